From an optimization exercise on the open Yosys and OpenROAD flow, aimed at small area; shortcuts taken in it are not production practice. RTL that was checked went through simulation tests only; none was proved equivalent to the original. The runs stand in the order in which they began. Some may have run side by side, so a run need not build on the results above it, and the first need not be the original design. The series may have gaps, and a smaller design here may also do less where the tests do not look. For runs 1 to 3, 6 to 8 and 11 to 16, only the layout was checked, not whether the RTL still works. Power and IR drop assume default switching activity.

--- design/flow/config.mk ---
export PLATFORM = sky130hd
export DESIGN_NAME = accel
export DESIGN_NICKNAME = accel
export VERILOG_FILES = /design/flow/design.v
export SDC_FILE = /design/flow/constraint.sdc
export NUM_CORES = 4
export LEC_CHECK = 0
export CAP_MARGIN = 20
export CORE_MARGIN = 2
export CORE_UTILIZATION = 40
export SLEW_MARGIN = 20
--- design/flow/constraint.sdc ---
create_clock -name core_clock -period 5.0 [get_ports {clock}]
set_input_delay 1.0000 -clock core_clock [delete_from_list [all_inputs] [get_ports {clock}]]
set_output_delay 1.0000 -clock core_clock [all_outputs]
set_load 0.01 [all_outputs]
--- design/flow/design.v ---
module adder #
(
  parameter ADDER_BITS = 8
)
(
  input                         clock,
  input                         reset,
  input                         rd_fire,
  input                         rd_first,
  input        [ADDER_BITS-1:0] rd_data,
  output       [ADDER_BITS-1:0] c_data
);
  logic [ADDER_BITS-1:0] acc;
  always_ff @(posedge clock)
    if (reset)
      acc <= 'd0;
    else if (rd_fire)
      acc <= (rd_first ? '0 : acc) + rd_data;
  assign c_data = acc;
endmodule
module csr #
 (parameter HOST_ADDR_BITS = 8,
  parameter HOST_DATA_BITS = 32
)
(
  input                         clock,
  input                         reset,
  input                         host_req_valid,
  input                         host_req_opcode,
  input    [HOST_ADDR_BITS-1:0] host_req_addr,
  input    [HOST_DATA_BITS-1:0] host_req_value,
  output                        host_req_deq,
  output                        host_resp_valid,
  output logic [HOST_DATA_BITS-1:0] host_resp_bits,
  output                        launch,
  input                         finish,
  input    [HOST_DATA_BITS-1:0] cycles,
  output   [HOST_DATA_BITS-1:0] length,
  output   [HOST_DATA_BITS-1:0] a_addr,
  output   [HOST_DATA_BITS-1:0] b_addr,
  output   [HOST_DATA_BITS-1:0] c_addr
);
  localparam NUM_REG = 6;
  logic rsp;
  always_ff @(posedge clock)
    if (reset)
      rsp <= 1'b0;
    else
      rsp <= host_req_valid & ~host_req_opcode & ~rsp;
  assign host_req_deq = host_req_valid & ~rsp;
  logic [HOST_DATA_BITS-1:0] rf [NUM_REG-1:0];
  logic        [NUM_REG-1:0] sel;
  logic [HOST_DATA_BITS-1:0] wdata;
  assign wdata = reset ? '0 : host_req_value;
  genvar i;
  for (i = 0; i < NUM_REG; i++) begin : g_reg
    wire hit = host_req_valid & ~rsp & (host_req_addr == i*4);
    wire wen = hit & host_req_opcode;
    always_ff @(posedge clock)
      if (reset)
        sel[i] <= 1'b0;
      else
        sel[i] <= hit & ~host_req_opcode;
    if (i == 0) begin
      always_ff @(posedge clock)
        if (finish & ~reset)
          rf[i] <= 'd2;
        else if (reset | wen)
          rf[i] <= wdata;
    end else if (i == 1) begin
      always_ff @(posedge clock)
        if (finish & ~reset)
          rf[i] <= cycles;
        else if (reset | wen)
          rf[i] <= wdata;
    end else begin
      always_ff @(posedge clock)
        if (reset | wen)
          rf[i] <= wdata;
    end
  end
  always_comb begin
    host_resp_bits = '0;
    for (int k = 0; k < NUM_REG; k++)
      host_resp_bits = host_resp_bits | (rf[k] & {HOST_DATA_BITS{sel[k]}});
  end
  assign host_resp_valid = rsp;
  assign launch = rf[0][0];
  assign length = rf[2];
  assign a_addr = rf[3];
  assign b_addr = rf[4];
  assign c_addr = rf[5];
endmodule
module mmu #
(
  parameter MEM_LEN_BITS = 8,
  parameter MEM_ADDR_BITS = 32,
  parameter HOST_DATA_BITS = 32
)
(
  input                         clock,
  input                         reset,
  output                        mem_req_valid,
  output                        mem_req_opcode,
  output     [MEM_LEN_BITS-1:0] mem_req_len,
  output    [MEM_ADDR_BITS-1:0] mem_req_addr,
  output                        mem_wr_valid,
  input                         mem_rd_valid,
  output                        mem_rd_ready,
  input                         launch,
  output                        finish,
  output   [HOST_DATA_BITS-1:0] cycles,
  input    [HOST_DATA_BITS-1:0] length,
  input    [HOST_DATA_BITS-1:0] a_addr,
  input    [HOST_DATA_BITS-1:0] b_addr,
  input    [HOST_DATA_BITS-1:0] c_addr,
  output                        rd_fire,
  output                        rd_first
);
  typedef enum logic [2:0] {IDLE   = 3'b000,
                            REQ_A  = 3'b001,
                            DATA_A = 3'b010,
                            REQ_B  = 3'b011,
                            DATA_B = 3'b110,
                            REQ_C  = 3'b101,
                            DATA_C = 3'b111,
                            FIN    = 3'b100} state_t;
  state_t nstate, cstate;
  logic [HOST_DATA_BITS-1:0] cnt;
  logic [HOST_DATA_BITS-1:0] cnt_inc;
  logic [HOST_DATA_BITS-1:0] cyc;
  logic                      last;
  assign cnt_inc = cnt + 1'b1;
  assign last = cnt_inc == length;
  always_ff @(posedge clock)
    if (reset)
      cstate <= IDLE;
    else
      cstate <= nstate;
  always_comb begin
    nstate = cstate;
    case (cstate)
      IDLE:   if (launch) nstate = REQ_A;
      REQ_A:  nstate = DATA_A;
      DATA_A: if (mem_rd_valid) nstate = REQ_B;
      REQ_B:  nstate = DATA_B;
      DATA_B: if (mem_rd_valid) nstate = REQ_C;
      REQ_C:  nstate = DATA_C;
      DATA_C: if (last) nstate = FIN; else nstate = REQ_A;
      FIN:    nstate = IDLE;
      default: ;
    endcase
  end
  always_ff @(posedge clock)
    if (reset | cstate == IDLE | cstate == FIN)
      cnt <= '0;
    else if (cstate == DATA_C)
      cnt <= cnt_inc;
  always_ff @(posedge clock)
    if (reset | cstate == IDLE)
      cyc <= '1;
    else
      cyc <= cyc + 1'b1;
  assign cycles = cyc;
  assign finish = cstate == FIN;
  localparam H = HOST_DATA_BITS / 2;
  logic                      nxt_b, nxt_c, nxt_inc;
  logic [HOST_DATA_BITS-1:0] base;
  logic                      lo_carry;
  logic              [H-1:0] lo_sum;
  logic [HOST_DATA_BITS-1:H] hi_sum;
  logic                      carry_q;
  logic [HOST_DATA_BITS-1:0] raddr;
  assign nxt_b = (cstate == REQ_A) | (cstate == DATA_A);
  assign nxt_c = (cstate == REQ_B) | (cstate == DATA_B);
  assign nxt_inc = (cstate == REQ_C) | (cstate == DATA_C);
  assign base = nxt_b ? b_addr : nxt_c ? c_addr : a_addr;
  logic [HOST_DATA_BITS:0] cy;
  logic [HOST_DATA_BITS-1:0] sum;
  always_comb begin
    cy[0] = nxt_inc;
    for (int i = 0; i < HOST_DATA_BITS; i++) begin
      sum[i] = base[i] ^ cnt[i] ^ ((i == H) ? carry_q : cy[i]);
      cy[i+1] = (base[i] & cnt[i]) | (((i == H) ? carry_q : cy[i]) & (base[i] ^ cnt[i]));
    end
  end
  assign lo_carry = cy[H];
  assign lo_sum = sum[H-1:0];
  assign hi_sum = sum[HOST_DATA_BITS-1:H];
  always_ff @(posedge clock) begin
    carry_q <= lo_carry;
    raddr <= {hi_sum, lo_sum};
  end
  assign mem_req_valid = (cstate == REQ_A) | (cstate == REQ_B) | (cstate == REQ_C);
  assign mem_req_opcode = cstate == REQ_C;
  assign mem_req_len = 'd0;
  assign mem_req_addr = raddr;
  assign mem_rd_ready = (cstate == DATA_A) | (cstate == DATA_B);
  assign mem_wr_valid = cstate == DATA_C;
  assign rd_fire = mem_rd_ready & mem_rd_valid;
  assign rd_first = cstate == DATA_A;
endmodule
module accel #
( parameter HOST_ADDR_BITS = 8,
  parameter HOST_DATA_BITS = 32,
  parameter MEM_LEN_BITS = 8,
  parameter MEM_ADDR_BITS = 32,
  parameter MEM_DATA_BITS = 64
)
(
  input                         clock,
  input                         reset,
  input                         host_req_valid,
  input                         host_req_opcode,
  input    [HOST_ADDR_BITS-1:0] host_req_addr,
  input    [HOST_DATA_BITS-1:0] host_req_value,
  output                        host_req_deq,
  output                        host_resp_valid,
  output   [HOST_DATA_BITS-1:0] host_resp_bits,
  output                        mem_req_valid,
  output                        mem_req_opcode,
  output     [MEM_LEN_BITS-1:0] mem_req_len,
  output    [MEM_ADDR_BITS-1:0] mem_req_addr,
  output                        mem_wr_valid,
  output    [MEM_DATA_BITS-1:0] mem_wr_bits,
  input                         mem_rd_valid,
  input     [MEM_DATA_BITS-1:0] mem_rd_bits,
  output                        mem_rd_ready
);
  localparam ADDER_BITS = 8;
  logic                      launch;
  logic                      finish;
  logic [HOST_DATA_BITS-1:0] cycles;
  logic [HOST_DATA_BITS-1:0] length;
  logic [HOST_DATA_BITS-1:0] a_addr;
  logic [HOST_DATA_BITS-1:0] b_addr;
  logic [HOST_DATA_BITS-1:0] c_addr;
  logic                      rd_fire;
  logic                      rd_first;
  logic     [ADDER_BITS-1:0] c_data;
  csr #
  (
    .HOST_ADDR_BITS(HOST_ADDR_BITS),
    .HOST_DATA_BITS(HOST_DATA_BITS)
  )
  c
  (
    .clock           (clock),
    .reset           (reset),
    .host_req_valid  (host_req_valid),
    .host_req_opcode (host_req_opcode),
    .host_req_addr   (host_req_addr),
    .host_req_value  (host_req_value),
    .host_req_deq    (host_req_deq),
    .host_resp_valid (host_resp_valid),
    .host_resp_bits  (host_resp_bits),
    .launch          (launch),
    .finish          (finish),
    .cycles          (cycles),
    .length          (length),
    .a_addr          (a_addr),
    .b_addr          (b_addr),
    .c_addr          (c_addr)
  );
  adder #
  (
    .ADDER_BITS(ADDER_BITS)
  )
  a
  (
    .clock    (clock),
    .reset    (reset),
    .rd_fire  (rd_fire),
    .rd_first (rd_first),
    .rd_data  (mem_rd_bits[ADDER_BITS-1:0]),
    .c_data   (c_data)
  );
  mmu #
  (
    .MEM_LEN_BITS(MEM_LEN_BITS),
    .MEM_ADDR_BITS(MEM_ADDR_BITS),
    .HOST_DATA_BITS(HOST_DATA_BITS)
  )
  m
  (
    .clock          (clock),
    .reset          (reset),
    .mem_req_valid  (mem_req_valid),
    .mem_req_opcode (mem_req_opcode),
    .mem_req_len    (mem_req_len),
    .mem_req_addr   (mem_req_addr),
    .mem_wr_valid   (mem_wr_valid),
    .mem_rd_valid   (mem_rd_valid),
    .mem_rd_ready   (mem_rd_ready),
    .launch         (launch),
    .finish         (finish),
    .cycles         (cycles),
    .length         (length),
    .a_addr         (a_addr),
    .b_addr         (b_addr),
    .c_addr         (c_addr),
    .rd_fire        (rd_fire),
    .rd_first       (rd_first)
  );
  assign mem_wr_bits = {{(MEM_DATA_BITS-ADDER_BITS){1'b0}}, c_data};
endmodule
--- design/flow/run.sh ---
#!/bin/bash
# synth_recipe.tcl (not shown) runs the flow's synth.tcl, then flattens the netlist and writes it again
# the make line also repeats each setting of config.mk as NAME=value (left out here)
make -C /OpenROAD-flow-scripts/flow DESIGN_CONFIG=/design/flow/config.mk WORK_HOME=/design/flow/orfs CLKGATE_MAP_FILE= SYNTH_SCRIPT=/design/flow/synth_recipe.tcl finish
==> results of run 1 <==
==> worst max-delay path, stage by stage (launching register included) <==
cell and delay (ns):
sky130_fd_sc_hd__dfxtp_2 0.35, sky130_fd_sc_hd__xor2_1 0.17, sky130_fd_sc_hd__nand2_2 0.10, sky130_fd_sc_hd__mux2i_1 0.13
sky130_fd_sc_hd__nor2_1 0.12, sky130_fd_sc_hd__a21oi_2 0.05, sky130_fd_sc_hd__fa_2 0.35, sky130_fd_sc_hd__fa_2 0.37
sky130_fd_sc_hd__fa_2 0.36, sky130_fd_sc_hd__fa_2 0.36, sky130_fd_sc_hd__fa_2 0.37, sky130_fd_sc_hd__fa_2 0.35
sky130_fd_sc_hd__fa_2 0.35, sky130_fd_sc_hd__fa_2 0.35, sky130_fd_sc_hd__fa_2 0.35, sky130_fd_sc_hd__fa_2 0.35
sky130_fd_sc_hd__fa_2 0.34, sky130_fd_sc_hd__fa_2 0.36, sky130_fd_sc_hd__fa_2 0.35, sky130_fd_sc_hd__inv_2 0.06
sky130_fd_sc_hd__fa_2 0.18, sky130_fd_sc_hd__inv_2 0.04, sky130_fd_sc_hd__fa_2 0.33, sky130_fd_sc_hd__inv_2 0.06
sky130_fd_sc_hd__fa_1 0.39
==> power by group through the flow <==
stage	Combinational (mW)	Clock (mW)	Sequential, mW
2_1_floorplan	0.218	0	2.90
3_3_place_gp	0.382	0	2.92
3_5_place_dp	0.386	0	2.92
4_1_cts	0.387	2.89	2.87
5_1_grt	0.424	3.00	2.88
6_report	0.388	2.85	2.87
==> worst min-delay path by stage <==
stage / startpoint / end / slack, ns / depth (start not counted)
floorplan: m.cyc[0]$_SDFF_PP1_ / m.cyc[0]$_SDFF_PP1_ / 0.40 / 1
global placement: m.cyc[0]$_SDFF_PP1_ / m.cyc[0]$_SDFF_PP1_ / 0.43 / 1
detailed placement: m.cyc[0]$_SDFF_PP1_ / m.cyc[0]$_SDFF_PP1_ / 0.44 / 1
CTS: c.rf[0][21]$_SDFFE_PP0P_ / c.rf[0][21]$_SDFFE_PP0P_ / 0.46 / 2
global route: c.rf[0][17]$_SDFFE_PP0P_ / c.rf[0][17]$_SDFFE_PP0P_ / 0.47 / 2
finish: m.cyc[0]$_SDFF_PP1_ / m.cyc[0]$_SDFF_PP1_ / 0.45 / 1
==> cell usage after synthesis, types with 3 or more instances <==
master,number,area share [%]
sky130_fd_sc_hd__clkbuf_8,3,0.27
sky130_fd_sc_hd__and4_1,5,0.29
sky130_fd_sc_hd__nor3_1,22,0.72
sky130_fd_sc_hd__o211ai_1,4,0.20
sky130_fd_sc_hd__ha_1,9,0.74
sky130_fd_sc_hd__clkbuf_1,64,1.6
sky130_fd_sc_hd__and2_1,5,0.21
sky130_fd_sc_hd__nor4_2,5,0.41
sky130_fd_sc_hd__nand3_1,64,2.1
sky130_fd_sc_hd__nor4_1,11,0.45
sky130_fd_sc_hd__nand2b_1,3,0.12
sky130_fd_sc_hd__nor2_1,93,2.3
sky130_fd_sc_hd__edfxtp_1,160,32
sky130_fd_sc_hd__a22oi_1,96,4.7
sky130_fd_sc_hd__a31oi_1,4,0.16
sky130_fd_sc_hd__o21ai_0,33,1.1
sky130_fd_sc_hd__nand4_1,24,0.99
sky130_fd_sc_hd__buf_1,6,0.15
sky130_fd_sc_hd__buf_6,4,0.30
sky130_fd_sc_hd__xnor2_1,58,3.3
sky130_fd_sc_hd__fa_1,32,4.2
sky130_fd_sc_hd__nor2b_1,44,1.8
sky130_fd_sc_hd__mux2i_1,33,2.2
sky130_fd_sc_hd__a21oi_1,119,3.9
sky130_fd_sc_hd__buf_4,68,3.4
sky130_fd_sc_hd__dfxtp_1,147,19
sky130_fd_sc_hd__xor2_1,33,1.9
sky130_fd_sc_hd__and3_1,15,0.62
sky130_fd_sc_hd__a211oi_1,6,0.30
sky130_fd_sc_hd__inv_1,73,1.8
sky130_fd_sc_hd__or3_1,14,0.58
sky130_fd_sc_hd__nand2_1,210,5.2
==> layout make-up <==
| class | instances | area [sq um] | share of cell area [%] |
|---|---|---|---|
| timing repair buffer | 192 | 1770 | 9.61 |
| sequential | 307 | 7760 | 42.0 |
| tap | 511 | 639 | 3.46 |
| inverter | 74 | 278 | 1.50 |
| multi-input combinational | 1053 | 6720 | 36.4 |
| clock inverter | 14 | 238 | 1.29 |
| clock buffer | 51 | 1060 | 5.74 |
==> cell families after synthesis <==
kind of cell	synth area share (%)
simple gates	17.2
flops	50.9
compound gates	11.9
buf+inv	7.54
xor+xnor	5.24
fa+ha+maj	4.95
mux	2.17
other cells	0.0246
==> stage by stage <==
stage / setup TNS, ns / util (%) / hold WS (ns) / area (sq um) / power [mW]
after floorplan: -13.17 / - / 0.400 / 15600 / 3.12
after global placement: -12.86 / 45.6 / 0.434 / 17200 / 3.30
after detailed placement: -13.28 / 45.6 / 0.444 / 17200 / 3.31
after CTS: -12.86 / 49.1 / 0.456 / 18500 / 6.15
after global routing: -16.24 / 49.1 / 0.468 / 18500 / 6.30
final: -13.67 / 49.1 / 0.452 / 18500 / 6.11
==> layer usage <==
layer	wire (um)	track usage, %
met1	20300	32.7
met2	19200	33.5
met3	3310	4.17
met4	773	4.92
met5	0	0
==> registers in the layout (all words and copies together), names as in the netlist <==
signal and count:
c.rf 192, m.cnt 32, m.cyc 32, m.raddr 32, a.acc 8, c.sel 6, m.cstate 3, c.rsp 1
m.carry_q 1
==> timing repair <==
item,4_1_cts,5_1_grt
pin swaps,2,3
resized for setup,1,6
endpoints found under the setup margin,13,13
endpoints found under the hold margin,0,0
buffers inserted,1,0
==> impl_metrics.json, run 1 <==
{
  "worst-r2r-cell-count": 24,
  "globalRoute.totalOverflow": 0,
  "violations": "setup timing",
  "syn-instance-count": 1518,
  "timing.setup.critical_path_class": "reg2reg",
  "cts_num_sinks": 307,
  "worst_setup_path_start": "m.cstate[0]$_SDFFE_PP0P_",
  "cts.root.buffer_cell": "sky130_fd_sc_hd__clkbuf_16",
  "share_seq_of_total_power_pct": 47.0,
  "drv_cap": 0,
  "grt_first_pass_wirelength_um": 66500,
  "cts_hold_buffers": 0,
  "placeableCoreArea_sq_um": 37600,
  "synth.distinct_cells": 70,
  "period_needed_ns": 6.72,
  "final_hold_viol_count": 0,
  "endpoint": "m.raddr[15]$_DFF_P_",
  "finish.net_count": 1814,
  "power.internal_mw": 4.75,
  "detail_route.vias_per_cell": 5.25,
  "std_cell_rows": 71,
  "setup-violations-final": 13,
  "flow.area_growth_from_synthesis_pct": 21.4,
  "async_flop_share_pct": 0,
  "num_vias": 11600,
  "ir_worst_vdd_v": 0.000187,
  "power_switching_share_pct": 22.2,
  "final_common_cell": "sky130_fd_sc_hd__nand2_1",
  "final_critical_path_setup_slack_ns": -1.72,
  "power.clock.fraction_pct": 46.7,
  "status": "failed layout checks",
  "worst_ep_arrival_time_ns": 7.11,
  "wire_per_inst_um": 19.8,
  "layout.cells.most_common_list": "sky130_fd_sc_hd__nand2_1 (209), sky130_fd_sc_hd__edfxtp_1 (160), sky130_fd_sc_hd__dfxtp_1 (139), sky130_fd_sc_hd__clkdlybuf4s50_1 (129), sky130_fd_sc_hd__a21oi_1 (117)",
  "layout.cells.non_filler": 2202,
  "worst_r2r_startpoint": "m.cstate[0]$_SDFFE_PP0P_",
  "die_w_um": 199,
  "worst_pin_slew_ns": 0.983,
  "endpoint_of_the_most_critical_register_to_register_path": "m.raddr[15]$_DFF_P_",
  "synth_seq_area_share_pct": 50.9,
  "hold_class": "reg2reg",
  "vias_in_the_first_global_route": 11200,
  "cp-end-kind": "flop",
  "fin_crit_sh_pct": 134,
  "post_place_cells": 2136,
  "num_io_pins": 251,
  "clock_insertion_delay_at_the_later_pin_of_the_skew_report_ns": 0.52,
  "combinationalPowerShare_pct": 6.3,
  "route.antenna.remaining_nets": 0,
  "relSlewSlack_pct": 34.3,
  "power-per-cell-area_nw_per_um2": 331,
  "place.detailed.hpwl_um": 30300,
  "synth-edff-count": 160,
  "worst_setup_hold_path_clk_slew_ns": 0.06,
  "worst-endpoint-required_ns": 5.39,
  "setup_repair_after_global_routing_missed_its_margin": "true",
  "antennaDiodeCount": 0,
  "detail_route.wirelength_um": 43600,
  "gp_routability_congestion": 0.841,
  "number_of_levels_in_the_clock_h_tree": 2,
  "grt_max_degree": 82,
  "timing_max_transition_violations_final": 0,
  "drt-pass1-iter-count": 5,
  "setup.worst_path.start_class": "flop",
  "tritoncts": "yes",
  "io_buffer_count": 130,
  "clock-skew-final_ns": 0.0195,
  "power.static_leakage_nw": 6.83,
  "synth-seq-cells": 307,
  "final_layout_size_suffix_gt1_share_pct": 11.8,
  "drt_first_iter_violations": 974,
  "dpl_ws_ns": -1.71,
  "syn-cell-area_sq_um": 15200,
  "synth_area_per_cell_sq_um": 10.0,
  "cts-buffers-inserted": 36,
  "start_util_pct": 40.5,
  "ctsLongestPathBuffers": 3,
  "critical_path_peak_fanout": 4,
  "gr-usage-all-layers_pct": 22.1,
  "die_height_um": 199,
  "remaining_drc_errors": 0,
  "switching_component_of_the_power_mw": 1.36,
  "die_area_sq_um": 39600,
  "antenna_violations_before_repair": 0,
  "ys_dominant_reg_cell": "sky130_fd_sc_hd__edfxtp_1",
  "yosys_warnings": 4,
  "regToRegSetupSlack_ns": -1.72,
  "filler_cell_count": 3416,
  "maximum_frequency_from_static_timing_analysis_ghz": 0.149
}
==> run 2: changes to the inputs <==
--- a/design/flow/design.v
+++ b/design/flow/design.v
@@ -154,3 +154,3 @@
   always_ff @(posedge clock)
-    if (reset | cstate == IDLE | cstate == FIN)
+    if (reset | cstate == IDLE)
       cnt <= '0;
@@ -165,30 +165,6 @@
   assign finish = cstate == FIN;
-  localparam H = HOST_DATA_BITS / 2;
-  logic                      nxt_b, nxt_c, nxt_inc;
   logic [HOST_DATA_BITS-1:0] base;
-  logic                      lo_carry;
-  logic              [H-1:0] lo_sum;
-  logic [HOST_DATA_BITS-1:H] hi_sum;
-  logic                      carry_q;
-  logic [HOST_DATA_BITS-1:0] raddr;
-  assign nxt_b = (cstate == REQ_A) | (cstate == DATA_A);
-  assign nxt_c = (cstate == REQ_B) | (cstate == DATA_B);
-  assign nxt_inc = (cstate == REQ_C) | (cstate == DATA_C);
-  assign base = nxt_b ? b_addr : nxt_c ? c_addr : a_addr;
-  logic [HOST_DATA_BITS:0] cy;
-  logic [HOST_DATA_BITS-1:0] sum;
-  always_comb begin
-    cy[0] = nxt_inc;
-    for (int i = 0; i < HOST_DATA_BITS; i++) begin
-      sum[i] = base[i] ^ cnt[i] ^ ((i == H) ? carry_q : cy[i]);
-      cy[i+1] = (base[i] & cnt[i]) | (((i == H) ? carry_q : cy[i]) & (base[i] ^ cnt[i]));
-    end
-  end
-  assign lo_carry = cy[H];
-  assign lo_sum = sum[H-1:0];
-  assign hi_sum = sum[HOST_DATA_BITS-1:H];
-  always_ff @(posedge clock) begin
-    carry_q <= lo_carry;
-    raddr <= {hi_sum, lo_sum};
-  end
+  assign base = (cstate == REQ_A) ? a_addr
+              : (cstate == REQ_B) ? b_addr
+              : c_addr;
   assign mem_req_valid = (cstate == REQ_A) | (cstate == REQ_B) | (cstate == REQ_C);
@@ -196,3 +172,22 @@
   assign mem_req_len = 'd0;
-  assign mem_req_addr = raddr;
+  logic [HOST_DATA_BITS-1:0] ap, ag, gg, pp;
+  always_comb begin
+    ap = base ^ cnt;
+    ag = base & cnt;
+    gg = ag;
+    pp = ap;
+    for (int l = 0; l < $clog2(HOST_DATA_BITS); l++)
+      for (int i = 0; i < HOST_DATA_BITS; i++)
+        if ((i % (2 << l)) == (2 << l) - 1) begin
+          gg[i] = gg[i] | (pp[i] & gg[i - (1 << l)]);
+          pp[i] = pp[i] & pp[i - (1 << l)];
+        end
+    for (int l = $clog2(HOST_DATA_BITS) - 2; l >= 0; l--)
+      for (int i = 0; i < HOST_DATA_BITS; i++)
+        if (i >= (2 << l) && (i % (2 << l)) == (1 << l) - 1) begin
+          gg[i] = gg[i] | (pp[i] & gg[i - (1 << l)]);
+          pp[i] = pp[i] & pp[i - (1 << l)];
+        end
+  end
+  assign mem_req_addr = ap ^ {gg[HOST_DATA_BITS-2:0], 1'b0};
   assign mem_rd_ready = (cstate == DATA_A) | (cstate == DATA_B);
==> run 2 against run 1 <==
  * The layout still fails its checks (setup timing)
  * Non-clock buffer count increased by 38
  * Combinational power rose by 7.5%
  * Maximum frequency is 20% higher
  * Total power is 14% lower
  * Setup slack improved by 1.1 ns
  * Sequential share of layout area shrank 2.8 points
  * Global-route usage grew 0.11 points
  * Clock power shrank about 20%
  * Sequential cell count fell by 33
  * Utilization rose by 0.49 points
  * Die area decreased by 2.6%
  * Largest cell class is now multi-input gates
  * Largest power group unchanged
  * Highest routed layer unchanged
==> impl_metrics.json, run 2 <==
{
  "final_common_cell": "sky130_fd_sc_hd__nand2_1",
  "worst_hold_slack_ns": 0.455,
  "final_layout_size_suffix_gt1_share_pct": 11.9,
  "critical_path_peak_fanout": 6,
  "syn-cell-area_sq_um": 14800,
  "worst_setup_hold_path_clk_slew_ns": 0.06,
  "route.antenna.remaining_nets": 0,
  "drv_cap": 0,
  "num_vias": 12000,
  "place.detailed.hpwl_um": 30500,
  "status": "failed layout checks",
  "cts_hold_buffers": 0,
  "syn-instance-count": 1543,
  "min_path_cells": 1,
  "ir_worst_vdd_v": 0.000283,
  "drt_first_iter_violations": 1094,
  "cp-end-kind": "primary output",
  "regToRegSetupSlack_ns": 1.16,
  "relSlewSlack_pct": 36.1,
  "power.clock.fraction_pct": 43.3,
  "final_hold_viol_count": 0,
  "timing.setup.critical_path_class": "reg2out",
  "io_buffer_count": 130,
  "worst-r2r-cell-count": 9,
  "cts-buffers-inserted": 29,
  "share_seq_of_total_power_pct": 48.8,
  "dpl_ws_ns": -0.655,
  "post_synth_main_area_contributors": "sky130_fd_sc_hd__edfxtp_1 (32%), sky130_fd_sc_hd__dfxtp_1 (15%), sky130_fd_sc_hd__nand2_1 (6.2%)",
  "antenna_violations_before_repair": 0,
  "combinationalPowerShare_pct": 7.9,
  "start_util_pct": 40.5,
  "detail_route.wirelength_um": 43600,
  "power_switching_share_pct": 22.9,
  "worst_pin_slew_ns": 0.958,
  "synth.top_cells.by_count": "sky130_fd_sc_hd__nand2_1 (243), sky130_fd_sc_hd__edfxtp_1 (160), sky130_fd_sc_hd__dfxtp_1 (114)",
  "wire_per_inst_um": 19.7,
  "num_io_pins": 251,
  "power.internal_mw": 4.06,
  "synth-seq-cells": 274,
  "switching_component_of_the_power_mw": 1.20,
  "setup-violations-final": 18,
  "placeableCoreArea_sq_um": 36500,
  "maximum_frequency_from_static_timing_analysis_ghz": 0.179,
  "number_of_levels_in_the_clock_h_tree": 1,
  "globalRoute.totalOverflow": 0,
  "reg_top3": "c.rf: 192 flops, m.cnt: 32 flops, m.cyc: 32 flops",
  "cts_num_sinks": 274,
  "flow.area_growth_from_synthesis_pct": 22.4,
  "die_w_um": 196,
  "synthMostInstantiatedCell": "sky130_fd_sc_hd__nand2_1",
  "grt_first_pass_wirelength_um": 66300,
  "critical-path-max-stage-delay_ns": 0.41,
  "ctsLongestPathBuffers": 3,
  "placed_area_sq_um": 17000,
  "synth.distinct_cells": 60,
  "worstPathCellList": "nand2b_4 -> nor2_4 -> nand2_1 -> o21ai_2 -> ha_2 -> inv_2 -> fa_2 -> nand2b_4 -> a21oi_4 -> o2111ai_4 -> o41ai_4 -> a2111oi_2 -> or3_4 -> o21a_1 -> o21a_1 -> fa_2 -> xor2_2 -> xnor2_1 -> buf_2",
  "detail_route.vias_per_cell": 5.44,
  "async_flop_share_pct": 0,
  "power-per-cell-area_nw_per_um2": 290,
  "tritoncts": "yes",
  "grt_max_degree": 37,
  "std_cell_rows": 70,
  "worst_path_max_delay_cell": "sky130_fd_sc_hd__o41ai_4",
  "yosys_warnings": 4,
  "largest_reg_flops": 192,
  "finish.net_count": 1884,
  "synth_area_per_cell_sq_um": 9.60,
  "synth_area_leader_cell": "sky130_fd_sc_hd__edfxtp_1",
  "setup.worst_path.start_class": "flop",
  "vias_in_the_first_global_route": 11600,
  "hold_class": "reg2reg",
  "drt-pass1-iter-count": 6,
  "clock_insertion_delay_at_the_later_pin_of_the_skew_report_ns": 0.54,
  "worst_ep_arrival_time_ns": 4.60,
  "gp_routability_congestion": 0.892,
  "fin_crit_sh_pct": 112,
  "layout.cells.most_common_list": "sky130_fd_sc_hd__nand2_1 (242), sky130_fd_sc_hd__edfxtp_1 (160), sky130_fd_sc_hd__clkdlybuf4s50_1 (115), sky130_fd_sc_hd__dfxtp_1 (105), sky130_fd_sc_hd__a21oi_1 (103)",
  "synth_seq_area_share_pct": 47.9,
  "layout.cell_area.non_filler_sq_um": 18100,
  "ys_dominant_reg_cell": "sky130_fd_sc_hd__edfxtp_1",
  "setup_repair_after_global_routing_missed_its_margin": "true",
  "die_area_sq_um": 38600,
  "period_needed_ns": 5.60,
  "synthDominantCellAreaShare_pct": 32.5,
  "antennaDiodeCount": 0,
  "violations": "setup timing",
  "power.static_leakage_nw": 7.13,
  "clock-skew-final_ns": 0.00945,
  "finalCoreUtilization_pct": 49.6,
  "timing_max_transition_violations_final": 0,
  "cts.root.buffer_cell": "sky130_fd_sc_hd__clkbuf_16",
  "final_critical_path_setup_slack_ns": -0.602,
  "register_with_the_most_flip_flops": "c.rf",
  "gr-usage-all-layers_pct": 22.2,
  "worst-endpoint-required_ns": 4.00,
  "synth-edff-count": 160,
  "remaining_drc_errors": 0,
  "die_height_um": 196
}
run 2: changes by cell type after synthesis, sizes merged, moves of 11 or more:
cell,previous run,this run
inv,74,37
fa,32,17
nand2,210,243
a21o,3,15
nand2b,3,16
ha,9,38
dfxtp,147,114
o21ai,35,54
a21oi,119,108
xor2,33,56
run 2: what timing repair did:
action / CTS / global route
endpoints found under the setup margin: 23 / 24
pin swaps: 7 / 12
cloned: 0 / 0
setup buffers: 3 / 1
resized for setup: 42 / 35
run 2: stage by stage:
step / TNS, ns / std cells / power, mW
CTS: -7.67 / 2209 / 5.29
finish: -5.85 / 2210 / 5.26
detailed placement: -2.93 / 2153 / 3.03
floorplan: -0.0161 / 1606 / 2.84
global route: -9.35 / 2210 / 5.42
global placement: -2.48 / 2153 / 3.02
run 2: layout make-up:
| class | count | area [sq um] |
|---|---|---|
| clock buffer | 35 | 788 |
| clock inverter | 18 | 223 |
| fill | 3375 | 18400 |
| inverter | 37 | 144 |
| multi-input combinational | 1148 | 7240 |
| sequential | 274 | 7100 |
| tap | 468 | 586 |
| timing repair buffer | 230 | 2050 |
run 2: logic make-up (layout without fill, tap and decap cells):
kind of cell	count (synthesis)	in the layout	synth area share, %
fa+ha+maj	55	55	5.51
simple gates	569	569	18.1
flops	274	274	47.9
other cells	1	64	0.0253
buf+inv	184	320	6.31
xor+xnor	104	104	6.15
compound gates	322	322	13.7
mux	34	34	2.30
run 2: routing by layer:
metal	routed length, um	global-route usage (%)	share of wire [%]	vias to the layer above
met2	20200	36.7	46	422
met5	0	0	0	-
met3	2690	2.91	6.2	63
met1	19500	30.6	45	5817
met4	1150	6.48	2.6	0
li1	-	-	-	5719
run 2: power by group through the flow:
stage / Clock, mW / Sequential (mW) / Combinational, mW
floorplan: 0 / 2.59 / 0.248
global placement: 0 / 2.61 / 0.409
detailed placement: 0 / 2.62 / 0.415
CTS: 2.31 / 2.57 / 0.415
global route: 2.39 / 2.58 / 0.456
finish: 2.28 / 2.57 / 0.417
run 2: worst max-delay path, delay by kind of cell (launching register included):
kind | cells | cell delay [ns]
DFF | 1 | 0.36
buffers and inverters | 2 | 0.20
and+or+nand+nor | 5 | 0.98
AOI/OAI and AO/OA | 7 | 1.32
adders and majority gates | 3 | 0.87
xor gates and xnor gates | 2 | 0.31
run 2: path summary, 6_finish.rpt:
kind	end	start
max	mem_req_addr[31]	m.cstate[1]$_SDFFE_PP0P_
max reg2reg	m.cstate[0]$_SDFFE_PP0P_	m.cnt[4]$_SDFFE_PP0P_
min	m.cyc[0]$_SDFF_PP1_	m.cyc[0]$_SDFF_PP1_
min reg2reg	m.cyc[0]$_SDFF_PP1_	m.cyc[0]$_SDFF_PP1_
==> run 3: changes to the inputs <==
==> design/flow/flow/run.sh (new file) <==
#!/bin/bash
set -euo pipefail
bash standard.sh BUFFER_PORTS_ARGS="-buffer_cell sky130_fd_sc_hd__buf_1" finish > standard.log 2>&1
==> design/flow/standard.sh (new file) <==
#!/bin/bash
# synth_recipe.tcl (not shown) runs the flow's synth.tcl, then flattens the netlist and writes it again
# the make line also repeats each setting of config.mk as NAME=value (left out here)
make -C /OpenROAD-flow-scripts/flow DESIGN_CONFIG=/design/flow/config.mk WORK_HOME=/design/flow/orfs CLKGATE_MAP_FILE= SYNTH_SCRIPT=/design/flow/synth_recipe.tcl "${@:-finish}"
removed: design/flow/run.sh
==> run 3 against run 2 <==
  * Still fails the layout checks on setup timing
  * Largest power group unchanged
  * Cell count barely moved
  * Maximum frequency fell by 1.1%
  * Clock power rose by 6%
  * Wire length rose by 2.3%
  * Combinational power fell by 7.4%
  * Synthesized cell count did not move
  * Synthesized area did not move
  * Global-route usage rose by 0.085 points
  * Register-to-register slack got worse by 0.04 ns
  * Clock-buffer cell count rose by 8
==> impl_metrics.json, run 3 <==
{
  "post_synth_main_area_contributors": "sky130_fd_sc_hd__edfxtp_1 (32%), sky130_fd_sc_hd__dfxtp_1 (15%), sky130_fd_sc_hd__nand2_1 (6.2%)",
  "register_with_the_most_flip_flops": "c.rf",
  "setup-violations-final": 16,
  "worstPathCellList": "nand2b_4 -> nor2_4 -> nand2_2 -> o21ai_2 -> ha_2 -> inv_2 -> fa_2 -> nand2b_4 -> a21oi_4 -> o2111ai_4 -> o41ai_4 -> a2111oi_2 -> or3_4 -> o21a_1 -> o21a_1 -> fa_2 -> xor2_2 -> xnor2_1 -> buf_2",
  "finish.net_count": 1883,
  "timing.critical_path.buf_inv": 2,
  "die_w_um": 196,
  "min-delay-start": "c.rf[0][5]$_SDFFE_PP0P_",
  "synthDominantCellAreaShare_pct": 32.5,
  "route.antenna.remaining_nets": 0,
  "power.internal_mw": 4.11,
  "regToRegSetupSlack_ns": 1.12,
  "drt-pass1-iter-count": 7,
  "synth-edff-count": 160,
  "remaining_drc_errors": 0,
  "power.static_leakage_nw": 6.93,
  "share_seq_of_total_power_pct": 47.8,
  "die_area_sq_um": 38600,
  "ctsLongestPathBuffers": 3,
  "endpoint_of_the_most_critical_register_to_register_path": "m.cstate[0]$_SDFFE_PP0P_",
  "ys_dominant_reg_cell": "sky130_fd_sc_hd__edfxtp_1",
  "number_of_levels_in_the_clock_h_tree": 1,
  "start_util_pct": 40.5,
  "final_hold_viol_count": 0,
  "num_vias": 12100,
  "die_height_um": 196,
  "worst-r2r-cell-count": 8,
  "timing.hold.worst_endpoint": "c.rf[0][5]$_SDFFE_PP0P_",
  "place.detailed.hpwl_um": 30100,
  "power.clock.fraction_pct": 45.0,
  "worst_ep_arrival_time_ns": 4.67,
  "synth-seq-cells": 274,
  "ir_worst_vdd_v": 0.000235,
  "detail_route.wirelength_um": 44600,
  "syn-cell-area_sq_um": 14800,
  "drt_first_iter_violations": 901,
  "detail_route.vias_per_cell": 5.46,
  "clock-skew-final_ns": 0.0331,
  "power_switching_share_pct": 23.5,
  "num_io_pins": 251,
  "synth_seq_area_share_pct": 47.9,
  "worst_setup_hold_path_clk_slew_ns": 0.06,
  "layout.cell_area.non_filler_sq_um": 17800,
  "io_buffer_count": 130,
  "tritoncts": "yes",
  "placeableCoreArea_sq_um": 36500,
  "dpl_ws_ns": -0.304,
  "worst-endpoint-required_ns": 4.00,
  "hold_class": "reg2reg",
  "synthMostInstantiatedCell": "sky130_fd_sc_hd__nand2_1",
  "largest_reg_flops": 192,
  "cts_num_sinks": 274,
  "final_layout_size_suffix_gt1_share_pct": 15.0,
  "std_cell_rows": 70,
  "filler_cell_count": 3392,
  "synth_area_leader_cell": "sky130_fd_sc_hd__edfxtp_1",
  "path_delay_family": "compound AO/OA/AOI/OAI gates",
  "synth.top_cells.by_count": "sky130_fd_sc_hd__nand2_1 (243), sky130_fd_sc_hd__edfxtp_1 (160), sky130_fd_sc_hd__dfxtp_1 (114)",
  "synth_area_per_cell_sq_um": 9.60,
  "worst_path_max_delay_cell": "sky130_fd_sc_hd__o41ai_4",
  "layout.cells.most_common_list": "sky130_fd_sc_hd__nand2_1 (231), sky130_fd_sc_hd__edfxtp_1 (160), sky130_fd_sc_hd__buf_1 (108), sky130_fd_sc_hd__dfxtp_1 (105), sky130_fd_sc_hd__a21oi_1 (98)",
  "cp-end-kind": "primary output",
  "gr-usage-all-layers_pct": 22.3,
  "worst_hold_slack_ns": 0.456,
  "placed_area_sq_um": 16000,
  "total_power_mw": 5.37,
  "status": "failed layout checks",
  "drv_cap": 0,
  "yosys_warnings": 4,
  "switching_component_of_the_power_mw": 1.27,
  "power-per-cell-area_nw_per_um2": 301,
  "flow.area_growth_from_synthesis_pct": 20.5,
  "critical-path-max-stage-delay_ns": 0.46,
  "violations": "setup timing",
  "syn-instance-count": 1543,
  "wire_per_inst_um": 20.2,
  "globalRoute.totalOverflow": 0,
  "cts.root.buffer_cell": "sky130_fd_sc_hd__clkbuf_16",
  "cts-buffers-inserted": 30,
  "timing_max_transition_violations_final": 0,
  "multi_input_area_sq_um": 7480,
  "min_path_cells": 2,
  "reg_top3": "c.rf: 192 flops, m.cnt: 32 flops, m.cyc: 32 flops",
  "grt_first_pass_wirelength_um": 66200,
  "async_flop_share_pct": 0,
  "flip_flop_and_latch_area_sq_um": 7100,
  "timing.setup.critical_path_class": "reg2out",
  "setup_repair_after_global_routing_missed_its_margin": "true",
  "final_common_cell": "sky130_fd_sc_hd__nand2_1",
  "grt_max_degree": 53,
  "worst_r2r_startpoint": "m.cnt[3]$_SDFFE_PP0P_",
  "relSlewSlack_pct": 30.0,
  "vias_in_the_first_global_route": 11500,
  "setup.worst_path.start_class": "flop",
  "antenna_violations_before_repair": 2,
  "clock_insertion_delay_at_the_later_pin_of_the_skew_report_ns": 0.59,
  "final_critical_path_setup_slack_ns": -0.665,
  "period_needed_ns": 5.67,
  "gp_routability_congestion": 0.901,
  "critical_path_peak_fanout": 6,
  "maximum_frequency_from_static_timing_analysis_ghz": 0.177,
  "synth.distinct_cells": 60,
  "fin_crit_sh_pct": 113,
  "combinationalPowerShare_pct": 7.2,
  "worst_pin_slew_ns": 1.05
}
run 3: cell types whose count changed in the layout (fill, tap and decap cells not counted), sizes merged, moves of 2 or more:
cell and delta:
inv +2, clkinvlp -2, buf +114, clkdlybuf4s50 -115, dlymetal6s2s -4, clkbuf +13, clkinv -4
run 3: layout make-up:
type                            count  area share [%]
Antenna cell                        1          0.0140
Multi-Input combinational cell   1148            41.9
Inverter                           37           0.807
Tap cell                          468            3.28
Clock buffer                       43            5.06
Sequential cell                   274            39.8
Timing Repair Buffer              228            8.05
Clock inverter                     13            1.06
run 3: per-stage QoR:
step,setup TNS [ns],utilization [%],cells
global placement,-0.411,43.8,2127
detailed placement,-0.552,43.8,2127
CTS,-4.61,47.0,2186
floorplan,-0.0161,-,1606
global route,-9.15,48.8,2211
finish,-6.04,48.8,2212
run 3: logic make-up after synthesis:
group           after synthesis  share of synthesized area [%]
flops                       274                           47.9
buf+inv                     184                           6.31
compound gates              322                           13.7
fa+ha+maj                    55                           5.51
mux                          34                           2.30
other cells                   1                         0.0253
simple gates                569                           18.1
xor+xnor                    104                           6.15
run 3: how the worst max path moves through the flow:
stage / endpoint / from / cells past startpoint / slack (ns)
global placement: mem_req_addr[31] / m.cstate[2]$_SDFFE_PP0P_ / 19 / -0.26
floorplan: mem_req_addr[31] / m.cstate[0]$_SDFFE_PP0P_ / 19 / -0.02
detailed placement: mem_req_addr[31] / m.cstate[2]$_SDFFE_PP0P_ / 19 / -0.30
global route: mem_req_addr[31] / m.cstate[1]$_SDFFE_PP0P_ / 19 / -0.88
finish: mem_req_addr[31] / m.cstate[1]$_SDFFE_PP0P_ / 19 / -0.67
CTS: mem_req_addr[31] / m.cstate[1]$_SDFFE_PP0P_ / 19 / -0.67
run 3: layer usage:
metal	up-vias	wire length (um)	track usage, %
met2	436	21300	37.4
met5	-	8	0
met3	72	3220	3.73
met1	5828	19000	29.7
li1	5732	-	-
met4	2	1120	6.57
run 3: repair_timing:
item,in CTS,in global routing
hold buffers,0,0
gates cloned,0,2
setup buffers,4,23
setup endpoints to repair,18,20
gates resized for setup,24,125
pin swaps,14,37
run 3: power by group through the flow:
stage / clock, mW / combinational (mW) / sequential [mW]
floorplan: 0 / 0.248 / 2.59
CTS: 2.44 / 0.359 / 2.57
detailed placement: 0 / 0.354 / 2.62
global route: 2.53 / 0.423 / 2.58
global placement: 0 / 0.348 / 2.61
finish: 2.42 / 0.386 / 2.57
run 3: worst reg2reg max path, stage by stage (launching register included):
cell	delay, ns
sky130_fd_sc_hd__dfxtp_1	0.51
sky130_fd_sc_hd__nand4_1	0.51
sky130_fd_sc_hd__or3_1	0.65
sky130_fd_sc_hd__or4_1	0.50
sky130_fd_sc_hd__a21oi_1	0.16
sky130_fd_sc_hd__a311oi_1	0.07
sky130_fd_sc_hd__or4b_1	0.46
sky130_fd_sc_hd__or4_1	0.59
sky130_fd_sc_hd__a211o_1	0.33
==> run 4: changes to the inputs <==
--- a/design/flow/design.v
+++ b/design/flow/design.v
@@ -172,22 +172,3 @@
   assign mem_req_len = 'd0;
-  logic [HOST_DATA_BITS-1:0] ap, ag, gg, pp;
-  always_comb begin
-    ap = base ^ cnt;
-    ag = base & cnt;
-    gg = ag;
-    pp = ap;
-    for (int l = 0; l < $clog2(HOST_DATA_BITS); l++)
-      for (int i = 0; i < HOST_DATA_BITS; i++)
-        if ((i % (2 << l)) == (2 << l) - 1) begin
-          gg[i] = gg[i] | (pp[i] & gg[i - (1 << l)]);
-          pp[i] = pp[i] & pp[i - (1 << l)];
-        end
-    for (int l = $clog2(HOST_DATA_BITS) - 2; l >= 0; l--)
-      for (int i = 0; i < HOST_DATA_BITS; i++)
-        if (i >= (2 << l) && (i % (2 << l)) == (1 << l) - 1) begin
-          gg[i] = gg[i] | (pp[i] & gg[i - (1 << l)]);
-          pp[i] = pp[i] & pp[i - (1 << l)];
-        end
-  end
-  assign mem_req_addr = ap ^ {gg[HOST_DATA_BITS-2:0], 1'b0};
+  assign mem_req_addr = base + cnt;
   assign mem_rd_ready = (cstate == DATA_A) | (cstate == DATA_B);
==> run 4 against run 3 <==
  * Maximum frequency is 18% higher
  * Cell count is 3.4% higher
  * First-iteration DRC count is 4.6% higher
  * The run now finishes clean
  * Register-to-register slack better by 0.19 ns
==> impl_metrics.json, run 4 <==
{
  "use_met3_pct": 2.48,
  "power-per-cell-area_nw_per_um2": 302,
  "setup-violations-final": 0,
  "wire_per_inst_um": 18.7,
  "timing.setup.critical_path_class": "reg2out",
  "share_seq_of_total_power_pct": 48.5,
  "cp-end-kind": "primary output",
  "synthDominantCellAreaShare_pct": 31.5,
  "syn-cell-area_sq_um": 15200,
  "synth.distinct_cells": 72,
  "num_vias": 12200,
  "period_needed_ns": 4.81,
  "start_util_pct": 40.6,
  "worst-endpoint-required_ns": 4.00,
  "maximum_frequency_from_static_timing_analysis_ghz": 0.208,
  "largest_reg_flops": 192,
  "ir_worst_vdd_v": 0.000221,
  "finish.net_count": 1906,
  "synth-edff-count": 160,
  "die_area_sq_um": 39700,
  "setup_repair_after_global_routing_missed_its_margin": "true",
  "die_height_um": 199,
  "clock_insertion_delay_at_the_later_pin_of_the_skew_report_ns": 0.55,
  "globalRoute.totalOverflow": 0,
  "async_flop_share_pct": 0,
  "reg_top3": "c.rf: 192 flops, m.cnt: 32 flops, m.cyc: 32 flops",
  "cts-buffers-inserted": 28,
  "drv_cap": 0,
  "synthMostInstantiatedCell": "sky130_fd_sc_hd__nand2_1",
  "power.static_leakage_nw": 6.32,
  "tritoncts": "yes",
  "std_cell_rows": 71,
  "critical_path_peak_fanout": 8,
  "cts.root.buffer_cell": "sky130_fd_sc_hd__clkbuf_16",
  "worst_pin_slew_ns": 0.897,
  "groute.layer.met1.usage_pct": 29.5,
  "final_hold_viol_count": 0,
  "post_synth_main_area_contributors": "sky130_fd_sc_hd__edfxtp_1 (32%), sky130_fd_sc_hd__dfxtp_1 (15%), sky130_fd_sc_hd__nand2_1 (6.1%)",
  "route.antenna.remaining_nets": 0,
  "ys_dominant_reg_cell": "sky130_fd_sc_hd__edfxtp_1",
  "io_buffer_count": 130,
  "hold_class": "reg2reg",
  "syn-instance-count": 1636,
  "fin_crit_sh_pct": 96.1,
  "detail_route.wirelength_um": 42900,
  "fin_tns_setup_ns": 0,
  "antenna_violations_before_repair": 0,
  "worst_ep_arrival_time_ns": 3.81,
  "num_io_pins": 251,
  "final_common_cell": "sky130_fd_sc_hd__nand2_1",
  "timing_max_transition_violations_final": 0,
  "cts_hold_buffers": 0,
  "antennaDiodeCount": 0,
  "flow.area_growth_from_synthesis_pct": 14.9,
  "clock-skew-final_ns": 0.0166,
  "number_of_levels_in_the_clock_h_tree": 1,
  "combinationalPowerShare_pct": 7.4,
  "status": "timing/DRC/antenna clean",
  "power.clock.fraction_pct": 44.1,
  "switching_component_of_the_power_mw": 1.24,
  "gr-usage-all-layers_pct": 21.0,
  "power.internal_mw": 4.05,
  "grt_max_degree": 49,
  "grt_first_pass_wirelength_um": 64200,
  "detail_route.vias_per_cell": 5.33,
  "filler_cell_count": 3579,
  "layout.cells.non_filler": 2288,
  "layout.cells.most_common_list": "sky130_fd_sc_hd__nand2_1 (246), sky130_fd_sc_hd__edfxtp_1 (160), sky130_fd_sc_hd__buf_1 (127), sky130_fd_sc_hd__a21oi_1 (122), sky130_fd_sc_hd__dfxtp_1 (110)",
  "die_w_um": 199,
  "met2_track_utilization_from_global_routing_pct": 34.5,
  "place.detailed.hpwl_um": 31300,
  "setup.worst_path.start_class": "flop",
  "synth_area_per_cell_sq_um": 9.32,
  "gp_routability_congestion": 0.893,
  "drt-pass1-iter-count": 5,
  "synth_seq_area_share_pct": 46.5,
  "yosys_warnings": 4,
  "worst_hold_slack_ns": 0.430,
  "register_with_the_most_flip_flops": "c.rf",
  "synth-seq-cells": 274,
  "synth_area_leader_cell": "sky130_fd_sc_hd__edfxtp_1",
  "final_layout_size_suffix_gt1_share_pct": 9.00,
  "cts_num_sinks": 274,
  "synth.top_cells.by_count": "sky130_fd_sc_hd__nand2_1 (247), sky130_fd_sc_hd__edfxtp_1 (160), sky130_fd_sc_hd__a21oi_1 (122)",
  "relSlewSlack_pct": 40.0,
  "placeableCoreArea_sq_um": 37600,
  "worst_setup_hold_path_clk_slew_ns": 0.06,
  "ctsLongestPathBuffers": 3,
  "post_place_cells": 2220,
  "remaining_drc_errors": 0,
  "power_switching_share_pct": 23.4,
  "busiest_layer": "met2",
  "vias_in_the_first_global_route": 11400,
  "drt_first_iter_violations": 942
}
run 4: cell count changes in the layout (fill, tap and decap cells not counted), sizes merged, moves of 8 or more:
cell and change:
fa -15, a21oi +14, xor2 -12, inv -16
nor2 +8, clkbuf -11, xnor2 +20, o21ai +16
nand3 +18, buf -47
run 4: critical path, cell delays in order (launching register included):
cell and delay [ns]:
sky130_fd_sc_hd__dfxtp_4 0.41, sky130_fd_sc_hd__buf_12 0.15, sky130_fd_sc_hd__buf_6 0.10, sky130_fd_sc_hd__mux2i_2 0.23, sky130_fd_sc_hd__o21ai_2 0.11, sky130_fd_sc_hd__ha_1 0.35
sky130_fd_sc_hd__buf_4 0.15, sky130_fd_sc_hd__nor2b_4 0.13, sky130_fd_sc_hd__o2111ai_4 0.20, sky130_fd_sc_hd__a2111o_1 0.26, sky130_fd_sc_hd__nand3_2 0.10, sky130_fd_sc_hd__a221o_1 0.38
sky130_fd_sc_hd__a211oi_2 0.28, sky130_fd_sc_hd__o21bai_1 0.12, sky130_fd_sc_hd__xor2_1 0.14, sky130_fd_sc_hd__buf_2 0.14
run 4: cell families after synthesis:
family / count (synthesis) / share of synthesized area [%]
AOI/OAI and AO/OA: 371 / 15.3
xor gates and xnor gates: 112 / 6.44
adders and majority gates: 42 / 3.55
buffers and inverters: 175 / 6.15
DFF: 274 / 46.5
muxes: 35 / 2.31
other: 1 / 0.0246
and+or+nand+nor: 626 / 19.7
run 4: cell type report:
class / instances / area [sq um] / share of cell area (%)
clock buffers: 37 / 858 / 4.90
multi-input cells: 1250 / 7700 / 43.9
flip-flops and latches: 274 / 7090 / 40.5
inverters: 24 / 90.1 / 0.514
repair buffers: 177 / 941 / 5.37
well taps: 511 / 639 / 3.65
clock inverters: 15 / 198 / 1.13
run 4: per-stage QoR:
stage | cell area (sq um) | setup WS, ns | power, mW | util (%)
after global routing | 17500 | -0.0434 | 5.47 | 46.6
after CTS | 17300 | 0.00392 | 5.31 | 46.0
after detailed placement | 16100 | 0.159 | 2.98 | 42.8
after floorplan | 15500 | 0.466 | 2.87 | -
after global placement | 16100 | 0.171 | 2.98 | 42.8
final | 17500 | 0.193 | 5.29 | 46.6
run 4: worst paths after layout:
check	startpoint	cells after the start	slack, ns	end
worst min register to register	m.cyc[0]$_SDFF_PP1_	1	0.43	m.cyc[0]$_SDFF_PP1_
worst max-delay path	m.cstate[1]$_SDFFE_PP0P_	15	0.19	mem_req_addr[30]
worst min-delay path	m.cyc[0]$_SDFF_PP1_	1	0.43	m.cyc[0]$_SDFF_PP1_
worst max register to register	m.cnt[0]$_SDFFE_PP0P_	9	1.31	m.cstate[2]$_SDFFE_PP0P_
run 4: what timing repair did:
item                       in CTS  in global routing
setup buffers                   3                 11
cloned                          1                  1
resized for setup              23                 41
setup endpoints to repair      12                  9
pin swaps                       7                 20
run 4: power by group through the flow:
stage / logic [mW] / registers, mW / clock network (mW)
floorplan: 0.276 / 2.59 / 0
global placement: 0.369 / 2.61 / 0
detailed placement: 0.373 / 2.61 / 0
CTS: 0.381 / 2.56 / 2.36
global route: 0.435 / 2.57 / 2.46
finish: 0.393 / 2.56 / 2.33
run 4: layer usage:
layer	part of all wire [%]	wire (um)
met2	46	19900
met3	5.6	2400
met4	2.2	958
met1	46	19600
met5	0	0
==> run 5: changes to the inputs <==
--- a/design/flow/config.mk
+++ b/design/flow/config.mk
@@ -9,3 +9,4 @@
 export CORE_MARGIN = 2
-export CORE_UTILIZATION = 40
+export CORE_UTILIZATION = 60
+export CTS_BUF_LIST = sky130_fd_sc_hd__clkbuf_4 sky130_fd_sc_hd__clkbuf_8
 export SLEW_MARGIN = 20
==> run 5 against run 4 <==
  * Design area decreased by 2.6%
  * Still clean on timing, DRC and antenna
  * Total power fell by 4.4%
  * Sequential power about the same
  * Critical path type unchanged
==> impl_metrics.json, run 5 <==
{
  "status": "timing/DRC/antenna clean",
  "clock_insertion_delay_at_the_later_pin_of_the_skew_report_ns": 0.56,
  "remaining_drc_errors": 0,
  "relSlewSlack_pct": 28.7,
  "synth-seq-cells": 274,
  "clock-skew-final_ns": 0.0122,
  "total_power_mw": 5.06,
  "synth_mux_area_share_pct": 2.31,
  "post_synth_main_area_contributors": "sky130_fd_sc_hd__edfxtp_1 (32%), sky130_fd_sc_hd__dfxtp_1 (15%), sky130_fd_sc_hd__nand2_1 (6.1%)",
  "ys_dominant_reg_cell": "sky130_fd_sc_hd__edfxtp_1",
  "synth.distinct_cells": 72,
  "syn-instance-count": 1636,
  "placed_area_sq_um": 15800,
  "yosys.area_share.xor_xnor_pct": 6.44,
  "final_layout_size_suffix_gt1_share_pct": 9.77,
  "synthDominantCellAreaShare_pct": 31.5,
  "cts-buffers-inserted": 45,
  "layout.cell_area.non_filler_sq_um": 17100,
  "period_needed_ns": 4.93,
  "start_util_pct": 60.9,
  "worst_ep_arrival_time_ns": 3.93,
  "gp_routability_congestion": 0.876,
  "post_place_cells": 2036,
  "grt_first_pass_wirelength_um": 62600,
  "synth-edff-count": 160,
  "synth_area_leader_cell": "sky130_fd_sc_hd__edfxtp_1",
  "die_area_sq_um": 26700,
  "synth_area_per_cell_sq_um": 9.32,
  "power.static_leakage_nw": 6.27,
  "dpl_ws_ns": 0.204,
  "die_w_um": 163,
  "yosys.area_share.adder_pct": 3.55,
  "synth_seq_area_share_pct": 46.5,
  "gr-usage-all-layers_pct": 30.4,
  "finish.net_count": 1917,
  "power.internal_mw": 3.84,
  "final_critical_path_setup_slack_ns": 0.0720,
  "num_vias": 12500,
  "setup_repair_after_global_routing_missed_its_margin": "true",
  "antennaDiodeCount": 0,
  "largest_reg_flops": 192,
  "min_path_cells": 1,
  "synth-compound-area-share_pct": 15.3,
  "flow.area_growth_from_synthesis_pct": 12.0,
  "switching_component_of_the_power_mw": 1.22,
  "tritoncts": "yes",
  "setup-violations-final": 0,
  "route.antenna.remaining_nets": 0,
  "synthMostInstantiatedCell": "sky130_fd_sc_hd__nand2_1",
  "worst_setup_hold_path_clk_slew_ns": 0.07,
  "number_of_levels_in_the_clock_h_tree": 2,
  "drt-pass1-iter-count": 5,
  "yosys_warnings": 4,
  "vias_in_the_first_global_route": 11400,
  "power_switching_share_pct": 24.0,
  "drt_first_iter_violations": 924,
  "timing.setup.critical_path_class": "reg2out",
  "layout.cells.non_filler": 2132,
  "syn-cell-area_sq_um": 15200,
  "worst-r2r-cell-count": 9,
  "detail_route.wirelength_um": 41400,
  "fin_crit_sh_pct": 98.6,
  "power.clock.fraction_pct": 41.7,
  "antenna_violations_before_repair": 0,
  "setup.worst_path.start_class": "flop",
  "register_with_the_most_flip_flops": "c.rf",
  "share_seq_of_total_power_pct": 50.7,
  "drv_cap": 0,
  "timing_max_transition_violations_final": 0,
  "die_height_um": 163,
  "power-per-cell-area_nw_per_um2": 296,
  "reg_top3": "c.rf: 192 flops, m.cnt: 32 flops, m.cyc: 32 flops",
  "placeableCoreArea_sq_um": 25000,
  "num_io_pins": 251,
  "grt_max_degree": 85,
  "globalRoute.totalOverflow": 0,
  "place.detailed.hpwl_um": 29200,
  "combinationalPowerShare_pct": 7.6,
  "async_flop_share_pct": 0,
  "ctsLongestPathBuffers": 3,
  "worst_pin_slew_ns": 1.07,
  "io_buffer_count": 130,
  "synth.top_cells.by_count": "sky130_fd_sc_hd__nand2_1 (247), sky130_fd_sc_hd__edfxtp_1 (160), sky130_fd_sc_hd__a21oi_1 (122)",
  "cts.root.buffer_cell": "sky130_fd_sc_hd__clkbuf_8",
  "combinational_family_with_the_most_area_after_synthesis": "simple AND/OR/NAND/NOR gates",
  "cts_num_sinks": 274,
  "std_cell_rows": 58,
  "critical_path_peak_fanout": 11,
  "filler_cell_count": 2086,
  "cp-end-kind": "primary output",
  "fin_tns_setup_ns": 0,
  "final_common_cell": "sky130_fd_sc_hd__nand2_1",
  "wire_per_inst_um": 19.4,
  "synth-simple-area-share_pct": 19.7,
  "detail_route.vias_per_cell": 5.88,
  "maximum_frequency_from_static_timing_analysis_ghz": 0.203,
  "worst-endpoint-required_ns": 4.00,
  "final_hold_viol_count": 0,
  "layout.cells.most_common_list": "sky130_fd_sc_hd__nand2_1 (247), sky130_fd_sc_hd__edfxtp_1 (160), sky130_fd_sc_hd__buf_1 (126), sky130_fd_sc_hd__a21oi_1 (122), sky130_fd_sc_hd__dfxtp_1 (107)",
  "ir_worst_vdd_v": 0.000218,
  "hold_class": "reg2reg"
}
run 5: timing repair:
item,CTS,global route
setup buffers,3,9
cloned,0,1
endpoints found under the setup margin,11,9
hold buffers,0,0
pin swaps,2,17
endpoints found under the hold margin,0,0
gates resized for setup,15,39
run 5: kinds of logic (layout without fill, tap and decap cells):
| kind of cell | Yosys count | in the layout |
|---|---|---|
| other | 1 | 64 |
| DFF | 274 | 274 |
| adders and majority gates | 42 | 42 |
| and+or+nand+nor | 626 | 627 |
| AOI/OAI and AO/OA | 371 | 371 |
| xor gates and xnor gates | 112 | 112 |
| buffers and inverters | 175 | 277 |
| muxes | 35 | 35 |
run 5: layer usage:
metal  vias up  global-route usage (%)  wire length (um)
li1       6048                       -                 -
met4         0                    10.3              1010
met2       467                    47.1             19000
met1      5952                    44.3             18500
met3        66                    4.06              2840
met5         -                       0                 0
run 5: worst max-delay path, cell delays in order (launching register included):
cell                       delay, ns
sky130_fd_sc_hd__dfxtp_4        0.43
sky130_fd_sc_hd__buf_6          0.20
sky130_fd_sc_hd__mux2i_1        0.10
sky130_fd_sc_hd__o21ai_1        0.32
sky130_fd_sc_hd__ha_2           0.39
sky130_fd_sc_hd__and2_1         0.18
sky130_fd_sc_hd__a221o_1        0.32
sky130_fd_sc_hd__a211oi_2       0.22
sky130_fd_sc_hd__nand3_1        0.14
sky130_fd_sc_hd__a221o_1        0.41
sky130_fd_sc_hd__a21o_1         0.20
sky130_fd_sc_hd__a21oi_1        0.17
sky130_fd_sc_hd__xnor2_1        0.13
sky130_fd_sc_hd__clkbuf_2       0.15
run 5: per-stage QoR:
stage | hold WS (ns) | util [%]
finish | 0.425 | 68.2
global route | 0.469 | 68.2
CTS | 0.423 | 67.4
detailed placement | 0.409 | 63.2
global placement | 0.403 | 63.2
floorplan | 0.388 | -
run 5: power by group through the flow:
stage                     logic (mW)  registers (mW)  clock network (mW)
after floorplan                0.276            2.59                   0
after global routing           0.422            2.58                2.23
after global placement         0.357            2.61                   0
after CTS                      0.367            2.56                2.13
after detailed placement       0.362            2.61                   0
final                          0.385            2.57                2.11
run 5: cell type report:
type / instances / area (sq um) / area share [%]
multi-input cells: 1251 / 7640 / 44.8
flip-flops and latches: 274 / 7100 / 41.6
repair buffers: 170 / 846 / 4.96
inverters: 24 / 90.1 / 0.528
well taps: 330 / 413 / 2.42
clock buffers: 71 / 865 / 5.07
clock inverters: 12 / 116 / 0.682
run 5: path summary, 6_finish.rpt:
check                           startpoint                  endpoint  slack (ns)
hold reg to reg        m.cyc[0]$_SDFF_PP1_       m.cyc[0]$_SDFF_PP1_        0.42
setup reg to reg     m.cnt[0]$_SDFFE_PP0P_  m.cstate[2]$_SDFFE_PP0P_        1.25
setup / recovery  m.cstate[1]$_SDFFE_PP0P_          mem_req_addr[28]        0.07
hold / removal         m.cyc[0]$_SDFF_PP1_       m.cyc[0]$_SDFF_PP1_        0.42
==> run 6: changes to the inputs <==
--- a/design/flow/design.v
+++ b/design/flow/design.v
@@ -53,3 +53,4 @@
   logic [HOST_DATA_BITS-1:0] wdata;
-  assign wdata = reset ? '0 : host_req_value;
+  logic                      done;
+  assign wdata = reset ? '0 : finish ? cycles : host_req_value;
   genvar i;
@@ -63,15 +64,18 @@
         sel[i] <= hit & ~host_req_opcode;
-    if (i == 0) begin
-      always_ff @(posedge clock)
-        if (finish & ~reset)
-          rf[i] <= 'd2;
-        else if (reset | wen)
+    if (i == 0) begin : g_ctrl
+      always_ff @(posedge clock)
+        if (reset)
+          done <= 1'b0;
+        else if (finish)
+          done <= 1'b1;
+        else if (wen)
+          done <= 1'b0;
+      always_ff @(posedge clock)
+        if (reset | wen)
           rf[i] <= wdata;
-    end else if (i == 1) begin
-      always_ff @(posedge clock)
-        if (finish & ~reset)
-          rf[i] <= cycles;
-        else if (reset | wen)
+    end else if (i == 1) begin : g_cycles
+      always_ff @(posedge clock)
+        if (reset | finish | wen)
           rf[i] <= wdata;
-    end else begin
+    end else begin : g_plain
       always_ff @(posedge clock)
@@ -81,5 +85,9 @@
   end
+  logic sel0_val, sel0_done;
+  assign sel0_val = sel[0] & ~done;
+  assign sel0_done = sel[0] & done;
   always_comb begin
-    host_resp_bits = '0;
-    for (int k = 0; k < NUM_REG; k++)
+    host_resp_bits = (rf[0] & {HOST_DATA_BITS{sel0_val}})
+                   | {{(HOST_DATA_BITS-2){1'b0}}, sel0_done, 1'b0};
+    for (int k = 1; k < NUM_REG; k++)
       host_resp_bits = host_resp_bits | (rf[k] & {HOST_DATA_BITS{sel[k]}});
@@ -87,3 +95,3 @@
   assign host_resp_valid = rsp;
-  assign launch = rf[0][0];
+  assign launch = rf[0][0] & ~done;
   assign length = rf[2];
--- a/design/flow/config.mk
+++ b/design/flow/config.mk
@@ -10,3 +10,2 @@
 export CORE_UTILIZATION = 60
-export CTS_BUF_LIST = sky130_fd_sc_hd__clkbuf_4 sky130_fd_sc_hd__clkbuf_8
 export SLEW_MARGIN = 20
==> run 6 against run 5 <==
  * Synthesized cell count decreased by 18%
  * Utilization increased by 0.39 points
  * Setup slack improved by 0.12 ns
  * Cell count shrank 15%
  * Critical path type unchanged
  * Critical endpoint is now mem_req_addr[25]
  * Largest cell class is now sequential cells
==> impl_metrics.json, run 6 <==
{
  "post_synth_main_area_contributors": "sky130_fd_sc_hd__edfxtp_1 (40%), sky130_fd_sc_hd__dfxtp_1 (12%), sky130_fd_sc_hd__a222oi_1 (4.4%)",
  "layout.cells.most_common_list": "sky130_fd_sc_hd__edfxtp_1 (192), sky130_fd_sc_hd__nand2_1 (159), sky130_fd_sc_hd__buf_1 (130), sky130_fd_sc_hd__nor2_1 (87), sky130_fd_sc_hd__dfxtp_1 (76)",
  "switching_component_of_the_power_mw": 1.44,
  "gp_routability_congestion": 0.924,
  "detail_route.vias_per_cell": 6.03,
  "drt_first_iter_violations": 1364,
  "final_hold_viol_count": 0,
  "clock_insertion_delay_at_the_later_pin_of_the_skew_report_ns": 0.54,
  "worst_path_max_delay_cell": "sky130_fd_sc_hd__dfxtp_2",
  "worst-r2r-cell-count": 9,
  "setup-violations-final": 0,
  "worst_setup_hold_path_clk_slew_ns": 0.06,
  "highest_metal_layer_with_signal_wires": "met4",
  "worst_r2r_startpoint": "m.cnt[0]$_SDFFE_PP0P_",
  "route.layer.met1.wl_um": 16000,
  "die_height_um": 159,
  "synthDominantCellAreaShare_pct": 40.2,
  "place.detailed.hpwl_um": 24800,
  "finish.net_count": 1621,
  "wl_met3_um": 3470,
  "combinationalPowerShare_pct": 13.7,
  "hold_class": "reg2reg",
  "regToRegSetupSlack_ns": 1.35,
  "worst_setup_path_start": "m.cstate[1]$_SDFFE_PP0P_",
  "critPathMostFrequentCell": "sky130_fd_sc_hd__a21oi_1",
  "setup.worst_path.start_class": "flop",
  "detail_route.wirelength_um": 37100,
  "tritoncts": "yes",
  "start_util_pct": 61.1,
  "critical_path_peak_fanout": 18,
  "post_place_cells": 1755,
  "gr-usage-all-layers_pct": 28.8,
  "ctsLongestPathBuffers": 3,
  "min-delay-start": "m.cyc[0]$_SDFF_PP1_",
  "cp-end-kind": "primary output",
  "placeableCoreArea_sq_um": 23500,
  "fin_crit_sh_pct": 96.2,
  "relSlewSlack_pct": 32.1,
  "final_layout_size_suffix_gt1_share_pct": 7.31,
  "clock-skew-final_ns": 0.0141,
  "share_seq_of_total_power_pct": 48.1,
  "number_of_levels_in_the_clock_h_tree": 1,
  "async_flop_share_pct": 0,
  "worst-endpoint-required_ns": 4.00,
  "timing_max_transition_violations_final": 0,
  "grt_first_pass_wirelength_um": 54500,
  "power.internal_mw": 4.14,
  "ir_worst_vdd_v": 0.000286,
  "globalRoute.totalOverflow": 0,
  "die_area_sq_um": 25200,
  "synth.top_cells.by_count": "sky130_fd_sc_hd__edfxtp_1 (192), sky130_fd_sc_hd__nand2_1 (159), sky130_fd_sc_hd__nor2_1 (88)",
  "power.clock.fraction_pct": 38.3,
  "num_vias": 10900,
  "grt_max_degree": 53,
  "io_buffer_count": 130,
  "remaining_drc_errors": 0,
  "num_io_pins": 251,
  "std_cell_rows": 56,
  "antennaDiodeCount": 0,
  "wire_per_inst_um": 20.5,
  "maximum_frequency_from_static_timing_analysis_ghz": 0.208,
  "synth_seq_area_share_pct": 51.8,
  "endpoint_of_the_most_critical_register_to_register_path": "m.cstate[2]$_SDFFE_PP0P_",
  "synth-edff-count": 192,
  "status": "timing/DRC/antenna clean",
  "synth-seq-cells": 275,
  "power.static_leakage_nw": 6.01,
  "synthMostInstantiatedCell": "sky130_fd_sc_hd__edfxtp_1",
  "cts-buffers-inserted": 28,
  "worstPathCellList": "buf_12 -> mux2i_1 -> o21ai_2 -> ha_2 -> a2111oi_1 -> o21ai_1 -> nand4_1 -> buf_4 -> a21oi_1 -> nor4_1 -> o21bai_1 -> a21oi_1 -> xnor2_1 -> buf_1",
  "drt-pass1-iter-count": 6,
  "endpoint": "mem_req_addr[25]",
  "critical-path-max-stage-delay_ns": 0.42,
  "flow.area_growth_from_synthesis_pct": 12.2,
  "ys_dominant_reg_cell": "sky130_fd_sc_hd__edfxtp_1",
  "cts_num_sinks": 275,
  "synth.distinct_cells": 66,
  "largest_reg_flops": 192,
  "drv_cap": 0,
  "layout.cells.non_filler": 1811,
  "cts.root.buffer_cell": "sky130_fd_sc_hd__clkbuf_16",
  "syn-instance-count": 1346,
  "worst_pin_slew_ns": 1.02,
  "met2_wirelength_um": 16800,
  "final_common_cell": "sky130_fd_sc_hd__edfxtp_1",
  "antenna_violations_before_repair": 0,
  "power-per-cell-area_nw_per_um2": 346,
  "worst_ep_arrival_time_ns": 3.81,
  "synth_area_leader_cell": "sky130_fd_sc_hd__edfxtp_1",
  "synth_area_per_cell_sq_um": 10.7,
  "vias_in_the_first_global_route": 9981,
  "yosys_warnings": 4,
  "die_w_um": 159,
  "period_needed_ns": 4.81,
  "power_switching_share_pct": 25.8,
  "cts_hold_buffers": 0,
  "reg_top3": "c.rf: 192 flops, m.cnt: 32 flops, m.cyc: 32 flops",
  "finalCoreUtilization_pct": 68.6,
  "timing.setup.critical_path_class": "reg2out",
  "syn-cell-area_sq_um": 14300,
  "register_with_the_most_flip_flops": "c.rf",
  "route.antenna.remaining_nets": 0
}
-- run 6: changes by cell type after synthesis, moves of 31 or more --
cell,before,now
sky130_fd_sc_hd__edfxtp_1,160,192
sky130_fd_sc_hd__nand3_1,86,34
sky130_fd_sc_hd__nor2b_1,52,15
sky130_fd_sc_hd__nand2_1,247,159
sky130_fd_sc_hd__a22o_1,0,32
sky130_fd_sc_hd__dfxtp_1,114,83
sky130_fd_sc_hd__a22oi_1,96,4
sky130_fd_sc_hd__a21oi_1,122,58
sky130_fd_sc_hd__a222oi_1,0,63
-- run 6: area by class of cell --
| type | count | area (sq um) |
|---|---|---|
| fillers | 1904 | 7380 |
| clock inverters | 18 | 190 |
| clock buffers | 34 | 744 |
| flip-flops and latches | 275 | 7440 |
| inverters | 27 | 101 |
| well taps | 319 | 399 |
| repair buffers | 156 | 756 |
| multi-input cells | 982 | 6460 |
-- run 6: power groups by stage --
stage | Clock [mW] | Sequential (mW) | Combinational [mW]
2_1_floorplan | 0 | 2.70 | 0.578
3_3_place_gp | 0 | 2.72 | 0.728
6_report | 2.13 | 2.68 | 0.762
4_1_cts | 2.14 | 2.67 | 0.745
5_1_grt | 2.22 | 2.69 | 0.850
3_5_place_dp | 0 | 2.72 | 0.736
-- run 6: logic make-up (layout without fill, tap and decap cells) --
kind of cell               count (synthesis)  after routing  share of synthesized area, %
AOI/OAI and AO/OA                        289            289                          14.5
adders and majority gates                 42             42                          3.77
buffers and inverters                    152            235                          5.70
muxes                                     38             38                          2.65
DFF                                      275            275                          51.8
xor gates and xnor gates                 123            123                          7.51
and+or+nand+nor                          426            426                          14.1
other                                      1             64                        0.0261
-- run 6: stage by stage --
stage               TNS (ns)  power (mW)  hold WS [ns]  instance area [sq um]  setup slack, ns
floorplan                  0        3.28         0.400                  14600            0.148
CTS                        0        5.56         0.436                  16000           0.0170
global route        -0.00232        5.76         0.452                  16100         -0.00232
detailed placement         0        3.46         0.422                  15000            0.325
global placement           0        3.44         0.416                  15000            0.377
finish                     0        5.57         0.436                  16100            0.192
-- run 6: how the worst min path moves through the flow --
stage / end / depth (start not counted)
after floorplan: m.cyc[0]$_SDFF_PP1_ / 1
after global placement: m.cyc[0]$_SDFF_PP1_ / 1
after detailed placement: m.cyc[0]$_SDFF_PP1_ / 1
after CTS: m.cyc[0]$_SDFF_PP1_ / 1
after global routing: m.cyc[0]$_SDFF_PP1_ / 1
final: m.cyc[0]$_SDFF_PP1_ / 1
-- run 6: metal layers --
layer	track usage (%)	vias to the layer above
met3	5.20	61
li1	-	5159
met4	7.98	0
met5	0	-
met1	41.5	5201
met2	45.0	499
-- run 6: what timing repair did --
| item | CTS | global route |
|---|---|---|
| endpoints found under the hold margin | 0 | 0 |
| pin swaps | 1 | 5 |
| setup endpoints to repair | 7 | 6 |
| setup buffers | 0 | 2 |
| cloned | 0 | 2 |
| gates resized for setup | 10 | 16 |
-- run 6: worst max-delay path, delay by kind of cell (launching register included) --
kind            cells  cell delay, ns
simple gates        2            0.55
compound gates      6            1.04
flops               1            0.42
fa+ha+maj           1            0.32
mux                 1            0.24
buf+inv             3            0.55
xor+xnor            1            0.14
==> run 7: changes to the inputs <==
--- a/design/flow/design.v
+++ b/design/flow/design.v
@@ -180,3 +180,15 @@
   assign mem_req_len = 'd0;
-  assign mem_req_addr = base + cnt;
+  logic [HOST_DATA_BITS-1:0] ap, gg, pp;
+  always_comb begin
+    ap = base ^ cnt;
+    gg = base & cnt;
+    pp = ap;
+    for (int l = 0; l < $clog2(HOST_DATA_BITS); l++)
+      for (int i = 0; i < HOST_DATA_BITS; i++)
+        if (((i >> l) & 1) == 1) begin
+          gg[i] = gg[i] | (pp[i] & gg[((i >> l) << l) - 1]);
+          pp[i] = pp[i] & pp[((i >> l) << l) - 1];
+        end
+  end
+  assign mem_req_addr = ap ^ {gg[HOST_DATA_BITS-2:0], 1'b0};
   assign mem_rd_ready = (cstate == DATA_A) | (cstate == DATA_B);
==> run 7 against run 6 <==
  * The layout now fails its checks (setup timing)
  * Clock power increased by 7%
  * Synthesized cell count decreased by 4.8%
  * Synthesized area down 1.3%
  * Critical path type unchanged
  * Critical endpoint is now mem_req_addr[22]
  * Highest routed layer unchanged
==> impl_metrics.json, run 7 <==
{
  "status": "failed layout checks",
  "violations": "setup timing",
  "power.internal_mw": 4.24,
  "switching_component_of_the_power_mw": 1.44,
  "setup-violations-final": 5,
  "num_io_pins": 251,
  "worst-endpoint-required_ns": 4.00,
  "power-per-cell-area_nw_per_um2": 350,
  "setup.worst_path.start_class": "flop",
  "synth_area_per_cell_sq_um": 11.0,
  "total_power_mw": 5.69,
  "worst_pin_slew_ns": 1.00,
  "std_cell_rows": 56,
  "die_height_um": 158,
  "synth.distinct_cells": 68,
  "route.antenna.remaining_nets": 0,
  "power.clock.fraction_pct": 40.0,
  "combinationalPowerShare_pct": 12.9,
  "synth-edff-count": 192,
  "synth_area_leader_cell": "sky130_fd_sc_hd__edfxtp_1",
  "syn-instance-count": 1282,
  "hold_class": "reg2reg",
  "yosys_warnings": 4,
  "ir_worst_vdd_v": 0.000261,
  "power.static_leakage_nw": 6.38,
  "final_critical_path_setup_slack_ns": -0.0840,
  "gr-usage-all-layers_pct": 29.3,
  "filler_cell_count": 1791,
  "final_hold_viol_count": 0,
  "maximum_frequency_from_static_timing_analysis_ghz": 0.197,
  "antennaDiodeCount": 0,
  "worst_hold_slack_ns": 0.426,
  "flow.area_growth_from_synthesis_pct": 15.0,
  "grt_first_pass_wirelength_um": 54900,
  "synthDominantCellAreaShare_pct": 40.7,
  "die_w_um": 158,
  "detail_route.wirelength_um": 36800,
  "timing.setup.critical_path_class": "reg2out",
  "layout.cells.most_common_list": "sky130_fd_sc_hd__edfxtp_1 (192), sky130_fd_sc_hd__nand2_1 (124), sky130_fd_sc_hd__buf_1 (117), sky130_fd_sc_hd__nor2_1 (88), sky130_fd_sc_hd__dfxtp_1 (75)",
  "cts_num_sinks": 275,
  "cp-end-kind": "primary output",
  "placeableCoreArea_sq_um": 23300,
  "place.detailed.hpwl_um": 24600,
  "drv_cap": 0,
  "multi_input_area_sq_um": 6390,
  "reg_top3": "c.rf: 192 flops, m.cnt: 32 flops, m.cyc: 32 flops",
  "clock-skew-final_ns": 0.00922,
  "largest_reg_flops": 192,
  "fin_crit_sh_pct": 102,
  "ctsLongestPathBuffers": 3,
  "post_synth_main_area_contributors": "sky130_fd_sc_hd__edfxtp_1 (41%), sky130_fd_sc_hd__dfxtp_1 (12%), sky130_fd_sc_hd__a222oi_1 (4.5%)",
  "share_seq_of_total_power_pct": 47.1,
  "start_util_pct": 60.7,
  "drt-pass1-iter-count": 7,
  "synthMostInstantiatedCell": "sky130_fd_sc_hd__edfxtp_1",
  "cts-buffers-inserted": 29,
  "detail_route.vias_per_cell": 5.96,
  "worst_setup_hold_path_clk_slew_ns": 0.06,
  "grt_max_degree": 47,
  "syn-cell-area_sq_um": 14200,
  "die_area_sq_um": 24800,
  "ys_dominant_reg_cell": "sky130_fd_sc_hd__edfxtp_1",
  "setup_repair_after_global_routing_missed_its_margin": "true",
  "dpl_ws_ns": 0.0855,
  "flip_flop_and_latch_area_sq_um": 7440,
  "synth-seq-cells": 275,
  "layout.cells.non_filler": 1772,
  "drt_first_iter_violations": 1251,
  "globalRoute.totalOverflow": 0,
  "relSlewSlack_pct": 32.9,
  "synth_seq_area_share_pct": 52.5,
  "async_flop_share_pct": 0,
  "worst_ep_arrival_time_ns": 4.08,
  "cts.root.buffer_cell": "sky130_fd_sc_hd__clkbuf_16",
  "final_common_cell": "sky130_fd_sc_hd__edfxtp_1",
  "number_of_levels_in_the_clock_h_tree": 1,
  "antenna_violations_before_repair": 0,
  "io_buffer_count": 130,
  "cts_hold_buffers": 0,
  "period_needed_ns": 5.08,
  "vias_in_the_first_global_route": 9785,
  "final_layout_size_suffix_gt1_share_pct": 12.0,
  "critical_path_peak_fanout": 9,
  "finish.net_count": 1586,
  "wire_per_inst_um": 20.7,
  "synth.top_cells.by_count": "sky130_fd_sc_hd__edfxtp_1 (192), sky130_fd_sc_hd__nand2_1 (125), sky130_fd_sc_hd__nor2_1 (90)",
  "register_with_the_most_flip_flops": "c.rf",
  "clock_insertion_delay_at_the_later_pin_of_the_skew_report_ns": 0.56,
  "tritoncts": "yes",
  "timing_max_transition_violations_final": 0,
  "gp_routability_congestion": 0.850,
  "power_switching_share_pct": 25.4,
  "num_vias": 10600,
  "post_place_cells": 1706,
  "remaining_drc_errors": 0
}
==> run 7: worst paths after layout <==
| kind | slack, ns | start | cells after the start | end |
|---|---|---|---|---|
| min | 0.43 | m.cyc[0]$_SDFF_PP1_ | 1 | m.cyc[0]$_SDFF_PP1_ |
| max | -0.08 | m.cstate[2]$_SDFFE_PP0P_ | 15 | mem_req_addr[22] |
| min reg2reg | 0.43 | m.cyc[0]$_SDFF_PP1_ | 1 | m.cyc[0]$_SDFF_PP1_ |
| max reg2reg | 1.51 | m.cnt[3]$_SDFFE_PP0P_ | 9 | m.cstate[0]$_SDFFE_PP0P_ |
==> run 7: critical path, stage by stage, from the launching register on <==
cell,delay (ns)
sky130_fd_sc_hd__dfxtp_4,0.36
sky130_fd_sc_hd__nand3b_1,0.24
sky130_fd_sc_hd__buf_6,0.19
sky130_fd_sc_hd__buf_8,0.15
sky130_fd_sc_hd__mux2i_1,0.11
sky130_fd_sc_hd__o21ai_0,0.39
sky130_fd_sc_hd__ha_1,0.34
sky130_fd_sc_hd__a21boi_0,0.16
sky130_fd_sc_hd__nor2_1,0.21
sky130_fd_sc_hd__o21ai_4,0.10
sky130_fd_sc_hd__a211o_1,0.32
sky130_fd_sc_hd__a2111oi_4,0.34
sky130_fd_sc_hd__o31ai_2,0.13
sky130_fd_sc_hd__a21oi_1,0.20
sky130_fd_sc_hd__xnor2_1,0.13
sky130_fd_sc_hd__buf_2,0.14
==> run 7: power groups by stage <==
stage                     clock network, mW  registers, mW  logic [mW]
after floorplan                           0           2.70       0.532
after global placement                    0           2.72       0.688
after detailed placement                  0           2.72       0.697
after CTS                              2.29           2.68       0.716
after global routing                   2.39           2.69       0.818
final                                  2.28           2.68       0.733
==> run 7: kinds of logic (layout without fill, tap and decap cells) <==
kind of cell | Yosys count | in the layout | share of synthesized area, %
compound gates | 269 | 269 | 13.8
xor+xnor | 112 | 112 | 6.93
fa+ha+maj | 45 | 45 | 4.30
buf+inv | 149 | 257 | 6.18
flops | 275 | 275 | 52.5
mux | 33 | 33 | 2.33
other cells | 1 | 64 | 0.0265
simple gates | 398 | 398 | 14.0
==> run 7: area by class of cell <==
class	instances	area share [%]
Sequential cell	275	45.7
Multi-Input combinational cell	921	39.3
Timing Repair Buffer	181	5.80
Clock buffer	34	4.57
Tap cell	319	2.45
Clock inverter	18	1.61
Inverter	24	0.554
==> run 7: stage by stage <==
step,setup TNS (ns),cell area [sq um],utilization [%]
final,-0.136,16300,69.7
after global routing,-1.27,16300,69.7
after CTS,-0.468,16100,69.0
after detailed placement,0,14900,63.7
after global placement,0,14900,63.7
after floorplan,0,14400,-
==> run 7: what timing repair did <==
item	in CTS	in global routing
buffers inserted	8	5
resized for setup	40	40
endpoints found under the setup margin	15	16
gates cloned	0	1
pin swaps	12	17
==> run 7: routing by layer <==
metal / global-route usage [%] / share of wire [%] / up-vias
met4: 7.19 / 1.8 / 0
met5: 0 / 0 / -
li1: - / - / 4983
met2: 45.7 / 46 / 501
met3: 4.46 / 9.0 / 50
met1: 43.4 / 44 / 5027
==> run 8: changes to the inputs <==
--- a/design/flow/design.v
+++ b/design/flow/design.v
@@ -180,15 +180,3 @@
   assign mem_req_len = 'd0;
-  logic [HOST_DATA_BITS-1:0] ap, gg, pp;
-  always_comb begin
-    ap = base ^ cnt;
-    gg = base & cnt;
-    pp = ap;
-    for (int l = 0; l < $clog2(HOST_DATA_BITS); l++)
-      for (int i = 0; i < HOST_DATA_BITS; i++)
-        if (((i >> l) & 1) == 1) begin
-          gg[i] = gg[i] | (pp[i] & gg[((i >> l) << l) - 1]);
-          pp[i] = pp[i] & pp[((i >> l) << l) - 1];
-        end
-  end
-  assign mem_req_addr = ap ^ {gg[HOST_DATA_BITS-2:0], 1'b0};
+  assign mem_req_addr = base + cnt;
   assign mem_rd_ready = (cstate == DATA_A) | (cstate == DATA_B);
--- a/design/flow/config.mk
+++ b/design/flow/config.mk
@@ -10,2 +10,4 @@
 export CORE_UTILIZATION = 60
+export CTS_CLUSTER_DIAMETER = 100
+export CTS_CLUSTER_SIZE = 25
 export SLEW_MARGIN = 20
==> run 8 against run 7 <==
  * Now clean on timing, DRC and antenna
  * Clock-buffer cell count is 10 lower
  * Setup slack better by 0.25 ns
  * Via count is 1.5% higher
  * Sequential share of layout area is 2.1 points higher
  * Cell count is 0.56% higher
  * Register-to-register slack worse by 0.13 ns
  * Utilization is 3.5 points lower
  * Sequential power hardly changed
  * Non-clock buffer count is 26 lower
  * Design area is 4.5% lower
  * Synthesized area is 1.3% higher
  * Critical endpoint is now mem_req_addr[25]
  * Largest cell class unchanged
  * Largest power group unchanged
==> impl_metrics.json, run 8 <==
{
  "syn-cell-area_sq_um": 14300,
  "finish.net_count": 1606,
  "cts_hold_buffers": 0,
  "timing_max_transition_violations_final": 0,
  "drt-pass1-iter-count": 7,
  "clock_insertion_delay_at_the_later_pin_of_the_skew_report_ns": 0.49,
  "synthMostInstantiatedCell": "sky130_fd_sc_hd__edfxtp_1",
  "die_area_sq_um": 25200,
  "cts_num_sinks": 275,
  "ir_worst_vdd_v": 0.000233,
  "clock-skew-final_ns": 0.0133,
  "placeableCoreArea_sq_um": 23500,
  "synthDominantCellAreaShare_pct": 40.2,
  "worst_pin_slew_ns": 1.01,
  "fin_tns_setup_ns": 0,
  "worst_r2r_startpoint": "m.cnt[0]$_SDFFE_PP0P_",
  "critical-path-max-stage-delay_ns": 0.43,
  "fin_crit_sh_pct": 96.7,
  "async_flop_share_pct": 0,
  "die_w_um": 159,
  "cp-end-kind": "primary output",
  "power.static_leakage_nw": 5.74,
  "status": "timing/DRC/antenna clean",
  "place.detailed.hpwl_um": 24800,
  "synth-seq-cells": 275,
  "synth_area_leader_cell": "sky130_fd_sc_hd__edfxtp_1",
  "antenna_violations_before_repair": 0,
  "layout.cell_area.non_filler_sq_um": 15500,
  "remaining_drc_errors": 0,
  "worst_setup_path_start": "m.cstate[1]$_SDFFE_PP0P_",
  "worst_setup_hold_path_clk_slew_ns": 0.10,
  "ys_dominant_reg_cell": "sky130_fd_sc_hd__edfxtp_1",
  "syn-instance-count": 1346,
  "power-per-cell-area_nw_per_um2": 301,
  "layout.cells.most_common_list": "sky130_fd_sc_hd__edfxtp_1 (192), sky130_fd_sc_hd__nand2_1 (159), sky130_fd_sc_hd__buf_1 (130), sky130_fd_sc_hd__nor2_1 (87), sky130_fd_sc_hd__dfxtp_1 (77)",
  "gp_routability_congestion": 0.924,
  "drt_first_iter_violations": 1218,
  "grt_max_degree": 53,
  "worstPathCellList": "buf_12 -> mux2i_1 -> o21ai_1 -> ha_1 -> a2111oi_1 -> o21ai_1 -> nand4_1 -> buf_4 -> a21oi_1 -> nor4_1 -> o21bai_1 -> a21oi_1 -> xnor2_1 -> buf_1",
  "vias_in_the_first_global_route": 9699,
  "synth_area_per_cell_sq_um": 10.7,
  "io_buffer_count": 130,
  "placed_area_sq_um": 15000,
  "gr-usage-all-layers_pct": 28.1,
  "setup-violations-final": 0,
  "min-delay-start": "m.cyc[0]$_SDFF_PP1_",
  "synth.top_cells.by_count": "sky130_fd_sc_hd__edfxtp_1 (192), sky130_fd_sc_hd__nand2_1 (159), sky130_fd_sc_hd__nor2_1 (88)",
  "std_cell_rows": 56,
  "maximum_frequency_from_static_timing_analysis_ghz": 0.207,
  "synth.distinct_cells": 66,
  "regToRegSetupSlack_ns": 1.38,
  "tritoncts": "yes",
  "start_util_pct": 61.1,
  "num_io_pins": 251,
  "hold_class": "reg2reg",
  "number_of_levels_in_the_clock_h_tree": 1,
  "globalRoute.totalOverflow": 0,
  "antennaDiodeCount": 0,
  "cts-buffers-inserted": 14,
  "worst_ep_arrival_time_ns": 3.84,
  "detail_route.wirelength_um": 36200,
  "worst-endpoint-required_ns": 4.00,
  "wire_per_inst_um": 20.3,
  "period_needed_ns": 4.84,
  "post_synth_main_area_contributors": "sky130_fd_sc_hd__edfxtp_1 (40%), sky130_fd_sc_hd__dfxtp_1 (12%), sky130_fd_sc_hd__a222oi_1 (4.4%)",
  "critical_path_peak_fanout": 18,
  "synth-edff-count": 192,
  "timing.setup.critical_path_class": "reg2out",
  "num_vias": 10700,
  "relSlewSlack_pct": 32.8,
  "reg_top3": "c.rf: 192 flops, m.cnt: 32 flops, m.cyc: 32 flops",
  "total_power_mw": 4.68,
  "flow.area_growth_from_synthesis_pct": 8.33,
  "die_height_um": 159,
  "route.antenna.remaining_nets": 0,
  "drv_cap": 0,
  "final_layout_size_suffix_gt1_share_pct": 5.13,
  "yosys_warnings": 4,
  "worst_path_max_delay_cell": "sky130_fd_sc_hd__dfxtp_2",
  "setup.worst_path.start_class": "flop",
  "final_hold_viol_count": 0,
  "synth_seq_area_share_pct": 51.8,
  "ctsLongestPathBuffers": 3,
  "detail_route.vias_per_cell": 6.02,
  "cts.root.buffer_cell": "sky130_fd_sc_hd__clkbuf_16",
  "register_with_the_most_flip_flops": "c.rf",
  "final_common_cell": "sky130_fd_sc_hd__edfxtp_1",
  "largest_reg_flops": 192,
  "grt_first_pass_wirelength_um": 53300
}
[run 8: changes by cell type in the layout (fill, tap and decap cells not counted), moves of 10 or more]
cell                        delta
sky130_fd_sc_hd__buf_2        -11
sky130_fd_sc_hd__buf_1        +13
sky130_fd_sc_hd__clkbuf_16    -13
sky130_fd_sc_hd__nand2_1      +35
sky130_fd_sc_hd__xnor2_1      +20
sky130_fd_sc_hd__buf_4        -24
sky130_fd_sc_hd__ha_1         +10
[run 8: per-layer routing]
| metal | share of wire (%) | GRT usage [%] |
|---|---|---|
| met1 | 44 | 41.7 |
| met5 | 0 | 0 |
| met2 | 45 | 43.6 |
| met3 | 9.3 | 4.06 |
| met4 | 2.1 | 7.25 |
[run 8: layout make-up]
| type | count | area, sq um |
|---|---|---|
| Timing Repair Buffer | 155 | 748 |
| Sequential cell | 275 | 7430 |
| Inverter | 27 | 101 |
| Multi-Input combinational cell | 982 | 6450 |
| Tap cell | 319 | 399 |
| Fill cell | 1968 | 7930 |
| Clock buffer | 24 | 409 |
[run 8: through the flow]
step	setup WS [ns]	utilization [%]	std cells	hold WS (ns)
floorplan	0.148	-	1409	0.400
global placement	0.377	64.0	1755	0.416
detailed placement	0.325	64.0	1755	0.422
CTS	0.000137	65.8	1779	0.445
global route	-0.0560	66.2	1782	0.463
finish	0.163	66.2	1782	0.441
[run 8: cell families after synthesis]
kind of cell	after synthesis	share of synthesized area, %
and+or+nand+nor	426	14.1
AOI/OAI and AO/OA	289	14.5
DFF	275	51.8
buffers and inverters	152	5.70
xor gates and xnor gates	123	7.51
adders and majority gates	42	3.77
muxes	38	2.65
other	1	0.0261
[run 8: power breakdown]
group	internal (mW)	switching (mW)
clock	0.567	0.682
sequential	2.58	0.0913
combinational	0.286	0.472
total	3.43	1.24
[run 8: repair_timing]
| item | in CTS | in global routing |
|---|---|---|
| pin swaps | 1 | 4 |
| setup buffers | 0 | 1 |
| cloned | 0 | 2 |
| setup endpoints to repair | 5 | 8 |
| resized for setup | 5 | 17 |
[run 8: path summary, 6_finish.rpt]
check,endpoint,cells after the start
worst min-delay path,m.cyc[0]$_SDFF_PP1_,1
worst max-delay path,mem_req_addr[25],14
worst max register to register,m.cstate[2]$_SDFFE_PP0P_,9
worst min register to register,m.cyc[0]$_SDFF_PP1_,1
[run 8: critical path, delay by kind of cell, from the launching register on]
kind / cells / cell delay (ns)
xor+xnor: 1 / 0.14
simple gates: 2 / 0.55
flops: 1 / 0.43
mux: 1 / 0.21
fa+ha+maj: 1 / 0.39
compound gates: 6 / 1.07
buf+inv: 3 / 0.56
==> run 9: changes to the inputs <==
--- a/design/flow/design.v
+++ b/design/flow/design.v
@@ -140,4 +140,24 @@
   logic                      last;
-  assign cnt_inc = cnt + 1'b1;
-  assign last = cnt_inc == length;
+  localparam H = HOST_DATA_BITS / 2;
+  logic cnt_wrap;
+  logic cyc_wrap;
+  logic last_q;
+  logic [HOST_DATA_BITS-1:0] cnt_cy, cyc_cy, cyc_inc;
+  assign cnt_cy[0] = 1'b1;
+  assign cyc_cy[0] = 1'b1;
+  assign cnt_cy[H] = cnt_wrap;
+  assign cyc_cy[H] = cyc_wrap;
+  for (genvar i = 1; i < HOST_DATA_BITS; i++) begin : g_cy
+    if (i != H) begin : g_rc
+      assign cnt_cy[i] = cnt_cy[i-1] & cnt[i-1];
+      assign cyc_cy[i] = cyc_cy[i-1] & cyc[i-1];
+    end
+  end
+  assign cnt_inc = cnt ^ cnt_cy;
+  assign cyc_inc = cyc ^ cyc_cy;
+  always_ff @(posedge clock) begin
+    cnt_wrap <= &cnt[H-1:0];
+    last_q <= cnt_inc == length;
+  end
+  assign last = last_q;
   always_ff @(posedge clock)
@@ -167,6 +187,9 @@
   always_ff @(posedge clock)
-    if (reset | cstate == IDLE)
+    if (reset | cstate == IDLE) begin
       cyc <= '1;
-    else
-      cyc <= cyc + 1'b1;
+      cyc_wrap <= 1'b1;
+    end else begin
+      cyc <= cyc_inc;
+      cyc_wrap <= (&cyc[H-1:1]) & ~cyc[0];
+    end
   assign cycles = cyc;
--- a/design/flow/config.mk
+++ b/design/flow/config.mk
@@ -10,4 +10,4 @@
 export CORE_UTILIZATION = 60
-export CTS_CLUSTER_DIAMETER = 100
-export CTS_CLUSTER_SIZE = 25
+export CTS_CLUSTER_DIAMETER = 120
+export CTS_CLUSTER_SIZE = 32
 export SLEW_MARGIN = 20
==> run 9 against run 8 <==
  * Clock skew is 0.0050 ns higher
  * First-iteration DRC count up 2.3%
  * Synthesized area down 1.6%
  * Critical path type unchanged
==> impl_metrics.json, run 9 <==
{
  "ctsLongestPathBuffers": 3,
  "cts_setup_buffers": 0,
  "syn-cell-area_sq_um": 14100,
  "final_common_cell": "sky130_fd_sc_hd__edfxtp_1",
  "die_area_sq_um": 24800,
  "placed_area_sq_um": 14800,
  "antennaDiodeCount": 0,
  "yosys.area_share.xor_xnor_pct": 4.22,
  "timing_max_transition_violations_final": 0,
  "syn-instance-count": 1227,
  "fin_tns_setup_ns": 0,
  "worst-r2r-cell-count": 19,
  "start_util_pct": 60.6,
  "ys_dominant_reg_cell": "sky130_fd_sc_hd__edfxtp_1",
  "combinational_family_with_the_most_area_after_synthesis": "compound AO/OA/AOI/OAI gates",
  "power.internal_mw": 3.34,
  "synthMostInstantiatedCell": "sky130_fd_sc_hd__edfxtp_1",
  "synth-edff-count": 192,
  "synth-seq-cells": 278,
  "die_height_um": 157,
  "register_with_the_most_flip_flops": "c.rf",
  "detail_route.wirelength_um": 33700,
  "combinationalPowerShare_pct": 13.8,
  "cts_num_sinks": 278,
  "finish.net_count": 1533,
  "grt_max_degree": 45,
  "wire_per_inst_um": 20.4,
  "synth.top_cells.by_count": "sky130_fd_sc_hd__edfxtp_1 (192), sky130_fd_sc_hd__nand2_1 (168), sky130_fd_sc_hd__ha_1 (96)",
  "die_w_um": 157,
  "cp-end-kind": "primary output",
  "setup-violations-final": 0,
  "power.static_leakage_nw": 5.80,
  "worst_path_max_delay_cell": "sky130_fd_sc_hd__a2111oi_2",
  "route.antenna.remaining_nets": 0,
  "min-delay-start": "m.cyc[0]$_SDFF_PP1_",
  "period_needed_ns": 4.72,
  "use_met3_pct": 3.30,
  "critical-path-max-stage-delay_ns": 0.40,
  "min_path_cells": 1,
  "worst_ep_arrival_time_ns": 3.72,
  "fin_crit_sh_pct": 94.3,
  "cts.root.buffer_cell": "sky130_fd_sc_hd__clkbuf_16",
  "antenna_violations_before_repair": 0,
  "critPathMostFrequentCell": "sky130_fd_sc_hd__o21ai_2",
  "remaining_drc_errors": 0,
  "endpoint_of_the_most_critical_register_to_register_path": "m.last_q$_DFF_P_",
  "vias_in_the_first_global_route": 9140,
  "hold_class": "reg2reg",
  "yosys.area_share.adder_pct": 8.80,
  "synth_mux_area_share_pct": 2.35,
  "num_vias": 9847,
  "ir_worst_vdd_v": 0.000237,
  "gp_routability_congestion": 0.846,
  "regToRegSetupSlack_ns": 0.67,
  "setup.worst_path.start_class": "flop",
  "post_place_cells": 1631,
  "synthDominantCellAreaShare_pct": 40.9,
  "async_flop_share_pct": 0,
  "synth.distinct_cells": 77,
  "final_hold_viol_count": 0,
  "busiest_layer": "met2",
  "setup_repair_after_global_routing_missed_its_margin": "false",
  "met2_track_utilization_from_global_routing_pct": 44.0,
  "worst_pin_slew_ns": 0.984,
  "synth_area_leader_cell": "sky130_fd_sc_hd__edfxtp_1",
  "io_buffer_count": 130,
  "worst_r2r_startpoint": "m.cnt[0]$_SDFFE_PP0P_",
  "gr-usage-all-layers_pct": 27.0,
  "std_cell_rows": 56,
  "critical_path_peak_fanout": 14,
  "power.clock.fraction_pct": 26.3,
  "yosys_warnings": 4,
  "timing.hold.worst_endpoint": "m.cyc[0]$_SDFF_PP1_",
  "final_layout_size_suffix_gt1_share_pct": 6.16,
  "switching_component_of_the_power_mw": 1.15,
  "clock_insertion_delay_at_the_later_pin_of_the_skew_report_ns": 0.49,
  "worst-endpoint-required_ns": 4.00,
  "cts-buffers-inserted": 12,
  "post_synth_main_area_contributors": "sky130_fd_sc_hd__edfxtp_1 (41%), sky130_fd_sc_hd__dfxtp_1 (12%), sky130_fd_sc_hd__ha_1 (8.5%)",
  "globalRoute.totalOverflow": 0,
  "reg_top3": "c.rf: 192 flops, m.cnt: 32 flops, m.cyc: 32 flops",
  "drv_cap": 0,
  "share_seq_of_total_power_pct": 59.9,
  "number_of_levels_in_the_clock_h_tree": 1,
  "place.detailed.hpwl_um": 23800,
  "num_io_pins": 251,
  "flow.area_growth_from_synthesis_pct": 7.16,
  "filler_cell_count": 1902,
  "layout.cell_area.non_filler_sq_um": 15100,
  "groute.layer.met1.usage_pct": 39.4,
  "synth_seq_area_share_pct": 53.1,
  "power_switching_share_pct": 25.7,
  "multi_input_area_sq_um": 6180,
  "detail_route.vias_per_cell": 5.96,
  "synth-simple-area-share_pct": 11.0,
  "timing.setup.critical_path_class": "reg2out",
  "power-per-cell-area_nw_per_um2": 297,
  "maximum_frequency_from_static_timing_analysis_ghz": 0.212,
  "synth-compound-area-share_pct": 15.1,
  "grt_first_pass_wirelength_um": 50900,
  "status": "timing/DRC/antenna clean",
  "drt-pass1-iter-count": 6,
  "clock-skew-final_ns": 0.0183,
  "drt_first_iter_violations": 1246,
  "worstPathCellList": "nand2b_2 -> buf_4 -> nand2_1 -> o21ai_0 -> ha_1 -> a2111oi_2 -> o21ai_2 -> a31oi_4 -> o21ai_2 -> o221ai_2 -> a31oi_1 -> xnor2_1 -> buf_1",
  "synth_area_per_cell_sq_um": 11.5,
  "layout.cells.non_filler": 1651,
  "total_power_mw": 4.49,
  "flip_flop_and_latch_area_sq_um": 7500,
  "largest_reg_flops": 192,
  "relSlewSlack_pct": 34.0,
  "tritoncts": "yes",
  "layout.cells.most_common_list": "sky130_fd_sc_hd__edfxtp_1 (192), sky130_fd_sc_hd__nand2_1 (168), sky130_fd_sc_hd__buf_1 (129), sky130_fd_sc_hd__ha_1 (96), sky130_fd_sc_hd__dfxtp_1 (80)",
  "worst_setup_hold_path_clk_slew_ns": 0.12,
  "placeableCoreArea_sq_um": 23300
}
[run 9: per-stage QoR]
step / utilization [%] / setup slack [ns] / hold slack [ns]
5_1_grt: 65.0 / 0.0128 / 0.491
3_5_place_dp: 63.4 / 0.689 / 0.442
2_1_floorplan: - / 0.440 / 0.383
4_1_cts: 65.0 / 0.157 / 0.468
3_3_place_gp: 63.4 / 0.723 / 0.436
6_report: 65.0 / 0.284 / 0.462
[run 9: metal layers]
metal	share of wire [%]	vias up	routed length (um)
met5	0	-	0
met4	1.5	0	505
met2	46	416	15600
met1	44	4697	15000
met3	7.8	27	2630
li1	-	4707	-
[run 9: how the worst max path moves through the flow]
stage / cells after the start / endpoint / startpoint
3_5_place_dp: 12 / mem_req_addr[30] / m.cstate[1]$_SDFFE_PP0P_
2_1_floorplan: 4 / c.rf[1][0]$_DFFE_PP_ / host_req_addr[1]
6_report: 13 / mem_req_addr[31] / m.cstate[2]$_SDFFE_PP0P_
4_1_cts: 12 / mem_req_addr[30] / m.cstate[1]$_SDFFE_PP0P_
3_3_place_gp: 19 / m.last_q$_DFF_P_ / m.cnt[0]$_SDFFE_PP0P_
5_1_grt: 12 / mem_req_addr[30] / m.cstate[2]$_SDFFE_PP0P_
[run 9: area by class of cell]
class	instances	area share [%]
Sequential cell	278	49.6
Multi-Input combinational cell	873	40.9
Timing Repair Buffer	147	4.19
Tap cell	319	2.64
Clock buffer	19	2.30
Inverter	14	0.348
Clock inverter	1	0.0745
[run 9: timing repair]
action / CTS / global route
gates resized for setup: 0 / 4
endpoints found under the setup margin: 0 / 6
hold buffers: 0 / 0
endpoints found under the hold margin: 0 / 0
[run 9: critical path: cells and delay by family (launching register included)]
family | cells | cell delay (ns)
xor+xnor | 1 | 0.19
flops | 1 | 0.32
simple gates | 2 | 0.37
buf+inv | 2 | 0.41
compound gates | 7 | 1.55
fa+ha+maj | 1 | 0.35
[run 9: kinds of logic after synthesis]
family,Yosys count
AOI/OAI and AO/OA,282
xor gates and xnor gates,68
adders and majority gates,98
buffers and inverters,139
DFF,278
muxes,33
other,1
and+or+nand+nor,328
[run 9: power groups by stage]
stage          Clock (mW)  Combinational [mW]  Sequential, mW
2_1_floorplan           0               0.465            2.72
3_3_place_gp            0               0.607            2.74
3_5_place_dp            0               0.620            2.74
4_1_cts              1.20               0.624            2.69
5_1_grt              1.27               0.707            2.71
6_report             1.18               0.619            2.69
==> run 10: changes to the inputs <==
--- a/design/flow/config.mk
+++ b/design/flow/config.mk
@@ -10,4 +10,4 @@
 export CORE_UTILIZATION = 60
-export CTS_CLUSTER_DIAMETER = 120
-export CTS_CLUSTER_SIZE = 32
+export CTS_CLUSTER_DIAMETER = 100
+export CTS_CLUSTER_SIZE = 25
 export SLEW_MARGIN = 20
==> run 10 against run 9 <==
  * Sequential share of layout area is 0.26 points lower
  * Via count is essentially flat
  * Synthesized area stayed put
  * Clock skew rose by 0.0029 ns
  * Clock-buffer cell count increased by 4
  * Total power is 2.9% higher
  * Clock power increased by 11%
  * Sequential cell count stayed put
  * Global-route usage rose by 0.13 points
  * Still clean on timing, DRC and antenna
  * Wire length rose by 0.42%
==> impl_metrics.json, run 10 <==
{
  "syn-instance-count": 1227,
  "fin_tns_setup_ns": 0,
  "cp-end-kind": "primary output",
  "worst_hold_slack_ns": 0.458,
  "synthDominantCellAreaShare_pct": 40.9,
  "start_util_pct": 60.6,
  "power-per-cell-area_nw_per_um2": 304,
  "flow.area_growth_from_synthesis_pct": 7.73,
  "layout.cells.most_common_list": "sky130_fd_sc_hd__edfxtp_1 (192), sky130_fd_sc_hd__nand2_1 (168), sky130_fd_sc_hd__buf_1 (129), sky130_fd_sc_hd__ha_1 (96), sky130_fd_sc_hd__dfxtp_1 (80)",
  "async_flop_share_pct": 0,
  "final_layout_size_suffix_gt1_share_pct": 6.43,
  "cts_hold_buffers": 0,
  "combinationalPowerShare_pct": 13.4,
  "share_seq_of_total_power_pct": 58.2,
  "synth_area_leader_cell": "sky130_fd_sc_hd__edfxtp_1",
  "power.internal_mw": 3.43,
  "critical_path_peak_fanout": 14,
  "number_of_levels_in_the_clock_h_tree": 1,
  "place.detailed.hpwl_um": 23800,
  "syn-cell-area_sq_um": 14100,
  "cts.root.buffer_cell": "sky130_fd_sc_hd__clkbuf_16",
  "reg_top3": "c.rf: 192 flops, m.cnt: 32 flops, m.cyc: 32 flops",
  "wire_per_inst_um": 20.4,
  "worst_ep_arrival_time_ns": 3.71,
  "drv_cap": 0,
  "layout.cells.non_filler": 1657,
  "switching_component_of_the_power_mw": 1.20,
  "die_w_um": 157,
  "synthMostInstantiatedCell": "sky130_fd_sc_hd__edfxtp_1",
  "synth_seq_area_share_pct": 53.1,
  "fin_crit_sh_pct": 94.2,
  "num_io_pins": 251,
  "setup.worst_path.start_class": "flop",
  "num_vias": 9854,
  "grt_max_degree": 45,
  "setup-violations-final": 0,
  "detail_route.vias_per_cell": 5.95,
  "ctsLongestPathBuffers": 3,
  "remaining_drc_errors": 0,
  "cts_num_sinks": 278,
  "ir_worst_vdd_v": 0.000273,
  "synth.distinct_cells": 77,
  "tritoncts": "yes",
  "register_with_the_most_flip_flops": "c.rf",
  "worst-endpoint-required_ns": 4.00,
  "placed_area_sq_um": 14800,
  "clock-skew-final_ns": 0.0212,
  "cts-buffers-inserted": 15,
  "maximum_frequency_from_static_timing_analysis_ghz": 0.212,
  "detail_route.wirelength_um": 33900,
  "route.layer.met1.wl_um": 14800,
  "placeableCoreArea_sq_um": 23300,
  "synth.top_cells.by_count": "sky130_fd_sc_hd__edfxtp_1 (192), sky130_fd_sc_hd__nand2_1 (168), sky130_fd_sc_hd__ha_1 (96)",
  "final_hold_viol_count": 0,
  "status": "timing/DRC/antenna clean",
  "relSlewSlack_pct": 33.6,
  "power_switching_share_pct": 25.9,
  "clock_insertion_delay_at_the_later_pin_of_the_skew_report_ns": 0.50,
  "largest_reg_flops": 192,
  "hold_class": "reg2reg",
  "layout.cell_area.non_filler_sq_um": 15200,
  "highest_metal_layer_with_signal_wires": "met4",
  "cts_setup_buffers": 0,
  "worst_pin_slew_ns": 0.994,
  "synth-seq-cells": 278,
  "synth-edff-count": 192,
  "met2_wirelength_um": 15800,
  "route.antenna.remaining_nets": 0,
  "grt_first_pass_wirelength_um": 51200,
  "power.clock.fraction_pct": 28.4,
  "drt_first_iter_violations": 1172,
  "drt-pass1-iter-count": 9,
  "std_cell_rows": 56,
  "wl_met3_um": 2780,
  "die_height_um": 157,
  "post_place_cells": 1631,
  "synth_area_per_cell_sq_um": 11.5,
  "gr-usage-all-layers_pct": 27.2,
  "worst_setup_hold_path_clk_slew_ns": 0.10,
  "timing.setup.critical_path_class": "reg2out",
  "die_area_sq_um": 24800,
  "post_synth_main_area_contributors": "sky130_fd_sc_hd__edfxtp_1 (41%), sky130_fd_sc_hd__dfxtp_1 (12%), sky130_fd_sc_hd__ha_1 (8.5%)",
  "timing_max_transition_violations_final": 0,
  "final_common_cell": "sky130_fd_sc_hd__edfxtp_1",
  "gp_routability_congestion": 0.846,
  "antenna_violations_before_repair": 0,
  "globalRoute.totalOverflow": 0,
  "setup_repair_after_global_routing_missed_its_margin": "false",
  "period_needed_ns": 4.71,
  "finish.net_count": 1536,
  "filler_cell_count": 1893,
  "vias_in_the_first_global_route": 9247,
  "ys_dominant_reg_cell": "sky130_fd_sc_hd__edfxtp_1",
  "io_buffer_count": 130,
  "antennaDiodeCount": 0,
  "power.static_leakage_nw": 5.84,
  "yosys_warnings": 4
}
run 10: metrics by stage:
stage | util, % | worst slack [ns] | power (mW)
global placement | 63.4 | 0.723 | 3.35
finish | 65.3 | 0.289 | 4.62
CTS | 65.3 | 0.159 | 4.65
floorplan | - | 0.440 | 3.18
detailed placement | 63.4 | 0.689 | 3.36
global route | 65.3 | 0.0150 | 4.83
run 10: worst max-delay path, stage by stage, from the launching register on:
cell	delay, ns
sky130_fd_sc_hd__dfxtp_1	0.32
sky130_fd_sc_hd__nand2b_2	0.30
sky130_fd_sc_hd__buf_4	0.23
sky130_fd_sc_hd__nand2_1	0.06
sky130_fd_sc_hd__o21ai_0	0.23
sky130_fd_sc_hd__ha_1	0.35
sky130_fd_sc_hd__a2111oi_2	0.40
sky130_fd_sc_hd__o21ai_2	0.15
sky130_fd_sc_hd__a31oi_4	0.26
sky130_fd_sc_hd__o21ai_2	0.13
sky130_fd_sc_hd__o221ai_2	0.26
sky130_fd_sc_hd__a31oi_1	0.15
sky130_fd_sc_hd__xnor2_1	0.19
sky130_fd_sc_hd__buf_1	0.17
run 10: cell families (layout without fill, tap and decap cells):
kind of cell / Yosys count / after routing / share of synthesized area [%]
buffers and inverters: 139 / 187 / 5.45
muxes: 33 / 33 / 2.35
and+or+nand+nor: 328 / 328 / 11.0
AOI/OAI and AO/OA: 282 / 282 / 15.1
adders and majority gates: 98 / 98 / 8.80
xor gates and xnor gates: 68 / 68 / 4.22
other: 1 / 64 / 0.0266
DFF: 278 / 278 / 53.1
run 10: final timing paths:
| check | from | endpoint | slack (ns) | cells after the start |
|---|---|---|---|---|
| max | m.cstate[2]$_SDFFE_PP0P_ | mem_req_addr[31] | 0.29 | 13 |
| min reg2reg | m.cyc[0]$_SDFF_PP1_ | m.cyc[0]$_SDFF_PP1_ | 0.46 | 1 |
| max reg2reg | m.cnt[0]$_SDFFE_PP0P_ | m.last_q$_DFF_P_ | 0.65 | 19 |
| min | m.cyc[0]$_SDFF_PP1_ | m.cyc[0]$_SDFF_PP1_ | 0.46 | 1 |
run 10: what timing repair did:
action,in CTS,in global routing
hold endpoints to repair,0,0
endpoints found under the setup margin,0,6
gates resized for setup,0,4
run 10: final cells by class:
| type | instances | area [sq um] | share of cell area, % |
|---|---|---|---|
| clock buffers | 23 | 405 | 2.67 |
| multi-input cells | 873 | 6180 | 40.6 |
| repair buffers | 147 | 633 | 4.17 |
| flip-flops and latches | 278 | 7500 | 49.3 |
| well taps | 319 | 399 | 2.63 |
| clock inverters | 3 | 33.8 | 0.222 |
| inverters | 14 | 52.6 | 0.346 |
run 10: layer usage:
layer / up-vias / global-route usage (%)
li1: 4714 / -
met2: 425 / 44.5
met5: - / 0
met1: 4686 / 39.1
met4: 0 / 5.67
met3: 29 / 3.58
run 10: power by group through the flow:
stage / Sequential (mW) / Clock (mW) / Combinational (mW)
4_1_cts: 2.69 / 1.33 / 0.624
3_3_place_gp: 2.74 / 0 / 0.607
6_report: 2.69 / 1.31 / 0.619
2_1_floorplan: 2.72 / 0 / 0.465
3_5_place_dp: 2.74 / 0 / 0.620
5_1_grt: 2.71 / 1.41 / 0.707
==> run 11: changes to the inputs <==
--- a/design/flow/design.v
+++ b/design/flow/design.v
@@ -137,13 +137,24 @@
   logic [HOST_DATA_BITS-1:0] cnt;
-  logic [HOST_DATA_BITS-1:0] cnt_inc;
   logic [HOST_DATA_BITS-1:0] cyc;
-  logic                      last;
+  logic                      last_q;
+  logic                      op_a, op_b, op_c, op_l, op_ci;
+  logic [HOST_DATA_BITS-1:0] opnd;
+  logic [HOST_DATA_BITS-1:0] sum;
+  assign op_a = cstate == REQ_A;
+  assign op_b = cstate == REQ_B;
+  assign op_c = cstate == REQ_C;
+  assign op_l = (cstate == DATA_A) | (cstate == DATA_B);
+  assign op_ci = op_l | (cstate == DATA_C);
+  assign opnd = (a_addr & {HOST_DATA_BITS{op_a}})
+              | (b_addr & {HOST_DATA_BITS{op_b}})
+              | (c_addr & {HOST_DATA_BITS{op_c}})
+              | (~length & {HOST_DATA_BITS{op_l}});
+  assign sum = opnd + cnt + op_ci;
+  always_ff @(posedge clock)
+    if (op_l)
+      last_q <= &sum;
   localparam H = HOST_DATA_BITS / 2;
-  logic cnt_wrap;
-  logic cyc_wrap;
-  logic last_q;
-  logic [HOST_DATA_BITS-1:0] cnt_cy, cyc_cy, cyc_inc;
-  assign cnt_cy[0] = 1'b1;
+  logic                      cyc_wrap;
+  logic [HOST_DATA_BITS-1:0] cyc_cy, cyc_inc;
   assign cyc_cy[0] = 1'b1;
-  assign cnt_cy[H] = cnt_wrap;
   assign cyc_cy[H] = cyc_wrap;
@@ -151,3 +162,2 @@
     if (i != H) begin : g_rc
-      assign cnt_cy[i] = cnt_cy[i-1] & cnt[i-1];
       assign cyc_cy[i] = cyc_cy[i-1] & cyc[i-1];
@@ -155,9 +165,3 @@
   end
-  assign cnt_inc = cnt ^ cnt_cy;
   assign cyc_inc = cyc ^ cyc_cy;
-  always_ff @(posedge clock) begin
-    cnt_wrap <= &cnt[H-1:0];
-    last_q <= cnt_inc == length;
-  end
-  assign last = last_q;
   always_ff @(posedge clock)
@@ -176,3 +180,3 @@
       REQ_C:  nstate = DATA_C;
-      DATA_C: if (last) nstate = FIN; else nstate = REQ_A;
+      DATA_C: if (last_q) nstate = FIN; else nstate = REQ_A;
       FIN:    nstate = IDLE;
@@ -185,3 +189,3 @@
     else if (cstate == DATA_C)
-      cnt <= cnt_inc;
+      cnt <= sum;
   always_ff @(posedge clock)
@@ -196,11 +200,7 @@
   assign finish = cstate == FIN;
-  logic [HOST_DATA_BITS-1:0] base;
-  assign base = (cstate == REQ_A) ? a_addr
-              : (cstate == REQ_B) ? b_addr
-              : c_addr;
-  assign mem_req_valid = (cstate == REQ_A) | (cstate == REQ_B) | (cstate == REQ_C);
-  assign mem_req_opcode = cstate == REQ_C;
+  assign mem_req_valid = op_a | op_b | op_c;
+  assign mem_req_opcode = op_c;
   assign mem_req_len = 'd0;
-  assign mem_req_addr = base + cnt;
-  assign mem_rd_ready = (cstate == DATA_A) | (cstate == DATA_B);
+  assign mem_req_addr = sum;
+  assign mem_rd_ready = op_l;
   assign mem_wr_valid = cstate == DATA_C;
==> run 11 against run 10 <==
  * Still clean
  * Wire length up 2.1%
  * Register-to-register slack worse by 0.10 ns
  * First-iteration DRC count up 0.60%
  * Synthesized area down 5.2%
  * Sequential share of layout area up 0.34 points
  * Critical path depth up 5
  * Via count up 0.59%
  * Highest routed layer unchanged
==> impl_metrics.json, run 11 <==
{
  "status": "timing/DRC/antenna clean",
  "synth-edff-count": 193,
  "reg_top3": "c.rf: 192 flops, m.cnt: 32 flops, m.cyc: 32 flops",
  "period_needed_ns": 4.92,
  "num_io_pins": 251,
  "die_height_um": 153,
  "gr-usage-all-layers_pct": 28.1,
  "setup_repair_after_global_routing_missed_its_margin": "true",
  "final_hold_viol_count": 0,
  "relSlewSlack_pct": 27.7,
  "total_power_mw": 4.60,
  "drt-pass1-iter-count": 10,
  "cp-end-kind": "primary output",
  "power.clock.fraction_pct": 28.7,
  "ir_worst_vdd_v": 0.000226,
  "filler_cell_count": 1651,
  "number_of_levels_in_the_clock_h_tree": 1,
  "timing.setup.critical_path_class": "reg2out",
  "worst_setup_hold_path_clk_slew_ns": 0.10,
  "critical_path_peak_fanout": 3,
  "antenna_violations_before_repair": 0,
  "power_switching_share_pct": 25.7,
  "globalRoute.totalOverflow": 0,
  "syn-instance-count": 1165,
  "switching_component_of_the_power_mw": 1.18,
  "power.internal_mw": 3.42,
  "detail_route.wirelength_um": 34600,
  "critical-path-max-stage-delay_ns": 0.36,
  "flow.area_growth_from_synthesis_pct": 12.8,
  "std_cell_rows": 54,
  "post_synth_main_area_contributors": "sky130_fd_sc_hd__edfxtp_1 (43%), sky130_fd_sc_hd__dfxtp_1 (13%), sky130_fd_sc_hd__ha_1 (6.2%)",
  "placeableCoreArea_sq_um": 21800,
  "timing_max_transition_violations_final": 0,
  "synth_area_per_cell_sq_um": 11.5,
  "register_with_the_most_flip_flops": "c.rf",
  "die_w_um": 153,
  "gp_routability_congestion": 0.849,
  "worst_hold_slack_ns": 0.443,
  "post_place_cells": 1545,
  "worst_pin_slew_ns": 1.08,
  "power-per-cell-area_nw_per_um2": 305,
  "grt_first_pass_wirelength_um": 51600,
  "synthDominantCellAreaShare_pct": 43.3,
  "synth_area_leader_cell": "sky130_fd_sc_hd__edfxtp_1",
  "die_area_sq_um": 23500,
  "drt_first_iter_violations": 1179,
  "clock_insertion_delay_at_the_later_pin_of_the_skew_report_ns": 0.51,
  "timing.critical_path.buf_inv": 3,
  "io_buffer_count": 130,
  "combinationalPowerShare_pct": 13.4,
  "drv_cap": 0,
  "syn-cell-area_sq_um": 13400,
  "worst_ep_arrival_time_ns": 3.92,
  "cts_num_sinks": 277,
  "power.static_leakage_nw": 5.73,
  "place.detailed.hpwl_um": 21800,
  "setup-violations-final": 0,
  "maximum_frequency_from_static_timing_analysis_ghz": 0.203,
  "vias_in_the_first_global_route": 9366,
  "yosys_warnings": 4,
  "cts-buffers-inserted": 15,
  "finish.net_count": 1484,
  "grt_max_degree": 35,
  "final_layout_size_suffix_gt1_share_pct": 11.9,
  "synth-seq-cells": 277,
  "hold_class": "reg2reg",
  "synth_seq_area_share_pct": 55.9,
  "clock-skew-final_ns": 0.0258,
  "ys_dominant_reg_cell": "sky130_fd_sc_hd__edfxtp_1",
  "placed_area_sq_um": 14100,
  "tritoncts": "yes",
  "remaining_drc_errors": 0,
  "ctsLongestPathBuffers": 3,
  "path_delay_family": "compound AO/OA/AOI/OAI gates",
  "setup.worst_path.start_class": "flop",
  "fin_crit_sh_pct": 98.5,
  "layout.cells.non_filler": 1595,
  "detail_route.vias_per_cell": 6.21,
  "final_common_cell": "sky130_fd_sc_hd__edfxtp_1",
  "wire_per_inst_um": 21.7,
  "share_seq_of_total_power_pct": 57.9,
  "start_util_pct": 61.3,
  "worst_path_max_delay_cell": "sky130_fd_sc_hd__dfxtp_2",
  "cts_hold_buffers": 0,
  "worstPathCellList": "nand2b_4 -> nor2_4 -> nand2_1 -> o21ai_1 -> a221oi_2 -> buf_4 -> fa_2 -> fa_2 -> nor2b_4 -> o2111ai_2 -> nand3_2 -> a31o_1 -> a31o_4 -> buf_6 -> a31o_4 -> a221oi_2 -> xnor2_1 -> buf_2",
  "synthMostInstantiatedCell": "sky130_fd_sc_hd__edfxtp_1",
  "layout.cell_area.non_filler_sq_um": 15100,
  "largest_reg_flops": 192,
  "fin_tns_setup_ns": 0,
  "antennaDiodeCount": 0,
  "synth.distinct_cells": 61,
  "route.antenna.remaining_nets": 0,
  "synth.top_cells.by_count": "sky130_fd_sc_hd__edfxtp_1 (193), sky130_fd_sc_hd__nand2_1 (152), sky130_fd_sc_hd__dfxtp_1 (84)",
  "worst-endpoint-required_ns": 4.00,
  "async_flop_share_pct": 0,
  "num_vias": 9912,
  "layout.cells.most_common_list": "sky130_fd_sc_hd__edfxtp_1 (193), sky130_fd_sc_hd__nand2_1 (151), sky130_fd_sc_hd__buf_1 (125), sky130_fd_sc_hd__dfxtp_1 (76), sky130_fd_sc_hd__a21oi_1 (66)",
  "cts.root.buffer_cell": "sky130_fd_sc_hd__clkbuf_16"
}
==> run 11: cell types whose count changed after synthesis, sizes merged, moves of 14 or more <==
cell / delta
xor2: -14
mux2i: -32
xnor2: -18
ha: -30
a221o: +30
nand2: -16
==> run 11: layer usage <==
layer	vias up	track usage, %	share of wire [%]
met5	-	0	0
met4	0	5.91	1.5
met3	44	3.80	8.7
met2	490	45.6	47
met1	4781	41.0	43
li1	4597	-	-
==> run 11: logic make-up (layout without fill, tap and decap cells) <==
| group | Yosys count | after routing | synth area share [%] |
|---|---|---|---|
| compound gates | 313 | 313 | 17.7 |
| xor+xnor | 36 | 36 | 2.58 |
| fa+ha+maj | 69 | 69 | 6.62 |
| buf+inv | 154 | 241 | 6.12 |
| flops | 277 | 277 | 55.9 |
| other cells | 1 | 64 | 0.0280 |
| simple gates | 315 | 315 | 11.0 |
==> run 11: final timing paths <==
check                                         startpoint                  end  slack, ns  depth (start not counted)
worst min register to register       m.cyc[0]$_SDFF_PP1_  m.cyc[0]$_SDFF_PP1_       0.44                          1
worst min-delay path                 m.cyc[0]$_SDFF_PP1_  m.cyc[0]$_SDFF_PP1_       0.44                          1
worst max register to register  m.cstate[2]$_SDFFE_PP0P_   m.last_q$_DFFE_PN_       0.55                         23
worst max-delay path            m.cstate[2]$_SDFFE_PP0P_     mem_req_addr[28]       0.08                         18
==> run 11: power by group through the flow <==
stage                     registers (mW)  clock network (mW)  logic, mW
after floorplan                     2.70                   0      0.419
after global routing                2.68                1.41      0.691
after global placement              2.71                   0      0.573
final                               2.66                1.32      0.615
after CTS                           2.66                1.34      0.596
after detailed placement            2.71                   0      0.582
==> run 11: repair_timing <==
item	CTS	global route
setup buffers	11	10
gates cloned	2	1
pin swaps	16	19
setup endpoints to repair	10	10
resized for setup	23	33
==> run 11: area by class of cell <==
class                           instances  area, sq um  area share (%)
Inverter                               25         93.8           0.622
Timing Repair Buffer                  190         1080            7.13
Sequential cell                       277         7490            49.7
Clock inverter                          3         41.3           0.274
Multi-Input combinational cell        797         5620            37.3
Tap cell                              280          350            2.32
Clock buffer                           23          405            2.69
==> run 11: stage by stage <==
step / utilization [%] / worst slack (ns)
floorplan: - / 0.389
global placement: 64.8 / 0.322
detailed placement: 64.8 / 0.241
CTS: 67.9 / -0.0113
global route: 69.1 / -0.0611
finish: 69.1 / 0.0752
==> run 12: changes to the inputs <==
--- a/design/flow/design.v
+++ b/design/flow/design.v
@@ -139,10 +139,10 @@
   logic                      last_q;
-  logic                      op_a, op_b, op_c, op_l, op_ci;
+  logic                      op_a, op_b, op_c, op_l, op_1;
   logic [HOST_DATA_BITS-1:0] opnd;
   logic [HOST_DATA_BITS-1:0] sum;
-  assign op_a = cstate == REQ_A;
-  assign op_b = cstate == REQ_B;
-  assign op_c = cstate == REQ_C;
-  assign op_l = (cstate == DATA_A) | (cstate == DATA_B);
-  assign op_ci = op_l | (cstate == DATA_C);
+  assign op_a = ~cstate[2] & ~cstate[1];              
+  assign op_b = ~cstate[2] & cstate[1] & cstate[0];   
+  assign op_c = cstate[2] & ~cstate[1];               
+  assign op_l = cstate[1] & ~cstate[0];               
+  assign op_1 = cstate[2] & cstate[1] & cstate[0];    
   assign opnd = (a_addr & {HOST_DATA_BITS{op_a}})
@@ -150,7 +150,8 @@
               | (c_addr & {HOST_DATA_BITS{op_c}})
-              | (~length & {HOST_DATA_BITS{op_l}});
-  assign sum = opnd + cnt + op_ci;
+              | (~length & {HOST_DATA_BITS{op_l}})
+              | {{(HOST_DATA_BITS-1){1'b0}}, op_1};
+  assign sum = opnd + cnt;
   always_ff @(posedge clock)
     if (op_l)
-      last_q <= &sum;
+      last_q <= sum == {{(HOST_DATA_BITS-1){1'b1}}, 1'b0};
   localparam H = HOST_DATA_BITS / 2;
@@ -200,4 +201,4 @@
   assign finish = cstate == FIN;
-  assign mem_req_valid = op_a | op_b | op_c;
-  assign mem_req_opcode = op_c;
+  assign mem_req_valid = (cstate == REQ_A) | (cstate == REQ_B) | (cstate == REQ_C);
+  assign mem_req_opcode = cstate[2];
   assign mem_req_len = 'd0;
==> run 12 against run 11 <==
  * Setup slack got worse by 0.31 ns
  * Register-to-register slack got worse by 0.22 ns
  * Synthesized cell count increased by 6.5%
  * Clock-buffer cell count decreased by 2
  * Non-clock buffer count increased by 21
  * Critical endpoint is now mem_req_addr[30]
  * Global-route usage increased by 0.36 points
  * Critical path type unchanged
  * First-iteration DRC count increased by 5.4%
  * Sequential power about the same
  * Design area increased by 2.7%
  * Via count increased by 5.0%
  * Now fails the layout checks on setup timing
  * Synthesized area increased by 3.0%
  * Clock power about the same
==> impl_metrics.json, run 12 <==
{
  "status": "failed layout checks",
  "violations": "setup timing",
  "post_place_cells": 1648,
  "filler_cell_count": 1748,
  "worst-r2r-cell-count": 18,
  "worst_ep_arrival_time_ns": 4.23,
  "hold_class": "reg2reg",
  "power-per-cell-area_nw_per_um2": 302,
  "num_vias": 10400,
  "globalRoute.totalOverflow": 0,
  "die_height_um": 156,
  "syn-cell-area_sq_um": 13800,
  "critical_path_peak_fanout": 2,
  "wire_per_inst_um": 20.9,
  "finalCoreUtilization_pct": 68.7,
  "synth-edff-count": 193,
  "vias_in_the_first_global_route": 9802,
  "ctsLongestPathBuffers": 3,
  "layout.cell_area.non_filler_sq_um": 15500,
  "layout.cells.most_common_list": "sky130_fd_sc_hd__edfxtp_1 (193), sky130_fd_sc_hd__nand2_1 (178), sky130_fd_sc_hd__buf_1 (124), sky130_fd_sc_hd__dfxtp_1 (76), sky130_fd_sc_hd__ha_1 (70)",
  "synthMostInstantiatedCell": "sky130_fd_sc_hd__edfxtp_1",
  "ys_dominant_reg_cell": "sky130_fd_sc_hd__edfxtp_1",
  "fin_crit_sh_pct": 105,
  "timing.critical_path.buf_inv": 2,
  "final_hold_viol_count": 0,
  "antenna_violations_before_repair": 0,
  "endpoint_of_the_most_critical_register_to_register_path": "m.last_q$_DFFE_PN_",
  "clock-skew-final_ns": 0.0265,
  "min-delay-start": "m.cyc[0]$_SDFF_PP1_",
  "layout.cells.non_filler": 1690,
  "critical-path-max-stage-delay_ns": 0.40,
  "worstPathCellList": "mux2_2 -> a22oi_2 -> nand2_2 -> ha_4 -> fa_2 -> a21o_1 -> a221oi_4 -> nand4b_1 -> a31oi_4 -> o41ai_2 -> nor4b_4 -> o31ai_1 -> a21oi_1 -> xor2_1 -> inv_1 -> buf_2",
  "num_io_pins": 251,
  "start_util_pct": 61.1,
  "final_layout_size_suffix_gt1_share_pct": 11.5,
  "worst_setup_hold_path_clk_slew_ns": 0.10,
  "synth_area_leader_cell": "sky130_fd_sc_hd__edfxtp_1",
  "tritoncts": "yes",
  "gr-usage-all-layers_pct": 28.5,
  "setup.worst_path.start_class": "flop",
  "grt_max_degree": 40,
  "synth.distinct_cells": 75,
  "async_flop_share_pct": 0,
  "cp-end-kind": "primary output",
  "detail_route.wirelength_um": 35400,
  "drt_first_iter_violations": 1243,
  "remaining_drc_errors": 0,
  "flow.area_growth_from_synthesis_pct": 12.4,
  "placeableCoreArea_sq_um": 22600,
  "path_delay_family": "compound AO/OA/AOI/OAI gates",
  "worst_setup_path_start": "c.rf[5][0]$_DFFE_PP_",
  "cts-buffers-inserted": 15,
  "post_synth_main_area_contributors": "sky130_fd_sc_hd__edfxtp_1 (42%), sky130_fd_sc_hd__dfxtp_1 (12%), sky130_fd_sc_hd__ha_1 (6.5%)",
  "detail_route.vias_per_cell": 6.16,
  "worst_r2r_startpoint": "c.rf[5][0]$_DFFE_PP_",
  "cts.root.buffer_cell": "sky130_fd_sc_hd__clkbuf_16",
  "yosys_warnings": 4,
  "place.detailed.hpwl_um": 23600,
  "ir_worst_vdd_v": 0.000232,
  "synth.top_cells.by_count": "sky130_fd_sc_hd__edfxtp_1 (193), sky130_fd_sc_hd__nand2_1 (179), sky130_fd_sc_hd__dfxtp_1 (84)",
  "syn-instance-count": 1241,
  "placed_area_sq_um": 14700,
  "timing_max_transition_violations_final": 0,
  "std_cell_rows": 55,
  "number_of_levels_in_the_clock_h_tree": 1,
  "worst_path_max_delay_cell": "sky130_fd_sc_hd__edfxtp_1",
  "synth-seq-cells": 277,
  "io_buffer_count": 130,
  "worst_pin_slew_ns": 0.990,
  "setup-violations-final": 3,
  "register_with_the_most_flip_flops": "c.rf",
  "period_needed_ns": 5.23,
  "timing.setup.critical_path_class": "reg2out",
  "min_path_cells": 1,
  "maximum_frequency_from_static_timing_analysis_ghz": 0.191,
  "worst_hold_slack_ns": 0.464,
  "die_area_sq_um": 24200,
  "final_common_cell": "sky130_fd_sc_hd__edfxtp_1",
  "relSlewSlack_pct": 33.7,
  "final_critical_path_setup_slack_ns": -0.230,
  "antennaDiodeCount": 0,
  "grt_first_pass_wirelength_um": 53300,
  "gp_routability_congestion": 0.840,
  "synthDominantCellAreaShare_pct": 42.1,
  "largest_reg_flops": 192,
  "drt-pass1-iter-count": 6,
  "synth_area_per_cell_sq_um": 11.1,
  "cts_num_sinks": 277,
  "route.antenna.remaining_nets": 0,
  "reg_top3": "c.rf: 192 flops, m.cnt: 32 flops, m.cyc: 32 flops",
  "die_w_um": 156,
  "regToRegSetupSlack_ns": 0.33,
  "synth_seq_area_share_pct": 54.3,
  "power.static_leakage_nw": 5.90,
  "drv_cap": 0,
  "clock_insertion_delay_at_the_later_pin_of_the_skew_report_ns": 0.50,
  "finish.net_count": 1580,
  "worst-endpoint-required_ns": 4.00,
  "timing.hold.worst_endpoint": "m.cyc[0]$_SDFF_PP1_",
  "setup_repair_after_global_routing_missed_its_margin": "true"
}
[run 12: worst max-delay path by stage]
stage	slack (ns)	cells past startpoint	to
after detailed placement	-0.04	16	mem_req_addr[30]
final	-0.23	16	mem_req_addr[30]
after global routing	-0.39	16	mem_req_addr[30]
after global placement	-0.02	16	mem_req_addr[30]
after CTS	-0.36	16	mem_req_addr[30]
after floorplan	0.05	18	mem_req_addr[30]
[run 12: layout make-up]
cell class	instances	area, sq um	share of cell area, %
Timing Repair Buffer	211	1200	7.74
Clock buffer	21	398	2.57
Clock inverter	4	33.8	0.218
Inverter	25	93.8	0.606
Sequential cell	277	7490	48.3
Multi-Input combinational cell	867	5920	38.2
Tap cell	285	357	2.30
[run 12: power by group]
| part | internal, mW | switching (mW) |
|---|---|---|
| logic | 0.272 | 0.440 |
| registers | 2.60 | 0.0653 |
| clock network | 0.573 | 0.734 |
| total | 3.44 | 1.24 |
[run 12: per-layer routing]
layer	GRT usage, %	vias up	routed length (um)
li1	-	4858	-
met1	40.0	5028	14900
met2	48.8	472	17000
met3	3.28	49	2930
met4	4.89	0	537
met5	0	-	0
[run 12: logic make-up (layout without fill, tap and decap cells)]
kind of cell	count (synthesis)	count (layout)	synth area share (%)
AOI/OAI and AO/OA	308	308	16.1
xor gates and xnor gates	32	32	2.09
adders and majority gates	74	74	6.83
buffers and inverters	160	261	6.18
DFF	277	277	54.3
muxes	35	35	2.55
other	1	64	0.0272
and+or+nand+nor	354	354	12.0
[run 12: metrics by stage]
step / power (mW) / TNS, ns / setup slack (ns)
floorplan: 3.17 / 0 / 0.0541
global placement: 3.37 / -0.0168 / -0.0168
global route: 4.90 / -1.19 / -0.394
detailed placement: 3.39 / -0.0359 / -0.0359
CTS: 4.69 / -0.657 / -0.360
finish: 4.68 / -0.385 / -0.230
[run 12: what timing repair did]
| item | 4_1_cts | 5_1_grt |
|---|---|---|
| resized for setup | 40 | 14 |
| setup buffers | 9 | 7 |
| hold buffers | 0 | 0 |
| cloned | 1 | 0 |
| endpoints found under the setup margin | 6 | 7 |
| pin swaps | 24 | 12 |
==> run 13: changes to the inputs <==
--- a/design/flow/design.v
+++ b/design/flow/design.v
@@ -150,8 +150,7 @@
               | (c_addr & {HOST_DATA_BITS{op_c}})
-              | (~length & {HOST_DATA_BITS{op_l}})
-              | {{(HOST_DATA_BITS-1){1'b0}}, op_1};
-  assign sum = opnd + cnt;
+              | (~length & {HOST_DATA_BITS{op_l}});
+  assign sum = opnd + cnt + (op_l | op_1);
   always_ff @(posedge clock)
     if (op_l)
-      last_q <= sum == {{(HOST_DATA_BITS-1){1'b1}}, 1'b0};
+      last_q <= &sum;
   localparam H = HOST_DATA_BITS / 2;
==> run 13 against run 12 <==
  * Wire length is 2.2% higher
  * Cell count increased by 1.6%
  * Now clean on timing, DRC and antenna
  * Via count up 2.2%
  * Critical path type unchanged
  * Critical path depth is the same
  * Largest cell class unchanged
  * Largest power group unchanged
  * Worst hold slack worse by 0.020 ns
  * Design area up 0.36%
  * Global-route usage increased by 0.21 points
  * Setup slack better by 0.36 ns
==> impl_metrics.json, run 13 <==
{
  "antennaDiodeCount": 0,
  "dpl_ws_ns": 0.225,
  "synthDominantCellAreaShare_pct": 41.3,
  "worst_hold_slack_ns": 0.444,
  "timing.critical_path.buf_inv": 3,
  "setup-violations-final": 0,
  "critical-path-max-stage-delay_ns": 0.40,
  "critical_path_peak_fanout": 8,
  "worst_pin_slew_ns": 0.960,
  "worst_setup_hold_path_clk_slew_ns": 0.10,
  "cp-end-kind": "primary output",
  "post_synth_main_area_contributors": "sky130_fd_sc_hd__edfxtp_1 (41%), sky130_fd_sc_hd__dfxtp_1 (12%), sky130_fd_sc_hd__ha_1 (5.9%)",
  "drt-pass1-iter-count": 6,
  "power.clock.fraction_pct": 27.9,
  "globalRoute.totalOverflow": 0,
  "std_cell_rows": 55,
  "layout.cell_area.non_filler_sq_um": 15600,
  "timing_max_transition_violations_final": 0,
  "finish.net_count": 1574,
  "multi_input_area_sq_um": 6150,
  "num_vias": 10600,
  "detail_route.vias_per_cell": 6.19,
  "layout.cells.non_filler": 1717,
  "status": "timing/DRC/antenna clean",
  "fin_tns_setup_ns": 0,
  "synth-compound-area-share_pct": 16.9,
  "final_critical_path_setup_slack_ns": 0.128,
  "switching_component_of_the_power_mw": 1.25,
  "drt_first_iter_violations": 1218,
  "ir_worst_vdd_v": 0.000332,
  "number_of_levels_in_the_clock_h_tree": 1,
  "combinational_family_with_the_most_area_after_synthesis": "compound AO/OA/AOI/OAI gates",
  "cts-buffers-inserted": 15,
  "gp_routability_congestion": 0.816,
  "synth.top_cells.by_count": "sky130_fd_sc_hd__edfxtp_1 (193), sky130_fd_sc_hd__nand2_1 (189), sky130_fd_sc_hd__dfxtp_1 (84)",
  "setup_repair_after_global_routing_missed_its_margin": "true",
  "antenna_violations_before_repair": 1,
  "power-per-cell-area_nw_per_um2": 302,
  "flow.area_growth_from_synthesis_pct": 10.8,
  "yosys.area_share.xor_xnor_pct": 1.86,
  "synth-seq-cells": 277,
  "reg_top3": "c.rf: 192 flops, m.cnt: 32 flops, m.cyc: 32 flops",
  "cts_num_sinks": 277,
  "final_common_cell": "sky130_fd_sc_hd__edfxtp_1",
  "clock-skew-final_ns": 0.0215,
  "synth_seq_area_share_pct": 53.3,
  "num_io_pins": 251,
  "synthMostInstantiatedCell": "sky130_fd_sc_hd__edfxtp_1",
  "grt_max_degree": 45,
  "clock_insertion_delay_at_the_later_pin_of_the_skew_report_ns": 0.50,
  "hold_class": "reg2reg",
  "fin_crit_sh_pct": 97.4,
  "yosys_warnings": 4,
  "die_height_um": 157,
  "die_w_um": 157,
  "vias_in_the_first_global_route": 9603,
  "die_area_sq_um": 24600,
  "start_util_pct": 61.6,
  "tritoncts": "yes",
  "largest_reg_flops": 192,
  "place.detailed.hpwl_um": 23700,
  "post_place_cells": 1666,
  "syn-cell-area_sq_um": 14000,
  "synth.distinct_cells": 78,
  "io_buffer_count": 130,
  "power_switching_share_pct": 26.7,
  "worst-endpoint-required_ns": 4.00,
  "wire_per_inst_um": 21.1,
  "power.static_leakage_nw": 5.76,
  "synth_area_leader_cell": "sky130_fd_sc_hd__edfxtp_1",
  "filler_cell_count": 1772,
  "register_with_the_most_flip_flops": "c.rf",
  "layout.cells.most_common_list": "sky130_fd_sc_hd__edfxtp_1 (193), sky130_fd_sc_hd__nand2_1 (189), sky130_fd_sc_hd__buf_1 (126), sky130_fd_sc_hd__dfxtp_1 (76), sky130_fd_sc_hd__a21oi_1 (72)",
  "placed_area_sq_um": 14600,
  "flip_flop_and_latch_area_sq_um": 7490,
  "period_needed_ns": 4.87,
  "maximum_frequency_from_static_timing_analysis_ghz": 0.205,
  "timing.setup.critical_path_class": "reg2out",
  "yosys.area_share.adder_pct": 6.31,
  "synth_area_per_cell_sq_um": 11.0,
  "final_hold_viol_count": 0,
  "combinationalPowerShare_pct": 15.3,
  "syn-instance-count": 1270,
  "power.internal_mw": 3.44,
  "placeableCoreArea_sq_um": 22800,
  "path_delay_family": "compound AO/OA/AOI/OAI gates",
  "ctsLongestPathBuffers": 3,
  "worstPathCellList": "nor2b_4 -> buf_8 -> nand2_1 -> o21ai_0 -> nand2_1 -> o21ai_1 -> ha_2 -> a31o_1 -> o2111ai_4 -> a21oi_4 -> o41ai_4 -> and2_4 -> mux2i_1 -> nand2_1 -> inv_1 -> clkbuf_2",
  "drv_cap": 0,
  "detail_route.wirelength_um": 36100,
  "ys_dominant_reg_cell": "sky130_fd_sc_hd__edfxtp_1",
  "final_layout_size_suffix_gt1_share_pct": 10.7,
  "route.antenna.remaining_nets": 0,
  "total_power_mw": 4.69,
  "critPathMostFrequentCell": "sky130_fd_sc_hd__nand2_1",
  "synth-simple-area-share_pct": 12.7,
  "synth_mux_area_share_pct": 2.43,
  "finalCoreUtilization_pct": 68.3,
  "setup.worst_path.start_class": "flop",
  "share_seq_of_total_power_pct": 56.8,
  "gr-usage-all-layers_pct": 28.7,
  "synth-edff-count": 193,
  "relSlewSlack_pct": 35.7,
  "remaining_drc_errors": 0,
  "worst_ep_arrival_time_ns": 3.87,
  "async_flop_share_pct": 0,
  "cts.root.buffer_cell": "sky130_fd_sc_hd__clkbuf_16",
  "worst_path_max_delay_cell": "sky130_fd_sc_hd__o41ai_4",
  "grt_first_pass_wirelength_um": 53600
}
[run 13: final timing paths]
check / from / to / slack [ns] / cells past startpoint
worst max register to register: m.cstate[0]$_SDFFE_PP0P_ / m.last_q$_DFFE_PN_ / 0.59 / 18
worst min register to register: m.cyc[0]$_SDFF_PP1_ / m.cyc[0]$_SDFF_PP1_ / 0.44 / 1
worst max-delay path: m.cstate[0]$_SDFFE_PP0P_ / mem_req_addr[31] / 0.13 / 16
worst min-delay path: m.cyc[0]$_SDFF_PP1_ / m.cyc[0]$_SDFF_PP1_ / 0.44 / 1
[run 13: repair_timing]
item,CTS,global route
setup endpoints to repair,9,10
hold buffers,0,0
pin swaps,3,21
resized for setup,17,54
buffers inserted,2,22
endpoints found under the hold margin,0,0
cloned,0,2
[run 13: cell type report]
class | count | share of cell area (%)
Tap cell | 313 | 2.52
Inverter | 17 | 0.410
Timing Repair Buffer | 188 | 6.51
Multi-Input combinational cell | 897 | 39.6
Sequential cell | 277 | 48.2
Clock buffer | 22 | 2.58
Clock inverter | 3 | 0.209
[run 13: kinds of logic after synthesis]
family | count (synthesis)
compound gates | 330
mux | 34
other cells | 1
simple gates | 371
buf+inv | 159
xor+xnor | 29
flops | 277
fa+ha+maj | 69
[run 13: power groups by stage]
| stage | registers [mW] | logic (mW) | clock network [mW] |
|---|---|---|---|
| 2_1_floorplan | 2.70 | 0.502 | 0 |
| 4_1_cts | 2.66 | 0.677 | 1.33 |
| 6_report | 2.67 | 0.716 | 1.31 |
| 3_5_place_dp | 2.72 | 0.665 | 0 |
| 3_3_place_gp | 2.71 | 0.653 | 0 |
| 5_1_grt | 2.68 | 0.809 | 1.41 |
[run 13: routing by layer]
layer,up-vias,share of wire [%],track usage (%)
li1,4951,-,-
met1,5145,43,41.5
met2,493,46,45.9
met3,47,9.0,4.43
met4,0,1.8,6.77
met5,-,0,0
[run 13: worst register-to-register path, stage by stage, from the launching register on]
cell and delay (ns):
sky130_fd_sc_hd__dfxtp_4 0.37, sky130_fd_sc_hd__nor2b_4 0.16, sky130_fd_sc_hd__nand2_1 0.06, sky130_fd_sc_hd__o21ai_0 0.07, sky130_fd_sc_hd__nand2_1 0.08, sky130_fd_sc_hd__o21ai_2 0.09
sky130_fd_sc_hd__fa_2 0.43, sky130_fd_sc_hd__fa_2 0.38, sky130_fd_sc_hd__a21o_1 0.21, sky130_fd_sc_hd__a221oi_4 0.33, sky130_fd_sc_hd__buf_4 0.20, sky130_fd_sc_hd__or4_1 0.18
sky130_fd_sc_hd__nand2_1 0.10, sky130_fd_sc_hd__a311oi_2 0.33, sky130_fd_sc_hd__nand3_1 0.22, sky130_fd_sc_hd__nor4b_2 0.36, sky130_fd_sc_hd__nand4_1 0.17, sky130_fd_sc_hd__nor4_2 0.33
sky130_fd_sc_hd__buf_4 0.20
==> run 14: changes to the inputs <==
--- a/design/flow/design.v
+++ b/design/flow/design.v
@@ -127,11 +127,3 @@
 );
-  typedef enum logic [2:0] {IDLE   = 3'b000,
-                            REQ_A  = 3'b001,
-                            DATA_A = 3'b010,
-                            REQ_B  = 3'b011,
-                            DATA_B = 3'b110,
-                            REQ_C  = 3'b101,
-                            DATA_C = 3'b111,
-                            FIN    = 3'b100} state_t;
-  state_t nstate, cstate;
+  logic s_idle, s_ra, s_da, s_rb, s_db, s_rc, s_dc, s_fin;
   logic [HOST_DATA_BITS-1:0] cnt;
@@ -139,10 +131,10 @@
   logic                      last_q;
-  logic                      op_a, op_b, op_c, op_l, op_1;
+  logic                      op_a, op_b, op_c, op_l, op_ci;
   logic [HOST_DATA_BITS-1:0] opnd;
   logic [HOST_DATA_BITS-1:0] sum;
-  assign op_a = ~cstate[2] & ~cstate[1];              
-  assign op_b = ~cstate[2] & cstate[1] & cstate[0];   
-  assign op_c = cstate[2] & ~cstate[1];               
-  assign op_l = cstate[1] & ~cstate[0];               
-  assign op_1 = cstate[2] & cstate[1] & cstate[0];    
+  assign op_a = s_ra;
+  assign op_b = s_rb;
+  assign op_c = s_rc;
+  assign op_l = s_da | s_db;
+  assign op_ci = op_l | s_dc;
   assign opnd = (a_addr & {HOST_DATA_BITS{op_a}})
@@ -151,3 +143,3 @@
               | (~length & {HOST_DATA_BITS{op_l}});
-  assign sum = opnd + cnt + (op_l | op_1);
+  assign sum = opnd + cnt + op_ci;
   always_ff @(posedge clock)
@@ -168,26 +160,20 @@
     if (reset)
-      cstate <= IDLE;
-    else
-      cstate <= nstate;
-  always_comb begin
-    nstate = cstate;
-    case (cstate)
-      IDLE:   if (launch) nstate = REQ_A;
-      REQ_A:  nstate = DATA_A;
-      DATA_A: if (mem_rd_valid) nstate = REQ_B;
-      REQ_B:  nstate = DATA_B;
-      DATA_B: if (mem_rd_valid) nstate = REQ_C;
-      REQ_C:  nstate = DATA_C;
-      DATA_C: if (last_q) nstate = FIN; else nstate = REQ_A;
-      FIN:    nstate = IDLE;
-      default: ;
-    endcase
-  end
+      {s_idle, s_ra, s_da, s_rb, s_db, s_rc, s_dc, s_fin} <= 8'b1000_0000;
+    else begin
+      s_idle <= (s_idle & ~launch) | s_fin;
+      s_ra   <= (s_idle & launch) | (s_dc & ~last_q);
+      s_da   <= s_ra | (s_da & ~mem_rd_valid);
+      s_rb   <= s_da & mem_rd_valid;
+      s_db   <= s_rb | (s_db & ~mem_rd_valid);
+      s_rc   <= s_db & mem_rd_valid;
+      s_dc   <= s_rc;
+      s_fin  <= s_dc & last_q;
+    end
   always_ff @(posedge clock)
-    if (reset | cstate == IDLE)
+    if (reset | s_idle)
       cnt <= '0;
-    else if (cstate == DATA_C)
+    else if (s_dc)
       cnt <= sum;
   always_ff @(posedge clock)
-    if (reset | cstate == IDLE) begin
+    if (reset | s_idle) begin
       cyc <= '1;
@@ -199,5 +185,5 @@
   assign cycles = cyc;
-  assign finish = cstate == FIN;
-  assign mem_req_valid = (cstate == REQ_A) | (cstate == REQ_B) | (cstate == REQ_C);
-  assign mem_req_opcode = cstate[2];
+  assign finish = s_fin;
+  assign mem_req_valid = s_ra | s_rb | s_rc;
+  assign mem_req_opcode = op_c;
   assign mem_req_len = 'd0;
@@ -205,5 +191,5 @@
   assign mem_rd_ready = op_l;
-  assign mem_wr_valid = cstate == DATA_C;
+  assign mem_wr_valid = s_dc;
   assign rd_fire = mem_rd_ready & mem_rd_valid;
-  assign rd_first = cstate == DATA_A;
+  assign rd_first = s_da;
 endmodule
==> run 14 against run 13 <==
  * Now fails the layout checks on setup timing
  * Setup slack worse by 0.13 ns
  * Non-clock buffer count shrank 20
  * Wire length decreased by 5.5%
  * Highest routed layer unchanged
==> impl_metrics.json, run 14 <==
{
  "status": "failed layout checks",
  "violations": "setup timing",
  "route.layer.met1.wl_um": 14500,
  "clock_insertion_delay_at_the_later_pin_of_the_skew_report_ns": 0.50,
  "final_hold_viol_count": 0,
  "maximum_frequency_from_static_timing_analysis_ghz": 0.200,
  "final_layout_size_suffix_gt1_share_pct": 8.67,
  "relSlewSlack_pct": 27.2,
  "ir_worst_vdd_v": 0.000235,
  "gp_routability_congestion": 0.842,
  "reg_top3": "c.rf: 192 flops, m.cnt: 32 flops, m.cyc: 32 flops",
  "grt_first_pass_wirelength_um": 52000,
  "synth-compound-area-share_pct": 14.7,
  "globalRoute.totalOverflow": 0,
  "num_vias": 9786,
  "wire_per_inst_um": 21.8,
  "register_with_the_most_flip_flops": "c.rf",
  "period_needed_ns": 5.00,
  "total_power_mw": 4.55,
  "grt_max_degree": 71,
  "place.detailed.hpwl_um": 22300,
  "syn-instance-count": 1154,
  "worst_setup_hold_path_clk_slew_ns": 0.09,
  "yosys_warnings": 4,
  "drt_first_iter_violations": 1312,
  "flow.area_growth_from_synthesis_pct": 9.25,
  "cts_num_sinks": 282,
  "detail_route.vias_per_cell": 6.25,
  "synth_seq_area_share_pct": 55.6,
  "worst_pin_slew_ns": 1.09,
  "post_synth_main_area_contributors": "sky130_fd_sc_hd__edfxtp_1 (43%), sky130_fd_sc_hd__dfxtp_1 (13%), sky130_fd_sc_hd__a222oi_1 (7.0%)",
  "worst_r2r_startpoint": "c.rf[3][0]$_DFFE_PP_",
  "share_seq_of_total_power_pct": 59.9,
  "fin_tns_setup_ns": -0.00609,
  "detail_route.wirelength_um": 34100,
  "power_switching_share_pct": 25.0,
  "std_cell_rows": 55,
  "timing_max_transition_violations_final": 0,
  "setup.worst_path.start_class": "flop",
  "layout.cells.most_common_list": "sky130_fd_sc_hd__edfxtp_1 (193), sky130_fd_sc_hd__buf_1 (121), sky130_fd_sc_hd__nor2_1 (104), sky130_fd_sc_hd__a222oi_1 (95), sky130_fd_sc_hd__dfxtp_1 (82)",
  "antenna_violations_before_repair": 0,
  "highest_metal_layer_with_signal_wires": "met4",
  "ys_dominant_reg_cell": "sky130_fd_sc_hd__edfxtp_1",
  "setup_repair_after_global_routing_missed_its_margin": "true",
  "start_util_pct": 60.7,
  "power.internal_mw": 3.41,
  "antennaDiodeCount": 0,
  "drt-pass1-iter-count": 10,
  "setup-violations-final": 3,
  "met2_wirelength_um": 15900,
  "wl_met3_um": 3300,
  "synth.top_cells.by_count": "sky130_fd_sc_hd__edfxtp_1 (193), sky130_fd_sc_hd__nor2_1 (105), sky130_fd_sc_hd__a222oi_1 (95)",
  "min-delay-start": "m.cyc[0]$_SDFF_PP1_",
  "gr-usage-all-layers_pct": 28.0,
  "clock-skew-final_ns": 0.0251,
  "synth_area_per_cell_sq_um": 11.8,
  "io_buffer_count": 130,
  "power.clock.fraction_pct": 28.7,
  "cp-end-kind": "primary output",
  "remaining_drc_errors": 0,
  "switching_component_of_the_power_mw": 1.14,
  "route.antenna.remaining_nets": 0,
  "synth-edff-count": 193,
  "die_area_sq_um": 23900,
  "post_place_cells": 1524,
  "num_io_pins": 251,
  "final_common_cell": "sky130_fd_sc_hd__edfxtp_1",
  "largest_reg_flops": 192,
  "dpl_ws_ns": 0.269,
  "die_w_um": 155,
  "yosys.area_share.xor_xnor_pct": 1.99,
  "final_critical_path_setup_slack_ns": -0.00332,
  "ctsLongestPathBuffers": 3,
  "timing.setup.critical_path_class": "reg2out",
  "synth.distinct_cells": 69,
  "drv_cap": 0,
  "vias_in_the_first_global_route": 9432,
  "syn-cell-area_sq_um": 13600,
  "cts.root.buffer_cell": "sky130_fd_sc_hd__clkbuf_16",
  "power.static_leakage_nw": 5.52,
  "synth-seq-cells": 282,
  "worst_ep_arrival_time_ns": 4.00,
  "async_flop_share_pct": 0,
  "die_height_um": 155,
  "tritoncts": "yes",
  "number_of_levels_in_the_clock_h_tree": 1,
  "combinationalPowerShare_pct": 11.4,
  "cts-buffers-inserted": 15,
  "power-per-cell-area_nw_per_um2": 306,
  "combinational_family_with_the_most_area_after_synthesis": "compound AO/OA/AOI/OAI gates",
  "placeableCoreArea_sq_um": 22400,
  "synthDominantCellAreaShare_pct": 42.5,
  "layout.cells.non_filler": 1565,
  "fin_crit_sh_pct": 100,
  "worst_setup_path_start": "c.rf[3][0]$_DFFE_PP_",
  "synth_area_leader_cell": "sky130_fd_sc_hd__edfxtp_1",
  "synth_mux_area_share_pct": 4.56,
  "synth-simple-area-share_pct": 10.5,
  "yosys.area_share.adder_pct": 6.50,
  "critical_path_peak_fanout": 5,
  "worst-endpoint-required_ns": 4.00,
  "synthMostInstantiatedCell": "sky130_fd_sc_hd__edfxtp_1",
  "hold_class": "reg2reg",
  "finalCoreUtilization_pct": 66.3,
  "finish.net_count": 1450
}
## run 14: cell count changes after synthesis, sizes merged, moves of 10 or more
cell	change
nand2	-128
a222oi	+32
a22o	-32
mux2i	+28
a21oi	-35
inv	+10
nor3	-14
nor2	+67
buf	-13
o21ai	-28
## run 14: power by group through the flow
stage          clock (mW)  sequential, mW  combinational [mW]
3_5_place_dp            0            2.78               0.494
2_1_floorplan           0            2.76               0.362
6_report             1.31            2.73               0.519
5_1_grt              1.40            2.74               0.581
4_1_cts              1.33            2.72               0.507
3_3_place_gp            0            2.77               0.489
## run 14: final cells by class
cell class	count	area [sq um]
Clock inverter	2	22.5
Timing Repair Buffer	168	797
Sequential cell	282	7590
Multi-Input combinational cell	779	5620
Tap cell	285	357
Clock buffer	23	405
Fill cell	1829	7550
Inverter	26	97.6
## run 14: cells by family (layout without fill, tap and decap cells)
group / count (synthesis) / after routing
and+or+nand+nor: 289 / 289
DFF: 282 / 282
AOI/OAI and AO/OA: 264 / 264
buffers and inverters: 156 / 219
adders and majority gates: 69 / 69
muxes: 62 / 62
xor gates and xnor gates: 31 / 31
other: 1 / 64
## run 14: worst max-delay path, cell delays in order, from the launching register on
cell                       delay (ns)
sky130_fd_sc_hd__edfxtp_1        0.40
sky130_fd_sc_hd__a222oi_1        0.34
sky130_fd_sc_hd__o21a_1          0.22
sky130_fd_sc_hd__fa_2            0.25
sky130_fd_sc_hd__inv_2           0.05
sky130_fd_sc_hd__fa_2            0.37
sky130_fd_sc_hd__a211oi_2        0.24
sky130_fd_sc_hd__o21bai_1        0.14
sky130_fd_sc_hd__a221o_1         0.43
sky130_fd_sc_hd__o211ai_2        0.30
sky130_fd_sc_hd__a31oi_4         0.15
sky130_fd_sc_hd__a31oi_4         0.28
sky130_fd_sc_hd__xnor2_2         0.17
sky130_fd_sc_hd__buf_2           0.16
## run 14: final timing paths
check	to	slack, ns	cells after the start
worst min-delay path	m.cyc[0]$_SDFF_PP1_	0.46	1
worst max-delay path	mem_req_addr[28]	-0.003	13
worst min register to register	m.cyc[0]$_SDFF_PP1_	0.46	1
worst max register to register	m.last_q$_DFFE_PP_	0.29	23
## run 14: timing repair
| action | in CTS | in global routing |
|---|---|---|
| setup endpoints to repair | 7 | 18 |
| setup buffers | 13 | 3 |
| hold buffers | 0 | 0 |
| pin swaps | 12 | 14 |
| resized for setup | 16 | 33 |
## run 14: through the flow
| step | instance area [sq um] | hold slack [ns] |
|---|---|---|
| floorplan | 13900 | 0.383 |
| global placement | 14200 | 0.434 |
| detailed placement | 14200 | 0.440 |
| CTS | 14800 | 0.465 |
| global route | 14900 | 0.472 |
| finish | 14900 | 0.460 |
## run 14: routing by layer
| layer | vias up | track usage, % |
|---|---|---|
| li1 | 4550 | - |
| met1 | 4727 | 40.5 |
| met2 | 471 | 45.5 |
| met3 | 38 | 4.26 |
| met4 | 0 | 5.56 |
| met5 | - | 0 |
==> run 15: changes to the inputs <==
==> design/flow/flow/run.sh (replaced) <==
#!/bin/bash
set -euo pipefail
bash standard.sh BUFFER_PORTS_ARGS="-buffer_cell sky130_fd_sc_hd__buf_1" SKIP_REPAIR_TIE_FANOUT=1 finish > standard.log 2>&1
==> run 15 against run 14 <==
  * Still fails the layout checks on setup timing
  * Global-route usage up 0.24 points
  * Clock power about the same
  * Sequential cell count unchanged
  * Cell count decreased by 3.3%
  * Largest cell class unchanged
  * Highest routed layer unchanged
==> impl_metrics.json, run 15 <==
{
  "synth-edff-count": 193,
  "final_hold_viol_count": 0,
  "tritoncts": "yes",
  "vias_in_the_first_global_route": 9342,
  "critical-path-max-stage-delay_ns": 0.42,
  "worst_pin_slew_ns": 1.09,
  "violations": "setup timing",
  "power.static_leakage_nw": 5.37,
  "grt_first_pass_wirelength_um": 51800,
  "route.antenna.remaining_nets": 0,
  "setup-violations-final": 6,
  "period_needed_ns": 5.11,
  "flow.area_growth_from_synthesis_pct": 8.48,
  "worst_setup_hold_path_clk_slew_ns": 0.09,
  "num_io_pins": 251,
  "clock_insertion_delay_at_the_later_pin_of_the_skew_report_ns": 0.49,
  "remaining_drc_errors": 0,
  "die_w_um": 155,
  "start_util_pct": 60.7,
  "synth_seq_area_share_pct": 55.6,
  "syn-instance-count": 1154,
  "die_height_um": 155,
  "final_critical_path_setup_slack_ns": -0.108,
  "synth_area_leader_cell": "sky130_fd_sc_hd__edfxtp_1",
  "hold_class": "reg2reg",
  "antennaDiodeCount": 0,
  "status": "failed layout checks",
  "synth.distinct_cells": 69,
  "number_of_levels_in_the_clock_h_tree": 1,
  "yosys_warnings": 4,
  "detail_route.wirelength_um": 34500,
  "power.clock.fraction_pct": 28.7,
  "worst_ep_arrival_time_ns": 4.11,
  "syn-cell-area_sq_um": 13600,
  "cts_hold_buffers": 0,
  "timing.critical_path.buf_inv": 2,
  "critPathMostFrequentCell": "sky130_fd_sc_hd__fa_2",
  "switching_component_of_the_power_mw": 1.14,
  "drv_cap": 0,
  "globalRoute.totalOverflow": 0,
  "synth.top_cells.by_count": "sky130_fd_sc_hd__edfxtp_1 (193), sky130_fd_sc_hd__nor2_1 (105), sky130_fd_sc_hd__a222oi_1 (95)",
  "detail_route.vias_per_cell": 6.41,
  "synth_area_per_cell_sq_um": 11.8,
  "drt_first_iter_violations": 1345,
  "share_seq_of_total_power_pct": 59.8,
  "die_area_sq_um": 23900,
  "cts.root.buffer_cell": "sky130_fd_sc_hd__clkbuf_16",
  "synth-seq-cells": 282,
  "total_power_mw": 4.56,
  "gp_routability_congestion": 0.918,
  "layout.cells.non_filler": 1513,
  "std_cell_rows": 55,
  "maximum_frequency_from_static_timing_analysis_ghz": 0.196,
  "reg_top3": "c.rf: 192 flops, m.cnt: 32 flops, m.cyc: 32 flops",
  "finish.net_count": 1398,
  "synthDominantCellAreaShare_pct": 42.5,
  "power_switching_share_pct": 25.0,
  "final_common_cell": "sky130_fd_sc_hd__edfxtp_1",
  "layout.cell_area.non_filler_sq_um": 14800,
  "worstPathCellList": "a222oi_1 -> o21a_2 -> fa_2 -> inv_2 -> fa_2 -> a211oi_2 -> o21bai_1 -> a221o_1 -> o211ai_2 -> a31oi_4 -> a311o_1 -> o311ai_4 -> buf_2",
  "ys_dominant_reg_cell": "sky130_fd_sc_hd__edfxtp_1",
  "power-per-cell-area_nw_per_um2": 309,
  "largest_reg_flops": 192,
  "relSlewSlack_pct": 27.3,
  "io_buffer_count": 130,
  "timing_max_transition_violations_final": 0,
  "finalCoreUtilization_pct": 65.9,
  "ctsLongestPathBuffers": 3,
  "antenna_violations_before_repair": 0,
  "path_delay_family": "compound AO/OA/AOI/OAI gates",
  "post_synth_main_area_contributors": "sky130_fd_sc_hd__edfxtp_1 (43%), sky130_fd_sc_hd__dfxtp_1 (13%), sky130_fd_sc_hd__a222oi_1 (7.0%)",
  "num_vias": 9697,
  "cts_num_sinks": 282,
  "critical_path_peak_fanout": 4,
  "setup_repair_after_global_routing_missed_its_margin": "true",
  "async_flop_share_pct": 0,
  "clock-skew-final_ns": 0.0154,
  "cts-buffers-inserted": 15,
  "combinationalPowerShare_pct": 11.6,
  "synthMostInstantiatedCell": "sky130_fd_sc_hd__edfxtp_1",
  "gr-usage-all-layers_pct": 28.2,
  "filler_cell_count": 1804,
  "setup.worst_path.start_class": "flop",
  "place.detailed.hpwl_um": 22400,
  "fin_crit_sh_pct": 102,
  "grt_max_degree": 65,
  "ir_worst_vdd_v": 0.000255,
  "register_with_the_most_flip_flops": "c.rf",
  "power.internal_mw": 3.42,
  "post_place_cells": 1464,
  "placed_area_sq_um": 14000,
  "multi_input_area_sq_um": 5420,
  "worst_path_max_delay_cell": "sky130_fd_sc_hd__a221o_1",
  "final_layout_size_suffix_gt1_share_pct": 10.2,
  "flip_flop_and_latch_area_sq_um": 7590,
  "wire_per_inst_um": 22.8,
  "placeableCoreArea_sq_um": 22400,
  "timing.setup.critical_path_class": "reg2out",
  "cp-end-kind": "primary output",
  "worst-endpoint-required_ns": 4.00,
  "drt-pass1-iter-count": 9,
  "layout.cells.most_common_list": "sky130_fd_sc_hd__edfxtp_1 (193), sky130_fd_sc_hd__buf_1 (122), sky130_fd_sc_hd__nor2_1 (103), sky130_fd_sc_hd__a222oi_1 (95), sky130_fd_sc_hd__dfxtp_1 (82)"
}
run 15: cell families (layout without fill, tap and decap cells):
| family | count (synthesis) | after routing | synth area share, % |
|---|---|---|---|
| buffers and inverters | 156 | 230 | 6.09 |
| xor gates and xnor gates | 31 | 31 | 1.99 |
| other | 1 | 1 | 0.0275 |
| adders and majority gates | 69 | 69 | 6.50 |
| DFF | 282 | 282 | 55.6 |
| muxes | 62 | 62 | 4.56 |
| and+or+nand+nor | 289 | 289 | 10.5 |
| AOI/OAI and AO/OA | 264 | 264 | 14.7 |
run 15: final cells by class:
cell class | instances | area share, %
clock buffer | 23 | 2.74
clock inverter | 2 | 0.152
inverter | 26 | 0.660
multi-input combinational | 716 | 36.7
sequential | 282 | 51.3
tap | 285 | 2.41
timing repair buffer | 179 | 6.01
run 15: worst paths after layout:
| path | startpoint | slack [ns] | end | cells after the start |
|---|---|---|---|---|
| worst max-delay path | c.rf[3][0]$_DFFE_PP_ | -0.11 | mem_req_addr[30] | 13 |
| worst min-delay path | m.cyc[0]$_SDFF_PP1_ | 0.45 | m.cyc[0]$_SDFF_PP1_ | 1 |
| worst max register to register | c.rf[3][0]$_DFFE_PP_ | 0.38 | m.last_q$_DFFE_PP_ | 17 |
| worst min register to register | m.cyc[0]$_SDFF_PP1_ | 0.45 | m.cyc[0]$_SDFF_PP1_ | 1 |
run 15: per-layer routing:
layer  wire, um  global-route usage [%]  vias to the layer above
met4        616                    5.95                        0
met3       3330                    3.39                       43
li1           -                       -                     4515
met1      14500                    40.9                     4608
met5          0                       0                        -
met2      16100                    46.4                      531
run 15: power by group through the flow:
stage	clock network (mW)	registers, mW	logic [mW]
floorplan	0	2.76	0.362
global placement	0	2.77	0.492
detailed placement	0	2.78	0.494
CTS	1.33	2.72	0.504
global route	1.40	2.74	0.589
finish	1.31	2.73	0.528
run 15: worst reg2reg max path: stages (launching register included):
cell,delay (ns)
sky130_fd_sc_hd__edfxtp_1,0.40
sky130_fd_sc_hd__a222oi_1,0.37
sky130_fd_sc_hd__o21a_2,0.25
sky130_fd_sc_hd__fa_2,0.24
sky130_fd_sc_hd__inv_2,0.04
sky130_fd_sc_hd__fa_2,0.39
sky130_fd_sc_hd__a211oi_2,0.27
sky130_fd_sc_hd__o21bai_1,0.12
sky130_fd_sc_hd__a221o_1,0.42
sky130_fd_sc_hd__buf_4,0.17
sky130_fd_sc_hd__buf_6,0.11
sky130_fd_sc_hd__a31o_4,0.24
sky130_fd_sc_hd__xnor2_2,0.14
sky130_fd_sc_hd__nor4_1,0.46
sky130_fd_sc_hd__and4_1,0.28
sky130_fd_sc_hd__nand4_1,0.11
sky130_fd_sc_hd__nor4_2,0.29
sky130_fd_sc_hd__buf_4,0.18
run 15: timing repair:
| item | 4_1_cts | 5_1_grt |
|---|---|---|
| pin swaps | 6 | 22 |
| setup endpoints to repair | 7 | 14 |
| resized for setup | 10 | 42 |
| setup buffers | 6 | 19 |
run 15: stage by stage:
step,TNS [ns],hold slack (ns),worst slack (ns)
global placement,0,0.436,0.254
finish,-0.424,0.446,-0.108
CTS,-0.135,0.459,-0.0805
detailed placement,0,0.435,0.238
floorplan,0,0.383,0.487
global route,-1.28,0.475,-0.219
==> run 16: changes to the inputs <==
--- a/design/flow/design.v
+++ b/design/flow/design.v
@@ -13,7 +13,14 @@
   logic [ADDER_BITS-1:0] acc;
+  logic [ADDER_BITS-1:0] x;
+  logic [ADDER_BITS-1:0] sum;
+  logic   [ADDER_BITS:0] cy;
+  assign x = acc & {ADDER_BITS{~rd_first}};
+  assign cy[0] = 1'b0;
+  for (genvar i = 0; i < ADDER_BITS; i++) begin : g_rc
+    assign sum[i] = x[i] ^ rd_data[i] ^ cy[i];
+    assign cy[i+1] = (x[i] & rd_data[i]) | (cy[i] & (x[i] ^ rd_data[i]));
+  end
   always_ff @(posedge clock)
-    if (reset)
-      acc <= 'd0;
-    else if (rd_fire)
-      acc <= (rd_first ? '0 : acc) + rd_data;
+    if (reset | rd_fire)
+      acc <= reset ? '0 : sum;
   assign c_data = acc;
==> run 16 against run 15 <==
  * Now clean on timing, DRC and antenna
  * Wire length up 0.12%
  * Synthesized cell count down 2.6%
  * First-iteration DRC count down 2.2%
  * Clock power about the same
  * Design area down 0.48%
  * Critical path depth down 1
  * Die area up 0.23%
  * Largest power group unchanged
==> impl_metrics.json, run 16 <==
{
  "relSlewSlack_pct": 31.2,
  "yosys.area_share.adder_pct": 6.67,
  "gr-usage-all-layers_pct": 27.9,
  "fin_crit_sh_pct": 98.7,
  "timing_max_transition_violations_final": 0,
  "worst_setup_path_start": "m.s_rb$_SDFF_PP0_",
  "endpoint_of_the_most_critical_register_to_register_path": "m.last_q$_DFFE_PP_",
  "ir_worst_vdd_v": 0.000253,
  "syn-instance-count": 1124,
  "cts_hold_buffers": 0,
  "place.detailed.hpwl_um": 22200,
  "yosys.area_share.xor_xnor_pct": 1.84,
  "cp-end-kind": "primary output",
  "synthDominantCellAreaShare_pct": 44.2,
  "critical_path_peak_fanout": 9,
  "detail_route.wirelength_um": 34600,
  "synthMostInstantiatedCell": "sky130_fd_sc_hd__edfxtp_1",
  "detail_route.vias_per_cell": 6.49,
  "gp_routability_congestion": 0.860,
  "std_cell_rows": 55,
  "wire_per_inst_um": 23.4,
  "die_area_sq_um": 24000,
  "critical-path-max-stage-delay_ns": 0.45,
  "synth_area_leader_cell": "sky130_fd_sc_hd__edfxtp_1",
  "worstPathCellList": "buf_4 -> a222oi_1 -> o21ai_2 -> ha_2 -> a21o_1 -> a211o_1 -> o2111ai_2 -> nand3_2 -> a311o_2 -> a311oi_2 -> xnor2_2 -> buf_2",
  "finalCoreUtilization_pct": 65.3,
  "power-per-cell-area_nw_per_um2": 314,
  "post_place_cells": 1439,
  "flow.area_growth_from_synthesis_pct": 7.70,
  "register_with_the_most_flip_flops": "c.rf",
  "worst-endpoint-required_ns": 4.00,
  "grt_first_pass_wirelength_um": 51500,
  "antenna_violations_before_repair": 0,
  "worst_r2r_startpoint": "c.rf[3][0]$_DFFE_PP_",
  "io_buffer_count": 130,
  "setup.worst_path.start_class": "flop",
  "total_power_mw": 4.62,
  "filler_cell_count": 1784,
  "multi_input_area_sq_um": 5300,
  "synth-simple-area-share_pct": 10.3,
  "synth_area_per_cell_sq_um": 12.1,
  "antennaDiodeCount": 0,
  "yosys_warnings": 4,
  "combinational_family_with_the_most_area_after_synthesis": "compound AO/OA/AOI/OAI gates",
  "remaining_drc_errors": 0,
  "clock-skew-final_ns": 0.0181,
  "number_of_levels_in_the_clock_h_tree": 1,
  "ctsLongestPathBuffers": 3,
  "setup-violations-final": 0,
  "final_hold_viol_count": 0,
  "period_needed_ns": 4.93,
  "ys_dominant_reg_cell": "sky130_fd_sc_hd__edfxtp_1",
  "finish.net_count": 1363,
  "drt_first_iter_violations": 1315,
  "start_util_pct": 60.7,
  "power.static_leakage_nw": 5.30,
  "num_vias": 9605,
  "cts-buffers-inserted": 15,
  "worst_hold_slack_ns": 0.479,
  "largest_reg_flops": 192,
  "reg_top3": "c.rf: 192 flops, m.cnt: 32 flops, m.cyc: 32 flops",
  "layout.cells.non_filler": 1479,
  "setup_repair_after_global_routing_missed_its_margin": "true",
  "worst_pin_slew_ns": 1.03,
  "endpoint": "mem_req_addr[31]",
  "die_w_um": 155,
  "flip_flop_and_latch_area_sq_um": 7680,
  "synth_seq_area_share_pct": 56.1,
  "num_io_pins": 251,
  "worst-r2r-cell-count": 15,
  "worst_path_max_delay_cell": "sky130_fd_sc_hd__a311o_2",
  "switching_component_of_the_power_mw": 1.17,
  "final_layout_size_suffix_gt1_share_pct": 10.9,
  "post_synth_main_area_contributors": "sky130_fd_sc_hd__edfxtp_1 (44%), sky130_fd_sc_hd__dfxtp_1 (12%), sky130_fd_sc_hd__a222oi_1 (7.0%)",
  "worst_ep_arrival_time_ns": 3.93,
  "route.antenna.remaining_nets": 0,
  "synth-compound-area-share_pct": 14.3,
  "synth_mux_area_share_pct": 4.47,
  "maximum_frequency_from_static_timing_analysis_ghz": 0.203,
  "power.clock.fraction_pct": 28.4,
  "synth-edff-count": 201,
  "async_flop_share_pct": 0,
  "layout.cells.most_common_list": "sky130_fd_sc_hd__edfxtp_1 (201), sky130_fd_sc_hd__buf_1 (126), sky130_fd_sc_hd__a222oi_1 (95), sky130_fd_sc_hd__nor2_1 (92), sky130_fd_sc_hd__dfxtp_1 (71)",
  "cts.root.buffer_cell": "sky130_fd_sc_hd__clkbuf_16",
  "synth.distinct_cells": 70,
  "worst_setup_hold_path_clk_slew_ns": 0.10,
  "hold_class": "reg2reg",
  "grt_max_degree": 65,
  "drt-pass1-iter-count": 9,
  "final_common_cell": "sky130_fd_sc_hd__edfxtp_1",
  "regToRegSetupSlack_ns": 0.73,
  "syn-cell-area_sq_um": 13700,
  "synth.top_cells.by_count": "sky130_fd_sc_hd__edfxtp_1 (201), sky130_fd_sc_hd__a222oi_1 (95), sky130_fd_sc_hd__nor2_1 (94)",
  "placeableCoreArea_sq_um": 22500,
  "combinationalPowerShare_pct": 12.0,
  "tritoncts": "yes",
  "cts_num_sinks": 282,
  "vias_in_the_first_global_route": 9343,
  "die_height_um": 155,
  "synth-seq-cells": 282,
  "power_switching_share_pct": 25.4,
  "clock_insertion_delay_at_the_later_pin_of_the_skew_report_ns": 0.50,
  "timing.setup.critical_path_class": "reg2out",
  "share_seq_of_total_power_pct": 59.7,
  "status": "timing/DRC/antenna clean",
  "power.internal_mw": 3.45,
  "drv_cap": 0,
  "fin_tns_setup_ns": 0,
  "globalRoute.totalOverflow": 0
}
==> run 16: power groups by stage <==
stage	clock (mW)	sequential (mW)	combinational, mW
6_report	1.31	2.76	0.552
3_5_place_dp	0	2.81	0.530
4_1_cts	1.33	2.76	0.534
2_1_floorplan	0	2.79	0.389
5_1_grt	1.40	2.78	0.624
3_3_place_gp	0	2.81	0.522
==> run 16: cells by family (layout without fill, tap and decap cells) <==
| group | after synthesis | count (layout) |
|---|---|---|
| compound gates | 244 | 244 |
| xor+xnor | 27 | 27 |
| fa+ha+maj | 68 | 68 |
| buf+inv | 156 | 226 |
| flops | 282 | 282 |
| mux | 61 | 61 |
| other cells | 1 | 1 |
| simple gates | 285 | 285 |
==> run 16: worst min path at each step <==
stage	cells past startpoint	endpoint	slack, ns	startpoint
after floorplan	1	m.cyc[0]$_SDFF_PP1_	0.38	m.cyc[0]$_SDFF_PP1_
after global placement	1	m.cyc[0]$_SDFF_PP1_	0.45	m.cyc[0]$_SDFF_PP1_
after detailed placement	1	m.cyc[0]$_SDFF_PP1_	0.47	m.cyc[0]$_SDFF_PP1_
after CTS	2	m.cnt[22]$_SDFFE_PP0P_	0.49	m.cnt[22]$_SDFFE_PP0P_
after global routing	1	m.cyc[0]$_SDFF_PP1_	0.51	m.cyc[0]$_SDFF_PP1_
final	1	m.cyc[0]$_SDFF_PP1_	0.48	m.cyc[0]$_SDFF_PP1_
==> run 16: through the flow <==
stage / worst slack [ns] / instance area [sq um]
detailed placement: 0.197 / 14000
finish: 0.0670 / 14700
global placement: 0.268 / 14000
floorplan: 0.667 / 13700
global route: -0.0777 / 14700
CTS: 0.00874 / 14500
==> run 16: cell type report <==
type	count	area share (%)
Sequential cell	282	52.2
Multi-Input combinational cell	686	36.0
Timing Repair Buffer	178	5.88
Clock buffer	22	2.73
Tap cell	285	2.42
Inverter	23	0.587
Clock inverter	3	0.153
==> run 16: repair_timing <==
item,CTS,global route
setup buffers,0,15
endpoints found under the setup margin,9,12
pin swaps,0,10
resized for setup,10,44
==> run 16: routing by layer <==
metal / track usage, % / routed length (um) / share of wire (%) / vias to the layer above
met5: 0 / 0 / 0 / -
met4: 6.26 / 542 / 1.6 / 0
met3: 4.46 / 3070 / 8.9 / 51
met2: 44.0 / 15900 / 46 / 472
met1: 41.1 / 15000 / 43 / 4660
li1: - / - / - / 4422
==> run 16: critical path: cells and delay by family (launching register included) <==
family | cells | cell delay [ns]
AO/OA/AOI/OAI | 7 | 2.01
buffers and inverters | 2 | 0.36
XOR/XNOR | 1 | 0.17
AND/OR/NAND/NOR | 1 | 0.19
flip-flops | 1 | 0.40
adder cells (fa/ha/maj) | 1 | 0.29
==> run 17: changes to the inputs <==
==> design/flow/design.v: back to that of run 9 <==
==> run 17 against run 16 <==
  * Still clean on timing, DRC and antenna
  * Design area increased by 1.8%
  * Non-clock buffer count down 30
  * Worst hold slack lost 0.025 ns
  * Clock skew up 0.0094 ns
  * Largest power group unchanged
==> impl_metrics.json, run 17 <==
{
  "num_vias": 9717,
  "detail_route.wirelength_um": 33800,
  "setup-violations-final": 0,
  "yosys_warnings": 4,
  "min-delay-start": "m.cyc[0]$_SDFF_PP1_",
  "maximum_frequency_from_static_timing_analysis_ghz": 0.210,
  "remaining_drc_errors": 0,
  "timing_max_transition_violations_final": 0,
  "status": "timing/DRC/antenna clean",
  "die_w_um": 157,
  "total_power_mw": 4.62,
  "drt-pass1-iter-count": 7,
  "drt_first_iter_violations": 1291,
  "die_area_sq_um": 24800,
  "synthDominantCellAreaShare_pct": 40.9,
  "endpoint_of_the_most_critical_register_to_register_path": "m.last_q$_DFF_P_",
  "wire_per_inst_um": 21.2,
  "power-per-cell-area_nw_per_um2": 309,
  "worst_setup_hold_path_clk_slew_ns": 0.10,
  "setup.worst_path.start_class": "flop",
  "detail_route.vias_per_cell": 6.09,
  "finish.net_count": 1474,
  "route.antenna.remaining_nets": 0,
  "critical_path_peak_fanout": 31,
  "reg_top3": "c.rf: 192 flops, m.cnt: 32 flops, m.cyc: 32 flops",
  "clock_insertion_delay_at_the_later_pin_of_the_skew_report_ns": 0.50,
  "power.static_leakage_nw": 5.63,
  "cts.root.buffer_cell": "sky130_fd_sc_hd__clkbuf_16",
  "regToRegSetupSlack_ns": 0.75,
  "synth_area_leader_cell": "sky130_fd_sc_hd__edfxtp_1",
  "gp_routability_congestion": 0.838,
  "register_with_the_most_flip_flops": "c.rf",
  "antenna_violations_before_repair": 0,
  "placeableCoreArea_sq_um": 23300,
  "fin_crit_sh_pct": 95.2,
  "largest_reg_flops": 192,
  "die_height_um": 157,
  "synth.top_cells.by_count": "sky130_fd_sc_hd__edfxtp_1 (192), sky130_fd_sc_hd__nand2_1 (168), sky130_fd_sc_hd__ha_1 (96)",
  "start_util_pct": 60.6,
  "cts-buffers-inserted": 15,
  "synthMostInstantiatedCell": "sky130_fd_sc_hd__edfxtp_1",
  "final_layout_size_suffix_gt1_share_pct": 6.74,
  "num_io_pins": 251,
  "timing.hold.worst_endpoint": "m.cyc[0]$_SDFF_PP1_",
  "min_path_cells": 1,
  "worst_pin_slew_ns": 1.02,
  "globalRoute.totalOverflow": 0,
  "tritoncts": "yes",
  "syn-instance-count": 1227,
  "io_buffer_count": 130,
  "ctsLongestPathBuffers": 3,
  "flow.area_growth_from_synthesis_pct": 6.14,
  "fin_tns_setup_ns": 0,
  "vias_in_the_first_global_route": 9229,
  "period_needed_ns": 4.76,
  "drv_cap": 0,
  "syn-cell-area_sq_um": 14100,
  "place.detailed.hpwl_um": 23500,
  "async_flop_share_pct": 0,
  "worst_ep_arrival_time_ns": 3.76,
  "post_synth_main_area_contributors": "sky130_fd_sc_hd__edfxtp_1 (41%), sky130_fd_sc_hd__dfxtp_1 (12%), sky130_fd_sc_hd__ha_1 (8.5%)",
  "cts_num_sinks": 278,
  "worst-endpoint-required_ns": 4.00,
  "layout.cells.most_common_list": "sky130_fd_sc_hd__edfxtp_1 (192), sky130_fd_sc_hd__nand2_1 (168), sky130_fd_sc_hd__buf_1 (129), sky130_fd_sc_hd__ha_1 (96), sky130_fd_sc_hd__dfxtp_1 (80)",
  "worst-r2r-cell-count": 19,
  "grt_max_degree": 65,
  "relSlewSlack_pct": 31.7,
  "final_common_cell": "sky130_fd_sc_hd__edfxtp_1",
  "cts_setup_buffers": 0,
  "gr-usage-all-layers_pct": 27.4,
  "ys_dominant_reg_cell": "sky130_fd_sc_hd__edfxtp_1",
  "synth-edff-count": 192,
  "timing.setup.critical_path_class": "reg2out",
  "worst_setup_path_start": "m.cstate[1]$_SDFFE_PP0P_",
  "grt_first_pass_wirelength_um": 51500,
  "synth-seq-cells": 278,
  "antennaDiodeCount": 0,
  "ir_worst_vdd_v": 0.000285,
  "setup_repair_after_global_routing_missed_its_margin": "false",
  "synth_seq_area_share_pct": 53.1,
  "final_hold_viol_count": 0,
  "std_cell_rows": 56,
  "worst_r2r_startpoint": "m.cnt[0]$_SDFFE_PP0P_",
  "cp-end-kind": "primary output",
  "hold_class": "reg2reg",
  "number_of_levels_in_the_clock_h_tree": 1,
  "clock-skew-final_ns": 0.0275,
  "synth.distinct_cells": 77,
  "synth_area_per_cell_sq_um": 11.5
}
run 17: report_power, final:
part           switching (mW)  total [mW]  internal, mW
Clock                   0.725        1.31         0.585
Combinational           0.390       0.622         0.232
Sequential             0.0814        2.69          2.61
Total                    1.20        4.62          3.43
run 17: layout make-up:
| class | instances | area [sq um] |
|---|---|---|
| clock buffers | 24 | 409 |
| fillers | 1924 | 8290 |
| multi-input cells | 810 | 5940 |
| inverters | 14 | 52.6 |
| well taps | 319 | 399 |
| repair buffers | 148 | 637 |
| flip-flops and latches | 278 | 7500 |
| clock inverters | 2 | 38.8 |
run 17: worst max path at each step:
stage	cells past startpoint	endpoint
final	12	mem_req_addr[30]
after detailed placement	12	mem_req_addr[30]
after global placement	12	mem_req_addr[30]
after floorplan	4	c.rf[1][0]$_DFFE_PP_
after global routing	11	mem_req_addr[31]
after CTS	12	mem_req_addr[30]
run 17: metal layers:
metal  global-route usage [%]  vias to the layer above  share of wire, %  wire (um)
met1                     40.1                     4676                45      15100
met5                        0                        -                 0          0
met4                     5.71                        0               1.8        611
met2                     43.7                      354                46      15500
met3                     4.27                       32               7.8       2630
li1                         -                     4655                 -          -
run 17: cell families (layout without fill, tap and decap cells):
logic type / count (synthesis) / count (layout) / share of synthesized area, %
multiplexers: 33 / 33 / 2.35
AND/OR/NAND/NOR: 328 / 328 / 11.0
other: 1 / 1 / 0.0266
AO/OA/AOI/OAI: 282 / 282 / 15.1
buffers and inverters: 139 / 188 / 5.45
XOR/XNOR: 68 / 68 / 4.22
flip-flops: 278 / 278 / 53.1
adder cells (fa/ha/maj): 98 / 98 / 8.80
run 17: worst max-delay path, cell delays in order, from the launching register on:
cell and delay, ns:
sky130_fd_sc_hd__dfxtp_4 0.53, sky130_fd_sc_hd__buf_12 0.28, sky130_fd_sc_hd__mux2i_1 0.10, sky130_fd_sc_hd__o21ai_0 0.42, sky130_fd_sc_hd__ha_1 0.41, sky130_fd_sc_hd__o21ai_0 0.31
sky130_fd_sc_hd__o21ai_1 0.13, sky130_fd_sc_hd__a32o_1 0.31, sky130_fd_sc_hd__nor2b_1 0.14, sky130_fd_sc_hd__o21bai_1 0.15, sky130_fd_sc_hd__o311ai_1 0.14, sky130_fd_sc_hd__xor2_1 0.16
sky130_fd_sc_hd__buf_1 0.17
run 17: metrics by stage:
| step | setup WS (ns) | utilization [%] | hold slack [ns] | instances | instance area, sq um |
|---|---|---|---|---|---|
| after floorplan | 0.440 | - | 0.383 | 1227 | 14100 |
| after detailed placement | 0.604 | 62.4 | 0.445 | 1569 | 14500 |
| after CTS | 0.0561 | 64.4 | 0.466 | 1595 | 15000 |
| final | 0.239 | 64.4 | 0.455 | 1595 | 15000 |
| after global placement | 0.681 | 62.4 | 0.446 | 1569 | 14500 |
| after global routing | 0.0591 | 64.4 | 0.484 | 1595 | 15000 |
run 17: what timing repair did:
| item | CTS | global route |
|---|---|---|
| hold buffers | 0 | 0 |
| setup endpoints to repair | 0 | 8 |
| resized for setup | 0 | 2 |
==> run 18: changes to the inputs <==
--- a/design/flow/design.v
+++ b/design/flow/design.v
@@ -13,7 +13,14 @@
   logic [ADDER_BITS-1:0] acc;
+  logic [ADDER_BITS-1:0] x;
+  logic [ADDER_BITS-1:0] sum;
+  logic   [ADDER_BITS:0] cy;
+  assign x = acc & {ADDER_BITS{~rd_first}};
+  assign cy[0] = 1'b0;
+  for (genvar i = 0; i < ADDER_BITS; i++) begin : g_rc
+    assign sum[i] = x[i] ^ rd_data[i] ^ cy[i];
+    assign cy[i+1] = (x[i] & rd_data[i]) | (cy[i] & (x[i] ^ rd_data[i]));
+  end
   always_ff @(posedge clock)
-    if (reset)
-      acc <= 'd0;
-    else if (rd_fire)
-      acc <= (rd_first ? '0 : acc) + rd_data;
+    if (reset | rd_fire)
+      acc <= reset ? '0 : sum;
   assign c_data = acc;
@@ -127,23 +134,23 @@
 );
-  typedef enum logic [2:0] {IDLE   = 3'b000,
-                            REQ_A  = 3'b001,
-                            DATA_A = 3'b010,
-                            REQ_B  = 3'b011,
-                            DATA_B = 3'b110,
-                            REQ_C  = 3'b101,
-                            DATA_C = 3'b111,
-                            FIN    = 3'b100} state_t;
-  state_t nstate, cstate;
+  logic s_idle, s_ra, s_da, s_rb, s_db, s_rc, s_dc, s_fin;
   logic [HOST_DATA_BITS-1:0] cnt;
-  logic [HOST_DATA_BITS-1:0] cnt_inc;
   logic [HOST_DATA_BITS-1:0] cyc;
-  logic                      last;
+  logic                      last_q;
+  logic                      op_l;
+  logic [HOST_DATA_BITS-1:0] opnd;
+  logic [HOST_DATA_BITS-1:0] sum;
+  assign op_l = s_da | s_db;
+  assign opnd = (a_addr & {HOST_DATA_BITS{s_ra}})
+              | (b_addr & {HOST_DATA_BITS{s_rb}})
+              | (c_addr & {HOST_DATA_BITS{s_rc}})
+              | (~length & {HOST_DATA_BITS{op_l}})
+              | {{(HOST_DATA_BITS-1){1'b0}}, s_dc};
+  assign sum = opnd + cnt;
+  always_ff @(posedge clock)
+    if (op_l)
+      last_q <= sum == {{(HOST_DATA_BITS-1){1'b1}}, 1'b0};
   localparam H = HOST_DATA_BITS / 2;
-  logic cnt_wrap;
-  logic cyc_wrap;
-  logic last_q;
-  logic [HOST_DATA_BITS-1:0] cnt_cy, cyc_cy, cyc_inc;
-  assign cnt_cy[0] = 1'b1;
+  logic                      cyc_wrap;
+  logic [HOST_DATA_BITS-1:0] cyc_cy, cyc_inc;
   assign cyc_cy[0] = 1'b1;
-  assign cnt_cy[H] = cnt_wrap;
   assign cyc_cy[H] = cyc_wrap;
@@ -151,3 +158,2 @@
     if (i != H) begin : g_rc
-      assign cnt_cy[i] = cnt_cy[i-1] & cnt[i-1];
       assign cyc_cy[i] = cyc_cy[i-1] & cyc[i-1];
@@ -155,35 +161,23 @@
   end
-  assign cnt_inc = cnt ^ cnt_cy;
   assign cyc_inc = cyc ^ cyc_cy;
-  always_ff @(posedge clock) begin
-    cnt_wrap <= &cnt[H-1:0];
-    last_q <= cnt_inc == length;
-  end
-  assign last = last_q;
   always_ff @(posedge clock)
     if (reset)
-      cstate <= IDLE;
-    else
-      cstate <= nstate;
-  always_comb begin
-    nstate = cstate;
-    case (cstate)
-      IDLE:   if (launch) nstate = REQ_A;
-      REQ_A:  nstate = DATA_A;
-      DATA_A: if (mem_rd_valid) nstate = REQ_B;
-      REQ_B:  nstate = DATA_B;
-      DATA_B: if (mem_rd_valid) nstate = REQ_C;
-      REQ_C:  nstate = DATA_C;
-      DATA_C: if (last) nstate = FIN; else nstate = REQ_A;
-      FIN:    nstate = IDLE;
-      default: ;
-    endcase
-  end
+      {s_idle, s_ra, s_da, s_rb, s_db, s_rc, s_dc, s_fin} <= 8'b1000_0000;
+    else begin
+      s_idle <= (s_idle & ~launch) | s_fin;
+      s_ra   <= (s_idle & launch) | (s_dc & ~last_q);
+      s_da   <= s_ra | (s_da & ~mem_rd_valid);
+      s_rb   <= s_da & mem_rd_valid;
+      s_db   <= s_rb | (s_db & ~mem_rd_valid);
+      s_rc   <= s_db & mem_rd_valid;
+      s_dc   <= s_rc;
+      s_fin  <= s_dc & last_q;
+    end
   always_ff @(posedge clock)
-    if (reset | cstate == IDLE)
+    if (reset | s_idle)
       cnt <= '0;
-    else if (cstate == DATA_C)
-      cnt <= cnt_inc;
+    else if (s_dc)
+      cnt <= sum;
   always_ff @(posedge clock)
-    if (reset | cstate == IDLE) begin
+    if (reset | s_idle) begin
       cyc <= '1;
@@ -195,15 +189,11 @@
   assign cycles = cyc;
-  assign finish = cstate == FIN;
-  logic [HOST_DATA_BITS-1:0] base;
-  assign base = (cstate == REQ_A) ? a_addr
-              : (cstate == REQ_B) ? b_addr
-              : c_addr;
-  assign mem_req_valid = (cstate == REQ_A) | (cstate == REQ_B) | (cstate == REQ_C);
-  assign mem_req_opcode = cstate == REQ_C;
+  assign finish = s_fin;
+  assign mem_req_valid = s_ra | s_rb | s_rc;
+  assign mem_req_opcode = s_rc;
   assign mem_req_len = 'd0;
-  assign mem_req_addr = base + cnt;
-  assign mem_rd_ready = (cstate == DATA_A) | (cstate == DATA_B);
-  assign mem_wr_valid = cstate == DATA_C;
+  assign mem_req_addr = sum;
+  assign mem_rd_ready = op_l;
+  assign mem_wr_valid = s_dc;
   assign rd_fire = mem_rd_ready & mem_rd_valid;
-  assign rd_first = cstate == DATA_A;
+  assign rd_first = s_da;
 endmodule
==> run 18 against run 17 <==
  * Still clean on timing, DRC and antenna
  * Sequential share of layout area grew 2.3 points
  * Critical path depth unchanged
  * Register-to-register slack worse by 0.10 ns
  * Die area decreased by 4.3%
  * Synthesized cell count is 10% lower
  * Critical path type unchanged
  * Largest cell class unchanged
  * Largest power group unchanged
  * Highest routed layer unchanged
==> impl_metrics.json, run 18 <==
{
  "hold_class": "reg2reg",
  "std_cell_rows": 54,
  "timing_max_transition_violations_final": 0,
  "synth-edff-count": 201,
  "clock-skew-final_ns": 0.0174,
  "timing.setup.critical_path_class": "reg2out",
  "gp_routability_congestion": 0.832,
  "final_hold_viol_count": 0,
  "ir_worst_vdd_v": 0.000271,
  "detail_route.wirelength_um": 33700,
  "antenna_violations_before_repair": 0,
  "power_switching_share_pct": 25.2,
  "async_flop_share_pct": 0,
  "io_buffer_count": 130,
  "syn-instance-count": 1101,
  "cp-end-kind": "primary output",
  "synth.distinct_cells": 68,
  "synth_area_per_cell_sq_um": 12.3,
  "ctsLongestPathBuffers": 3,
  "flow.area_growth_from_synthesis_pct": 8.65,
  "cts_hold_buffers": 0,
  "maximum_frequency_from_static_timing_analysis_ghz": 0.206,
  "power.internal_mw": 3.46,
  "fin_crit_sh_pct": 97.0,
  "grt_first_pass_wirelength_um": 51100,
  "register_with_the_most_flip_flops": "c.rf",
  "final_critical_path_setup_slack_ns": 0.152,
  "finish.net_count": 1342,
  "period_needed_ns": 4.85,
  "drt-pass1-iter-count": 9,
  "antennaDiodeCount": 0,
  "final_common_cell": "sky130_fd_sc_hd__edfxtp_1",
  "wire_per_inst_um": 23.2,
  "final_layout_size_suffix_gt1_share_pct": 10.5,
  "remaining_drc_errors": 0,
  "setup-violations-final": 0,
  "worst_pin_slew_ns": 0.931,
  "cts.root.buffer_cell": "sky130_fd_sc_hd__clkbuf_16",
  "setup.worst_path.start_class": "flop",
  "placeableCoreArea_sq_um": 22000,
  "clock_insertion_delay_at_the_later_pin_of_the_skew_report_ns": 0.49,
  "route.antenna.remaining_nets": 0,
  "power-per-cell-area_nw_per_um2": 315,
  "number_of_levels_in_the_clock_h_tree": 1,
  "synthMostInstantiatedCell": "sky130_fd_sc_hd__edfxtp_1",
  "switching_component_of_the_power_mw": 1.16,
  "num_vias": 9306,
  "syn-cell-area_sq_um": 13500,
  "yosys_warnings": 4,
  "worst_setup_hold_path_clk_slew_ns": 0.10,
  "synth_area_leader_cell": "sky130_fd_sc_hd__edfxtp_1",
  "die_w_um": 154,
  "gr-usage-all-layers_pct": 27.8,
  "power.clock.fraction_pct": 28.3,
  "combinationalPowerShare_pct": 12.2,
  "reg_top3": "c.rf: 192 flops, m.cnt: 32 flops, m.cyc: 32 flops",
  "ys_dominant_reg_cell": "sky130_fd_sc_hd__edfxtp_1",
  "worst_ep_arrival_time_ns": 3.85,
  "num_io_pins": 251,
  "relSlewSlack_pct": 37.9,
  "dpl_ws_ns": 0.366,
  "grt_max_degree": 65,
  "status": "timing/DRC/antenna clean",
  "synth.top_cells.by_count": "sky130_fd_sc_hd__edfxtp_1 (201), sky130_fd_sc_hd__nor2_1 (94), sky130_fd_sc_hd__a222oi_1 (93)",
  "regToRegSetupSlack_ns": 0.65,
  "detail_route.vias_per_cell": 6.41,
  "worst-endpoint-required_ns": 4.00,
  "synth_seq_area_share_pct": 56.8,
  "share_seq_of_total_power_pct": 59.6,
  "critical_path_peak_fanout": 17,
  "layout.cells.most_common_list": "sky130_fd_sc_hd__edfxtp_1 (201), sky130_fd_sc_hd__buf_1 (127), sky130_fd_sc_hd__a222oi_1 (93), sky130_fd_sc_hd__nor2_1 (92), sky130_fd_sc_hd__dfxtp_1 (70)",
  "globalRoute.totalOverflow": 0,
  "power.static_leakage_nw": 5.25,
  "die_height_um": 154,
  "cts-buffers-inserted": 15,
  "cts_num_sinks": 282,
  "synthDominantCellAreaShare_pct": 44.7,
  "place.detailed.hpwl_um": 21900,
  "synth-seq-cells": 282,
  "drv_cap": 0,
  "die_area_sq_um": 23700,
  "finalCoreUtilization_pct": 66.8,
  "largest_reg_flops": 192,
  "start_util_pct": 61.4,
  "tritoncts": "yes",
  "post_synth_main_area_contributors": "sky130_fd_sc_hd__edfxtp_1 (45%), sky130_fd_sc_hd__dfxtp_1 (12%), sky130_fd_sc_hd__a222oi_1 (6.9%)",
  "vias_in_the_first_global_route": 9064,
  "drt_first_iter_violations": 1331
}
## run 18: cell count changes after synthesis, sizes merged, moves of 10 or more
cell	delta
ha	-34
a21oi	-38
xnor2	-22
mux2i	+28
a222oi	+30
a21o	+12
nor2b	+10
xor2	-20
o21ai	-10
nor2	+48
nand2	-109
a22o	-31
## run 18: path summary, 6_finish.rpt
kind / startpoint / to / cells past startpoint
worst max-delay path: m.s_ra$_SDFF_PP0_ / mem_req_addr[30] / 12
worst min-delay path: m.cyc[0]$_SDFF_PP1_ / m.cyc[0]$_SDFF_PP1_ / 1
worst max register to register: m.s_da$_SDFF_PP0_ / m.last_q$_DFFE_PN_ / 16
worst min register to register: m.cyc[0]$_SDFF_PP1_ / m.cyc[0]$_SDFF_PP1_ / 1
## run 18: per-stage QoR
| step | instance area (sq um) | power, mW | setup TNS (ns) | hold slack [ns] | std cells |
|---|---|---|---|---|---|
| after global placement | 13900 | 3.31 | 0 | 0.434 | 1412 |
| final | 14700 | 4.62 | 0 | 0.452 | 1452 |
| after detailed placement | 13900 | 3.33 | 0 | 0.431 | 1412 |
| after global routing | 14700 | 4.79 | -0.0210 | 0.464 | 1452 |
| after floorplan | 13500 | 3.17 | 0 | 0.383 | 1101 |
| after CTS | 14400 | 4.61 | 0 | 0.454 | 1439 |
## run 18: cells by family after synthesis
group	synth area share, %
other	0.0278
AO/OA/AOI/OAI	14.5
XOR/XNOR	1.69
buffers and inverters	5.97
AND/OR/NAND/NOR	9.78
flip-flops	56.8
multiplexers	4.45
adder cells (fa/ha/maj)	6.79
## run 18: power by group through the flow
stage	Combinational [mW]	Sequential [mW]	Clock, mW
2_1_floorplan	0.377	2.79	0
3_3_place_gp	0.516	2.80	0
3_5_place_dp	0.529	2.81	0
4_1_cts	0.534	2.75	1.32
5_1_grt	0.625	2.77	1.39
6_report	0.562	2.75	1.31
## run 18: area by class of cell
type | instances | area, sq um
clock inverters | 3 | 23.8
fillers | 1712 | 7300
well taps | 280 | 350
repair buffers | 175 | 842
clock buffers | 22 | 402
multi-input cells | 669 | 5290
inverters | 21 | 78.8
flip-flops and latches | 282 | 7670
## run 18: layer usage
layer	track usage [%]	part of all wire, %	vias up
met4	5.21	1.6	0
met2	45.3	46	426
met5	0	0	-
li1	-	-	4334
met3	2.85	8.2	40
met1	41.2	44	4506
## run 18: timing repair
action,in CTS,in global routing
pin swaps,4,23
setup endpoints to repair,5,13
buffers inserted,2,13
gates resized for setup,9,50
## run 18: worst max-delay path: stages, from the launching register on
cell and delay (ns):
sky130_fd_sc_hd__dfxtp_4 0.39, sky130_fd_sc_hd__buf_4 0.16, sky130_fd_sc_hd__buf_4 0.21, sky130_fd_sc_hd__a222oi_1 0.38, sky130_fd_sc_hd__o21ai_1 0.15, sky130_fd_sc_hd__ha_1 0.40, sky130_fd_sc_hd__nand4_1 0.16, sky130_fd_sc_hd__or4_1 0.48
sky130_fd_sc_hd__a21o_1 0.16, sky130_fd_sc_hd__nand4_1 0.20, sky130_fd_sc_hd__a41oi_1 0.19, sky130_fd_sc_hd__xnor2_1 0.28, sky130_fd_sc_hd__buf_2 0.19
==> run 19: changes to the inputs <==
--- a/design/flow/config.mk
+++ b/design/flow/config.mk
@@ -7,3 +7,3 @@
 export LEC_CHECK = 0
-export CAP_MARGIN = 20
+export CAP_MARGIN = 5
 export CORE_MARGIN = 2
@@ -12,2 +12,2 @@
 export CTS_CLUSTER_SIZE = 25
-export SLEW_MARGIN = 20
+export SLEW_MARGIN = 5
==> run 19 against run 18 <==
  * Still clean on timing, DRC and antenna
  * Worst hold slack stayed put
  * Total power did not move
  * Clock skew stayed put
  * Critical path depth unchanged
  * Sequential share of layout area unchanged
  * Largest power group unchanged
==> impl_metrics.json, run 19 <==
{
  "reg_top3": "c.rf: 192 flops, m.cnt: 32 flops, m.cyc: 32 flops",
  "vias_in_the_first_global_route": 9064,
  "flow.area_growth_from_synthesis_pct": 8.65,
  "drv_cap": 0,
  "worst_setup_hold_path_clk_slew_ns": 0.10,
  "die_height_um": 154,
  "cts_num_sinks": 282,
  "share_seq_of_total_power_pct": 59.6,
  "num_vias": 9306,
  "critical_path_peak_fanout": 17,
  "route.antenna.remaining_nets": 0,
  "combinationalPowerShare_pct": 12.2,
  "cp-end-kind": "primary output",
  "num_io_pins": 251,
  "relSlewSlack_pct": 37.9,
  "ir_worst_vdd_v": 0.000271,
  "placed_area_sq_um": 13900,
  "die_w_um": 154,
  "grt_first_pass_wirelength_um": 51100,
  "worst_path_max_delay_cell": "sky130_fd_sc_hd__or4_1",
  "critical-path-max-stage-delay_ns": 0.48,
  "synth.distinct_cells": 68,
  "power.internal_mw": 3.46,
  "yosys_warnings": 4,
  "timing.hold.worst_endpoint": "m.cyc[0]$_SDFF_PP1_",
  "layout.cells.non_filler": 1452,
  "wire_per_inst_um": 23.2,
  "remaining_drc_errors": 0,
  "fin_crit_sh_pct": 97.0,
  "synth-seq-cells": 282,
  "final_hold_viol_count": 0,
  "power_switching_share_pct": 25.2,
  "placeableCoreArea_sq_um": 22000,
  "power.clock.fraction_pct": 28.3,
  "detail_route.vias_per_cell": 6.41,
  "switching_component_of_the_power_mw": 1.16,
  "syn-cell-area_sq_um": 13500,
  "power.static_leakage_nw": 5.25,
  "power-per-cell-area_nw_per_um2": 315,
  "min_path_cells": 1,
  "finish.net_count": 1342,
  "ys_dominant_reg_cell": "sky130_fd_sc_hd__edfxtp_1",
  "final_common_cell": "sky130_fd_sc_hd__edfxtp_1",
  "worst_pin_slew_ns": 0.931,
  "globalRoute.totalOverflow": 0,
  "synth_area_per_cell_sq_um": 12.3,
  "layout.cell_area.non_filler_sq_um": 14700,
  "synth_seq_area_share_pct": 56.8,
  "post_place_cells": 1412,
  "largest_reg_flops": 192,
  "hold_class": "reg2reg",
  "drt-pass1-iter-count": 9,
  "endpoint_of_the_most_critical_register_to_register_path": "m.last_q$_DFFE_PN_",
  "grt_max_degree": 65,
  "synth-edff-count": 201,
  "register_with_the_most_flip_flops": "c.rf",
  "gp_routability_congestion": 0.832,
  "setup-violations-final": 0,
  "io_buffer_count": 130,
  "period_needed_ns": 4.85,
  "worst-r2r-cell-count": 16,
  "timing.setup.critical_path_class": "reg2out",
  "cts-buffers-inserted": 15,
  "min-delay-start": "m.cyc[0]$_SDFF_PP1_",
  "drt_first_iter_violations": 1331,
  "synthMostInstantiatedCell": "sky130_fd_sc_hd__edfxtp_1",
  "post_synth_main_area_contributors": "sky130_fd_sc_hd__edfxtp_1 (45%), sky130_fd_sc_hd__dfxtp_1 (12%), sky130_fd_sc_hd__a222oi_1 (6.9%)",
  "std_cell_rows": 54,
  "cts.root.buffer_cell": "sky130_fd_sc_hd__clkbuf_16",
  "antennaDiodeCount": 0,
  "regToRegSetupSlack_ns": 0.65,
  "timing.critical_path.buf_inv": 3,
  "layout.cells.most_common_list": "sky130_fd_sc_hd__edfxtp_1 (201), sky130_fd_sc_hd__buf_1 (127), sky130_fd_sc_hd__a222oi_1 (93), sky130_fd_sc_hd__nor2_1 (92), sky130_fd_sc_hd__dfxtp_1 (70)",
  "maximum_frequency_from_static_timing_analysis_ghz": 0.206,
  "place.detailed.hpwl_um": 21900,
  "worst-endpoint-required_ns": 4.00,
  "async_flop_share_pct": 0,
  "die_area_sq_um": 23700,
  "start_util_pct": 61.4,
  "timing_max_transition_violations_final": 0,
  "detail_route.wirelength_um": 33700,
  "synthDominantCellAreaShare_pct": 44.7,
  "synth_area_leader_cell": "sky130_fd_sc_hd__edfxtp_1",
  "worst_r2r_startpoint": "m.s_da$_SDFF_PP0_",
  "cts_hold_buffers": 0,
  "path_delay_family": "compound AO/OA/AOI/OAI gates",
  "ctsLongestPathBuffers": 3,
  "worst_hold_slack_ns": 0.452,
  "number_of_levels_in_the_clock_h_tree": 1,
  "filler_cell_count": 1712,
  "setup.worst_path.start_class": "flop",
  "status": "timing/DRC/antenna clean",
  "clock-skew-final_ns": 0.0174,
  "final_layout_size_suffix_gt1_share_pct": 10.5,
  "antenna_violations_before_repair": 0,
  "timing.critical_path.depth": 12,
  "dpl_ws_ns": 0.366,
  "worstPathCellList": "buf_4 -> buf_4 -> a222oi_1 -> o21ai_1 -> ha_1 -> nand4_1 -> or4_1 -> a21o_1 -> nand4_1 -> a41oi_1 -> xnor2_1 -> buf_2",
  "syn-instance-count": 1101,
  "synth.top_cells.by_count": "sky130_fd_sc_hd__edfxtp_1 (201), sky130_fd_sc_hd__nor2_1 (94), sky130_fd_sc_hd__a222oi_1 (93)",
  "final_critical_path_setup_slack_ns": 0.152,
  "clock_insertion_delay_at_the_later_pin_of_the_skew_report_ns": 0.49,
  "tritoncts": "yes",
  "gr-usage-all-layers_pct": 27.8,
  "worst_ep_arrival_time_ns": 3.85
}
[run 19: worst max path at each step]
| stage | start | endpoint |
|---|---|---|
| final | m.s_ra$_SDFF_PP0_ | mem_req_addr[30] |
| after global routing | m.s_rb$_SDFF_PP0_ | mem_req_addr[31] |
| after CTS | m.s_rc$_SDFF_PP0_ | mem_req_addr[31] |
| after detailed placement | m.s_ra$_SDFF_PP0_ | mem_req_addr[28] |
| after global placement | m.s_ra$_SDFF_PP0_ | mem_req_addr[31] |
| after floorplan | host_req_valid | c.rf[1][0]$_DFFE_PP_ |
[run 19: per-stage QoR]
step	total power, mW	setup TNS (ns)	utilization (%)
floorplan	3.17	0	-
global placement	3.31	0	63.4
detailed placement	3.33	0	63.4
CTS	4.61	0	65.5
global route	4.79	-0.0210	66.8
finish	4.62	0	66.8
[run 19: kinds of logic after synthesis]
group / Yosys count / synth area share, %
DFF: 282 / 56.8
and+or+nand+nor: 266 / 9.78
AOI/OAI and AO/OA: 247 / 14.5
buffers and inverters: 150 / 5.97
adders and majority gates: 69 / 6.79
muxes: 60 / 4.45
xor gates and xnor gates: 26 / 1.69
other: 1 / 0.0278
[run 19: per-layer routing]
| metal | up-vias | track usage (%) | wire (um) |
|---|---|---|---|
| met4 | 0 | 5.21 | 537 |
| li1 | 4334 | - | - |
| met3 | 40 | 2.85 | 2760 |
| met1 | 4506 | 41.2 | 14700 |
| met5 | - | 0 | 0 |
| met2 | 426 | 45.3 | 15600 |
[run 19: worst register-to-register path: stages (launching register included)]
cell,delay [ns]
sky130_fd_sc_hd__dfxtp_2,0.35
sky130_fd_sc_hd__nor2_2,0.05
sky130_fd_sc_hd__buf_4,0.19
sky130_fd_sc_hd__o211ai_1,0.43
sky130_fd_sc_hd__ha_2,0.29
sky130_fd_sc_hd__inv_1,0.06
sky130_fd_sc_hd__fa_2,0.37
sky130_fd_sc_hd__nand2b_4,0.17
sky130_fd_sc_hd__a21oi_4,0.17
sky130_fd_sc_hd__buf_4,0.14
sky130_fd_sc_hd__o21ai_0,0.09
sky130_fd_sc_hd__a211oi_1,0.36
sky130_fd_sc_hd__nand4_1,0.21
sky130_fd_sc_hd__a2111oi_2,0.42
sky130_fd_sc_hd__nand4_1,0.16
sky130_fd_sc_hd__nor4_1,0.41
sky130_fd_sc_hd__and4_1,0.34
[run 19: layout make-up]
cell class / instances / area, sq um / share of cell area, %
Clock inverter: 3 / 23.8 / 0.162
Inverter: 21 / 78.8 / 0.538
Clock buffer: 22 / 402 / 2.74
Sequential cell: 282 / 7670 / 52.3
Tap cell: 280 / 350 / 2.39
Timing Repair Buffer: 175 / 842 / 5.74
Multi-Input combinational cell: 669 / 5290 / 36.1
[run 19: timing repair]
| item | 4_1_cts | 5_1_grt |
|---|---|---|
| resized for setup | 9 | 50 |
| buffers inserted | 2 | 13 |
| endpoints found under the setup margin | 5 | 13 |
| pin swaps | 4 | 23 |
[run 19: power groups by stage]
| stage | Combinational, mW | Clock, mW | Sequential, mW |
|---|---|---|---|
| floorplan | 0.377 | 0 | 2.79 |
| global placement | 0.516 | 0 | 2.80 |
| detailed placement | 0.529 | 0 | 2.81 |
| CTS | 0.534 | 1.32 | 2.75 |
| global route | 0.625 | 1.39 | 2.77 |
| finish | 0.562 | 1.31 | 2.75 |
==> run 20: changes to the inputs <==
--- a/design/flow/config.mk
+++ b/design/flow/config.mk
@@ -7,7 +7,8 @@
 export LEC_CHECK = 0
-export CAP_MARGIN = 5
+export CAP_MARGIN = 20
 export CORE_MARGIN = 2
-export CORE_UTILIZATION = 60
+export CORE_UTILIZATION = 70
 export CTS_CLUSTER_DIAMETER = 100
 export CTS_CLUSTER_SIZE = 25
-export SLEW_MARGIN = 5
+export GPL_TIMING_DRIVEN = 0
+export SLEW_MARGIN = 20
==> run 20 against run 19 <==
  * Synthesized area unchanged
  * Sequential cell count unchanged
  * Still clean
  * Register-to-register slack worse by 0.05 ns
  * Clock-buffer cell count up 1
  * Critical path depth up 1
  * Design area up 4.2%
  * Clock skew down 0.0024 ns
==> impl_metrics.json, run 20 <==
{
  "flow.area_growth_from_synthesis_pct": 13.2,
  "vias_in_the_first_global_route": 9523,
  "syn-cell-area_sq_um": 13500,
  "critical-path-max-stage-delay_ns": 0.41,
  "place.detailed.hpwl_um": 25000,
  "cts_num_sinks": 282,
  "flip_flop_and_latch_area_sq_um": 7670,
  "antenna_violations_before_repair": 0,
  "die_w_um": 143,
  "io_buffer_count": 129,
  "synth_seq_area_share_pct": 56.8,
  "worst_path_max_delay_cell": "sky130_fd_sc_hd__a222oi_1",
  "cts.root.buffer_cell": "sky130_fd_sc_hd__clkbuf_16",
  "globalRoute.totalOverflow": 0,
  "power.static_leakage_nw": 5.63,
  "detail_route.vias_per_cell": 6.61,
  "power-per-cell-area_nw_per_um2": 307,
  "tritoncts": "yes",
  "num_vias": 10100,
  "largest_reg_flops": 192,
  "fin_crit_sh_pct": 98.2,
  "wire_per_inst_um": 23.3,
  "setup_repair_after_global_routing_missed_its_margin": "true",
  "detail_route.wirelength_um": 35500,
  "multi_input_area_sq_um": 5280,
  "timing.critical_path.buf_inv": 3,
  "final_hold_viol_count": 0,
  "ir_worst_vdd_v": 0.000246,
  "worst_pin_slew_ns": 0.836,
  "setup.worst_path.start_class": "flop",
  "met2_track_utilization_from_global_routing_pct": 56.1,
  "drt_first_iter_violations": 1761,
  "use_met3_pct": 6.04,
  "synth.top_cells.by_count": "sky130_fd_sc_hd__edfxtp_1 (201), sky130_fd_sc_hd__nor2_1 (94), sky130_fd_sc_hd__a222oi_1 (93)",
  "placed_area_sq_um": 14500,
  "die_area_sq_um": 20400,
  "groute.layer.met1.usage_pct": 46.7,
  "clock_insertion_delay_at_the_later_pin_of_the_skew_report_ns": 0.50,
  "total_power_mw": 4.69,
  "synth.distinct_cells": 68,
  "filler_cell_count": 1170,
  "placeableCoreArea_sq_um": 18800,
  "clock-skew-final_ns": 0.0150,
  "drt-pass1-iter-count": 8,
  "layout.cells.most_common_list": "sky130_fd_sc_hd__edfxtp_1 (201), sky130_fd_sc_hd__buf_1 (132), sky130_fd_sc_hd__a222oi_1 (93), sky130_fd_sc_hd__nor2_1 (92), sky130_fd_sc_hd__buf_4 (76)",
  "cts-buffers-inserted": 15,
  "setup-violations-final": 0,
  "status": "timing/DRC/antenna clean",
  "gp_routability_congestion": 0.894,
  "antennaDiodeCount": 0,
  "timing_max_transition_violations_final": 0,
  "reg_top3": "c.rf: 192 flops, m.cnt: 32 flops, m.cyc: 32 flops",
  "ctsLongestPathBuffers": 3,
  "synth-seq-cells": 282,
  "ys_dominant_reg_cell": "sky130_fd_sc_hd__edfxtp_1",
  "post_synth_main_area_contributors": "sky130_fd_sc_hd__edfxtp_1 (45%), sky130_fd_sc_hd__dfxtp_1 (12%), sky130_fd_sc_hd__a222oi_1 (6.9%)",
  "hold_class": "reg2reg",
  "start_util_pct": 71.6,
  "gr-usage-all-layers_pct": 34.1,
  "cts_hold_buffers": 0,
  "busiest_layer": "met2",
  "synth-edff-count": 201,
  "num_io_pins": 251,
  "die_height_um": 143,
  "maximum_frequency_from_static_timing_analysis_ghz": 0.204,
  "finish.net_count": 1435,
  "remaining_drc_errors": 0,
  "drv_cap": 0,
  "layout.cell_area.non_filler_sq_um": 15300,
  "synthMostInstantiatedCell": "sky130_fd_sc_hd__edfxtp_1",
  "async_flop_share_pct": 0,
  "route.antenna.remaining_nets": 0,
  "synth_area_per_cell_sq_um": 12.3,
  "synthDominantCellAreaShare_pct": 44.7,
  "final_layout_size_suffix_gt1_share_pct": 12.6,
  "grt_first_pass_wirelength_um": 52700,
  "worst_ep_arrival_time_ns": 3.91,
  "worst-endpoint-required_ns": 4.00,
  "worst_setup_hold_path_clk_slew_ns": 0.10,
  "cp-end-kind": "primary output",
  "critical_path_peak_fanout": 10,
  "grt_max_degree": 65,
  "number_of_levels_in_the_clock_h_tree": 1,
  "std_cell_rows": 50,
  "synth_area_leader_cell": "sky130_fd_sc_hd__edfxtp_1",
  "register_with_the_most_flip_flops": "c.rf",
  "period_needed_ns": 4.91,
  "syn-instance-count": 1101,
  "relSlewSlack_pct": 44.3,
  "final_common_cell": "sky130_fd_sc_hd__edfxtp_1",
  "path_delay_family": "compound AO/OA/AOI/OAI gates",
  "timing.setup.critical_path_class": "reg2out",
  "yosys_warnings": 4,
  "worstPathCellList": "clkbuf_4 -> a222oi_1 -> o21ai_2 -> ha_4 -> o211ai_1 -> a21oi_4 -> o2111ai_4 -> a21o_1 -> nand4_1 -> and4_1 -> a211oi_2 -> inv_1 -> buf_2"
}
==> run 20: worst paths after layout <==
| path | from | depth (start not counted) | slack [ns] | to |
|---|---|---|---|---|
| max | m.s_ra$_SDFF_PP0_ | 13 | 0.09 | mem_req_addr[28] |
| max reg2reg | m.s_db$_SDFF_PP0_ | 15 | 0.60 | m.last_q$_DFFE_PN_ |
| min | m.cyc[0]$_SDFF_PP1_ | 1 | 0.47 | m.cyc[0]$_SDFF_PP1_ |
| min reg2reg | m.cyc[0]$_SDFF_PP1_ | 1 | 0.47 | m.cyc[0]$_SDFF_PP1_ |
==> run 20: cells by family after synthesis <==
| kind of cell | Yosys count | synth area share [%] |
|---|---|---|
| AOI/OAI and AO/OA | 247 | 14.5 |
| xor gates and xnor gates | 26 | 1.69 |
| adders and majority gates | 69 | 6.79 |
| buffers and inverters | 150 | 5.97 |
| DFF | 282 | 56.8 |
| muxes | 60 | 4.45 |
| other | 1 | 0.0278 |
| and+or+nand+nor | 266 | 9.78 |
==> run 20: per-stage QoR <==
step	setup TNS [ns]	setup WS, ns	hold slack (ns)	util (%)	std cells
6_report	0	0.0879	0.467	81.1	1525
5_1_grt	-0.0879	-0.0448	0.489	81.1	1525
4_1_cts	0	0.00443	0.462	80.3	1519
3_5_place_dp	-0.850	-0.337	0.439	77.3	1497
3_3_place_gp	-54.68	-1.66	0.430	75.9	1490
2_1_floorplan	0	0.532	0.383	-	1101
==> run 20: layout make-up <==
cell class	instances	share of cell area, %
sequential	282	50.2
multi-input combinational	669	34.6
buffer	123	4.97
timing repair buffer	145	4.80
clock buffer	23	2.65
tap	260	2.13
inverter	21	0.516
clock inverter	2	0.139
==> run 20: routing by layer <==
metal	part of all wire [%]	routed length (um)
met1	38	13400
met2	48	16900
met5	0	0
met3	12	4250
met4	2.7	955
==> run 20: timing repair <==
item | 4_1_cts | 5_1_grt
pin swaps | 5 | 17
setup endpoints to repair | 22 | 10
gates cloned | 0 | 0
setup buffers | 2 | 7
gates resized for setup | 45 | 44
==> run 20: report_power, final <==
group | internal [mW] | switching [mW]
registers | 2.68 | 0.0845
clock network | 0.577 | 0.745
logic | 0.239 | 0.369
total | 3.49 | 1.20
==> run 21: changes to the inputs <==
--- a/design/flow/config.mk
+++ b/design/flow/config.mk
@@ -9,6 +9,5 @@
 export CORE_MARGIN = 2
-export CORE_UTILIZATION = 70
-export CTS_CLUSTER_DIAMETER = 100
-export CTS_CLUSTER_SIZE = 25
-export GPL_TIMING_DRIVEN = 0
+export CORE_UTILIZATION = 60
+export CTS_CLUSTER_DIAMETER = 110
+export CTS_CLUSTER_SIZE = 30
 export SLEW_MARGIN = 20
==> run 21 against run 20 <==
  * Synthesized cell count unchanged
  * Critical path depth unchanged
  * Still clean on timing, DRC and antenna
  * First-iteration DRC count shrank 14%
  * Clock skew increased by 0.023 ns
  * Synthesized area unchanged
  * Maximum frequency rose by 1.4%
  * Clock-buffer cell count shrank 4
  * Critical endpoint is now mem_req_addr[31]
  * Via count is 6.8% lower
  * Design area down 4.0%
  * Largest power group unchanged
==> impl_metrics.json, run 21 <==
{
  "worst_path_max_delay_cell": "sky130_fd_sc_hd__dfxtp_4",
  "worstPathCellList": "buf_4 -> a222oi_1 -> o21ai_0 -> ha_2 -> a21o_1 -> a221oi_4 -> o221ai_4 -> a21oi_4 -> nor2_1 -> o311ai_2 -> o2bb2ai_2 -> xnor2_2 -> buf_2",
  "hold_class": "reg2reg",
  "synth-edff-count": 201,
  "synth_seq_area_share_pct": 56.8,
  "post_synth_main_area_contributors": "sky130_fd_sc_hd__edfxtp_1 (45%), sky130_fd_sc_hd__dfxtp_1 (12%), sky130_fd_sc_hd__a222oi_1 (6.9%)",
  "layout.cells.most_common_list": "sky130_fd_sc_hd__edfxtp_1 (201), sky130_fd_sc_hd__buf_1 (127), sky130_fd_sc_hd__nor2_1 (93), sky130_fd_sc_hd__a222oi_1 (93), sky130_fd_sc_hd__dfxtp_1 (69)",
  "cts.root.buffer_cell": "sky130_fd_sc_hd__clkbuf_16",
  "cts_num_sinks": 282,
  "grt_max_degree": 65,
  "post_place_cells": 1412,
  "synth.distinct_cells": 68,
  "wire_per_inst_um": 23.3,
  "timing_max_transition_violations_final": 0,
  "std_cell_rows": 54,
  "worst_hold_slack_ns": 0.453,
  "finish.net_count": 1342,
  "timing.hold.worst_endpoint": "m.cyc[0]$_SDFF_PP1_",
  "yosys_warnings": 4,
  "status": "timing/DRC/antenna clean",
  "antennaDiodeCount": 0,
  "route.antenna.remaining_nets": 0,
  "power.static_leakage_nw": 5.25,
  "power-per-cell-area_nw_per_um2": 315,
  "num_io_pins": 251,
  "drt_first_iter_violations": 1512,
  "endpoint_of_the_most_critical_register_to_register_path": "m.last_q$_DFFE_PN_",
  "start_util_pct": 61.4,
  "min-delay-start": "m.cyc[0]$_SDFF_PP1_",
  "worst_pin_slew_ns": 0.924,
  "regToRegSetupSlack_ns": 0.66,
  "num_vias": 9388,
  "drt-pass1-iter-count": 7,
  "ys_dominant_reg_cell": "sky130_fd_sc_hd__edfxtp_1",
  "fin_tns_setup_ns": 0,
  "final_common_cell": "sky130_fd_sc_hd__edfxtp_1",
  "syn-instance-count": 1101,
  "dpl_ws_ns": 0.366,
  "filler_cell_count": 1703,
  "fin_crit_sh_pct": 96.9,
  "die_w_um": 154,
  "finalCoreUtilization_pct": 66.7,
  "worst_ep_arrival_time_ns": 3.84,
  "die_height_um": 154,
  "synth-seq-cells": 282,
  "total_power_mw": 4.62,
  "worst_setup_hold_path_clk_slew_ns": 0.11,
  "flow.area_growth_from_synthesis_pct": 8.63,
  "clock-skew-final_ns": 0.0385,
  "number_of_levels_in_the_clock_h_tree": 1,
  "synthDominantCellAreaShare_pct": 44.7,
  "layout.cell_area.non_filler_sq_um": 14700,
  "final_critical_path_setup_slack_ns": 0.156,
  "cts-buffers-inserted": 13,
  "placeableCoreArea_sq_um": 22000,
  "setup.worst_path.start_class": "flop",
  "final_layout_size_suffix_gt1_share_pct": 10.5,
  "flip_flop_and_latch_area_sq_um": 7680,
  "cts_hold_buffers": 0,
  "globalRoute.totalOverflow": 0,
  "synthMostInstantiatedCell": "sky130_fd_sc_hd__edfxtp_1",
  "cp-end-kind": "primary output",
  "antenna_violations_before_repair": 0,
  "worst-r2r-cell-count": 16,
  "maximum_frequency_from_static_timing_analysis_ghz": 0.206,
  "io_buffer_count": 130,
  "critical_path_peak_fanout": 13,
  "setup-violations-final": 0,
  "placed_area_sq_um": 13900,
  "die_area_sq_um": 23700,
  "layout.cells.non_filler": 1451,
  "vias_in_the_first_global_route": 9101,
  "register_with_the_most_flip_flops": "c.rf",
  "synth_area_per_cell_sq_um": 12.3,
  "tritoncts": "yes",
  "synth_area_leader_cell": "sky130_fd_sc_hd__edfxtp_1",
  "critical-path-max-stage-delay_ns": 0.40,
  "detail_route.vias_per_cell": 6.47,
  "final_hold_viol_count": 0,
  "timing.setup.critical_path_class": "reg2out",
  "gr-usage-all-layers_pct": 28.0,
  "ir_worst_vdd_v": 0.000263,
  "remaining_drc_errors": 0,
  "ctsLongestPathBuffers": 3,
  "relSlewSlack_pct": 38.4,
  "drv_cap": 0,
  "detail_route.wirelength_um": 33800,
  "clock_insertion_delay_at_the_later_pin_of_the_skew_report_ns": 0.53,
  "period_needed_ns": 4.84,
  "worst_r2r_startpoint": "m.s_da$_SDFF_PP0_",
  "worst-endpoint-required_ns": 4.00,
  "gp_routability_congestion": 0.832,
  "place.detailed.hpwl_um": 21900,
  "min_path_cells": 1,
  "async_flop_share_pct": 0,
  "reg_top3": "c.rf: 192 flops, m.cnt: 32 flops, m.cyc: 32 flops",
  "multi_input_area_sq_um": 5290,
  "grt_first_pass_wirelength_um": 51500,
  "syn-cell-area_sq_um": 13500,
  "synth.top_cells.by_count": "sky130_fd_sc_hd__edfxtp_1 (201), sky130_fd_sc_hd__nor2_1 (94), sky130_fd_sc_hd__a222oi_1 (93)",
  "largest_reg_flops": 192
}
## run 21: cell count changes in the layout (fill, tap and decap cells not counted), moves of 5 or more
| cell | change |
|---|---|
| sky130_fd_sc_hd__clkbuf_1 | -43 |
| sky130_fd_sc_hd__buf_4 | -31 |
| sky130_fd_sc_hd__dfxtp_2 | +7 |
| sky130_fd_sc_hd__buf_16 | -6 |
| sky130_fd_sc_hd__dfxtp_1 | -6 |
| sky130_fd_sc_hd__buf_1 | -5 |
## run 21: how the worst max path moves through the flow
stage / depth (start not counted) / from / endpoint
after CTS: 12 / m.s_ra$_SDFF_PP0_ / mem_req_addr[30]
after global placement: 13 / m.s_ra$_SDFF_PP0_ / mem_req_addr[31]
after detailed placement: 14 / m.s_ra$_SDFF_PP0_ / mem_req_addr[28]
after floorplan: 5 / host_req_valid / c.rf[1][0]$_DFFE_PP_
final: 13 / m.s_rb$_SDFF_PP0_ / mem_req_addr[31]
after global routing: 13 / m.s_rb$_SDFF_PP0_ / mem_req_addr[31]
## run 21: report_power, final
part	switching (mW)	internal [mW]
combinational	0.355	0.208
clock	0.743	0.559
sequential	0.0774	2.68
total	1.17	3.44
## run 21: worst max-delay path: cells and delay by family, from the launching register on
kind / cells / cell delay, ns
compound gates: 8 / 1.94
xor+xnor: 1 / 0.17
fa+ha+maj: 1 / 0.34
simple gates: 1 / 0.11
buf+inv: 2 / 0.39
flops: 1 / 0.40
## run 21: layout make-up
class,count,area share (%)
timing repair buffer,177,5.87
clock inverter,3,0.376
tap,280,2.39
sequential,282,52.4
clock buffer,19,2.37
multi-input combinational,669,36.1
inverter,21,0.538
## run 21: metal layers
metal	routed length, um	GRT usage (%)	vias to the layer above
met2	15700	45.9	466
met4	503	5.25	0
met1	14500	41.0	4547
li1	-	-	4331
met3	3050	3.52	44
met5	0	0	-
## run 21: kinds of logic after synthesis
group | share of synthesized area, %
other | 0.0278
flip-flops | 56.8
multiplexers | 4.45
buffers and inverters | 5.97
AO/OA/AOI/OAI | 14.5
adder cells (fa/ha/maj) | 6.79
AND/OR/NAND/NOR | 9.78
XOR/XNOR | 1.69
## run 21: repair_timing
item                       4_1_cts  5_1_grt
setup endpoints to repair        6        9
gates resized for setup         13       49
buffers inserted                 2       15
pin swaps                        4       23
gates cloned                     0        0
==> run 22: changes to the inputs <==
--- a/design/flow/config.mk
+++ b/design/flow/config.mk
@@ -10,4 +10,5 @@
 export CORE_UTILIZATION = 60
-export CTS_CLUSTER_DIAMETER = 110
-export CTS_CLUSTER_SIZE = 30
+export CTS_BUF_LIST = sky130_fd_sc_hd__clkbuf_8
+export CTS_CLUSTER_DIAMETER = 90
+export CTS_CLUSTER_SIZE = 20
 export SLEW_MARGIN = 20
==> run 22 against run 21 <==
  * Total power decreased by 3.3%
  * Synthesized cell count unchanged
  * First-iteration DRC count increased by 4.9%
  * Sequential power about the same
  * Setup slack got worse by 0.055 ns
  * Sequential cell count unchanged
  * Clock skew decreased by 0.00094 ns
  * Critical path type unchanged
  * Utilization increased by 0.59 points
  * Maximum frequency decreased by 1.1%
  * Still clean
  * Design area increased by 0.88%
  * Critical endpoint is now mem_req_addr[27]
==> impl_metrics.json, run 22 <==
{
  "ys_dominant_reg_cell": "sky130_fd_sc_hd__edfxtp_1",
  "worst-endpoint-required_ns": 4.00,
  "num_io_pins": 251,
  "route.antenna.remaining_nets": 0,
  "remaining_drc_errors": 0,
  "worst-r2r-cell-count": 14,
  "synth_area_per_cell_sq_um": 12.3,
  "setup_repair_after_global_routing_missed_its_margin": "true",
  "synth-seq-cells": 282,
  "combinational_family_with_the_most_area_after_synthesis": "compound AO/OA/AOI/OAI gates",
  "async_flop_share_pct": 0,
  "fin_crit_sh_pct": 98.0,
  "tritoncts": "yes",
  "critical_path_peak_fanout": 14,
  "synth-edff-count": 201,
  "setup-violations-final": 0,
  "cts_hold_buffers": 0,
  "wire_per_inst_um": 23.1,
  "flow.area_growth_from_synthesis_pct": 9.59,
  "start_util_pct": 61.4,
  "final_common_cell": "sky130_fd_sc_hd__edfxtp_1",
  "synth_mux_area_share_pct": 4.45,
  "die_w_um": 154,
  "cts.root.buffer_cell": "sky130_fd_sc_hd__clkbuf_8",
  "std_cell_rows": 54,
  "syn-instance-count": 1101,
  "synth_area_leader_cell": "sky130_fd_sc_hd__edfxtp_1",
  "drt-pass1-iter-count": 10,
  "gr-usage-all-layers_pct": 28.2,
  "placeableCoreArea_sq_um": 22000,
  "grt_first_pass_wirelength_um": 51700,
  "yosys_warnings": 4,
  "final_layout_size_suffix_gt1_share_pct": 12.8,
  "relSlewSlack_pct": 38.7,
  "io_buffer_count": 130,
  "gp_routability_congestion": 0.832,
  "layout.cells.most_common_list": "sky130_fd_sc_hd__edfxtp_1 (201), sky130_fd_sc_hd__buf_1 (125), sky130_fd_sc_hd__a222oi_1 (93), sky130_fd_sc_hd__nor2_1 (92), sky130_fd_sc_hd__dfxtp_1 (69)",
  "min_path_cells": 1,
  "ir_worst_vdd_v": 0.000252,
  "timing_max_transition_violations_final": 0,
  "post_synth_main_area_contributors": "sky130_fd_sc_hd__edfxtp_1 (45%), sky130_fd_sc_hd__dfxtp_1 (12%), sky130_fd_sc_hd__a222oi_1 (6.9%)",
  "power.static_leakage_nw": 5.39,
  "synth_seq_area_share_pct": 56.8,
  "die_height_um": 154,
  "final_hold_viol_count": 0,
  "worst_ep_arrival_time_ns": 3.90,
  "register_with_the_most_flip_flops": "c.rf",
  "yosys.area_share.xor_xnor_pct": 1.69,
  "worst_setup_hold_path_clk_slew_ns": 0.12,
  "antennaDiodeCount": 0,
  "grt_max_degree": 65,
  "reg_top3": "c.rf: 192 flops, m.cnt: 32 flops, m.cyc: 32 flops",
  "status": "timing/DRC/antenna clean",
  "synth.top_cells.by_count": "sky130_fd_sc_hd__edfxtp_1 (201), sky130_fd_sc_hd__nor2_1 (94), sky130_fd_sc_hd__a222oi_1 (93)",
  "synth-compound-area-share_pct": 14.5,
  "synthMostInstantiatedCell": "sky130_fd_sc_hd__edfxtp_1",
  "total_power_mw": 4.47,
  "place.detailed.hpwl_um": 21900,
  "detail_route.vias_per_cell": 6.39,
  "globalRoute.totalOverflow": 0,
  "clock-skew-final_ns": 0.0375,
  "synthDominantCellAreaShare_pct": 44.7,
  "number_of_levels_in_the_clock_h_tree": 1,
  "worst_hold_slack_ns": 0.460,
  "cts_num_sinks": 282,
  "worst_pin_slew_ns": 0.920,
  "timing.setup.critical_path_class": "reg2out",
  "die_area_sq_um": 23700,
  "drv_cap": 0,
  "cp-end-kind": "primary output",
  "syn-cell-area_sq_um": 13500,
  "vias_in_the_first_global_route": 9229,
  "largest_reg_flops": 192,
  "antenna_violations_before_repair": 0,
  "finish.net_count": 1364,
  "setup.worst_path.start_class": "flop",
  "clock_insertion_delay_at_the_later_pin_of_the_skew_report_ns": 0.57,
  "period_needed_ns": 4.90,
  "drt_first_iter_violations": 1586,
  "power-per-cell-area_nw_per_um2": 302,
  "maximum_frequency_from_static_timing_analysis_ghz": 0.204,
  "num_vias": 9447,
  "ctsLongestPathBuffers": 3,
  "filler_cell_count": 1710,
  "yosys.area_share.adder_pct": 6.79,
  "detail_route.wirelength_um": 34200,
  "cts-buffers-inserted": 19,
  "synth-simple-area-share_pct": 9.78,
  "synth.distinct_cells": 68,
  "hold_class": "reg2reg"
}
==> run 22: cell counts after synthesis <==
No cell type changed its count.
==> run 22: area by class of cell <==
cell class / count / area, sq um / share of cell area [%]
Sequential cell: 282 / 7680 / 51.9
Multi-Input combinational cell: 669 / 5320 / 36.0
Timing Repair Buffer: 193 / 997 / 6.74
Clock buffer: 19 / 262 / 1.77
Tap cell: 280 / 350 / 2.37
Inverter: 21 / 78.8 / 0.533
Clock inverter: 15 / 97.6 / 0.660
==> run 22: final timing paths <==
path                       startpoint             endpoint  slack [ns]
hold reg to reg   m.cyc[0]$_SDFF_PP1_  m.cyc[0]$_SDFF_PP1_        0.46
setup reg to reg    m.s_ra$_SDFF_PP0_   m.last_q$_DFFE_PN_        0.73
hold / removal    m.cyc[0]$_SDFF_PP1_  m.cyc[0]$_SDFF_PP1_        0.46
setup / recovery    m.s_da$_SDFF_PP0_     mem_req_addr[27]        0.10
==> run 22: worst max-delay path, stage by stage, from the launching register on <==
cell and delay, ns:
sky130_fd_sc_hd__dfxtp_2 0.36, sky130_fd_sc_hd__nor2_4 0.42, sky130_fd_sc_hd__o2111ai_1 0.35, sky130_fd_sc_hd__ha_1 0.39, sky130_fd_sc_hd__a21o_1 0.22, sky130_fd_sc_hd__a31oi_2 0.29
sky130_fd_sc_hd__o221ai_4 0.18, sky130_fd_sc_hd__a21oi_4 0.26, sky130_fd_sc_hd__buf_6 0.13, sky130_fd_sc_hd__o21ai_2 0.08, sky130_fd_sc_hd__a211o_1 0.35, sky130_fd_sc_hd__and2_4 0.18
sky130_fd_sc_hd__buf_1 0.12
==> run 22: kinds of logic (layout without fill, tap and decap cells) <==
kind of cell,count (synthesis),count (layout)
DFF,282,282
and+or+nand+nor,266,266
AOI/OAI and AO/OA,247,247
buffers and inverters,150,248
adders and majority gates,69,69
muxes,60,60
xor gates and xnor gates,26,26
other,1,1
==> run 22: per-stage QoR <==
stage	cells	setup WS, ns	utilization [%]	cell area [sq um]	setup TNS, ns
2_1_floorplan	1101	0.532	-	13500	0
3_3_place_gp	1412	0.360	63.4	13900	0
3_5_place_dp	1412	0.366	63.4	13900	0
4_1_cts	1457	-0.0231	65.7	14400	-0.0231
5_1_grt	1479	-0.0456	67.3	14800	-0.0580
6_report	1479	0.101	67.3	14800	0
==> run 22: metal layers <==
| layer | vias to the layer above | track usage, % | wire [um] |
|---|---|---|---|
| met1 | 4607 | 40.3 | 14500 |
| li1 | 4380 | - | - |
| met2 | 429 | 45.8 | 16200 |
| met4 | 0 | 5.96 | 507 |
| met3 | 31 | 4.99 | 3090 |
| met5 | - | 0 | 0 |
==> run 22: what timing repair did <==
| action | CTS | global route |
|---|---|---|
| gates resized for setup | 19 | 59 |
| endpoints found under the setup margin | 11 | 17 |
| setup buffers | 11 | 23 |
| pin swaps | 11 | 29 |
| endpoints found under the hold margin | 0 | 0 |
==> run 22: where the power goes <==
| group | internal (mW) | switching [mW] |
|---|---|---|
| sequential | 2.68 | 0.0777 |
| combinational | 0.217 | 0.359 |
| clock | 0.381 | 0.755 |
| total | 3.27 | 1.19 |
==> run 23: changes to the inputs <==
--- a/design/flow/config.mk
+++ b/design/flow/config.mk
@@ -10,5 +10,5 @@
 export CORE_UTILIZATION = 60
-export CTS_BUF_LIST = sky130_fd_sc_hd__clkbuf_8
-export CTS_CLUSTER_DIAMETER = 90
-export CTS_CLUSTER_SIZE = 20
+export CTS_BUF_LIST = sky130_fd_sc_hd__clkbuf_8 sky130_fd_sc_hd__clkbuf_16
+export CTS_CLUSTER_DIAMETER = 100
+export CTS_CLUSTER_SIZE = 25
 export SLEW_MARGIN = 20
==> run 23 against run 22 <==
  * Still clean on timing, DRC and antenna
  * Sequential cell count did not move
  * Critical path depth did not move
  * Clock power rose by 14%
  * Sequential power barely moved
  * Synthesized area did not move
  * Register-to-register slack got worse by 0.13 ns
  * Largest cell class unchanged
  * Critical path type unchanged
==> impl_metrics.json, run 23 <==
{
  "period_needed_ns": 4.85,
  "worst_setup_hold_path_clk_slew_ns": 0.10,
  "cts-buffers-inserted": 15,
  "relSlewSlack_pct": 37.9,
  "die_height_um": 154,
  "power.internal_mw": 3.44,
  "layout.cell_area.non_filler_sq_um": 14700,
  "endpoint_of_the_most_critical_register_to_register_path": "m.last_q$_DFFE_PN_",
  "total_power_mw": 4.61,
  "timing_max_transition_violations_final": 0,
  "tritoncts": "yes",
  "met2_wirelength_um": 15700,
  "detail_route.wirelength_um": 33700,
  "ys_dominant_reg_cell": "sky130_fd_sc_hd__edfxtp_1",
  "flow.area_growth_from_synthesis_pct": 8.65,
  "syn-instance-count": 1101,
  "clock-skew-final_ns": 0.0183,
  "finalCoreUtilization_pct": 66.8,
  "critical_path_peak_fanout": 17,
  "synth-edff-count": 201,
  "fin_crit_sh_pct": 97.0,
  "finish.net_count": 1342,
  "regToRegSetupSlack_ns": 0.60,
  "route.antenna.remaining_nets": 0,
  "highest_metal_layer_with_signal_wires": "met4",
  "async_flop_share_pct": 0,
  "grt_first_pass_wirelength_um": 51100,
  "worst-r2r-cell-count": 16,
  "ctsLongestPathBuffers": 3,
  "number_of_levels_in_the_clock_h_tree": 1,
  "power.static_leakage_nw": 5.28,
  "cts.root.buffer_cell": "sky130_fd_sc_hd__clkbuf_16",
  "setup.worst_path.start_class": "flop",
  "detail_route.vias_per_cell": 6.42,
  "wire_per_inst_um": 23.2,
  "cts_hold_buffers": 0,
  "yosys_warnings": 4,
  "final_common_cell": "sky130_fd_sc_hd__edfxtp_1",
  "synthMostInstantiatedCell": "sky130_fd_sc_hd__edfxtp_1",
  "route.layer.met1.wl_um": 14700,
  "placed_area_sq_um": 13900,
  "final_layout_size_suffix_gt1_share_pct": 10.5,
  "synth.top_cells.by_count": "sky130_fd_sc_hd__edfxtp_1 (201), sky130_fd_sc_hd__nor2_1 (94), sky130_fd_sc_hd__a222oi_1 (93)",
  "timing.hold.worst_endpoint": "m.cyc[0]$_SDFF_PP1_",
  "setup-violations-final": 0,
  "share_seq_of_total_power_pct": 59.7,
  "status": "timing/DRC/antenna clean",
  "largest_reg_flops": 192,
  "maximum_frequency_from_static_timing_analysis_ghz": 0.206,
  "synthDominantCellAreaShare_pct": 44.7,
  "cp-end-kind": "primary output",
  "wl_met3_um": 2820,
  "post_synth_main_area_contributors": "sky130_fd_sc_hd__edfxtp_1 (45%), sky130_fd_sc_hd__dfxtp_1 (12%), sky130_fd_sc_hd__a222oi_1 (6.9%)",
  "reg_top3": "c.rf: 192 flops, m.cnt: 32 flops, m.cyc: 32 flops",
  "synth_seq_area_share_pct": 56.8,
  "start_util_pct": 61.4,
  "die_w_um": 154,
  "std_cell_rows": 54,
  "power-per-cell-area_nw_per_um2": 315,
  "antenna_violations_before_repair": 0,
  "num_io_pins": 251,
  "worst_r2r_startpoint": "m.s_da$_SDFF_PP0_",
  "power.clock.fraction_pct": 28.1,
  "worst_ep_arrival_time_ns": 3.85,
  "antennaDiodeCount": 0,
  "drv_cap": 0,
  "fin_tns_setup_ns": 0,
  "timing.setup.critical_path_class": "reg2out",
  "remaining_drc_errors": 0,
  "combinationalPowerShare_pct": 12.2,
  "final_hold_viol_count": 0,
  "drt-pass1-iter-count": 8,
  "worst_pin_slew_ns": 0.931,
  "grt_max_degree": 65,
  "min_path_cells": 1,
  "syn-cell-area_sq_um": 13500,
  "worst-endpoint-required_ns": 4.00,
  "die_area_sq_um": 23700,
  "synth-seq-cells": 282,
  "gp_routability_congestion": 0.832,
  "gr-usage-all-layers_pct": 27.8,
  "synth_area_per_cell_sq_um": 12.3,
  "ir_worst_vdd_v": 0.000269,
  "power_switching_share_pct": 25.4,
  "vias_in_the_first_global_route": 9070,
  "globalRoute.totalOverflow": 0,
  "hold_class": "reg2reg",
  "drt_first_iter_violations": 1407,
  "clock_insertion_delay_at_the_later_pin_of_the_skew_report_ns": 0.49,
  "synth.distinct_cells": 68,
  "min-delay-start": "m.cyc[0]$_SDFF_PP1_",
  "num_vias": 9323,
  "cts_num_sinks": 282,
  "io_buffer_count": 130,
  "register_with_the_most_flip_flops": "c.rf",
  "placeableCoreArea_sq_um": 22000,
  "switching_component_of_the_power_mw": 1.17,
  "place.detailed.hpwl_um": 21900,
  "synth_area_leader_cell": "sky130_fd_sc_hd__edfxtp_1",
  "layout.cells.most_common_list": "sky130_fd_sc_hd__edfxtp_1 (201), sky130_fd_sc_hd__buf_1 (127), sky130_fd_sc_hd__a222oi_1 (93), sky130_fd_sc_hd__nor2_1 (92), sky130_fd_sc_hd__dfxtp_1 (70)"
}
-- run 23: cell counts after synthesis --
Identical to the previous run, type by type.
-- run 23: how the worst max path moves through the flow --
stage,start,to,depth (start not counted)
after global placement,m.s_ra$_SDFF_PP0_,mem_req_addr[31],13
after detailed placement,m.s_ra$_SDFF_PP0_,mem_req_addr[28],14
final,m.s_ra$_SDFF_PP0_,mem_req_addr[30],12
after global routing,m.s_rb$_SDFF_PP0_,mem_req_addr[31],13
after floorplan,host_req_valid,c.rf[1][0]$_DFFE_PP_,5
after CTS,m.s_rc$_SDFF_PP0_,mem_req_addr[31],13
-- run 23: worst max-delay path, stage by stage (launching register included) --
cell	delay (ns)
sky130_fd_sc_hd__dfxtp_4	0.39
sky130_fd_sc_hd__buf_4	0.16
sky130_fd_sc_hd__buf_4	0.21
sky130_fd_sc_hd__a222oi_1	0.37
sky130_fd_sc_hd__o21ai_1	0.16
sky130_fd_sc_hd__ha_1	0.40
sky130_fd_sc_hd__nand4_1	0.16
sky130_fd_sc_hd__or4_1	0.48
sky130_fd_sc_hd__a21o_1	0.16
sky130_fd_sc_hd__nand4_1	0.20
sky130_fd_sc_hd__a41oi_1	0.19
sky130_fd_sc_hd__xnor2_1	0.28
sky130_fd_sc_hd__buf_2	0.19
-- run 23: what timing repair did --
action / 4_1_cts / 5_1_grt
endpoints found under the setup margin: 5 / 13
pin swaps: 4 / 23
setup buffers: 2 / 13
resized for setup: 9 / 50
-- run 23: metrics by stage --
| stage | setup slack (ns) | instances | hold WS (ns) |
|---|---|---|---|
| after global placement | 0.360 | 1412 | 0.434 |
| after CTS | 0.000553 | 1439 | 0.454 |
| final | 0.152 | 1452 | 0.451 |
| after global routing | -0.0210 | 1452 | 0.464 |
| after detailed placement | 0.366 | 1412 | 0.431 |
| after floorplan | 0.532 | 1101 | 0.383 |
-- run 23: cell type report --
class                           count  area [sq um]
Sequential cell                   282          7670
Multi-Input combinational cell    669          5290
Clock buffer                       15           375
Clock inverter                     10          50.0
Fill cell                        1712          7300
Tap cell                          280           350
Timing Repair Buffer              175           842
Inverter                           21          78.8
-- run 23: cells by family (layout without fill, tap and decap cells) --
group | after synthesis | count (layout) | share of synthesized area (%)
xor gates and xnor gates | 26 | 26 | 1.69
adders and majority gates | 69 | 69 | 6.79
and+or+nand+nor | 266 | 266 | 9.78
DFF | 282 | 282 | 56.8
AOI/OAI and AO/OA | 247 | 247 | 14.5
muxes | 60 | 60 | 4.45
buffers and inverters | 150 | 221 | 5.97
other | 1 | 1 | 0.0278
-- run 23: power groups by stage --
stage / combinational, mW / clock [mW] / sequential, mW
after global placement: 0.516 / 0 / 2.80
after CTS: 0.534 / 1.31 / 2.75
after global routing: 0.625 / 1.38 / 2.77
after detailed placement: 0.529 / 0 / 2.81
after floorplan: 0.377 / 0 / 2.79
final: 0.562 / 1.30 / 2.75
-- run 23: per-layer routing --
metal,up-vias,GRT usage (%)
met3,37,2.85
met1,4520,41.2
met2,433,45.3
met5,-,0
li1,4333,-
met4,0,5.21

port drivers added, routing unchanged:
In the flow no input, the clock included, has a driving cell. The finished layouts below were timed again as built, in two steps. Step 1 (the two cells are an assumption about what drives the block):
set clk [get_ports {clock}]
set_driving_cell -lib_cell sky130_fd_sc_hd__clkbuf_16 $clk
set_driving_cell -lib_cell sky130_fd_sc_hd__buf_2 [delete_from_list [all_inputs] $clk]
Step 2 times the ports against the registers' clock, not the clock port: input delays grow and output delays shrink by t, the midpoint of the rising clock arrivals with the driver on. Slacks: ideal ports / drivers / drivers and shift; pairs: ideal ports / drivers.
run	t (ns)	setup slack, ns	hold slack, ns	clock arrival spread, ns	worst register clock-pin slew, ns
run 1	0.570	-1.720 / -1.720 / -1.720	0.452 / 0.452 / 0.452	0.023 / 0.023	0.06 / 0.06
run 2	0.595	-0.602 / -0.655 / -0.060	0.455 / 0.455 / 0.455	0.013 / 0.013	0.07 / 0.07
run 3	0.627	-0.665 / -0.716 / -0.090	0.456 / 0.456 / 0.456	0.034 / 0.035	0.07 / 0.07
run 4	0.597	0.193 / 0.141 / 0.738	0.430 / 0.430 / 0.430	0.017 / 0.017	0.07 / 0.07
run 5	0.603	0.072 / 0.025 / 0.628	0.425 / 0.425 / 0.425	0.014 / 0.015	0.07 / 0.07
run 6	0.585	0.192 / 0.142 / 0.728	0.436 / 0.436 / 0.436	0.015 / 0.015	0.07 / 0.07
run 7	0.603	-0.084 / -0.134 / 0.469	0.426 / 0.426 / 0.426	0.011 / 0.011	0.06 / 0.06
run 8	0.528	0.163 / 0.116 / 0.644	0.441 / 0.441 / 0.441	0.019 / 0.019	0.11 / 0.11
run 9	0.527	0.284 / 0.238 / 0.670	0.462 / 0.462 / 0.462	0.020 / 0.020	0.12 / 0.12
run 10	0.534	0.289 / 0.243 / 0.645	0.458 / 0.458 / 0.458	0.021 / 0.021	0.10 / 0.10
run 11	0.542	0.075 / 0.027 / 0.553	0.443 / 0.443 / 0.443	0.027 / 0.027	0.10 / 0.10
run 12	0.532	-0.230 / -0.277 / 0.255	0.464 / 0.464 / 0.464	0.026 / 0.026	0.10 / 0.10
run 13	0.546	0.128 / 0.076 / 0.592	0.444 / 0.444 / 0.444	0.023 / 0.023	0.10 / 0.10
run 14	0.537	-0.003 / -0.052 / 0.285	0.460 / 0.460 / 0.460	0.026 / 0.026	0.11 / 0.11
run 15	0.532	-0.108 / -0.155 / 0.377	0.446 / 0.446 / 0.446	0.017 / 0.017	0.10 / 0.10
run 16	0.540	0.067 / 0.020 / 0.560	0.479 / 0.479 / 0.479	0.021 / 0.021	0.10 / 0.10
run 17	0.527	0.239 / 0.198 / 0.725	0.455 / 0.455 / 0.455	0.027 / 0.028	0.10 / 0.10
run 18	0.530	0.152 / 0.104 / 0.633	0.452 / 0.452 / 0.452	0.018 / 0.019	0.10 / 0.10
run 19	0.530	0.152 / 0.104 / 0.633	0.452 / 0.452 / 0.452	0.018 / 0.019	0.10 / 0.10
run 20	0.538	0.088 / 0.041 / 0.579	0.467 / 0.467 / 0.467	0.015 / 0.015	0.10 / 0.10
run 21	0.554	0.156 / 0.110 / 0.646	0.453 / 0.453 / 0.453	0.038 / 0.039	0.12 / 0.12
run 22	0.597	0.101 / 0.054 / 0.651	0.460 / 0.460 / 0.460	0.039 / 0.040	0.12 / 0.12
run 23	0.530	0.152 / 0.104 / 0.599	0.451 / 0.451 / 0.451	0.020 / 0.019	0.10 / 0.10
